Context: an optimization exercise on an open-source flow, tuned for small area and a short achievable clock period. The choices shown serve that exercise and are no tape-out recipe.
In this exercise RTL edits were held to simulation tests only and were not proved equivalent to the original.
Order is by start time. A run may have started before the one above it ended, and the first run may already hold edits.
Some runs may be left out. An edit can pass the tests and still lose a function that they never use.
The clock cells of runs 14 and 18 to 25 come from the design's own scripts or RTL, not from TritonCTS.
No driver is modelled on the clock port, so clock power and skew are understated where the tree is cut down; a real chip needs a root buffer or a tree.
Power figures rest on the tool's default switching activity, not on a simulated workload.

===== flow/run.sh =====
#!/bin/bash
# synth_recipe.tcl (not shown) runs the flow's synth.tcl, then flattens the netlist and writes it again
# the make line also repeats each setting of config.mk as NAME=value (left out here)
make -C /OpenROAD-flow-scripts/flow DESIGN_CONFIG=/design/flow/config.mk WORK_HOME=/design/flow/orfs CLKGATE_MAP_FILE= SYNTH_SCRIPT=/design/flow/synth_recipe.tcl finish

===== flow/config.mk =====
export PLATFORM = sky130hd
export DESIGN_NAME = videogen
export DESIGN_NICKNAME = videogen
export VERILOG_FILES = /design/flow/design.v
export SDC_FILE = /design/flow/constraint.sdc
export NUM_CORES = 4
export LEC_CHECK = 0
export CAP_MARGIN = 20
export CORE_MARGIN = 2
export CORE_UTILIZATION = 40
export SLEW_MARGIN = 20

===== flow/constraint.sdc =====
create_clock -name core_clock -period 40.0 [get_ports {clk}]
set_input_delay 8.0000 -clock core_clock [delete_from_list [all_inputs] [get_ports {clk}]]
set_output_delay 8.0000 -clock core_clock [all_outputs]
set_load 0.01 [all_outputs]

===== flow/design.v =====
module videogen(
  input clk,
  input resetn,
  output logic [23:0] data,
  output hsync,
  output vsync,
  output data_en
);
  logic[9:0] hctr;
  logic[9:0] vctr;
  always_ff @(posedge clk) begin
    if(!resetn) begin
      hctr <= 10'h0;
      vctr <= 10'h0;
    end else begin
      if(hctr == 799) begin
        hctr <= 10'h0;
        if(vctr == 624) begin
          vctr <= 10'h0;
        end else begin
          vctr <= vctr + 10'h1;
        end
      end else begin
        hctr <= hctr + 10'h1;
      end
    end
  end
  logic hblank;
  logic vblank;
  assign hblank = hctr >= 640;
  assign vblank = vctr >= 480;
  assign data_en = ~(hblank || vblank);
  assign hsync = hctr >= 680 && hctr < 760;
  assign vsync = vctr >= 500 && vctr < 600;
  localparam W = 640;
  localparam W4 = W / 4;
  localparam W2 = W / 2;
  localparam H = 480;
  localparam H1 = H / 4;
  localparam H2 = H / 2;
  localparam H3 = H * 3 / 4;
  localparam TRISLOPE8 = 12;
  logic xsign;
  logic[9:0] xnorm;
  logic[9:0] ynorm;
  always_comb begin
    if(hctr >= W2) begin
      xnorm = hctr - W2;
      xsign = 0;
    end else begin
      xnorm = W2 - hctr;
      xsign = 1;
    end
    ynorm = vctr - H1;
  end
  logic tricutoff;
  assign tricutoff = xnorm * TRISLOPE8 / 8 <= vctr - H1;
  logic[7:0] red_dist;
  logic[7:0] green_dist;
  logic[7:0] blue_dist;
  assign green_dist = (W4 * ynorm + H2 * xnorm) * 255 / (W * H / 4);
  assign blue_dist = (W4 * ynorm - H2 * xnorm) * 255 / (W * H / 4);
  assign red_dist = 255 - green_dist - blue_dist;
  always_comb begin
    if(vctr >= H1 && vctr <= H3 && tricutoff) begin
      if(xsign) begin
        data[7:0] = blue_dist;
        data[15:8] = green_dist;
        data[23:16] = red_dist;
      end else begin
        data[7:0] = green_dist;
        data[15:8] = blue_dist;
        data[23:16] = red_dist;
      end
    end else begin
      data[23:0] = 24'h00_00_00;
    end
  end
endmodule

==> flow_metrics.env, run 1 <==
export IMPL_fmax_mhz=26.6
export IMPL_slew_viol_final=0
export IMPL_clock_sinks=20
export IMPL_tritoncts="yes"
export IMPL_tns_ns=0
export IMPL_drtIter0Drc=2267
export IMPL_cts_max_level=1
export IMPL_dr_pass1_iters=5
export IMPL_drc_errors=0
export IMPL_required_ns=32.00
export IMPL_path_max_fanout=24
export IMPL_core_um2=64700
export IMPL_fp_dieW_um=260
export IMPL_synth_seq_cells=20
export IMPL_vias_per_cell=6.00
export IMPL_worst_slew_pin_slew_ns=1.19
export IMPL_skew_ns=0.00537
export IMPL_grt_first_pass_wirelength_um=130000
export IMPL_synth_area_um2=26300
export IMPL_hold_class="reg -> reg"
export IMPL_grt_max_degree=26
export IMPL_synth_edf_count=0
export IMPL_cp_end_kind="output pin"
export IMPL_area_growth_pct=4.20
export IMPL_row_count=93
export IMPL_startpoint_type="flip-flop"
export IMPL_rsz0062_at_grt="false"
export IMPL_syn_nets=4007
export IMPL_period_minus_slack_ns=37.66
export IMPL_cts_setup_buffers=0
export IMPL_cts_resized=0
export IMPL_portBuffers=28
export IMPL_yosys_warnings=1
export IMPL_avgSynthCellArea_um2=7.15
export IMPL_synthFlopType="dfxtp_1"
export IMPL_dp_hpwl_um=64700
export IMPL_io_pins=29
export IMPL_track_usage_pct=22.5
export IMPL_ant_nets=0
export IMPL_critPathKind="reg -> out"
export IMPL_dieArea_um2=67700
export IMPL_clock_root_buffer="clkbuf_16"
export IMPL_busiest_layer="met2"
export IMPL_grtUsageMet2_pct=37.0
export IMPL_ys_seq_area_share_pct=1.52
export IMPL_numCtsBuffers=3
export IMPL_dp_cells=4450
export IMPL_clk_pin_slew_ns=0.06
export IMPL_wl_per_cell_um=17.6
export IMPL_relSlewSlack_pct=20.0
export IMPL_grt_use_met1_pct=33.9
export IMPL_final_cell_count_no_fill=4454
export IMPL_cts_buffer_depth=2
export IMPL_synth_cell_type_count=150
export IMPL_async_flop_share_pct=0
export IMPL_drive_above_1_share_pct=6.64
export IMPL_setup_viol=0
export IMPL_hold_buffers=0
export IMPL_crit_arrival_ns=29.66
export IMPL_place_congestion=0.901
export IMPL_die_h_um=260
export IMPL_status="timing/DRC/antenna clean"
export IMPL_drv_cap=0
export IMPL_syn_inst=3672
export IMPL_diodes=0
export IMPL_grt_util_met3_pct=0.848
export IMPL_critical_path_max_stage_delay_ns=0.59
export IMPL_num_vias=26716
export IMPL_cp_slowest_cell="or4_1"
export IMPL_grt_overflow=0
export IMPL_routed_wl_um=78300
export IMPL_insertion_delay_ns=0.25
export IMPL_start_util_pct=40.6
export IMPL_layout_commonest_cell="inv_1"
export IMPL_antenna_found_initial=0
export IMPL_nets=3936
export IMPL_mostFrequentLayoutCells="inv_1, nor2_1, nand2_1, a21oi_1, xnor2_1"
export IMPL_grt_pass1_vias=24918
export IMPL_finalHoldViolations=0
export IMPL_period_share_pct=94.1
worst max-delay path: cells and delay by family (launching register included):
family,cells,cell delay [ns]
and+or+nand+nor,35,8.92
DFF,1,0.31
xor gates and xnor gates,8,2.14
AOI/OAI and AO/OA,37,10.30
adders and majority gates,11,4.70
buffers and inverters,18,3.00
area by class of cell:
type                       count  area [µm²]
fill                        6864       37300
sequential                    20         400
tap                          855        1070
multi-input combinational   3168       24000
inverter                     351        1320
timing repair buffer          57         505
clock buffer                   3        75.1
through the flow:
step	cell area [µm²]	setup WS [ns]	hold slack, ns	util [%]
finish	27400	2.34	0.578	42.3
global route	27400	0.106	0.653	42.3
CTS	27300	1.48	0.590	42.2
detailed placement	27200	1.79	0.575	42.1
global placement	27200	2.40	0.562	42.1
floorplan	26300	7.41	0.529	-
state kept, by name, summed over array words and instances (netlist names):
name	count
hctr	10
vctr	10
synthesized netlist by cell type, types with 20 or more instances:
cell      count  area [µm²]
inv_1       332        1250
nor2_1      311        1170
nand2_1     282        1060
a21oi_1     257        1290
xnor2_1     257        2250
ha_1        186        2330
fa_1        147        2940
o21ai_0     146         731
nand3_1     136         681
nor3_1      123         616
xor2_1      108         946
clkbuf_1     74         278
a21o_1       57         428
and2_1       56         350
nand2b_1     56         350
a211oi_1     55         413
o211ai_1     49         368
mux2i_1      42         420
nand4_1      42         263
a31oi_1      41         257
o21bai_1     41         308
and3_1       40         250
nor4_1       40         250
o21ai_1      38         190
buf_2        37         185
o21a_1       33         248
or3_1        33         206
or2_2        25         156
nor2b_1      23         144
o31ai_1      23         173
a211o_1      21         184
dfxtp_1      20         400
metal layers:
| metal | share of wire, % | routed length (µm) | vias to the layer above |
|---|---|---|---|
| met5 | 0 | 0 | - |
| met4 | 0.57 | 444 | 0 |
| met3 | 4.7 | 3690 | 42 |
| met2 | 45 | 34900 | 736 |
| met1 | 50 | 39300 | 12780 |
| li1 | - | - | 13158 |
logic make-up after synthesis:
family	share of synthesized area, %
simple gates	25.6
compound gates	29.9
buf+inv	7.43
xor+xnor	12.7
fa+ha+maj	20.3
mux	2.43
flops	1.52
worst paths after layout:
| check | startpoint | end | slack (ns) | cells past startpoint |
|---|---|---|---|---|
| setup / recovery | hctr[0] | data[23] | 2.34 | 109 |
| hold / removal | vctr[6] | vctr[6] | 0.58 | 2 |
| setup reg to reg | hctr[0] | vctr[9] | 37.19 | 9 |
| hold reg to reg | vctr[6] | vctr[6] | 0.58 | 2 |
Power of run 1 is left out: the tool's default activity adds up to more than one toggle a clock period on the data nets, which glitch-free logic cannot reach.
==> run 2: changes to the inputs <==
==> flow/design.v (replaced) <==
module videogen(
  input clk,
  input resetn,
  output logic [23:0] data,
  output logic hsync,
  output logic vsync,
  output logic data_en
);
  logic [9:0] hctr;
  logic [9:0] vctr;
  always_ff @(posedge clk) begin
    if (!resetn) begin
      hctr <= 10'd1;
      vctr <= 10'd0;
    end else begin
      if (hctr == 10'd799) begin
        hctr <= 10'd0;
        if (vctr == 10'd624) vctr <= 10'd0;
        else vctr <= vctr + 10'd1;
      end else begin
        hctr <= hctr + 10'd1;
      end
    end
  end
  logic        xsign;
  logic [8:0]  xn;       
  logic [7:0]  yn;       
  logic [10:0] t3;       
  logic [11:0] dd;       
  logic [10:0] ss;       
  logic [14:0] gp, bp;
  logic [7:0]  g, b, r;
  logic        intri;
  always_comb begin
    xsign = hctr < 10'd320;
    xn    = xsign ? 9'(10'd320 - hctr) : 9'(hctr - 10'd320);
    yn    = 8'(vctr - 10'd120);
    t3    = {2'b0, xn} + {1'b0, xn, 1'b0};
    ss    = {2'b0, yn, 1'b0} + t3;
    dd    = {3'b0, yn, 1'b0} - {1'b0, t3};
    gp    = {4'b0, ss} + {ss, 4'b0};
    bp    = {3'b0, dd} + {dd[10:0], 4'b0};
    intri = (vctr >= 10'd120) && (vctr <= 10'd360) && !(dd[11] && dd[10:0] != 11'h7ff);
    g = gp[13:6];
    b = dd[11] ? 8'd115 : bp[13:6];
    r = 8'd255 - g - b;
  end
  always_ff @(posedge clk) begin
    if (!resetn) begin
      data    <= 24'h0;
      hsync   <= 1'b0;
      vsync   <= 1'b0;
      data_en <= 1'b1;
    end else begin
      data_en <= (hctr < 10'd640) && (vctr < 10'd480);
      hsync   <= (hctr >= 10'd680) && (hctr < 10'd760);
      vsync   <= (vctr >= 10'd500) && (vctr < 10'd600);
      if (intri)
        data <= xsign ? {r, g, b} : {r, b, g};
      else
        data <= 24'h0;
    end
  end
endmodule
==> flow_metrics.env, run 2 <==
export IMPL_dp_cells=684
export IMPL_clk_pin_slew_ns=0.08
export IMPL_top_regs="data x24, hctr x10, vctr x10"
export IMPL_drtIter0Drc=133
export IMPL_rsz0062_at_grt="false"
export IMPL_largest_reg_flops=24
export IMPL_required_ns=40.20
export IMPL_async_flop_share_pct=0
export IMPL_cp_slowest_cell="clkdlybuf4s50_1"
export IMPL_area_growth_pct=9.41
export IMPL_vias_per_cell=5.25
export IMPL_crit_arrival_ns=10.48
export IMPL_ff2ff_path_depth=34
export IMPL_finalHoldViolations=0
export IMPL_synthFlopType="dfxtp_1"
export IMPL_startpoint_type="primary input"
export IMPL_yosysTopAreaCell="dfxtp_1"
export IMPL_rrSetupSlack_ns=31.80
export IMPL_setup_viol=0
export IMPL_synth_edf_count=0
export IMPL_fp_dieW_um=109
export IMPL_status="timing/DRC/antenna clean"
export IMPL_largest_register="data"
export IMPL_synth_seq_cells=47
export IMPL_critical_path_max_stage_delay_ns=0.53
export IMPL_grt_max_degree=25
export IMPL_dr_pass1_iters=4
export IMPL_cp_end_kind="flip-flop"
export IMPL_final_util_pct=44.8
export IMPL_wl_per_cell_um=14.0
export IMPL_synth_area_um2=4440
export IMPL_ant_nets=0
export IMPL_dp_hpwl_um=7810
export IMPL_grt_first_pass_wirelength_um=16100
export IMPL_core_um2=10800
export IMPL_cts_buffer_depth=2
export IMPL_grt_overflow=0
export IMPL_cts_setup_buffers=0
export IMPL_portBuffers=28
export IMPL_start_util_pct=41.0
export IMPL_routed_wl_um=9650
export IMPL_slew_viol_final=0
export IMPL_mostFrequentLayoutCells="nor2_1, ha_1, dfxtp_1, inv_1, xnor2_1"
export IMPL_dieArea_um2=12000
export IMPL_final_cell_count_no_fill=690
export IMPL_syn_inst=533
export IMPL_synth_cell_type_count=70
export IMPL_num_vias=3622
export IMPL_hold_depth=2
export IMPL_clock_sinks=47
export IMPL_period_minus_slack_ns=10.28
export IMPL_syn_nets=595
export IMPL_hold_class="reg -> reg"
export IMPL_synth_most_common_cell="nor2_1"
export IMPL_layout_commonest_cell="nor2_1"
export IMPL_avgSynthCellArea_um2=8.33
export IMPL_crit_chain="clkdlybuf4s50_1, inv_1, nor4b_1, o2111a_1, nand4_1, and4b_2, a31oi_4, a211oi_1"
export IMPL_worst_slew_pin_slew_ns=0.830
export IMPL_numCtsBuffers=5
export IMPL_drc_errors=0
export IMPL_row_count=38
export IMPL_place_congestion=0.897
export IMPL_io_pins=29
export IMPL_insertion_delay_ns=0.30
export IMPL_drive_above_1_share_pct=7.27
export IMPL_drv_cap=0
export IMPL_clock_root_buffer="clkbuf_8"
export IMPL_die_h_um=109
export IMPL_yosys_warnings=1
export IMPL_cts_resized=0
export IMPL_ys_seq_area_share_pct=21.2
export IMPL_tns_ns=0
export IMPL_nets=613
export IMPL_diodes=0
export IMPL_grt_pass1_vias=3469
export IMPL_skew_ns=0.00627
export IMPL_path_max_fanout=24
export IMPL_period_share_pct=25.7
export IMPL_antenna_found_initial=0
export IMPL_fmax_mhz=97.3
export IMPL_hold_buffers=0
export IMPL_track_usage_pct=17.0
export IMPL_relSlewSlack_pct=43.9
export IMPL_synth_top_area_share_pct=21.2
export IMPL_cts_max_level=2
export IMPL_tritoncts="yes"
export IMPL_synthTopCellsByCount="nor2_1, ha_1, dfxtp_1, inv_1, xnor2_1"
export IMPL_synthTopCellsByArea="dfxtp_1, ha_1, xnor2_1"
export IMPL_critPathKind="in -> reg"
-- run 2: path summary, 6_finish.rpt --
kind / start / to
setup reg to reg: hctr[7] / data[23]
hold / removal: vctr[9] / vctr[9]
setup / recovery: resetn / data[12]
hold reg to reg: vctr[9] / vctr[9]
-- run 2: final cells by class --
| cell class | instances | area [µm²] |
|---|---|---|
| fill | 1130 | 5980 |
| multi-input combinational | 425 | 3220 |
| sequential | 47 | 941 |
| timing repair buffer | 29 | 288 |
| tap | 140 | 175 |
| inverter | 43 | 163 |
| clock buffer | 6 | 72.6 |
-- run 2: worst max-delay path, delay by kind of cell --
family | cells | cell delay (ns)
compound gates | 3 | 0.89
buf+inv | 2 | 0.66
simple gates | 3 | 0.93
-- run 2: kinds of logic after synthesis --
kind of cell,synth area share (%)
simple gates,21.8
compound gates,16.9
xor+xnor,14.2
buf+inv,6.31
fa+ha+maj,17.6
flops,21.2
mux,1.97
-- run 2: routing by layer --
metal | routed length, µm | global-route usage (%)
met3 | 393 | 3.14
met1 | 4350 | 20.4
met2 | 4670 | 30.2
met5 | 0 | 0
met4 | 234 | 5.88
-- run 2: through the flow --
stage	hold WS, ns	worst slack (ns)	cell area (µm²)
finish	0.582	29.72	4860
global route	0.606	29.50	4860
CTS	0.580	29.68	4860
detailed placement	0.567	29.37	4790
global placement	0.535	29.47	4790
floorplan	0.508	30.47	4440
Power of run 2 is not shown: the default activity estimate is doubtful for this run.
==> run 3: changes to the inputs <==
==> flow/design.v (replaced) <==
module videogen(
  input clk,
  input resetn,
  output logic [23:0] data,
  output logic hsync,
  output logic vsync,
  output logic data_en
);
  function automatic [13:0] add14(input [13:0] a, input [13:0] b, input ci);
    logic [14:0] c;
    c[0] = ci;
    for (int i = 0; i < 14; i++) begin
      add14[i] = a[i] ^ b[i] ^ c[i];
      c[i+1]   = (a[i] & b[i]) | (c[i] & (a[i] ^ b[i]));
    end
  endfunction
  logic [9:0] uc;
  logic [9:0] yc;
  logic [9:0] uc_inc, yc_inc;
  assign uc_inc = 10'(add14({4'b0, uc}, 14'd0, 1'b1));
  assign yc_inc = 10'(add14({4'b0, yc}, 14'd0, 1'b1));
  always_ff @(posedge clk) begin
    if (!resetn) begin
      uc <= 10'(-319);
      yc <= 10'(-120);
    end else begin
      if (uc == 10'd479) begin
        uc <= 10'(-320);
        if (yc == 10'd504) yc <= 10'(-120);
        else yc <= yc_inc;
      end else begin
        uc <= uc_inc;
      end
    end
  end
  logic [11:0] a3;         
  logic [11:0] zl, zm;     
  logic [13:0] pl, pm;     
  logic        ml, mm;     
  logic [7:0]  l, m, r;
  logic        intri;
  always_comb begin
    a3 = 12'(add14({{5{uc[8]}}, uc[8:0]}, {{4{uc[8]}}, uc[8:0], 1'b0}, 1'b0));
    zl = 12'(add14({5'b0, yc[7:0], 1'b0}, {2'b0, a3}, 1'b0));
    zm = 12'(add14({5'b0, yc[7:0], 1'b0}, {2'b0, ~a3}, 1'b1));
    pl = add14({{2{zl[11]}}, zl}, {zl[9:0], 4'b0}, 1'b0);
    pm = add14({{2{zm[11]}}, zm}, {zm[9:0], 4'b0}, 1'b0);
    ml = &zl;
    mm = &zm;
    l = pl[13:6] & ~{ml, 3'b0, ml, ml, 2'b0};
    m = pm[13:6] & ~{mm, 3'b0, mm, mm, 2'b0};
    r = 8'(add14({6'b0, ~l}, {6'b0, ~m}, 1'b1));
    intri = !yc[9] && (yc[8:0] <= 9'd240) && (uc[9] == uc[8])
            && (!zl[11] || ml) && (!zm[11] || mm);
  end
  always_ff @(posedge clk) begin
    if (!resetn) begin
      data    <= 24'h0;
      hsync   <= 1'b0;
      vsync   <= 1'b0;
      data_en <= 1'b1;
    end else begin
      data_en <= (uc[9] || uc < 10'd320) && (yc[9] || yc < 10'd360);
      hsync   <= !uc[9] && uc >= 10'd360 && uc < 10'd440;
      vsync   <= !yc[9] && yc >= 10'd380 && yc < 10'd480;
      data    <= intri ? {r, m, l} : 24'h0;
    end
  end
endmodule
==> flow_metrics.env, run 3 <==
export IMPL_ff2ff_path_depth=24
export IMPL_nets=403
export IMPL_clock_sinks=47
export IMPL_drtIter0Drc=40
export IMPL_setup_viol=0
export IMPL_grt_first_pass_wirelength_um=9900
export IMPL_hold_class="reg -> reg"
export IMPL_track_usage_pct=14.6
export IMPL_startpoint_type="primary input"
export IMPL_mostFrequentLayoutCells="inv_1, dfxtp_1, fa_1, ha_1, clkdlybuf4s50_1"
export IMPL_vdd_drop_max_uv=20.0
export IMPL_final_util_pct=47.7
export IMPL_area_growth_pct=15.0
export IMPL_cp_slowest_cell="clkdlybuf4s50_1"
export IMPL_p_switching_w=0.0000332
export IMPL_clkPwrFrac_pct=27.6
export IMPL_core_um2=7770
export IMPL_die_h_um=93.7
export IMPL_synthTopCellsByCount="inv_1, dfxtp_1, fa_1, ha_1, and2_1"
export IMPL_largest_register="data"
export IMPL_antenna_found_initial=0
export IMPL_place_congestion=0.834
export IMPL_period_share_pct=23.9
export IMPL_num_vias=2010
export IMPL_finalHoldViolations=0
export IMPL_nFillCells=740
export IMPL_cts_max_level=2
export IMPL_path_max_fanout=8
export IMPL_numCtsBuffers=5
export IMPL_critical_path_max_stage_delay_ns=0.56
export IMPL_avgSynthCellArea_um2=11.0
export IMPL_routed_wl_um=5810
export IMPL_async_flop_share_pct=0
export IMPL_p_leak_nw=1.70
export IMPL_powerDensity_nw_per_um2=29.7
export IMPL_synth_cell_type_count=45
export IMPL_synth_top_area_share_pct=29.2
export IMPL_worst_slew_pin_slew_ns=0.741
export IMPL_dieArea_um2=8780
export IMPL_relSlewSlack_pct=50.0
export IMPL_dp_hpwl_um=4800
export IMPL_switching_share_pct=30.2
export IMPL_slew_viol_final=0
export IMPL_period_minus_slack_ns=9.58
export IMPL_tritoncts="yes"
export IMPL_insertion_delay_ns=0.29
export IMPL_rrSetupSlack_ns=32.23
export IMPL_syn_nets=373
export IMPL_row_count=32
export IMPL_top_regs="data x24, uc x10, yc x10"
export IMPL_seqPwrFrac_pct=43.3
export IMPL_cp_end_kind="flip-flop"
export IMPL_p_int_w=0.0000768
export IMPL_tns_ns=0
export IMPL_wl_per_cell_um=13.7
export IMPL_io_pins=29
export IMPL_clock_root_buffer="clkbuf_8"
export IMPL_layout_commonest_cell="inv_1"
export IMPL_largest_reg_flops=24
export IMPL_ys_seq_area_share_pct=29.2
export IMPL_skew_ns=0.00550
export IMPL_synth_seq_cells=47
export IMPL_synth_area_um2=3220
export IMPL_holdWs_ns=0.542
export IMPL_fmax_mhz=104
export IMPL_crit_chain="clkdlybuf4s50_1, nor4bb_1, o41ai_1, a221oi_2, and2_1"
export IMPL_hold_buffers=0
export IMPL_yosysTopAreaCell="dfxtp_1"
export IMPL_endpoint="data[17]"
export IMPL_cts_buffer_depth=2
export IMPL_grt_overflow=0
export IMPL_diodes=0
export IMPL_required_ns=40.23
export IMPL_rsz0062_at_grt="false"
export IMPL_fp_dieW_um=93.7
export IMPL_cts_setup_buffers=0
export IMPL_vias_per_cell=4.73
export IMPL_dr_pass1_iters=4
export IMPL_crit_arrival_ns=9.81
export IMPL_grt_max_degree=17
export IMPL_start_util_pct=41.4
export IMPL_r2r_end="data[23]"
export IMPL_synth_edf_count=0
export IMPL_synth_most_common_cell="inv_1"
export IMPL_clk_pin_slew_ns=0.08
export IMPL_ant_nets=0
export IMPL_drc_errors=0
export IMPL_status="timing/DRC/antenna clean"
export IMPL_syn_inst=292
export IMPL_critPathKind="in -> reg"
export IMPL_grt_pass1_vias=2064
export IMPL_portBuffers=28
export IMPL_drv_cap=0
export IMPL_drive_above_1_share_pct=7.43
export IMPL_worst_r2r_startpoint="uc[0]"
export IMPL_crit_start="resetn"
export IMPL_yosys_warnings=1
export IMPL_cts_resized=0
export IMPL_synthTopCellsByArea="dfxtp_1, fa_1, ha_1"
export IMPL_synthFlopType="dfxtp_1"
export IMPL_pwr_share_comb_pct=29.0
run 3: layout make-up:
| class | instances | area (µm²) | area share (%) |
|---|---|---|---|
| multi-input cells | 181 | 2030 | 54.9 |
| flip-flops and latches | 47 | 941 | 25.4 |
| repair buffers | 28 | 280 | 7.57 |
| inverters | 59 | 221 | 5.98 |
| well taps | 102 | 128 | 3.45 |
| clock buffers | 8 | 100 | 2.70 |
run 3: power by group through the flow:
stage          clock network, W  logic [W]  registers, W
2_1_floorplan                 0  0.0000252     0.0000486
4_1_cts               0.0000317  0.0000325     0.0000477
6_report              0.0000304  0.0000319     0.0000476
3_5_place_dp                  0  0.0000324     0.0000488
5_1_grt               0.0000336  0.0000384     0.0000477
3_3_place_gp                  0  0.0000319     0.0000488
run 3: logic make-up after synthesis:
logic type               count (synthesis)  share of synthesized area (%)
buffers and inverters                   64                           7.74
AO/OA/AOI/OAI                           28                           6.80
adder cells (fa/ha/maj)                 79                           40.3
flip-flops                              47                           29.2
AND/OR/NAND/NOR                         68                           12.9
multiplexers                             1                          0.350
XOR/XNOR                                 5                           2.68
run 3: worst min path at each step:
stage | startpoint | to | slack (ns) | depth (start not counted)
detailed placement | uc[9] | uc[9] | 0.51 | 2
global route | yc[8] | yc[8] | 0.57 | 2
global placement | uc[9] | uc[9] | 0.51 | 2
finish | uc[9] | uc[9] | 0.54 | 2
CTS | uc[9] | uc[9] | 0.53 | 2
floorplan | yc[9] | yc[9] | 0.47 | 2
run 3: metal layers:
| layer | track usage (%) | share of wire [%] | vias to the layer above |
|---|---|---|---|
| li1 | - | - | 997 |
| met1 | 18.5 | 46 | 970 |
| met2 | 25.8 | 50 | 39 |
| met3 | 2.65 | 3.0 | 4 |
| met4 | 3.50 | 0.74 | 0 |
| met5 | 0 | 0 | - |
run 3: critical path: cells and delay by family:
| kind | cells | cell delay (ns) |
|---|---|---|
| AOI/OAI and AO/OA | 2 | 0.70 |
| and+or+nand+nor | 2 | 0.55 |
| buffers and inverters | 1 | 0.56 |
run 3: through the flow:
| stage | setup WS [ns] | instance area [µm²] | power, W | instances |
|---|---|---|---|---|
| final | 30.42 | 3700 | 0.000110 | 425 |
| after CTS | 30.25 | 3700 | 0.000112 | 425 |
| after global placement | 30.03 | 3600 | 0.0000807 | 417 |
| after global routing | 30.18 | 3700 | 0.000120 | 425 |
| after floorplan | 30.98 | 3220 | 0.0000738 | 292 |
| after detailed placement | 29.93 | 3600 | 0.0000812 | 417 |
==> run 4: changes to the inputs <==
==> flow/design.v (replaced) <==
module vg_fa(input a, input b, input c, output s, output co);
  assign s  = a ^ b ^ c;
  assign co = (a & b) | (c & (a ^ b));
endmodule
module vg_ha(input a, input b, output s, output co);
  assign s  = a ^ b;
  assign co = a & b;
endmodule
module vg_mul17(input [9:0] z, output [7:0] p);
  logic [13:5] c;
  assign c[5] = z[4] & z[0];
  assign c[6] = (z[5] & z[1]) | (c[5] & (z[5] | z[1]));
  genvar i;
  for (i = 6; i <= 9; i++) begin : f
    vg_fa fa (.a(z[i]), .b(z[i-4]), .c(c[i]), .s(p[i-6]), .co(c[i+1]));
  end
  for (i = 10; i <= 12; i++) begin : h
    vg_ha ha (.a(z[i-4]), .b(c[i]), .s(p[i-6]), .co(c[i+1]));
  end
  assign p[7] = z[9] ^ c[13];
endmodule
module vg_pix(
  input  [8:0]  u,
  input  [7:0]  y,
  output [10:0] zl,
  output [10:0] zm,
  output [7:0]  lf,
  output [7:0]  mf,
  output [7:0]  s
);
  logic [10:0] a3;
  logic [10:2] c;
  assign a3[0] = u[0];
  vg_ha a3h (.a(u[1]), .b(u[0]), .s(a3[1]), .co(c[2]));
  genvar i;
  for (i = 2; i <= 8; i++) begin : a3f
    vg_fa fa (.a(u[i]), .b(u[i-1]), .c(c[i]), .s(a3[i]), .co(c[i+1]));
  end
  assign a3[9]  = c[9];
  assign a3[10] = u[8];
  logic [10:2] k;
  assign zl[0] = a3[0];
  vg_ha zlh (.a(y[0]), .b(a3[1]), .s(zl[1]), .co(k[2]));
  for (i = 2; i <= 8; i++) begin : zlf
    vg_fa fa (.a(y[i-1]), .b(a3[i]), .c(k[i]), .s(zl[i]), .co(k[i+1]));
  end
  logic k10;
  vg_ha zlh9 (.a(a3[9]), .b(k[9]), .s(zl[9]), .co(k10));
  assign zl[10] = a3[10] ^ k10;
  logic [10:0] na3;
  assign na3 = ~a3;
  logic [10:1] j;
  assign zm[0] = a3[0];
  assign j[1]  = na3[0];
  for (i = 1; i <= 8; i++) begin : zmf
    vg_fa fa (.a(y[i-1]), .b(na3[i]), .c(j[i]), .s(zm[i]), .co(j[i+1]));
  end
  logic j10;
  vg_ha zmh9 (.a(na3[9]), .b(j[9]), .s(zm[9]), .co(j10));
  assign zm[10] = na3[10] ^ j10;
  logic [7:0] l, m;
  vg_mul17 ml17 (.z(zl[9:0]), .p(l));
  vg_mul17 mm17 (.z(zm[9:0]), .p(m));
  assign lf = {l[7], l[6:4] | {3{zl[10]}}, l[3:2] & ~{2{zl[10]}}, l[1:0]};
  assign mf = {m[7], m[6:4] | {3{zm[10]}}, m[3:2] & ~{2{zm[10]}}, m[1:0]};
  logic [7:1] q;
  vg_ha sh (.a(lf[0]), .b(mf[0]), .s(s[0]), .co(q[1]));
  for (i = 1; i <= 6; i++) begin : sf
    vg_fa fa (.a(lf[i]), .b(mf[i]), .c(q[i]), .s(s[i]), .co(q[i+1]));
  end
  logic q8;
  vg_fa sf7 (.a(lf[7]), .b(mf[7]), .c(q[7]), .s(s[7]), .co(q8));
endmodule
module vg_inc(
  input  [9:0] uc,
  input  [9:0] yc,
  input        u_wrap,
  output [9:0] ui,
  output [9:0] yi,
  output       c5
);
  logic [10:1] c;
  assign ui[0] = ~uc[0];
  assign c[1]  = uc[0];
  genvar i;
  for (i = 1; i <= 8; i++) begin : uh
    vg_ha ha (.a(uc[i]), .b(c[i]), .s(ui[i]), .co(c[i+1]));
  end
  assign ui[9] = uc[9] ^ c[9];
  assign c5 = c[5];
  logic [10:1] d;
  vg_ha yh0 (.a(yc[0]), .b(u_wrap), .s(yi[0]), .co(d[1]));
  for (i = 1; i <= 8; i++) begin : yh
    vg_ha ha (.a(yc[i]), .b(d[i]), .s(yi[i]), .co(d[i+1]));
  end
  assign yi[9] = yc[9] ^ d[9];
endmodule
module vg_ctl(
  input  [9:0]  uc,
  input  [9:0]  yc,
  input         c5,       
  input  [10:0] zl,
  input  [10:0] zm,
  output        u_wrap,   
  output        w2,       
  output        intri,
  output        hs_n,
  output        vs_n,
  output        de_n
);
  logic y_wrap, de_h, de_v, y_ok, u_ok;
  assign u_wrap = c5 & uc[6] & uc[7] & uc[8] & !uc[9];
  assign y_wrap = !yc[9] & yc[8] & yc[7] & yc[6] & yc[5] & yc[4] & yc[3];
  assign w2     = u_wrap & y_wrap;
  assign de_h   = uc[9] | !uc[8] | (!uc[7] & !uc[6]);                       
  assign de_v   = yc[9] | !yc[8] | (!yc[7] & !yc[6]) | (!yc[7] & !yc[5])
                | (!yc[7] & !yc[4] & !yc[3]);                              
  assign hs_n   = !uc[9] & uc[8] & ((uc[7] & !uc[6] & !(uc[5] & uc[4] & uc[3]))
                                    | (uc[6] & uc[5] & (uc[4] | uc[3])));  
  assign vs_n   = (!yc[9] & yc[8] & yc[7] & !(yc[6] & yc[5]))
                | (yc[8] & !yc[7] & yc[6] & yc[5] & yc[4] & yc[3] & yc[2]);  
  assign y_ok   = !yc[8] & !(yc[7] & yc[6] & yc[5] & yc[4] & (yc[3] | yc[2] | yc[1] | yc[0]));  
  assign u_ok   = uc[9] | !uc[8];                                          
  assign de_n   = de_h & de_v;
  assign intri  = y_ok & u_ok & (!zl[10] | (&zl)) & (!zm[10] | (&zm));
endmodule
module videogen(
  input clk,
  input resetn,
  output logic [23:0] data,
  output logic hsync,
  output logic vsync,
  output logic data_en
);
  logic [9:0]  uc, yc, ui, yi;
  logic [10:0] zl, zm;
  logic [7:0]  lf, mf, s;
  logic        c5, u_wrap, w2, intri, hs_n, vs_n, de_n;
  vg_pix pix (.u(uc[8:0]), .y(yc[7:0]), .zl(zl), .zm(zm), .lf(lf), .mf(mf), .s(s));
  vg_inc inc (.uc(uc), .yc(yc), .u_wrap(u_wrap), .ui(ui), .yi(yi), .c5(c5));
  vg_ctl ctl (.uc(uc), .yc(yc), .c5(c5), .zl(zl), .zm(zm), .u_wrap(u_wrap), .w2(w2),
              .intri(intri), .hs_n(hs_n), .vs_n(vs_n), .de_n(de_n));
  logic en;
  assign en = resetn & intri;
  always_ff @(posedge clk) begin
    if (!resetn) begin
      uc <= 10'd705;   
      yc <= 10'd904;   
    end else begin
      uc <= u_wrap ? 10'd704 : ui;
      yc <= w2 ? 10'd904 : yi;
    end
  end
  always_ff @(posedge clk) begin
    data    <= {24{en}} & {~s, mf, lf};
    hsync   <= resetn & hs_n;
    vsync   <= resetn & vs_n;
    data_en <= !resetn | de_n;
  end
endmodule
--- a/flow/config.mk
+++ b/flow/config.mk
@@ -11 +11,3 @@
 export SLEW_MARGIN = 20
+export SYNTH_HIERARCHICAL = 1
+export SYNTH_MINIMUM_KEEP_SIZE = 0
==> flow_metrics.env, run 4 <==
export IMPL_rsz0062_at_grt="false"
export IMPL_cts_resized=0
export IMPL_yosys_warnings=7
export IMPL_grt_first_pass_wirelength_um=8180
export IMPL_dieArea_um2=7610
export IMPL_diodes=0
export IMPL_clk_pin_slew_ns=0.08
export IMPL_finalHoldViolations=0
export IMPL_hold_end="uc[9]"
export IMPL_io_pins=29
export IMPL_synth_top_area_share_pct=33.9
export IMPL_grt_max_degree=24
export IMPL_nets=330
export IMPL_cp_end_kind="flip-flop"
export IMPL_seqPwrFrac_pct=48.2
export IMPL_slew_viol_final=0
export IMPL_mostFrequentLayoutCells="dfxtp_1, fa_1, ha_1, clkdlybuf4s50_1, and2_1"
export IMPL_tns_ns=0
export IMPL_p_int_w=0.0000713
export IMPL_grt_pass1_vias=1746
export IMPL_drv_cap=0
export IMPL_synthFlopType="dfxtp_1"
export IMPL_critPathKind="in -> reg"
export IMPL_status="timing/DRC/antenna clean"
export IMPL_tritoncts="yes"
export IMPL_hold_class="reg -> reg"
export IMPL_core_um2=6760
export IMPL_clkPwrFrac_pct=29.0
export IMPL_largest_register="data"
export IMPL_synth_seq_cells=47
export IMPL_antenna_found_initial=0
export IMPL_synthTopCellsByArea="dfxtp_1, fa_1, ha_1"
export IMPL_r2r_end="data[23]"
export IMPL_crit_arrival_ns=9.41
export IMPL_worst_r2r_startpoint="uc[0]"
export IMPL_skew_ns=0.0101
export IMPL_dp_hpwl_um=3650
export IMPL_drtIter0Drc=71
export IMPL_hold_start="uc[9]"
export IMPL_fmax_mhz=109
export IMPL_yosysTopAreaCell="dfxtp_1"
export IMPL_syn_inst=233
export IMPL_relSlewSlack_pct=56.2
export IMPL_drive_above_1_share_pct=4.94
export IMPL_numCtsBuffers=5
export IMPL_rrSetupSlack_ns=32.47
export IMPL_largest_reg_flops=24
export IMPL_synth_cell_type_count=31
export IMPL_synthTopCellsByCount="dfxtp_1, fa_1, ha_1, and2_1, and3_1"
export IMPL_layout_commonest_cell="dfxtp_1"
export IMPL_ff2ff_path_depth=19
export IMPL_p_leak_nw=1.43
export IMPL_worst_slew_pin_slew_ns=0.655
export IMPL_powerDensity_nw_per_um2=30.9
export IMPL_row_count=30
export IMPL_cts_setup_buffers=0
export IMPL_critical_path_max_stage_delay_ns=0.89
export IMPL_dp_cells=336
export IMPL_async_flop_share_pct=0
export IMPL_syn_nets=300
export IMPL_ant_nets=0
export IMPL_fp_dieW_um=87.3
export IMPL_cts_max_level=2
export IMPL_portBuffers=28
export IMPL_insertion_delay_ns=0.30
export IMPL_synth_most_common_cell="dfxtp_1"
export IMPL_p_switching_w=0.0000277
export IMPL_synth_area_um2=2770
export IMPL_clock_sinks=47
export IMPL_startpoint_type="primary input"
export IMPL_ys_seq_area_share_pct=33.9
export IMPL_num_vias=1618
export IMPL_final_cell_count_no_fill=343
export IMPL_place_congestion=0.815
export IMPL_routed_wl_um=4510
export IMPL_holdWs_ns=0.566
export IMPL_place_area_um2=3120
export IMPL_track_usage_pct=13.9
export IMPL_crit_chain="clkdlybuf4s50_1, nand2_1, nor2_1"
export IMPL_dr_pass1_iters=4
export IMPL_start_util_pct=41.0
export IMPL_wl_per_cell_um=13.1
export IMPL_switching_share_pct=28.0
export IMPL_vdd_drop_max_uv=11.4
export IMPL_final_cell_area_um2=3210
export IMPL_cts_buffer_depth=2
export IMPL_cp_slowest_cell="clkdlybuf4s50_1"
export IMPL_synth_edf_count=0
export IMPL_vias_per_cell=4.72
export IMPL_hold_buffers=0
export IMPL_top_regs="data x24, uc x10, yc x10"
export IMPL_period_minus_slack_ns=9.19
export IMPL_setup_viol=0
export IMPL_clock_root_buffer="clkbuf_8"
export IMPL_period_share_pct=23.0
export IMPL_drc_errors=0
export IMPL_avgSynthCellArea_um2=11.9
export IMPL_required_ns=40.23
export IMPL_hold_depth=2
export IMPL_final_util_pct=47.5
export IMPL_grt_overflow=0
export IMPL_pwr_share_comb_pct=22.8
export IMPL_die_h_um=87.3
export IMPL_path_max_fanout=23
export IMPL_area_growth_pct=15.7
[run 4: logic make-up after synthesis]
| kind of cell | synth area share [%] |
|---|---|
| and+or+nand+nor | 17.6 |
| xor gates and xnor gates | 2.44 |
| buffers and inverters | 3.07 |
| muxes | 0.361 |
| AOI/OAI and AO/OA | 3.20 |
| adders and majority gates | 39.4 |
| DFF | 33.9 |
[run 4: worst max-delay path: cells and delay by family]
kind                   cells  cell delay [ns]
buffers and inverters      1             0.89
AND/OR/NAND/NOR            2             0.52
[run 4: layout make-up]
type / count / area (µm²)
fillers: 646 / 3550
multi-input cells: 167 / 1750
flip-flops and latches: 47 / 941
repair buffers: 28 / 280
well taps: 80 / 100
clock buffers: 6 / 82.6
inverters: 14 / 52.6
clock inverters: 1 / 5.00
[run 4: Yosys stat by module (local to each module, per instance), excerpt]
module	flops+latches	times used
vg_ctl	0	1
vg_fa	0	37
vg_ha	0	28
vg_inc	0	1
vg_pix	0	1
videogen	47	1
[run 4: metal layers]
metal  GRT usage (%)  share of wire, %  routed length [µm]  up-vias
met1            18.1                47                2120      762
met2            22.9                48                2180       27
li1                -                 -                   -      824
met3            3.41               3.3                 149        5
met4            4.20               1.3                  57        0
met5               0                 0                   0        -
[run 4: how the worst max path moves through the flow]
stage | start | endpoint | slack (ns) | cells after the start
6_report | resetn | data[23] | 30.81 | 3
5_1_grt | resetn | data[20] | 30.66 | 3
4_1_cts | resetn | data[23] | 30.77 | 3
3_5_place_dp | resetn | data[23] | 30.46 | 3
3_3_place_gp | resetn | data[22] | 30.51 | 3
2_1_floorplan | resetn | yc[0] | 31.58 | 2
[run 4: per-stage QoR]
stage | setup WS (ns) | total power (W)
after detailed placement | 30.46 | 0.0000715
after CTS | 30.77 | 0.000101
after global routing | 30.66 | 0.000107
after global placement | 30.51 | 0.0000713
after floorplan | 31.58 | 0.0000669
final | 30.81 | 0.0000990
[run 4: power groups by stage]
stage               registers, W   logic, W  clock network, W
global placement       0.0000489  0.0000225                 0
floorplan              0.0000487  0.0000182                 0
detailed placement     0.0000489  0.0000226                 0
CTS                    0.0000478  0.0000229         0.0000300
finish                 0.0000477  0.0000226         0.0000287
global route           0.0000479  0.0000275         0.0000316
==> run 5: changes to the inputs <==
==> flow/flow/run.sh (new file) <==
#!/bin/bash
# The standard layout, with plain buf_1 cells as the port buffers instead of
# the delay buffers ORFS picks by default. Each step's log stays under orfs/logs;
# make's own output goes to flow_make.log.
set -euo pipefail
bash standard.sh "BUFFER_PORTS_ARGS=-buffer_cell sky130_fd_sc_hd__buf_1" finish > flow_make.log 2>&1
==> flow/standard.sh (new file) <==
#!/bin/bash
# synth_recipe.tcl (not shown) runs the flow's synth.tcl, then flattens the netlist and writes it again
# the make line also repeats each setting of config.mk as NAME=value (left out here)
make -C /OpenROAD-flow-scripts/flow DESIGN_CONFIG=/design/flow/config.mk WORK_HOME=/design/flow/orfs CLKGATE_MAP_FILE= SYNTH_SCRIPT=/design/flow/synth_recipe.tcl "${@:-finish}"
removed: flow/run.sh
==> flow_metrics.env, run 5 <==
export IMPL_status="timing/DRC/antenna clean"
export IMPL_tns_ns=0
export IMPL_avgSynthCellArea_um2=11.9
export IMPL_cp_slowest_cell="dfxtp_1"
export IMPL_clk_pin_slew_ns=0.08
export IMPL_crit_family="flip-flops"
export IMPL_place_area_um2=2950
export IMPL_rsz0062_at_grt="false"
export IMPL_diodes=0
export IMPL_crit_arrival_ns=0.76
export IMPL_powerDensity_nw_per_um2=34.6
export IMPL_grt_max_degree=24
export IMPL_synthTopCellsByArea="dfxtp_1, fa_1, ha_1"
export IMPL_wl_met3_um=160
export IMPL_worst_slew_pin_slew_ns=0.421
export IMPL_p_leak_nw=1.38
export IMPL_synth_area_um2=2770
export IMPL_grt_overflow=0
export IMPL_die_h_um=87.3
export IMPL_yosysTopAreaCell="dfxtp_1"
export IMPL_dieArea_um2=7610
export IMPL_clock_sinks=47
export IMPL_cp_end_kind="output pin"
export IMPL_setup_viol=0
export IMPL_skew_ns=0.0133
export IMPL_cts_resized=0
export IMPL_hold_class="reg -> reg"
export IMPL_route_met2_wl_um=2300
export IMPL_cts_buffer_depth=2
export IMPL_portBuffers=28
export IMPL_core_um2=6760
export IMPL_insertion_delay_ns=0.30
export IMPL_place_congestion=0.729
export IMPL_synth_top_area_share_pct=33.9
export IMPL_fp_dieW_um=87.3
export IMPL_dr_pass1_iters=4
export IMPL_synthTopCellsByCount="dfxtp_1, fa_1, ha_1, and2_1, and3_1"
export IMPL_relSlewSlack_pct=71.9
export IMPL_critPathKind="reg -> out"
export IMPL_period_minus_slack_ns=8.76
export IMPL_layout_commonest_cell="dfxtp_1"
export IMPL_async_flop_share_pct=0
export IMPL_vdd_drop_max_uv=17.8
export IMPL_track_usage_pct=13.6
export IMPL_critical_path_max_stage_delay_ns=0.32
export IMPL_drive_above_1_share_pct=5.66
export IMPL_synth_cell_type_count=31
export IMPL_highest_layer="met4"
export IMPL_period_share_pct=21.9
export IMPL_clock_root_buffer="clkbuf_8"
export IMPL_largest_reg_flops=24
export IMPL_nets=331
export IMPL_path_buf_inv=1
export IMPL_final_cell_area_um2=3070
export IMPL_syn_nets=300
export IMPL_grt_first_pass_wirelength_um=8110
export IMPL_crit_chain="buf_1"
export IMPL_met1Wirelength_um=2130
export IMPL_ant_nets=0
export IMPL_syn_inst=233
export IMPL_hold_buffers=0
export IMPL_yosys_warnings=7
export IMPL_finalHoldViolations=0
export IMPL_vias_per_cell=4.77
export IMPL_routed_wl_um=4620
export IMPL_wl_per_cell_um=13.4
export IMPL_io_pins=29
export IMPL_drtIter0Drc=117
export IMPL_top_regs="data x24, uc x10, yc x10"
export IMPL_slew_viol_final=0
export IMPL_startpoint_type="flip-flop"
export IMPL_row_count=30
export IMPL_dp_hpwl_um=3760
export IMPL_synth_seq_cells=47
export IMPL_required_ns=32.00
export IMPL_drv_cap=0
export IMPL_antenna_found_initial=0
export IMPL_tritoncts="yes"
export IMPL_largest_register="data"
export IMPL_synth_edf_count=0
export IMPL_synthFlopType="dfxtp_1"
export IMPL_ys_seq_area_share_pct=33.9
export IMPL_start_util_pct=41.0
export IMPL_grt_pass1_vias=1714
export IMPL_drc_errors=0
export IMPL_num_vias=1644
export IMPL_numCtsBuffers=5
export IMPL_fmax_mhz=114
export IMPL_mostFrequentLayoutCells="dfxtp_1, fa_1, ha_1, buf_1, and2_1"
export IMPL_synth_most_common_cell="dfxtp_1"
export IMPL_area_growth_pct=10.7
export IMPL_path_max_fanout=1
export IMPL_cts_max_level=2
export IMPL_cts_setup_buffers=0
[run 5: changes by cell type in the layout (fill, tap and decap cells not counted), sizes merged]
cell,before,now
buf,0,29
bufinv,0,1
clkdlybuf4s50,28,0
[run 5: worst reg2reg max path: cells and delay by family, from the launching register on]
kind	cells	cell delay, ns
buffers and inverters	1	0.07
adders and majority gates	16	6.79
and+or+nand+nor	2	0.22
DFF	1	0.42
[run 5: cells by family after synthesis]
logic type      synth area share [%]
xor+xnor                        2.44
mux                            0.361
simple gates                    17.6
compound gates                  3.20
flops                           33.9
fa+ha+maj                       39.4
buf+inv                         3.07
[run 5: power by group]
group          internal (W)  switching [W]  leakage, nW  total (W)
clock             0.0000202      0.0000154       0.0612  0.0000356
combinational     0.0000107      0.0000122        0.941  0.0000229
sequential        0.0000471    0.000000667        0.380  0.0000478
[run 5: final timing paths]
path         startpoint       end  slack (ns)  cells after the start
min reg2reg       uc[9]     uc[9]        0.56                      2
min               uc[9]     uc[9]        0.56                      2
max               hsync     hsync       31.24                      1
max reg2reg       uc[0]  data[23]       32.39                     19
[run 5: stage by stage]
stage / cells / util [%] / setup WS, ns / hold slack, ns / total power [W]
2_1_floorplan: 233 / - / 31.58 / 0.521 / 0.0000669
3_3_place_gp: 337 / 43.7 / 31.23 / 0.541 / 0.0000710
3_5_place_dp: 337 / 43.7 / 31.21 / 0.540 / 0.0000716
4_1_cts: 345 / 45.4 / 31.23 / 0.560 / 0.000108
5_1_grt: 345 / 45.4 / 31.19 / 0.588 / 0.000113
6_report: 345 / 45.4 / 31.24 / 0.558 / 0.000106
[run 5: cell type report]
class                           instances  area [µm²]
Timing Repair Buffer                   29         113
Inverter                               14        52.6
Tap cell                               80         100
Fill cell                             687        3690
Clock buffer                            6        82.6
Multi-Input combinational cell        167        1750
Clock inverter                          2        35.0
Sequential cell                        47         941
[run 5: routing by layer]
layer  vias up  track usage [%]
met2        33             23.9
met5         -                0
li1        831                -
met4         0             2.94
met3         5             2.84
met1       775             17.3
[run 5: Yosys stat by module, one instance, submodules excluded, a selection]
| module | cells inside | times used |
|---|---|---|
| vg_ha | 1 | 28 |
| vg_ctl | 30 | 1 |
| vg_pix | 26 | 1 |
| videogen | 101 | 1 |
| vg_fa | 1 | 37 |
| vg_mul17 | 4 | 2 |
==> run 6: changes to the inputs <==
==> flow/flow/run.sh (replaced) <==
#!/bin/bash
# The standard layout with three changes in how it is made:
#  - after the standard synthesis, combinational cells are swapped for the
#    smallest drive strength of the same function (flow/downsize.tcl);
#  - plain buf_1 cells as the port buffers instead of the delay buffers ORFS
#    picks by default;
#  - clock tree synthesis without dummy loads.
# Each tool's output goes to a log of its own here; ORFS's step logs stay
# under orfs/logs.
set -euo pipefail
bash standard.sh synth > flow_synth.log 2>&1
RESULTS=$PWD/orfs/results/$FLOW_PLATFORM/videogen/base \
  openroad -no_init -exit flow/downsize.tcl > flow_downsize.log 2>&1
bash standard.sh \
  "BUFFER_PORTS_ARGS=-buffer_cell sky130_fd_sc_hd__buf_1" \
  "CTS_ARGS=-sink_clustering_enable -repair_clock_nets -dont_use_dummy_load" \
  finish > flow_make.log 2>&1
==> flow/flow/downsize.tcl (new file) <==
# Swap each combinational cell of the synthesized netlist for the smallest
# cell of the same function (same name but for the drive strength suffix;
# the platform's don't-use cells all have other names).
# Registers and the adder cells are left as synthesis made them. Timing has a
# large margin at the design's clock; the later repair steps of the standard
# flow upsize or buffer wherever slew or capacitance calls for it.
set odb $::env(RESULTS)/1_synth.odb
read_db $odb
set db [ord::get_db]
set block [ord::get_db_block]
set masters {}
foreach lib [$db getLibs] {
  foreach m [$lib getMasters] { dict set masters [$m getName] $m }
}
proc area {m} { expr {double([$m getWidth]) * [$m getHeight]} }
set swapped 0
foreach inst [$block getInsts] {
  set m [$inst getMaster]
  set name [$m getName]
  if {![regexp {^(sky130_fd_sc_hd__[a-z0-9]+)_([0-9]+)$} $name -> base drive]} continue
  if {[string match "*df*" $base] || [string match "*__fa" $base] || [string match "*__ha" $base]
      || [string match "*clk*" $base] || [string match "*conb*" $base]} continue
  set best $m
  foreach d {0 1 2 4} {
    set cand "${base}_$d"
    if {![dict exists $masters $cand]} continue
    set cm [dict get $masters $cand]
    if {[area $cm] < [area $best]} { set best $cm }
  }
  if {$best ne $m} {
    puts "swap [$inst getName] $name -> [$best getName]"
    $inst swapMaster $best
    incr swapped
  }
}
puts "swapped $swapped cells"
write_db $odb
==> flow_metrics.env, run 6 <==
export IMPL_status="timing/DRC/antenna clean"
export IMPL_period_minus_slack_ns=8.77
export IMPL_nets=331
export IMPL_r2r_end="data[23]"
export IMPL_worst_slew_pin_slew_ns=0.457
export IMPL_grt_pass1_vias=1718
export IMPL_cts_max_level=2
export IMPL_path_buf_inv=1
export IMPL_diodes=0
export IMPL_layout_commonest_cell="dfxtp_1"
export IMPL_hold_end="uc[9]"
export IMPL_clock_sinks=47
export IMPL_cp_slowest_cell="dfxtp_1"
export IMPL_antenna_found_initial=0
export IMPL_track_usage_pct=13.9
export IMPL_startpoint_type="flip-flop"
export IMPL_required_ns=32.00
export IMPL_tritoncts="yes"
export IMPL_tns_ns=0
export IMPL_skew_ns=0.0162
export IMPL_syn_nets=300
export IMPL_final_cell_count_no_fill=342
export IMPL_clk_pin_slew_ns=0.09
export IMPL_crit_chain="buf_1"
export IMPL_synth_area_um2=2730
export IMPL_area_growth_pct=9.62
export IMPL_numCtsBuffers=5
export IMPL_nFillCells=648
export IMPL_grt_first_pass_wirelength_um=8070
export IMPL_yosys_warnings=7
export IMPL_drc_errors=0
export IMPL_worst_r2r_startpoint="uc[0]"
export IMPL_hold_start="uc[9]"
export IMPL_die_h_um=86.6
export IMPL_fmax_mhz=114
export IMPL_fp_dieW_um=86.6
export IMPL_grt_overflow=0
export IMPL_total_power_w=0.0000960
export IMPL_top_regs="data x24, uc x10, yc x10"
export IMPL_avgSynthCellArea_um2=11.7
export IMPL_place_ws_ns=31.14
export IMPL_regArea_um2=941
export IMPL_dp_cells=337
export IMPL_io_pins=29
export IMPL_portBuffers=28
export IMPL_cts_resized=0
export IMPL_rsz0062_at_grt="false"
export IMPL_drv_cap=0
export IMPL_fin_ws_ns=31.23
export IMPL_crit_arrival_ns=0.77
export IMPL_relSlewSlack_pct=69.4
export IMPL_place_congestion=0.730
export IMPL_num_vias=1665
export IMPL_critical_path_max_stage_delay_ns=0.32
export IMPL_crit_start="hsync"
export IMPL_vias_per_cell=4.87
export IMPL_hold_buffers=0
export IMPL_ant_nets=0
export IMPL_vdd_drop_max_uv=11.1
export IMPL_cp_end_kind="output pin"
export IMPL_row_count=30
export IMPL_cts_buffer_depth=2
export IMPL_largest_reg_flops=24
export IMPL_drive_above_1_share_pct=2.29
export IMPL_grt_max_degree=24
export IMPL_rrSetupSlack_ns=32.45
export IMPL_syn_inst=233
export IMPL_final_util_pct=44.8
export IMPL_path_max_fanout=1
export IMPL_powerDensity_nw_per_um2=32.1
export IMPL_multiInputGateArea_um2=1720
export IMPL_critPathKind="reg -> out"
export IMPL_clock_root_buffer="clkbuf_8"
export IMPL_routed_wl_um=4600
export IMPL_start_util_pct=40.9
export IMPL_largest_register="data"
export IMPL_setup_viol=0
export IMPL_drtIter0Drc=81
export IMPL_ff2ff_path_depth=19
export IMPL_p_leak_nw=1.35
export IMPL_finalHoldViolations=0
export IMPL_core_um2=6680
export IMPL_dr_pass1_iters=4
export IMPL_dp_hpwl_um=3720
export IMPL_wl_per_cell_um=13.5
export IMPL_hold_depth=2
export IMPL_slew_viol_final=0
export IMPL_cts_setup_buffers=0
export IMPL_hold_class="reg -> reg"
export IMPL_crit_family="flip-flops"
export IMPL_period_share_pct=21.9
export IMPL_mostFrequentLayoutCells="dfxtp_1, fa_1, ha_1, buf_1, and2_1"
export IMPL_dieArea_um2=7500
export IMPL_insertion_delay_ns=0.30
## run 6: per-layer routing
metal	global-route usage [%]	wire length, µm	up-vias
met5	0	0	-
met4	4.12	68	0
met3	3.62	183	7
met2	23.8	2230	34
met1	17.3	2120	794
li1	-	-	830
## run 6: worst max path at each step
| stage | cells past startpoint | endpoint | slack, ns |
|---|---|---|---|
| 6_report | 1 | hsync | 31.23 |
| 2_1_floorplan | 2 | yc[0] | 31.52 |
| 4_1_cts | 1 | hsync | 31.22 |
| 3_3_place_gp | 4 | uc[2] | 31.16 |
| 3_5_place_dp | 4 | yc[4] | 31.14 |
| 5_1_grt | 1 | hsync | 31.19 |
## run 6: cell type report
class / count / area share, %
Sequential cell: 47 / 31.4
Multi-Input combinational cell: 167 / 57.4
Tap cell: 80 / 3.34
Inverter: 14 / 1.76
Timing Repair Buffer: 29 / 3.76
Clock buffer: 5 / 2.30
## run 6: report_power, final
| group | switching, W | leakage [nW] | internal, W | total, W |
|---|---|---|---|---|
| clock | 0.0000145 | 0.0359 | 0.0000113 | 0.0000258 |
| combinational | 0.0000119 | 0.933 | 0.0000105 | 0.0000224 |
| sequential | 0.000000630 | 0.380 | 0.0000471 | 0.0000478 |
## run 6: per-stage QoR
| step | hold slack [ns] | cell area [µm²] |
|---|---|---|
| 4_1_cts | 0.583 | 2990 |
| 3_3_place_gp | 0.540 | 2920 |
| 3_5_place_dp | 0.549 | 2920 |
| 2_1_floorplan | 0.521 | 2730 |
| 6_report | 0.580 | 2990 |
| 5_1_grt | 0.627 | 2990 |
==> run 7: changes to the inputs <==
--- a/flow/flow/run.sh
+++ b/flow/flow/run.sh
@@ -15,3 +15,3 @@
   "BUFFER_PORTS_ARGS=-buffer_cell sky130_fd_sc_hd__buf_1" \
-  "CTS_ARGS=-sink_clustering_enable -repair_clock_nets -dont_use_dummy_load" \
+  "CTS_ARGS=-sink_clustering_enable -repair_clock_nets -dont_use_dummy_load -buf_list sky130_fd_sc_hd__clkbuf_8 -sink_clustering_size 50 -sink_clustering_max_diameter 300" \
   finish > flow_make.log 2>&1
==> flow_metrics.env, run 7 <==
export IMPL_status="timing/DRC/antenna clean"
export IMPL_drtIter0Drc=81
export IMPL_relSlewSlack_pct=69.4
export IMPL_fp_dieW_um=86.6
export IMPL_syn_nets=300
export IMPL_crit_family="flip-flops"
export IMPL_syn_inst=233
export IMPL_vias_per_cell=4.87
export IMPL_grt_max_degree=24
export IMPL_diodes=0
export IMPL_vdd_drop_max_uv=11.1
export IMPL_mostFrequentLayoutCells="dfxtp_1, fa_1, ha_1, buf_1, and2_1"
export IMPL_dr_pass1_iters=4
export IMPL_io_pins=29
export IMPL_cts_max_level=2
export IMPL_antenna_found_initial=0
export IMPL_critPathKind="reg -> out"
export IMPL_hold_depth=2
export IMPL_grt_first_pass_wirelength_um=8070
export IMPL_insertion_delay_ns=0.30
export IMPL_slew_viol_final=0
export IMPL_avgSynthCellArea_um2=11.7
export IMPL_clk_pin_slew_ns=0.09
export IMPL_synth_area_um2=2730
export IMPL_start_util_pct=40.9
export IMPL_numCtsBuffers=5
export IMPL_routed_wl_um=4600
export IMPL_final_util_pct=44.8
export IMPL_top_regs="data x24, uc x10, yc x10"
export IMPL_skew_ns=0.0162
export IMPL_dieArea_um2=7500
export IMPL_finalHoldViolations=0
export IMPL_yosys_warnings=7
export IMPL_grt_overflow=0
export IMPL_row_count=30
export IMPL_crit_arrival_ns=0.77
export IMPL_place_congestion=0.730
export IMPL_cts_buffer_depth=2
export IMPL_p_leak_nw=1.35
export IMPL_rsz0062_at_grt="false"
export IMPL_startpoint_type="flip-flop"
export IMPL_critical_path_max_stage_delay_ns=0.32
export IMPL_cts_setup_buffers=0
export IMPL_largest_reg_flops=24
export IMPL_ant_nets=0
export IMPL_wl_per_cell_um=13.5
export IMPL_num_vias=1665
export IMPL_largest_register="data"
export IMPL_nFillCells=648
export IMPL_clock_sinks=47
export IMPL_grt_pass1_vias=1718
export IMPL_dp_hpwl_um=3720
export IMPL_tritoncts="yes"
export IMPL_path_max_fanout=1
export IMPL_cp_slowest_cell="dfxtp_1"
export IMPL_clock_root_buffer="clkbuf_8"
export IMPL_area_growth_pct=9.62
export IMPL_core_um2=6680
export IMPL_tns_ns=0
export IMPL_final_cell_area_um2=2990
export IMPL_period_minus_slack_ns=8.77
export IMPL_place_area_um2=2920
export IMPL_crit_chain="buf_1"
export IMPL_ff2ff_path_depth=19
export IMPL_worstSetupPathDepth=1
export IMPL_drv_cap=0
export IMPL_layout_commonest_cell="dfxtp_1"
export IMPL_cp_end_kind="output pin"
export IMPL_hold_class="reg -> reg"
export IMPL_drive_above_1_share_pct=2.29
export IMPL_cts_resized=0
export IMPL_path_buf_inv=1
export IMPL_drc_errors=0
export IMPL_period_share_pct=21.9
export IMPL_die_h_um=86.6
export IMPL_nets=331
export IMPL_required_ns=32.00
export IMPL_hold_buffers=0
export IMPL_setup_viol=0
export IMPL_track_usage_pct=13.9
export IMPL_powerDensity_nw_per_um2=32.1
export IMPL_portBuffers=28
export IMPL_worst_slew_pin_slew_ns=0.457
export IMPL_fmax_mhz=114
## run 7: layer usage
metal	vias up	GRT usage, %	share of wire, %
met5	-	0	0
met4	0	4.12	1.5
met3	7	3.62	4.0
met2	34	23.8	49
met1	794	17.3	46
li1	830	-	-
## run 7: path summary, 6_finish.rpt
check                           startpoint       end  slack, ns
worst max register to register       uc[0]  data[23]      32.45
worst min register to register       uc[9]     uc[9]       0.58
worst max-delay path                 hsync     hsync      31.23
worst min-delay path                 uc[9]     uc[9]       0.58
## run 7: area by class of cell
type                       instances  area, µm²  share of cell area (%)
multi-input combinational        167       1720                    57.4
inverter                          14       52.6                    1.76
sequential                        47        941                    31.4
clock buffer                       5       68.8                    2.30
tap                               80        100                    3.34
timing repair buffer              29        113                    3.76
## run 7: metrics by stage
stage	worst slack [ns]	power (W)	std cells	hold slack, ns
after global placement	31.16	0.0000709	337	0.540
after floorplan	31.52	0.0000667	233	0.521
final	31.23	0.0000960	342	0.580
after global routing	31.19	0.000104	342	0.627
after detailed placement	31.14	0.0000714	337	0.549
after CTS	31.22	0.0000973	342	0.583
## run 7: worst reg2reg max path, stage by stage, from the launching register on
cell	delay, ns
dfxtp_1	0.41
ha_1	0.24
fa_1	0.52
inv_1	0.07
fa_1	0.42
fa_1	0.40
fa_1	0.40
fa_1	0.40
fa_1	0.41
fa_1	0.40
fa_1	0.56
fa_1	0.48
fa_1	0.42
and2_1	0.17
fa_1	0.42
fa_1	0.40
fa_1	0.39
fa_1	0.40
fa_1	0.49
nor2_1	0.04
## run 7: report_power, final
part	internal, W	switching [W]
Sequential	0.0000471	0.000000630
Clock	0.0000113	0.0000145
Combinational	0.0000105	0.0000119
==> run 8: changes to the inputs <==
==> flow/design.v (replaced) <==
module vg_fa(input a, input b, input c, output s, output co);
  assign s  = a ^ b ^ c;
  assign co = (a & b) | (c & (a ^ b));
endmodule
module vg_ha(input a, input b, output s, output co);
  assign s  = a ^ b;
  assign co = a & b;
endmodule
module vg_mul17(input [9:0] z, output [7:0] p);
  logic [13:5] c;
  assign c[5] = z[4] & z[0];
  assign c[6] = (z[5] & z[1]) | (c[5] & (z[5] | z[1]));
  genvar i;
  for (i = 6; i <= 9; i++) begin : f
    vg_fa fa (.a(z[i]), .b(z[i-4]), .c(c[i]), .s(p[i-6]), .co(c[i+1]));
  end
  for (i = 10; i <= 12; i++) begin : h
    vg_ha ha (.a(z[i-4]), .b(c[i]), .s(p[i-6]), .co(c[i+1]));
  end
  assign p[7] = z[9] ^ c[13];
endmodule
module vg_pix(
  input  [10:0] a,
  input  [7:0]  y,
  output [10:0] zl,
  output [10:0] zm,
  output [7:0]  lf,
  output [7:0]  mf,
  output [7:0]  s
);
  genvar i;
  logic [10:2] k;
  assign zl[0] = a[0];
  vg_ha zlh (.a(y[0]), .b(a[1]), .s(zl[1]), .co(k[2]));
  for (i = 2; i <= 8; i++) begin : zlf
    vg_fa fa (.a(y[i-1]), .b(a[i]), .c(k[i]), .s(zl[i]), .co(k[i+1]));
  end
  logic k10;
  vg_ha zlh9 (.a(a[9]), .b(k[9]), .s(zl[9]), .co(k10));
  assign zl[10] = a[10] ^ k10;
  logic [10:0] na;
  assign na = ~a;
  logic [10:1] j;
  assign zm[0] = a[0];
  assign j[1]  = na[0];
  for (i = 1; i <= 8; i++) begin : zmf
    vg_fa fa (.a(y[i-1]), .b(na[i]), .c(j[i]), .s(zm[i]), .co(j[i+1]));
  end
  logic j10;
  vg_ha zmh9 (.a(na[9]), .b(j[9]), .s(zm[9]), .co(j10));
  assign zm[10] = na[10] ^ j10;
  logic [7:0] l, m;
  vg_mul17 ml17 (.z(zl[9:0]), .p(l));
  vg_mul17 mm17 (.z(zm[9:0]), .p(m));
  assign lf = {l[7], l[6:4] | {3{zl[10]}}, l[3:2] & ~{2{zl[10]}}, l[1:0]};
  assign mf = {m[7], m[6:4] | {3{zm[10]}}, m[3:2] & ~{2{zm[10]}}, m[1:0]};
  logic [7:1] q;
  vg_ha sh (.a(lf[0]), .b(mf[0]), .s(s[0]), .co(q[1]));
  for (i = 1; i <= 6; i++) begin : sf
    vg_fa fa (.a(lf[i]), .b(mf[i]), .c(q[i]), .s(s[i]), .co(q[i+1]));
  end
  logic q8;
  vg_fa sf7 (.a(lf[7]), .b(mf[7]), .c(q[7]), .s(s[7]), .co(q8));
endmodule
module vg_inc(
  input  [10:0] ac,
  input  [9:0]  yc,
  input         u_wrap,
  output [10:0] ai,
  output [9:0]  yi
);
  genvar i;
  logic [10:2] c;
  assign ai[0] = ~ac[0];
  assign ai[1] = ~(ac[1] ^ ac[0]);
  assign c[2]  = ac[1] | ac[0];
  for (i = 2; i <= 9; i++) begin : ah
    vg_ha ha (.a(ac[i]), .b(c[i]), .s(ai[i]), .co(c[i+1]));
  end
  assign ai[10] = ac[10] ^ c[10];
  logic [10:1] d;
  vg_ha yh0 (.a(yc[0]), .b(u_wrap), .s(yi[0]), .co(d[1]));
  for (i = 1; i <= 8; i++) begin : yh
    vg_ha ha (.a(yc[i]), .b(d[i]), .s(yi[i]), .co(d[i+1]));
  end
  assign yi[9] = yc[9] ^ d[9];
endmodule
module vg_ctl(
  input  [10:0] ac,
  input  [9:0]  yc,
  input         hf,       
  input         hsync,    
  input  [10:0] zl,
  input  [10:0] zm,
  output        u_wrap,   
  output        w2,       
  output        hf_n,     
  output        intri,
  output        hs_n,
  output        vs_n,
  output        de_n
);
  logic e319, e479, e360, e440, y_wrap, de_v, y_ok;
  assign e319   = !ac[10] & ac[9] & ac[8] & ac[7] & ac[5] & ac[3] & ac[2] & !ac[1];  
  assign e479   = !ac[9] & ac[8] & ac[7] & ac[3] & ac[2] & !ac[1];                  
  assign e360   = !ac[8] & ac[5] & ac[4] & ac[3];                                   
  assign e440   = ac[8] & ac[5] & ac[3];                                            
  assign u_wrap = !hf & e479;
  assign hf_n   = hf ? !e319 : e479;
  assign hs_n   = hsync ? !e440 : (!hf & e360);
  assign y_wrap = !yc[9] & yc[8] & yc[7] & yc[6] & yc[5] & yc[4] & yc[3];          
  assign w2     = u_wrap & y_wrap;
  assign de_v   = yc[9] | !yc[8] | (!yc[7] & !yc[6]) | (!yc[7] & !yc[5])
                | (!yc[7] & !yc[4] & !yc[3]);                                      
  assign vs_n   = (!yc[9] & yc[8] & yc[7] & !(yc[6] & yc[5]))
                | (yc[8] & !yc[7] & yc[6] & yc[5] & yc[4] & yc[3] & yc[2]);       
  assign y_ok   = !yc[8] & !(yc[7] & yc[6] & yc[5] & yc[4] & (yc[3] | yc[2] | yc[1] | yc[0]));  
  assign de_n   = hf & de_v;
  assign intri  = y_ok & (!zl[10] | (&zl)) & (!zm[10] | (&zm));
endmodule
module videogen(
  input clk,
  input resetn,
  output logic [23:0] data,
  output logic hsync,
  output logic vsync,
  output logic data_en
);
  logic [10:0] ac, ai;
  logic [9:0]  yc, yi;
  logic        hf;
  logic [10:0] zl, zm;
  logic [7:0]  lf, mf, s;
  logic        u_wrap, w2, hf_n, intri, hs_n, vs_n, de_n;
  vg_pix pix (.a(ac), .y(yc[7:0]), .zl(zl), .zm(zm), .lf(lf), .mf(mf), .s(s));
  vg_inc inc (.ac(ac), .yc(yc), .u_wrap(u_wrap), .ai(ai), .yi(yi));
  vg_ctl ctl (.ac(ac), .yc(yc), .hf(hf), .hsync(hsync), .zl(zl), .zm(zm),
              .u_wrap(u_wrap), .w2(w2), .hf_n(hf_n), .intri(intri),
              .hs_n(hs_n), .vs_n(vs_n), .de_n(de_n));
  logic en;
  assign en = resetn & intri;
  always_ff @(posedge clk) begin
    if (!resetn) begin
      ac <= 11'd1091;   
      yc <= 10'd904;    
      hf <= 1'b1;
    end else begin
      ac <= u_wrap ? 11'd1088 : ai;   
      yc <= w2 ? 10'd904 : yi;
      hf <= hf_n;
    end
  end
  always_ff @(posedge clk) begin
    data    <= {24{en}} & {~s, mf, lf};
    hsync   <= resetn & hs_n;
    vsync   <= resetn & vs_n;
    data_en <= !resetn | de_n;
  end
endmodule
--- a/flow/flow/run.sh
+++ b/flow/flow/run.sh
@@ -15,3 +15,3 @@
   "BUFFER_PORTS_ARGS=-buffer_cell sky130_fd_sc_hd__buf_1" \
-  "CTS_ARGS=-sink_clustering_enable -repair_clock_nets -dont_use_dummy_load -buf_list sky130_fd_sc_hd__clkbuf_8 -sink_clustering_size 50 -sink_clustering_max_diameter 300" \
+  "CTS_ARGS=-sink_clustering_enable -repair_clock_nets -dont_use_dummy_load" \
   finish > flow_make.log 2>&1
==> flow_metrics.env, run 8 <==
export IMPL_setup_viol=0
export IMPL_crit_family="flip-flops"
export IMPL_cp_slowest_cell="dfxtp_1"
export IMPL_fmax_mhz=114
export IMPL_dieArea_um2=7320
export IMPL_endpoint="hsync"
export IMPL_place_congestion=0.909
export IMPL_skew_ns=0.0133
export IMPL_row_count=29
export IMPL_cts_max_level=2
export IMPL_mostFrequentLayoutCells="dfxtp_1, fa_1, ha_1, buf_1, inv_1"
export IMPL_slew_viol_final=0
export IMPL_io_pins=29
export IMPL_routed_wl_um=4520
export IMPL_vias_per_cell=4.88
export IMPL_grt_overflow=0
export IMPL_diodes=0
export IMPL_track_usage_pct=13.8
export IMPL_yosys_warnings=7
export IMPL_area_growth_pct=9.64
export IMPL_vdd_drop_max_uv=16.3
export IMPL_clk_pin_slew_ns=0.08
export IMPL_hold_class="reg -> reg"
export IMPL_startpoint_type="flip-flop"
export IMPL_numCtsBuffers=5
export IMPL_tns_ns=0
export IMPL_total_power_w=0.0000871
export IMPL_insertion_delay_ns=0.29
export IMPL_grt_util_met3_pct=2.79
export IMPL_die_h_um=85.6
export IMPL_ant_nets=0
export IMPL_rrSetupSlack_ns=32.82
export IMPL_drc_errors=0
export IMPL_portBuffers=28
export IMPL_crit_arrival_ns=0.79
export IMPL_dp_hpwl_um=3650
export IMPL_required_ns=32.00
export IMPL_syn_nets=295
export IMPL_grt_pass1_vias=1727
export IMPL_drtIter0Drc=60
export IMPL_cts_buffer_depth=2
export IMPL_hold_buffers=0
export IMPL_drive_above_1_share_pct=2.27
export IMPL_worst_r2r_startpoint="ac[0]"
export IMPL_ff2ff_path_depth=18
export IMPL_largest_reg_flops=24
export IMPL_num_vias=1664
export IMPL_nets=326
export IMPL_top_regs="data x24, ac x11, yc x10"
export IMPL_nFillCells=623
export IMPL_grt_max_degree=26
export IMPL_status="timing/DRC/antenna clean"
export IMPL_crit_chain="buf_1"
export IMPL_avgSynthCellArea_um2=11.3
export IMPL_synth_area_um2=2660
export IMPL_path_max_fanout=2
export IMPL_grtUsageMet2_pct=23.2
export IMPL_fp_dieW_um=85.6
export IMPL_start_util_pct=41.7
export IMPL_worstSetupPathDepth=1
export IMPL_grt_first_pass_wirelength_um=7880
export IMPL_finalHoldViolations=0
export IMPL_period_minus_slack_ns=8.79
export IMPL_grt_use_met1_pct=17.2
export IMPL_path_buf_inv=1
export IMPL_dp_cells=336
export IMPL_rsz0062_at_grt="false"
export IMPL_cts_setup_buffers=0
export IMPL_p_leak_nw=1.33
export IMPL_dr_pass1_iters=4
export IMPL_powerDensity_nw_per_um2=29.9
export IMPL_cts_resized=0
export IMPL_cp_end_kind="output pin"
export IMPL_antenna_found_initial=0
export IMPL_relSlewSlack_pct=46.0
export IMPL_layout_commonest_cell="dfxtp_1"
export IMPL_critPathKind="reg -> out"
export IMPL_r2r_end="data[23]"
export IMPL_busiest_layer="met2"
export IMPL_drv_cap=0
export IMPL_crit_start="hsync"
export IMPL_wl_per_cell_um=13.3
export IMPL_worst_slew_pin_slew_ns=0.803
export IMPL_critical_path_max_stage_delay_ns=0.35
export IMPL_tritoncts="yes"
export IMPL_clock_sinks=49
export IMPL_final_cell_count_no_fill=341
export IMPL_syn_inst=235
export IMPL_clock_root_buffer="clkbuf_8"
export IMPL_largest_register="data"
export IMPL_core_um2=6390
export IMPL_period_share_pct=22.0
==> run 8: layout make-up <==
cell class              instances  area (µm²)  share of cell area, %
multi-input cells             161        1580                   54.3
inverters                      20        75.1                   2.57
well taps                      77        96.3                   3.30
clock buffers                   5        68.8                   2.36
repair buffers                 29         113                   3.86
flip-flops and latches         49         981                   33.6
==> run 8: worst min path at each step <==
stage                from    end  slack, ns  cells after the start
floorplan              hf  ac[0]       0.53                      2
global placement    yc[9]  yc[9]       0.56                      2
detailed placement  yc[9]  yc[9]       0.56                      2
CTS                 yc[9]  yc[9]       0.59                      2
global route        yc[9]  yc[9]       0.63                      2
finish              yc[9]  yc[9]       0.59                      2
==> run 8: metrics by stage <==
step	hold WS, ns	instance area, µm²	worst slack [ns]	util, %
2_1_floorplan	0.528	2660	31.52	-
6_report	0.585	2920	31.21	45.7
3_5_place_dp	0.555	2850	31.13	44.6
3_3_place_gp	0.558	2850	31.15	44.6
4_1_cts	0.585	2920	31.20	45.7
5_1_grt	0.633	2920	31.17	45.7
==> run 8: where the power goes <==
part / internal, W / switching [W]
sequential: 0.0000493 / 0.000000896
clock: 0.0000113 / 0.0000146
combinational: 0.00000504 / 0.00000598
total: 0.0000656 / 0.0000215
==> run 8: per-layer routing <==
layer / vias to the layer above / routed length [µm]
met4: 0 / 82
met2: 33 / 2150
met5: - / 0
met1: 788 / 2120
met3: 10 / 174
li1: 833 / -
==> run 9: changes to the inputs <==
--- a/flow/flow/run.sh
+++ b/flow/flow/run.sh
@@ -15,3 +15,3 @@
   "BUFFER_PORTS_ARGS=-buffer_cell sky130_fd_sc_hd__buf_1" \
-  "CTS_ARGS=-sink_clustering_enable -repair_clock_nets -dont_use_dummy_load" \
+  "CTS_ARGS=-sink_clustering_enable -repair_clock_nets -dont_use_dummy_load -buf_list sky130_fd_sc_hd__clkbuf_16 -sink_clustering_size 50 -sink_clustering_max_diameter 500" \
   finish > flow_make.log 2>&1
==> flow_metrics.env, run 9 <==
export IMPL_status="timing/DRC/antenna clean"
export IMPL_setup_viol=0
export IMPL_cts_buffer_depth=2
export IMPL_required_ns=32.00
export IMPL_grt_overflow=0
export IMPL_period_minus_slack_ns=8.78
export IMPL_io_pins=29
export IMPL_layout_commonest_cell="dfxtp_1"
export IMPL_grt_max_degree=26
export IMPL_drive_above_1_share_pct=2.27
export IMPL_fp_dieW_um=85.6
export IMPL_numCtsBuffers=5
export IMPL_worst_slew_pin_slew_ns=0.844
export IMPL_row_count=29
export IMPL_rsz0062_at_grt="false"
export IMPL_slew_viol_final=0
export IMPL_critical_path_max_stage_delay_ns=0.35
export IMPL_startpoint_type="flip-flop"
export IMPL_dp_hpwl_um=3650
export IMPL_hold_buffers=0
export IMPL_vdd_drop_max_uv=18.7
export IMPL_powerDensity_nw_per_um2=33.3
export IMPL_start_util_pct=41.7
export IMPL_largest_reg_flops=24
export IMPL_tritoncts="yes"
export IMPL_relSlewSlack_pct=43.2
export IMPL_skew_ns=0.00933
export IMPL_nets=326
export IMPL_final_cell_area_um2=2970
export IMPL_cts_resized=0
export IMPL_portBuffers=28
export IMPL_syn_inst=235
export IMPL_fmax_mhz=114
export IMPL_p_leak_nw=1.35
export IMPL_grt_first_pass_wirelength_um=7960
export IMPL_crit_family="flip-flops"
export IMPL_crit_arrival_ns=0.78
export IMPL_place_congestion=0.909
export IMPL_crit_chain="buf_1"
export IMPL_cp_end_kind="output pin"
export IMPL_nFillCells=617
export IMPL_path_buf_inv=1
export IMPL_routed_wl_um=4530
export IMPL_hold_class="reg -> reg"
export IMPL_clock_root_buffer="clkbuf_16"
export IMPL_drv_cap=0
export IMPL_critPathKind="reg -> out"
export IMPL_place_area_um2=2850
export IMPL_num_vias=1653
export IMPL_wl_per_cell_um=13.3
export IMPL_path_max_fanout=2
export IMPL_tns_ns=0
export IMPL_diodes=0
export IMPL_drtIter0Drc=46
export IMPL_clk_pin_slew_ns=0.06
export IMPL_mostFrequentLayoutCells="dfxtp_1, fa_1, ha_1, buf_1, inv_1"
export IMPL_cts_max_level=2
export IMPL_dieArea_um2=7320
export IMPL_die_h_um=85.6
export IMPL_vias_per_cell=4.85
export IMPL_insertion_delay_ns=0.28
export IMPL_final_util_pct=46.6
export IMPL_area_growth_pct=11.8
export IMPL_track_usage_pct=14.1
export IMPL_core_um2=6390
export IMPL_cp_slowest_cell="dfxtp_1"
export IMPL_drc_errors=0
export IMPL_syn_nets=295
export IMPL_largest_register="data"
export IMPL_grt_pass1_vias=1724
export IMPL_holdWs_ns=0.581
export IMPL_period_share_pct=22.0
export IMPL_yosys_warnings=7
export IMPL_cts_setup_buffers=0
export IMPL_dr_pass1_iters=4
export IMPL_avgSynthCellArea_um2=11.3
export IMPL_synth_area_um2=2660
export IMPL_top_regs="data x24, ac x11, yc x10"
export IMPL_antenna_found_initial=0
export IMPL_clock_sinks=49
export IMPL_finalHoldViolations=0
export IMPL_ant_nets=0
## run 9: path summary, 6_finish.rpt
path                             from  endpoint  slack [ns]  cells after the start
worst max-delay path            hsync     hsync       31.22                      1
worst min-delay path            yc[9]     yc[9]        0.58                      2
worst max register to register  ac[0]  data[23]       32.81                     18
worst min register to register  yc[9]     yc[9]        0.58                      2
## run 9: worst reg2reg max path: cells and delay by family, from the launching register on
family                   cells  cell delay, ns
adder cells (fa/ha/maj)     15            6.31
flip-flops                   1            0.47
AND/OR/NAND/NOR              2            0.21
buffers and inverters        1            0.09
## run 9: area by class of cell
type	count	area [µm²]	share of cell area, %
flip-flops and latches	49	981	33.0
repair buffers	29	113	3.79
well taps	77	96.3	3.24
clock buffers	5	125	4.21
inverters	20	75.1	2.53
multi-input cells	161	1580	53.2
## run 9: per-layer routing
layer	vias up	part of all wire [%]	track usage, %
li1	833	-	-
met1	785	47	17.3
met2	30	48	23.4
met3	5	3.6	3.75
met4	0	1.5	6.49
met5	-	0	0
## run 9: report_power, final
part,leakage [nW],internal [W],switching (W)
Sequential,0.396,0.0000494,0.000000917
Combinational,0.895,0.00000505,0.00000603
Clock,0.0616,0.0000221,0.0000155
## run 9: per-stage QoR
step | cells | setup WS, ns | total power (W)
floorplan | 235 | 31.52 | 0.0000598
global placement | 336 | 31.15 | 0.0000624
detailed placement | 336 | 31.13 | 0.0000625
CTS | 341 | 31.22 | 0.000101
global route | 341 | 31.18 | 0.000104
finish | 341 | 31.22 | 0.0000990
==> run 10: changes to the inputs <==
--- a/flow/flow/run.sh
+++ b/flow/flow/run.sh
@@ -15,3 +15,4 @@
   "BUFFER_PORTS_ARGS=-buffer_cell sky130_fd_sc_hd__buf_1" \
-  "CTS_ARGS=-sink_clustering_enable -repair_clock_nets -dont_use_dummy_load -buf_list sky130_fd_sc_hd__clkbuf_16 -sink_clustering_size 50 -sink_clustering_max_diameter 500" \
+  "CTS_ARGS=-sink_clustering_enable -repair_clock_nets -dont_use_dummy_load" \
+  "POST_CTS_TCL=$PWD/flow/post_cts.tcl" \
   finish > flow_make.log 2>&1
==> flow/flow/post_cts.tcl (new file) <==
set block [ord::get_db_block]
set db [ord::get_db]
set clk_net [[$block findBTerm clk] getNet]
set roots {}
foreach it [$clk_net getITerms] {
  if {[$it isInputSignal]} { lappend roots [$it getInst] }
}
if {[llength $roots] != 1} { error "post_cts: clock port drives [llength $roots] cells" }
set root [lindex $roots 0]
proc out_net {inst} {
  foreach it [$inst getITerms] {
    if {[$it isOutputSignal]} { return [$it getNet] }
  }
  return ""
}
set root_out [out_net $root]
set leaves {}
foreach it [$root_out getITerms] {
  if {![$it isInputSignal]} continue
  set leaf [$it getInst]
  if {![string match "sky130_fd_sc_hd__clkbuf_*" [[$leaf getMaster] getName]]} {
    error "post_cts: root buffer drives [$leaf getName], not a clock buffer"
  }
  lappend leaves $it
}
if {[llength $leaves] > 4} { error "post_cts: [llength $leaves] leaf buffers" }
foreach it $leaves {
  $it disconnect
  $it connect $clk_net
}
puts "post_cts: removed [$root getName]; the clock port now drives [llength $leaves] leaf buffers"
odb::dbInst_destroy $root
odb::dbNet_destroy $root_out
detailed_placement
check_placement -verbose
estimate_parasitics -placement
report_clock_skew
==> flow_metrics.env, run 10 <==
export IMPL_path_max_fanout=25
export IMPL_portBuffers=28
export IMPL_dp_cells=336
export IMPL_cp_slowest_cell="and2b_1"
export IMPL_powerDensity_nw_per_um2=28.6
export IMPL_worst_slew_pin_slew_ns=0.792
export IMPL_num_vias=1662
export IMPL_top_regs="data x24, ac x11, yc x10"
export IMPL_dp_hpwl_um=3650
export IMPL_crit_arrival_ns=8.78
export IMPL_final_cell_area_um2=2900
export IMPL_io_pins=29
export IMPL_final_cell_count_no_fill=340
export IMPL_diodes=0
export IMPL_relSlewSlack_pct=46.7
export IMPL_place_congestion=0.909
export IMPL_insertion_delay_ns=0.15
export IMPL_clock_sinks=49
export IMPL_critical_path_max_stage_delay_ns=0.32
export IMPL_antenna_found_initial=0
export IMPL_syn_nets=295
export IMPL_p_leak_nw=1.32
export IMPL_grt_overflow=0
export IMPL_slew_viol_final=0
export IMPL_period_minus_slack_ns=8.69
export IMPL_dieArea_um2=7320
export IMPL_path_buf_inv=2
export IMPL_fin_ws_ns=31.31
export IMPL_die_h_um=85.6
export IMPL_skew_ns=0.0134
export IMPL_core_um2=6390
export IMPL_largest_register="data"
export IMPL_drive_above_1_share_pct=1.90
export IMPL_place_area_um2=2850
export IMPL_area_growth_pct=9.12
export IMPL_tns_ns=0
export IMPL_track_usage_pct=13.6
export IMPL_routed_wl_um=4490
export IMPL_largest_reg_flops=24
export IMPL_clk_pin_slew_ns=0.08
export IMPL_drtIter0Drc=47
export IMPL_vias_per_cell=4.89
export IMPL_nets=325
export IMPL_layout_commonest_cell="dfxtp_1"
export IMPL_required_ns=40.09
export IMPL_wl_per_cell_um=13.2
export IMPL_grt_pass1_vias=1708
export IMPL_fp_dieW_um=85.6
export IMPL_syn_inst=235
export IMPL_place_ws_ns=31.13
export IMPL_status="timing/DRC/antenna clean"
export IMPL_critPathKind="in -> reg"
export IMPL_ant_nets=0
export IMPL_period_share_pct=21.7
export IMPL_finalHoldViolations=0
export IMPL_row_count=29
export IMPL_dr_pass1_iters=4
export IMPL_holdWs_ns=0.585
export IMPL_mostFrequentLayoutCells="dfxtp_1, fa_1, ha_1, buf_1, inv_1"
export IMPL_hold_class="reg -> reg"
export IMPL_drv_cap=0
export IMPL_drc_errors=0
export IMPL_vdd_drop_max_uv=16.3
export IMPL_grt_first_pass_wirelength_um=7850
export IMPL_nFillCells=625
export IMPL_avgSynthCellArea_um2=11.3
export IMPL_crit_family="simple AND/OR/NAND/NOR gates"
export IMPL_cp_end_kind="flip-flop"
export IMPL_rsz0062_at_grt="false"
export IMPL_yosys_warnings=7
export IMPL_crit_chain="buf_1, buf_4, and2b_1, and2_1"
export IMPL_grt_max_degree=26
export IMPL_start_util_pct=41.7
export IMPL_startpoint_type="primary input"
export IMPL_fmax_mhz=115
export IMPL_synth_area_um2=2660
export IMPL_setup_viol=0
-- run 10: metrics by stage --
| step | utilization (%) | power [W] |
|---|---|---|
| finish | 45.5 | 0.0000829 |
| global route | 45.5 | 0.0000875 |
| detailed placement | 44.6 | 0.0000625 |
| global placement | 44.6 | 0.0000624 |
| floorplan | - | 0.0000598 |
-- run 10: worst reg2reg max path, cell delays in order, from the launching register on --
cell and delay (ns):
dfxtp_1 0.48, inv_1 0.09, fa_1 0.39, fa_1 0.40
fa_1 0.40, fa_1 0.40, fa_1 0.40, fa_1 0.53
fa_1 0.47, fa_1 0.41, fa_1 0.40, fa_1 0.42
and2_1 0.17, fa_1 0.42, fa_1 0.40, fa_1 0.39
fa_1 0.39, fa_1 0.49, nor2_1 0.04
-- run 10: cell type report --
| class | instances | area, µm² | area share [%] |
|---|---|---|---|
| Tap cell | 77 | 96.3 | 3.32 |
| Sequential cell | 49 | 981 | 33.8 |
| Inverter | 20 | 75.1 | 2.59 |
| Multi-Input combinational cell | 161 | 1580 | 54.5 |
| Timing Repair Buffer | 29 | 113 | 3.88 |
| Clock buffer | 4 | 55.1 | 1.90 |
-- run 10: worst paths after layout --
kind                              from        to  slack [ns]  cells past startpoint
worst min-delay path             yc[9]     yc[9]        0.58                      2
worst min register to register   yc[9]     yc[9]        0.58                      2
worst max-delay path            resetn     yc[5]       31.31                      4
worst max register to register   ac[0]  data[23]       32.81                     18
-- run 10: routing by layer --
metal	GRT usage, %	part of all wire, %	vias up
met5	0	0	-
met4	5.19	1.7	0
met1	17.2	47	792
met3	2.50	3.7	8
li1	-	-	830
met2	23.2	48	32
-- run 10: report_power, final --
part | total, W | internal [W] | switching [W]
clock network | 0.0000217 | 0.00000918 | 0.0000125
registers | 0.0000502 | 0.0000493 | 0.000000896
logic | 0.0000110 | 0.00000504 | 0.00000598
==> run 11: changes to the inputs <==
--- a/flow/design.v
+++ b/flow/design.v
@@ -26,5 +26,5 @@
   output [10:0] zm,
-  output [7:0]  lf,
-  output [7:0]  mf,
-  output [7:0]  s
+  output [7:0]  dl,
+  output [7:0]  dm,
+  output [7:0]  dr
 );
@@ -54,11 +54,23 @@
   vg_mul17 mm17 (.z(zm[9:0]), .p(m));
-  assign lf = {l[7], l[6:4] | {3{zl[10]}}, l[3:2] & ~{2{zl[10]}}, l[1:0]};
-  assign mf = {m[7], m[6:4] | {3{zm[10]}}, m[3:2] & ~{2{zm[10]}}, m[1:0]};
+  logic [6:2] ln, mn;
+  assign ln = ~{l[6:4] | {3{zl[10]}}, l[3:2] & ~{2{zl[10]}}};
+  assign mn = ~{m[6:4] | {3{zm[10]}}, m[3:2] & ~{2{zm[10]}}};
+  assign dl = {l[7], ln, l[1:0]};
+  assign dm = {m[7], mn, m[1:0]};
   logic [7:1] q;
-  vg_ha sh (.a(lf[0]), .b(mf[0]), .s(s[0]), .co(q[1]));
-  for (i = 1; i <= 6; i++) begin : sf
-    vg_fa fa (.a(lf[i]), .b(mf[i]), .c(q[i]), .s(s[i]), .co(q[i+1]));
+  logic [7:3] qn;
+  logic [7:0] s;
+  logic [6:2] rp;
+  vg_ha sh (.a(dl[0]), .b(dm[0]), .s(s[0]), .co(q[1]));
+  vg_fa sf1 (.a(dl[1]), .b(dm[1]), .c(q[1]), .s(s[1]), .co(q[2]));
+  logic q2n;
+  assign q2n = ~q[2];
+  vg_fa sf2 (.a(ln[2]), .b(mn[2]), .c(q2n), .s(rp[2]), .co(qn[3]));
+  for (i = 3; i <= 6; i++) begin : sf
+    vg_fa fa (.a(ln[i]), .b(mn[i]), .c(qn[i]), .s(rp[i]), .co(qn[i+1]));
   end
+  assign q[7] = ~qn[7];
   logic q8;
-  vg_fa sf7 (.a(lf[7]), .b(mf[7]), .c(q[7]), .s(s[7]), .co(q8));
+  vg_fa sf7 (.a(dl[7]), .b(dm[7]), .c(q[7]), .s(s[7]), .co(q8));
+  assign dr = {s[7], rp, s[1:0]};
 endmodule
@@ -110,9 +122,9 @@
   assign hs_n   = hsync ? !e440 : (!hf & e360);
-  assign y_wrap = !yc[9] & yc[8] & yc[7] & yc[6] & yc[5] & yc[4] & yc[3];          
+  assign y_wrap = yc[9] & yc[7] & yc[6] & yc[5] & yc[4] & yc[3];                    
   assign w2     = u_wrap & y_wrap;
-  assign de_v   = yc[9] | !yc[8] | (!yc[7] & !yc[6]) | (!yc[7] & !yc[5])
-                | (!yc[7] & !yc[4] & !yc[3]);                                      
-  assign vs_n   = (!yc[9] & yc[8] & yc[7] & !(yc[6] & yc[5]))
-                | (yc[8] & !yc[7] & yc[6] & yc[5] & yc[4] & yc[3] & yc[2]);       
-  assign y_ok   = !yc[8] & !(yc[7] & yc[6] & yc[5] & yc[4] & (yc[3] | yc[2] | yc[1] | yc[0]));  
+  assign de_v   = !yc[9] | (!yc[7] & !(yc[6] & yc[5] & (yc[4] | yc[3])));          
+  assign vs_n   = yc[9] & ((yc[7] & !(yc[6] & yc[5]))
+                           | (yc[6] & yc[5] & yc[4] & yc[3] & yc[2]));              
+  assign y_ok   = (!yc[9] & !yc[7])
+                | (yc[8] & !(yc[6] & yc[5] & yc[4] & (yc[3] | yc[2] | yc[1] | yc[0])));  
   assign de_n   = hf & de_v;
@@ -132,5 +144,5 @@
   logic [10:0] zl, zm;
-  logic [7:0]  lf, mf, s;
+  logic [7:0]  dl, dm, dr;
   logic        u_wrap, w2, hf_n, intri, hs_n, vs_n, de_n;
-  vg_pix pix (.a(ac), .y(yc[7:0]), .zl(zl), .zm(zm), .lf(lf), .mf(mf), .s(s));
+  vg_pix pix (.a(ac), .y(yc[7:0]), .zl(zl), .zm(zm), .dl(dl), .dm(dm), .dr(dr));
   vg_inc inc (.ac(ac), .yc(yc), .u_wrap(u_wrap), .ai(ai), .yi(yi));
@@ -141,2 +153,3 @@
   assign en = resetn & intri;
+  localparam logic [23:0] POL = {8'b1000_0011, 8'b0111_1100, 8'b0111_1100};
   always_ff @(posedge clk) begin
@@ -144,3 +157,3 @@
       ac <= 11'd1091;   
-      yc <= 10'd904;    
+      yc <= 10'd136;    
       hf <= 1'b1;
@@ -148,3 +161,3 @@
       ac <= u_wrap ? 11'd1088 : ai;   
-      yc <= w2 ? 10'd904 : yi;
+      yc <= w2 ? 10'd136 : yi;
       hf <= hf_n;
@@ -153,3 +166,3 @@
   always_ff @(posedge clk) begin
-    data    <= {24{en}} & {~s, mf, lf};
+    data    <= {24{en}} & ({dr, dm, dl} ^ POL);
     hsync   <= resetn & hs_n;
--- a/flow/flow/run.sh
+++ b/flow/flow/run.sh
@@ -1,3 +1,3 @@
 #!/bin/bash
-# The standard layout with three changes in how it is made:
+# The standard layout with four changes in how it is made:
 #  - after the standard synthesis, combinational cells are swapped for the
@@ -6,3 +6,5 @@
 #    picks by default;
-#  - clock tree synthesis without dummy loads.
+#  - clock tree synthesis without dummy loads;
+#  - the clock tree's root buffer is removed, so the clock port feeds the
+#    leaf buffers directly (flow/post_cts.tcl).
 # Each tool's output goes to a log of its own here; ORFS's step logs stay
==> flow_metrics.env, run 11 <==
export IMPL_vdd_drop_max_uv=19.4
export IMPL_die_h_um=85.1
export IMPL_yosys_stat_chipArea_um2=2650
export IMPL_io_pins=29
export IMPL_hold_class="reg -> reg"
export IMPL_nFillCells=615
export IMPL_wl_per_cell_um=12.9
export IMPL_diodes=0
export IMPL_grt_use_met1_pct=17.9
export IMPL_crit_arrival_ns=8.76
export IMPL_grt_first_pass_wirelength_um=7660
export IMPL_synthFlopType="dfxtp_1"
export IMPL_crit_chain="buf_1, buf_4, nand2_1, nor2_1"
export IMPL_grt_overflow=0
export IMPL_relSlewSlack_pct=64.4
export IMPL_crit_family="simple AND/OR/NAND/NOR gates"
export IMPL_clk_pin_slew_ns=0.07
export IMPL_finalHoldViolations=0
export IMPL_largest_register="data"
export IMPL_drive_above_1_share_pct=3.02
export IMPL_largest_reg_flops=24
export IMPL_path_max_fanout=20
export IMPL_syn_nets=297
export IMPL_routed_wl_um=4400
export IMPL_powerDensity_nw_per_um2=28.5
export IMPL_synth_most_common_cell="dfxtp_1"
export IMPL_mostFrequentLayoutCells="dfxtp_1, fa_1, ha_1, buf_1, nor2_1"
export IMPL_period_share_pct=21.7
export IMPL_grt_util_met3_pct=2.33
export IMPL_dp_hpwl_um=3690
export IMPL_antenna_found_initial=0
export IMPL_setup_viol=0
export IMPL_dieArea_um2=7240
export IMPL_critPathKind="in -> reg"
export IMPL_fp_dieW_um=85.1
export IMPL_clock_sinks=49
export IMPL_num_vias=1672
export IMPL_portBuffers=28
export IMPL_status="timing/DRC/antenna clean"
export IMPL_skew_ns=0.0128
export IMPL_synth_area_um2=2630
export IMPL_avgSynthCellArea_um2=11.1
export IMPL_vias_per_cell=4.89
export IMPL_ant_nets=0
export IMPL_cp_end_kind="flip-flop"
export IMPL_drv_cap=0
export IMPL_path_buf_inv=2
export IMPL_top_regs="data x24, ac x11, yc x10"
export IMPL_rsz0062_at_grt="false"
export IMPL_grt_max_degree=21
export IMPL_place_congestion=0.880
export IMPL_start_util_pct=41.4
export IMPL_tns_ns=0
export IMPL_ys_seq_area_share_pct=37.1
export IMPL_synth_seq_cells=49
export IMPL_syn_inst=237
export IMPL_area_growth_pct=9.38
export IMPL_dr_pass1_iters=4
export IMPL_synthTopCellsByCount="dfxtp_1, fa_1, ha_1, nor2_1, inv_1"
export IMPL_fmax_mhz=115
export IMPL_yosys_warnings=7
export IMPL_drc_errors=0
export IMPL_synth_edf_count=0
export IMPL_core_um2=6350
export IMPL_synth_cell_type_count=36
export IMPL_required_ns=40.06
export IMPL_drtIter0Drc=45
export IMPL_slew_viol_final=0
export IMPL_synthTopCellsByArea="dfxtp_1, fa_1, ha_1"
export IMPL_grt_pass1_vias=1659
export IMPL_grtUsageMet2_pct=22.4
export IMPL_critical_path_max_stage_delay_ns=0.29
export IMPL_startpoint_type="primary input"
export IMPL_synth_top_area_share_pct=37.1
export IMPL_async_flop_share_pct=0
export IMPL_worst_slew_pin_slew_ns=0.530
export IMPL_layout_commonest_cell="dfxtp_1"
export IMPL_period_minus_slack_ns=8.69
export IMPL_nets=327
export IMPL_cp_slowest_cell="nand2_1"
export IMPL_p_leak_nw=1.32
export IMPL_busiest_layer="met2"
export IMPL_insertion_delay_ns=0.14
export IMPL_yosysTopAreaCell="dfxtp_1"
export IMPL_final_util_pct=45.3
export IMPL_track_usage_pct=13.4
export IMPL_row_count=29
[run 11: modules after synthesis (local to each module, per instance)]
module,copies in the design,flops+latches,cells inside
vg_pix,1,0,28
vg_mul17,2,0,4
vg_fa,30,0,1
vg_ha,27,0,1
videogen,1,49,107
vg_inc,1,0,7
vg_ctl,1,0,30
[run 11: worst reg2reg max path, cell delays in order, from the launching register on]
cell	delay [ns]
dfxtp_1	0.48
inv_1	0.09
fa_1	0.39
fa_1	0.40
fa_1	0.39
fa_1	0.39
fa_1	0.39
fa_1	0.53
fa_1	0.46
fa_1	0.40
fa_1	0.49
nand2_1	0.10
fa_1	0.43
fa_1	0.39
fa_1	0.38
fa_1	0.38
fa_1	0.39
inv_1	0.08
fa_1	0.42
nor2_1	0.12
[run 11: logic make-up (layout without fill, tap and decap cells)]
logic type	after synthesis	count (layout)	share of synthesized area, %
compound gates	14	14	3.45
simple gates	83	83	17.2
fa+ha+maj	58	58	35.9
flops	49	49	37.1
xor+xnor	6	6	1.99
buf+inv	27	55	4.40
[run 11: power breakdown]
part / internal (W) / switching [W] / total (W)
Combinational: 0.00000485 / 0.00000584 / 0.0000107
Sequential: 0.0000493 / 0.00000101 / 0.0000503
Clock: 0.00000915 / 0.0000117 / 0.0000209
Total: 0.0000633 / 0.0000186 / 0.0000819
[run 11: per-stage QoR]
stage | hold slack, ns | setup WS (ns) | cells | instance area (µm²) | power (W)
finish | 0.592 | 31.31 | 342 | 2880 | 0.0000819
floorplan | 0.539 | 31.28 | 237 | 2630 | 0.0000599
global route | 0.633 | 31.18 | 342 | 2880 | 0.0000869
detailed placement | 0.581 | 31.14 | 338 | 2820 | 0.0000624
global placement | 0.565 | 31.15 | 338 | 2820 | 0.0000622
[run 11: area by class of cell]
cell class              count  area [µm²]  share of cell area (%)
multi-input cells         161        1540                    53.7
flip-flops and latches     49         981                    34.1
repair buffers             30         120                    4.18
well taps                  77        96.3                    3.35
inverters                  21        78.8                    2.74
clock buffers               4        55.1                    1.91
[run 11: per-layer routing]
layer	routed length, µm	vias to the layer above
li1	-	837
met1	2080	801
met2	2110	29
met3	154	5
met4	50	0
met5	0	-
[run 11: path summary, 6_finish.rpt]
kind / start / endpoint / slack [ns] / depth (start not counted)
worst max-delay path: resetn / data[16] / 31.31 / 4
worst min-delay path: yc[8] / yc[8] / 0.59 / 2
worst max register to register: ac[0] / data[23] / 32.85 / 19
worst min register to register: yc[8] / yc[8] / 0.59 / 2
==> run 12: changes to the inputs <==
--- a/flow/design.v
+++ b/flow/design.v
@@ -19,3 +19,3 @@
   end
-  assign p[7] = z[9] ^ c[13];
+  assign p[7] = ~(z[9] ^ c[13]);
 endmodule
@@ -51,3 +51,3 @@
   assign zm[10] = na[10] ^ j10;
-  logic [7:0] l, m;
+  logic [7:0] l, m;    
   vg_mul17 ml17 (.z(zl[9:0]), .p(l));
@@ -59,6 +59,6 @@
   assign dm = {m[7], mn, m[1:0]};
-  logic [7:1] q;
-  logic [7:3] qn;
-  logic [7:0] s;
-  logic [6:2] rp;
+  logic [2:1] q;
+  logic [8:3] qn;
+  logic [1:0] s;
+  logic [7:2] rp;
   vg_ha sh (.a(dl[0]), .b(dm[0]), .s(s[0]), .co(q[1]));
@@ -67,10 +67,7 @@
   assign q2n = ~q[2];
-  vg_fa sf2 (.a(ln[2]), .b(mn[2]), .c(q2n), .s(rp[2]), .co(qn[3]));
-  for (i = 3; i <= 6; i++) begin : sf
-    vg_fa fa (.a(ln[i]), .b(mn[i]), .c(qn[i]), .s(rp[i]), .co(qn[i+1]));
+  vg_fa sf2 (.a(dl[2]), .b(dm[2]), .c(q2n), .s(rp[2]), .co(qn[3]));
+  for (i = 3; i <= 7; i++) begin : sf
+    vg_fa fa (.a(dl[i]), .b(dm[i]), .c(qn[i]), .s(rp[i]), .co(qn[i+1]));
   end
-  assign q[7] = ~qn[7];
-  logic q8;
-  vg_fa sf7 (.a(dl[7]), .b(dm[7]), .c(q[7]), .s(s[7]), .co(q8));
-  assign dr = {s[7], rp, s[1:0]};
+  assign dr = {rp, s[1:0]};
 endmodule
@@ -80,3 +77,3 @@
   input         u_wrap,
-  output [10:0] ai,
+  output [10:2] ai,
   output [9:0]  yi
@@ -85,4 +82,2 @@
   logic [10:2] c;
-  assign ai[0] = ~ac[0];
-  assign ai[1] = ~(ac[1] ^ ac[0]);
   assign c[2]  = ac[1] | ac[0];
@@ -140,3 +135,4 @@
 );
-  logic [10:0] ac, ai;
+  logic [10:0] ac;
+  logic [10:2] ai;
   logic [9:0]  yc, yi;
@@ -153,3 +149,3 @@
   assign en = resetn & intri;
-  localparam logic [23:0] POL = {8'b1000_0011, 8'b0111_1100, 8'b0111_1100};
+  localparam logic [23:0] POL = {8'b0000_0011, 8'b1111_1100, 8'b1111_1100};
   always_ff @(posedge clk) begin
@@ -160,3 +156,3 @@
     end else begin
-      ac <= u_wrap ? 11'd1088 : ai;   
+      ac <= u_wrap ? 11'd1088 : {ai, ~(ac[1] ^ ac[0]), ~ac[0]};   
       yc <= w2 ? 10'd136 : yi;
==> flow_metrics.env, run 12 <==
export IMPL_highest_layer="met4"
export IMPL_num_vias=1660
export IMPL_period_minus_slack_ns=9.14
export IMPL_startpoint_type="primary input"
export IMPL_path_max_fanout=19
export IMPL_core_um2=6310
export IMPL_crit_chain="buf_1, nand2_1, nor2_1"
export IMPL_regArea_um2=981
export IMPL_relSlewSlack_pct=53.0
export IMPL_period_share_pct=22.8
export IMPL_finalHoldViolations=0
export IMPL_grt_max_degree=20
export IMPL_hold_class="reg -> reg"
export IMPL_syn_nets=289
export IMPL_met1Wirelength_um=2200
export IMPL_status="timing/DRC/antenna clean"
export IMPL_worst_slew_pin_slew_ns=0.705
export IMPL_synth_cell_type_count=35
export IMPL_wl_met3_um=216
export IMPL_place_area_um2=2790
export IMPL_synthFlopType="dfxtp_1"
export IMPL_row_count=29
export IMPL_grt_overflow=0
export IMPL_routed_wl_um=4700
export IMPL_slew_viol_final=0
export IMPL_antenna_found_initial=0
export IMPL_area_growth_pct=9.44
export IMPL_rsz0062_at_grt="false"
export IMPL_tns_ns=0
export IMPL_nets=319
export IMPL_cp_slowest_cell="buf_1"
export IMPL_worstSetupPathDepth=3
export IMPL_synth_edf_count=0
export IMPL_clock_sinks=49
export IMPL_skew_ns=0.0166
export IMPL_avgSynthCellArea_um2=11.3
export IMPL_syn_inst=230
export IMPL_multiInputGateArea_um2=1550
export IMPL_clk_pin_slew_ns=0.09
export IMPL_dr_pass1_iters=4
export IMPL_dieArea_um2=7150
export IMPL_fp_dieW_um=84.6
export IMPL_diodes=0
export IMPL_yosys_stat_chipArea_um2=2610
export IMPL_powerDensity_nw_per_um2=29.0
export IMPL_path_buf_inv=1
export IMPL_route_met2_wl_um=2230
export IMPL_track_usage_pct=14.2
export IMPL_portBuffers=28
export IMPL_crit_family="simple AND/OR/NAND/NOR gates"
export IMPL_drc_errors=0
export IMPL_synthTopCellsByCount="dfxtp_1, fa_1, ha_1, nor2_1, and2_1"
export IMPL_die_h_um=84.6
export IMPL_drive_above_1_share_pct=2.71
export IMPL_place_congestion=0.774
export IMPL_vdd_drop_max_uv=15.5
export IMPL_ff2ff_path_depth=18
export IMPL_synth_most_common_cell="dfxtp_1"
export IMPL_drtIter0Drc=66
export IMPL_synth_area_um2=2600
export IMPL_crit_arrival_ns=9.21
export IMPL_setup_viol=0
export IMPL_largest_reg_flops=24
export IMPL_ant_nets=0
export IMPL_async_flop_share_pct=0
export IMPL_insertion_delay_ns=0.15
export IMPL_synth_seq_cells=49
export IMPL_synth_top_area_share_pct=37.6
export IMPL_largest_register="data"
export IMPL_mostFrequentLayoutCells="dfxtp_1, fa_1, buf_1, ha_1, nor2_1"
export IMPL_yosysTopAreaCell="dfxtp_1"
export IMPL_io_pins=29
export IMPL_grt_pass1_vias=1721
export IMPL_hold_depth=2
export IMPL_dp_hpwl_um=3790
export IMPL_final_cell_area_um2=2840
export IMPL_drv_cap=0
export IMPL_grt_first_pass_wirelength_um=8200
export IMPL_top_regs="data x24, ac x11, yc x10"
export IMPL_critical_path_max_stage_delay_ns=0.52
export IMPL_critPathKind="in -> reg"
export IMPL_synthTopCellsByArea="dfxtp_1, fa_1, ha_1"
export IMPL_fmax_mhz=109
export IMPL_wl_per_cell_um=14.0
export IMPL_layout_commonest_cell="dfxtp_1"
export IMPL_vias_per_cell=4.96
export IMPL_cp_end_kind="flip-flop"
export IMPL_total_power_w=0.0000825
export IMPL_p_leak_nw=1.26
export IMPL_yosys_warnings=7
export IMPL_ys_seq_area_share_pct=37.6
export IMPL_start_util_pct=41.1
export IMPL_nFillCells=620
export IMPL_required_ns=40.08
## run 12: logic make-up after synthesis
family | synth area share, %
AO/OA/AOI/OAI | 3.21
XOR/XNOR | 2.35
adder cells (fa/ha/maj) | 36.0
buffers and inverters | 3.17
flip-flops | 37.6
AND/OR/NAND/NOR | 17.7
## run 12: final timing paths
path / startpoint / to / slack [ns]
worst max-delay path: resetn / data[11] / 30.86
worst min-delay path: yc[8] / yc[8] / 0.59
worst max register to register: ac[0] / data[23] / 32.84
worst min register to register: yc[8] / yc[8] / 0.59
## run 12: routing by layer
metal	track usage, %	up-vias
li1	-	816
met5	0	-
met2	23.8	38
met3	2.95	5
met4	3.03	0
met1	19.1	801
## run 12: layout make-up
class                           count  share of cell area (%)
Multi-Input combinational cell    162                    54.4
Sequential cell                    49                    34.5
Timing Repair Buffer               29                    3.96
Tap cell                           77                    3.39
Clock buffer                        4                    1.94
Inverter                           14                    1.85
## run 12: power by group
group	switching, W	leakage [nW]	internal [W]	total [W]
Clock	0.0000121	0.0288	0.00000917	0.0000213
Combinational	0.00000599	0.833	0.00000487	0.0000109
Sequential	0.00000104	0.396	0.0000493	0.0000503
Total	0.0000192	1.26	0.0000633	0.0000825
## run 12: per-module statistics from Yosys, one instance, submodules excluded
| module | area, µm² | copies in the design |
|---|---|---|
| videogen | 1290 | 1 |
| vg_ctl | 186 | 1 |
| vg_pix | 119 | 1 |
| vg_inc | 23.8 | 1 |
| vg_mul17 | 23.8 | 2 |
| vg_fa | 20.0 | 30 |
| vg_ha | 12.5 | 27 |
## run 12: worst register-to-register path: stages, from the launching register on
cell	delay, ns
dfxtp_1	0.50
inv_1	0.10
fa_1	0.39
fa_1	0.39
fa_1	0.38
fa_1	0.38
fa_1	0.39
fa_1	0.40
fa_1	0.54
fa_1	0.46
fa_1	0.49
nand2_1	0.10
fa_1	0.43
fa_1	0.40
fa_1	0.39
fa_1	0.39
fa_1	0.39
fa_1	0.43
and3_1	0.15
## run 12: through the flow
stage               std cells  util (%)  hold WS [ns]  worst slack, ns
floorplan                 230         -         0.518            31.44
global placement          331      44.2         0.567            30.78
detailed placement        331      44.2         0.575            30.70
global route              335      45.0         0.634            30.69
finish                    335      45.0         0.591            30.86
==> run 13: changes to the inputs <==
--- a/flow/config.mk
+++ b/flow/config.mk
@@ -7,6 +7,6 @@
 export LEC_CHECK = 0
-export CAP_MARGIN = 20
+export CAP_MARGIN = 0
 export CORE_MARGIN = 2
 export CORE_UTILIZATION = 40
-export SLEW_MARGIN = 20
+export SLEW_MARGIN = 0
 export SYNTH_HIERARCHICAL = 1
==> flow_metrics.env, run 13 <==
export IMPL_required_ns=40.08
export IMPL_syn_inst=230
export IMPL_period_share_pct=22.8
export IMPL_status="timing/DRC/antenna clean"
export IMPL_place_congestion=0.774
export IMPL_syn_nets=289
export IMPL_start_util_pct=41.1
export IMPL_slew_viol_final=0
export IMPL_synth_seq_cells=49
export IMPL_wl_per_cell_um=14.0
export IMPL_vias_per_cell=4.96
export IMPL_synthFlopType="dfxtp_1"
export IMPL_powerDensity_nw_per_um2=29.0
export IMPL_num_vias=1660
export IMPL_yosys_stat_chipArea_um2=2610
export IMPL_r2r_end="data[23]"
export IMPL_row_count=29
export IMPL_drv_cap=0
export IMPL_final_cell_area_um2=2840
export IMPL_p_int_w=0.0000633
export IMPL_grt_pass1_vias=1721
export IMPL_avgSynthCellArea_um2=11.3
export IMPL_p_switching_w=0.0000192
export IMPL_yosysTopAreaCell="dfxtp_1"
export IMPL_cp_slowest_cell="buf_1"
export IMPL_largest_register="data"
export IMPL_skew_ns=0.0166
export IMPL_clkPwrFrac_pct=25.8
export IMPL_antenna_found_initial=0
export IMPL_pwr_share_comb_pct=13.2
export IMPL_clock_sinks=49
export IMPL_rsz0062_at_grt="false"
export IMPL_top_regs="data x24, ac x11, yc x10"
export IMPL_ys_seq_area_share_pct=37.6
export IMPL_worst_slew_pin_slew_ns=0.705
export IMPL_switching_share_pct=23.2
export IMPL_drc_errors=0
export IMPL_grt_first_pass_wirelength_um=8200
export IMPL_drive_above_1_share_pct=2.71
export IMPL_synth_most_common_cell="dfxtp_1"
export IMPL_crit_family="simple AND/OR/NAND/NOR gates"
export IMPL_seqPwrFrac_pct=61.0
export IMPL_endpoint="data[11]"
export IMPL_critical_path_max_stage_delay_ns=0.52
export IMPL_fin_ws_ns=30.86
export IMPL_drtIter0Drc=66
export IMPL_finalHoldViolations=0
export IMPL_synthTopCellsByArea="dfxtp_1, fa_1, ha_1"
export IMPL_fp_dieW_um=84.6
export IMPL_cp_end_kind="flip-flop"
export IMPL_crit_chain="buf_1, nand2_1, nor2_1"
export IMPL_setup_viol=0
export IMPL_crit_arrival_ns=9.21
export IMPL_worst_r2r_startpoint="ac[0]"
export IMPL_critPathKind="in -> reg"
export IMPL_track_usage_pct=14.2
export IMPL_diodes=0
export IMPL_synth_area_um2=2600
export IMPL_yosys_warnings=7
export IMPL_startpoint_type="primary input"
export IMPL_area_growth_pct=9.44
export IMPL_synthTopCellsByCount="dfxtp_1, fa_1, ha_1, nor2_1, and2_1"
export IMPL_relSlewSlack_pct=53.0
export IMPL_portBuffers=28
export IMPL_io_pins=29
export IMPL_nets=319
export IMPL_routed_wl_um=4700
export IMPL_dr_pass1_iters=4
export IMPL_crit_start="resetn"
export IMPL_grt_max_degree=20
export IMPL_rrSetupSlack_ns=32.84
export IMPL_period_minus_slack_ns=9.14
export IMPL_synth_cell_type_count=35
export IMPL_core_um2=6310
export IMPL_tns_ns=0
export IMPL_ant_nets=0
export IMPL_worstSetupPathDepth=3
export IMPL_hold_class="reg -> reg"
export IMPL_clk_pin_slew_ns=0.09
export IMPL_place_ws_ns=30.70
export IMPL_insertion_delay_ns=0.15
export IMPL_mostFrequentLayoutCells="dfxtp_1, fa_1, buf_1, ha_1, nor2_1"
export IMPL_p_leak_nw=1.26
export IMPL_place_area_um2=2790
export IMPL_die_h_um=84.6
export IMPL_path_buf_inv=1
export IMPL_synth_edf_count=0
export IMPL_ff2ff_path_depth=18
export IMPL_final_util_pct=45.0
export IMPL_path_max_fanout=19
export IMPL_dieArea_um2=7150
export IMPL_grt_overflow=0
export IMPL_async_flop_share_pct=0
export IMPL_largest_reg_flops=24
export IMPL_vdd_drop_max_uv=15.5
export IMPL_synth_top_area_share_pct=37.6
export IMPL_dp_hpwl_um=3790
export IMPL_fmax_mhz=109
export IMPL_layout_commonest_cell="dfxtp_1"
==> run 13: cell counts in the layout (fill, tap and decap cells not counted) <==
Identical to the previous run, type by type.
==> run 13: worst register-to-register path, cell delays in order (launching register included) <==
cell	delay, ns
dfxtp_1	0.50
inv_1	0.10
fa_1	0.39
fa_1	0.39
fa_1	0.38
fa_1	0.38
fa_1	0.39
fa_1	0.40
fa_1	0.54
fa_1	0.46
fa_1	0.49
nand2_1	0.10
fa_1	0.43
fa_1	0.40
fa_1	0.39
fa_1	0.39
fa_1	0.39
fa_1	0.43
and3_1	0.15
==> run 13: cell type report <==
| cell class | count | area, µm² |
|---|---|---|
| fillers | 620 | 3470 |
| multi-input cells | 162 | 1550 |
| flip-flops and latches | 49 | 981 |
| well taps | 77 | 96.3 |
| inverters | 14 | 52.6 |
| repair buffers | 29 | 113 |
| clock buffers | 4 | 55.1 |
==> run 13: worst min-delay path by stage <==
stage | start | to | slack, ns | cells past startpoint
3_5_place_dp | yc[8] | yc[8] | 0.57 | 2
3_3_place_gp | yc[8] | yc[8] | 0.57 | 2
6_report | yc[8] | yc[8] | 0.59 | 2
5_1_grt | yc[8] | yc[8] | 0.63 | 2
2_1_floorplan | ac[0] | ac[0] | 0.52 | 1
==> run 13: power by group through the flow <==
stage                     Clock (W)  Sequential [W]  Combinational [W]
after floorplan                   0       0.0000512         0.00000848
after global placement            0       0.0000515          0.0000107
after detailed placement          0       0.0000515          0.0000108
after global routing      0.0000236       0.0000505          0.0000130
final                     0.0000213       0.0000503          0.0000109
==> run 13: per-stage QoR <==
step                      hold slack, ns  total power (W)  cells
final                              0.591        0.0000825    335
after global placement             0.567        0.0000622    331
after floorplan                    0.518        0.0000596    230
after global routing               0.634        0.0000872    335
after detailed placement           0.575        0.0000623    331
==> run 13: Yosys stat by module, one instance, submodules excluded <==
module / times used / area [µm²]
vg_ctl: 1 / 186
vg_fa: 30 / 20.0
vg_ha: 27 / 12.5
vg_inc: 1 / 23.8
vg_mul17: 2 / 23.8
vg_pix: 1 / 119
videogen: 1 / 1290
==> run 13: routing by layer <==
metal  routed length [µm]  global-route usage, %
met1                 2200                   19.1
met2                 2230                   23.8
met3                  216                   2.95
met4                   46                   3.03
met5                    0                      0
==> run 13: logic make-up (layout without fill, tap and decap cells) <==
kind of cell | count (synthesis) | after routing | share of synthesized area, %
flops | 49 | 49 | 37.6
fa+ha+maj | 57 | 57 | 36.0
compound gates | 12 | 12 | 3.21
buf+inv | 19 | 47 | 3.17
simple gates | 86 | 86 | 17.7
xor+xnor | 7 | 7 | 2.35
==> run 14: changes to the inputs <==
==> flow/flow/post_cts.tcl (replaced) <==
# After clock tree synthesis: replace the clock tree by 3 buffers of
# type sky130_fd_sc_hd__clkbuf_8, each fed from the clock port and driving one cluster of the
# registers (k-means on their placed positions). Each register stays one
# buffer from the clock port.
set nleaf 3
set bufname sky130_fd_sc_hd__clkbuf_8
set block [ord::get_db_block]
set db [ord::get_db]
set clk_net [[$block findBTerm clk] getNet]
proc out_net {inst} {
  foreach it [$inst getITerms] {
    if {[$it isOutputSignal]} { return [$it getNet] }
  }
  return ""
}
# collect the clock buffers (everything reached from the port through
# clkbuf cells) and the register clock pins
set sinks {}
set bufs {}
set front [list $clk_net]
while {[llength $front]} {
  set net [lindex $front 0]
  set front [lrange $front 1 end]
  foreach it [$net getITerms] {
    if {![$it isInputSignal]} continue
    set inst [$it getInst]
    set m [[$inst getMaster] getName]
    if {[string match "sky130_fd_sc_hd__clkbuf_*" $m]} {
      lappend bufs $inst
      lappend front [out_net $inst]
    } else {
      lappend sinks $it
    }
  }
}
puts "post_cts: [llength $bufs] clock buffers, [llength $sinks] sinks"
foreach b $bufs {
  set on [out_net $b]
  foreach it [$on getITerms] { $it disconnect }
  foreach it [$b getITerms] { $it disconnect }
  odb::dbNet_destroy $on
  odb::dbInst_destroy $b
}
# k-means on sink positions
set pts {}
foreach it $sinks {
  set box [[$it getInst] getBBox]
  lappend pts [list [expr {([$box xMin] + [$box xMax]) / 2.0}] [expr {([$box yMin] + [$box yMax]) / 2.0}]]
}
set order [lsort -real -index 0 -indices $pts]
set n [llength $pts]
set cent {}
for {set k 0} {$k < $nleaf} {incr k} {
  lappend cent [lindex $pts [lindex $order [expr {int(($k + 0.5) * $n / $nleaf)}]]]
}
for {set iter 0} {$iter < 50} {incr iter} {
  set assign {}
  foreach p $pts {
    set best 0; set bd 1e30
    for {set k 0} {$k < $nleaf} {incr k} {
      set c [lindex $cent $k]
      set d [expr {abs([lindex $p 0] - [lindex $c 0]) + abs([lindex $p 1] - [lindex $c 1])}]
      if {$d < $bd} { set bd $d; set best $k }
    }
    lappend assign $best
  }
  set newc {}
  for {set k 0} {$k < $nleaf} {incr k} {
    set sx 0; set sy 0; set cnt 0
    foreach p $pts a $assign {
      if {$a == $k} { set sx [expr {$sx + [lindex $p 0]}]; set sy [expr {$sy + [lindex $p 1]}]; incr cnt }
    }
    if {$cnt} { lappend newc [list [expr {$sx / $cnt}] [expr {$sy / $cnt}]] } else { lappend newc [lindex $cent $k] }
  }
  set cent $newc
}
set master [$db findMaster $bufname]
for {set k 0} {$k < $nleaf} {incr k} {
  set inst [odb::dbInst_create $block $master "clkleaf_$k"]
  set net [odb::dbNet_create $block "clknet_leaf_$k"]
  $net setSigType CLOCK
  [$inst findITerm A] connect $clk_net
  [$inst findITerm X] connect $net
  set cnt 0
  foreach it $sinks a $assign {
    if {$a == $k} { $it connect $net; incr cnt }
  }
  set c [lindex $cent $k]
  $inst setLocation [expr {int([lindex $c 0])}] [expr {int([lindex $c 1])}]
  $inst setPlacementStatus PLACED
  puts "post_cts: clkleaf_$k ($bufname) drives $cnt registers"
}
detailed_placement
check_placement -verbose
estimate_parasitics -placement
report_clock_skew
--- a/flow/config.mk
+++ b/flow/config.mk
@@ -7,6 +7,6 @@
 export LEC_CHECK = 0
-export CAP_MARGIN = 0
+export CAP_MARGIN = 20
 export CORE_MARGIN = 2
 export CORE_UTILIZATION = 40
-export SLEW_MARGIN = 0
+export SLEW_MARGIN = 20
 export SYNTH_HIERARCHICAL = 1
==> flow_metrics.env, run 14 <==
export IMPL_routed_wl_um=4690
export IMPL_drive_above_1_share_pct=2.33
export IMPL_rsz0062_at_grt="false"
export IMPL_synth_cell_type_count=35
export IMPL_startpoint_type="primary input"
export IMPL_synth_area_um2=2600
export IMPL_p_leak_nw=1.25
export IMPL_powerDensity_nw_per_um2=28.2
export IMPL_antenna_found_initial=0
export IMPL_grt_pass1_vias=1693
export IMPL_final_cell_count_no_fill=334
export IMPL_wl_per_cell_um=14.0
export IMPL_synthTopCellsByCount="dfxtp_1, fa_1, ha_1, nor2_1, and2_1"
export IMPL_yosys_stat_chipArea_um2=2610
export IMPL_diodes=0
export IMPL_synthAdderAreaFrac_pct=36.0
export IMPL_nFillCells=622
export IMPL_skew_ns=0.0296
export IMPL_dieArea_um2=7150
export IMPL_yosys_warnings=7
export IMPL_layout_commonest_cell="dfxtp_1"
export IMPL_fp_dieW_um=84.6
export IMPL_relSlewSlack_pct=51.0
export IMPL_area_growth_pct=8.91
export IMPL_cp_slowest_cell="buf_1"
export IMPL_die_h_um=84.6
export IMPL_critical_path_max_stage_delay_ns=0.54
export IMPL_synth_top_area_share_pct=37.6
export IMPL_synth_xor_area_share_pct=2.35
export IMPL_ys_seq_area_share_pct=37.6
export IMPL_path_max_fanout=19
export IMPL_start_util_pct=41.1
export IMPL_top_regs="data x24, ac x11, yc x10"
export IMPL_row_count=29
export IMPL_mostFrequentLayoutCells="dfxtp_1, fa_1, buf_1, ha_1, nor2_1"
export IMPL_synth_most_common_cell="dfxtp_1"
export IMPL_dp_cells=331
export IMPL_period_minus_slack_ns=9.17
export IMPL_grt_overflow=0
export IMPL_synth_seq_cells=49
export IMPL_drv_cap=0
export IMPL_async_flop_share_pct=0
export IMPL_grt_max_degree=22
export IMPL_crit_family="simple AND/OR/NAND/NOR gates"
export IMPL_syn_inst=230
export IMPL_vias_per_cell=4.96
export IMPL_largest_register="data"
export IMPL_finalHoldViolations=0
export IMPL_num_vias=1656
export IMPL_grt_util_met3_pct=3.24
export IMPL_insertion_delay_ns=0.17
export IMPL_grt_first_pass_wirelength_um=8140
export IMPL_cp_end_kind="flip-flop"
export IMPL_tns_ns=0
export IMPL_busiest_layer="met2"
export IMPL_nets=318
export IMPL_synth_edf_count=0
export IMPL_synth_mux_area_share_pct=0
export IMPL_period_share_pct=22.9
export IMPL_slew_viol_final=0
export IMPL_portBuffers=28
export IMPL_hold_class="reg -> reg"
export IMPL_drc_errors=0
export IMPL_crit_arrival_ns=9.24
export IMPL_yosys_area_share_simple_pct=17.7
export IMPL_vdd_drop_max_uv=30.1
export IMPL_crit_chain="buf_1, nand2_1, nor2_1"
export IMPL_core_um2=6310
export IMPL_critPathKind="in -> reg"
export IMPL_place_congestion=0.774
export IMPL_avgSynthCellArea_um2=11.3
export IMPL_synthFlopType="dfxtp_1"
export IMPL_track_usage_pct=14.4
export IMPL_io_pins=29
export IMPL_status="timing/DRC/antenna clean"
export IMPL_worst_slew_pin_slew_ns=0.735
export IMPL_largest_reg_flops=24
export IMPL_grt_use_met1_pct=19.1
export IMPL_ant_nets=0
export IMPL_setup_viol=0
export IMPL_required_ns=40.07
export IMPL_synth_compound_area_share_pct=3.21
export IMPL_syn_nets=289
export IMPL_grtUsageMet2_pct=23.3
export IMPL_clock_sinks=49
export IMPL_clk_pin_slew_ns=0.09
export IMPL_synth_top_family_by_area="adder cells"
export IMPL_dp_hpwl_um=3790
export IMPL_path_buf_inv=1
export IMPL_drtIter0Drc=83
export IMPL_dr_pass1_iters=4
export IMPL_fmax_mhz=109
export IMPL_yosysTopAreaCell="dfxtp_1"
export IMPL_synthTopCellsByArea="dfxtp_1, fa_1, ha_1"
[run 14: cell counts after synthesis]
Identical to the previous run, type by type.
[run 14: where the power goes]
part	switching (W)	internal, W	leakage (nW)	total [W]
combinational	0.00000592	0.00000484	0.833	0.0000108
clock	0.0000118	0.00000695	0.0216	0.0000187
sequential	0.00000104	0.0000493	0.396	0.0000504
[run 14: through the flow]
stage	hold slack, ns	setup slack, ns	util [%]	total power [W]	area (µm²)
2_1_floorplan	0.518	31.44	-	0.0000596	2600
3_3_place_gp	0.567	30.78	44.2	0.0000622	2790
3_5_place_dp	0.575	30.70	44.2	0.0000623	2790
5_1_grt	0.638	30.67	44.8	0.0000846	2830
6_report	0.594	30.83	44.8	0.0000798	2830
[run 14: layout make-up]
class / instances / area [µm²] / share of cell area, %
repair buffers: 29 / 113 / 3.98
plain buffers: 3 / 41.3 / 1.46
inverters: 14 / 52.6 / 1.86
well taps: 77 / 96.3 / 3.41
flip-flops and latches: 49 / 981 / 34.7
multi-input cells: 162 / 1550 / 54.6
[run 14: cell families (layout without fill, tap and decap cells)]
kind of cell,count (synthesis),after routing
compound gates,12,12
xor+xnor,7,7
fa+ha+maj,57,57
buf+inv,19,46
flops,49,49
simple gates,86,86
[run 14: modules after synthesis, one instance, submodules excluded]
module    cells inside  cell area, µm²  times used
vg_mul17             4            23.8           2
vg_ha                1            12.5          27
vg_pix              27             119           1
vg_inc               3            23.8           1
vg_fa                1            20.0          30
videogen           105            1290           1
vg_ctl              30             186           1
[run 14: metal layers]
metal / up-vias / share of wire, %
li1: 816 / -
met1: 805 / 48
met2: 30 / 46
met3: 5 / 3.7
met4: 0 / 1.5
met5: - / 0
[run 14: worst paths after layout]
check,slack [ns],cells past startpoint,start,endpoint
setup / recovery,30.83,3,resetn,data[11]
hold reg to reg,0.59,2,yc[8],yc[8]
setup reg to reg,32.79,18,ac[0],data[23]
hold / removal,0.59,2,yc[8],yc[8]
[run 14: tightest hold or removal path: stages (launching register included)]
cell and delay (ns):
dfxtp_1 0.34, ha_1 0.12, and2_1 0.10
==> run 15: changes to the inputs <==
==> flow/flow/post_cts.tcl (replaced) <==
set block [ord::get_db_block]
set db [ord::get_db]
set clk_net [[$block findBTerm clk] getNet]
set roots {}
foreach it [$clk_net getITerms] {
  if {[$it isInputSignal]} { lappend roots [$it getInst] }
}
if {[llength $roots] != 1} { error "post_cts: clock port drives [llength $roots] cells" }
set root [lindex $roots 0]
proc out_net {inst} {
  foreach it [$inst getITerms] {
    if {[$it isOutputSignal]} { return [$it getNet] }
  }
  return ""
}
set root_out [out_net $root]
set leaves {}
foreach it [$root_out getITerms] {
  if {![$it isInputSignal]} continue
  set leaf [$it getInst]
  if {![string match "sky130_fd_sc_hd__clkbuf_*" [[$leaf getMaster] getName]]} {
    error "post_cts: root buffer drives [$leaf getName], not a clock buffer"
  }
  lappend leaves $it
}
if {[llength $leaves] > 4} { error "post_cts: [llength $leaves] leaf buffers" }
foreach it $leaves {
  $it disconnect
  $it connect $clk_net
}
puts "post_cts: removed [$root getName]; the clock port now drives [llength $leaves] leaf buffers"
odb::dbInst_destroy $root
odb::dbNet_destroy $root_out
detailed_placement
check_placement -verbose
estimate_parasitics -placement
report_clock_skew
--- a/flow/config.mk
+++ b/flow/config.mk
@@ -10,3 +10,3 @@
 export CORE_UTILIZATION = 40
-export SLEW_MARGIN = 20
+export SLEW_MARGIN = 85
 export SYNTH_HIERARCHICAL = 1
==> flow_metrics.env, run 15 <==
export IMPL_async_flop_share_pct=0
export IMPL_nets=324
export IMPL_synthTopCellsByCount="dfxtp_1, fa_1, ha_1, nor2_1, and2_1"
export IMPL_skew_ns=0.0174
export IMPL_area_growth_pct=15.8
export IMPL_startpoint_type="primary input"
export IMPL_diodes=0
export IMPL_largest_register="data"
export IMPL_synth_top_area_share_pct=37.6
export IMPL_p_leak_nw=1.30
export IMPL_place_congestion=0.774
export IMPL_start_util_pct=41.1
export IMPL_fmax_mhz=115
export IMPL_finalHoldViolations=0
export IMPL_syn_nets=289
export IMPL_multiInputGateArea_um2=1650
export IMPL_ff2ff_path_depth=18
export IMPL_slew_viol_final=0
export IMPL_ys_seq_area_share_pct=37.6
export IMPL_final_util_pct=47.6
export IMPL_vias_per_cell=4.96
export IMPL_crit_arrival_ns=8.74
export IMPL_yosysTopAreaCell="dfxtp_1"
export IMPL_dieArea_um2=7150
export IMPL_io_pins=29
export IMPL_rrSetupSlack_ns=33.00
export IMPL_powerDensity_nw_per_um2=27.5
export IMPL_path_max_fanout=11
export IMPL_critPathKind="in -> reg"
export IMPL_layout_commonest_cell="dfxtp_1"
export IMPL_fp_dieW_um=84.6
export IMPL_period_share_pct=21.8
export IMPL_hold_end="ac[0]"
export IMPL_grt_first_pass_wirelength_um=8110
export IMPL_drive_above_1_share_pct=19.4
export IMPL_synthFlopType="dfxtp_1"
export IMPL_hold_class="reg -> reg"
export IMPL_required_ns=40.03
export IMPL_hold_start="ac[0]"
export IMPL_grt_overflow=0
export IMPL_cp_end_kind="flip-flop"
export IMPL_nFillCells=569
export IMPL_hold_depth=1
export IMPL_clock_sinks=49
export IMPL_antenna_found_initial=0
export IMPL_synth_cell_type_count=35
export IMPL_relSlewSlack_pct=82.8
export IMPL_synth_most_common_cell="dfxtp_1"
export IMPL_regArea_um2=1000
export IMPL_core_um2=6310
export IMPL_clk_pin_slew_ns=0.08
export IMPL_yosys_stat_chipArea_um2=2610
export IMPL_drc_errors=0
export IMPL_num_vias=1685
export IMPL_worst_r2r_startpoint="ac[1]"
export IMPL_place_ws_ns=31.14
export IMPL_synth_seq_cells=49
export IMPL_synth_edf_count=0
export IMPL_yosys_warnings=7
export IMPL_row_count=29
export IMPL_track_usage_pct=14.3
export IMPL_status="timing/DRC/antenna clean"
export IMPL_holdWs_ns=0.544
export IMPL_avgSynthCellArea_um2=11.3
export IMPL_tns_ns=0
export IMPL_fin_ws_ns=31.29
export IMPL_dr_pass1_iters=5
export IMPL_top_regs="data x24, ac x11, yc x10"
export IMPL_routed_wl_um=4800
export IMPL_drtIter0Drc=89
export IMPL_insertion_delay_ns=0.15
export IMPL_synth_area_um2=2600
export IMPL_r2r_end="data[23]"
export IMPL_place_area_um2=2910
export IMPL_dp_hpwl_um=3890
export IMPL_grt_pass1_vias=1685
export IMPL_crit_start="resetn"
export IMPL_worst_slew_pin_slew_ns=0.258
export IMPL_vdd_drop_max_uv=15.2
export IMPL_setup_viol=0
export IMPL_drv_cap=0
export IMPL_final_cell_area_um2=3010
export IMPL_syn_inst=230
export IMPL_mostFrequentLayoutCells="dfxtp_1, buf_1, ha_1, fa_1, nor2_1"
export IMPL_synthTopCellsByArea="dfxtp_1, fa_1, ha_1"
export IMPL_period_minus_slack_ns=8.71
export IMPL_rsz0062_at_grt="false"
export IMPL_wl_per_cell_um=14.1
export IMPL_die_h_um=84.6
export IMPL_grt_max_degree=16
export IMPL_largest_reg_flops=24
export IMPL_ant_nets=0
export IMPL_portBuffers=28
-- run 15: cell counts after synthesis --
Identical to the previous run, type by type.
-- run 15: modules after synthesis (local to each module, per instance) --
| module | flops+latches | times used | area, µm² |
|---|---|---|---|
| vg_ctl | 0 | 1 | 186 |
| vg_fa | 0 | 30 | 20.0 |
| vg_ha | 0 | 27 | 12.5 |
| vg_inc | 0 | 1 | 23.8 |
| vg_mul17 | 0 | 2 | 23.8 |
| vg_pix | 0 | 1 | 119 |
| videogen | 49 | 1 | 1290 |
-- run 15: how the worst max path moves through the flow --
| stage | to | slack (ns) | cells after the start |
|---|---|---|---|
| 5_1_grt | yc[6] | 31.24 | 4 |
| 3_3_place_gp | data[17] | 30.78 | 3 |
| 2_1_floorplan | data[10] | 31.44 | 3 |
| 6_report | yc[6] | 31.29 | 4 |
| 3_5_place_dp | yc[6] | 31.14 | 4 |
-- run 15: cell type report --
class                   count  area share, %
inverters                  14           1.75
well taps                  77           3.20
repair buffers             34           4.91
flip-flops and latches     49           33.4
multi-input cells         162           54.9
clock buffers               4           1.83
-- run 15: cell families after synthesis --
| family | count (synthesis) | synth area share, % |
|---|---|---|
| compound gates | 12 | 3.21 |
| fa+ha+maj | 57 | 36.0 |
| simple gates | 86 | 17.7 |
| flops | 49 | 37.6 |
| xor+xnor | 7 | 2.35 |
| buf+inv | 19 | 3.17 |
-- run 15: report_power, final --
| part | internal, W | switching, W |
|---|---|---|
| Sequential | 0.0000494 | 0.00000101 |
| Clock | 0.00000916 | 0.0000122 |
| Combinational | 0.00000503 | 0.00000592 |
| Total | 0.0000636 | 0.0000191 |
-- run 15: worst max-delay path, stage by stage --
cell	delay [ns]
buf_2	0.12
buf_2	0.17
and2b_2	0.27
and2_1	0.17
-- run 15: routing by layer --
metal	part of all wire (%)	vias to the layer above	global-route usage [%]
li1	-	822	-
met1	47	822	20.5
met3	3.9	4	3.15
met2	48	37	22.0
met4	0.73	0	3.90
met5	0	-	0
-- run 15: stage by stage --
step,std cells,total power (W)
6_report,340,0.0000827
5_1_grt,340,0.0000882
3_5_place_dp,336,0.0000625
3_3_place_gp,331,0.0000622
2_1_floorplan,230,0.0000596
==> run 16: changes to the inputs <==
--- a/flow/flow/run.sh
+++ b/flow/flow/run.sh
@@ -18,2 +18,3 @@
   "CTS_ARGS=-sink_clustering_enable -repair_clock_nets -dont_use_dummy_load" \
+  "PRE_RESIZE_TCL=$PWD/flow/pre_resize.tcl" \
   "POST_CTS_TCL=$PWD/flow/post_cts.tcl" \
==> flow/flow/pre_resize.tcl (new file) <==
# Before the placement's repair step: the input port buffer of resetn and the
# gates that fan its value out to many registers drive large loads, and the
# synthesis and downsizing left them at the smallest drive. Give the input
# buffer and every combinational gate with 8 or more loads a stronger
# version of the same cell.
set block [ord::get_db_block]
set db [ord::get_db]
proc load_count {net} {
  set n 0
  foreach it [$net getITerms] { if {[$it isInputSignal]} { incr n } }
  return $n
}
proc stronger {inst drive} {
  set name [[$inst getMaster] getName]
  if {![regexp {^(sky130_fd_sc_hd__[a-z0-9]+)_([0-9]+)$} $name -> base d]} { return }
  if {$d >= $drive} { return }
  set m [[ord::get_db] findMaster "${base}_$drive"]
  if {$m eq "NULL" || $m eq ""} { return }
  puts "pre_resize: [$inst getName] $name -> [$m getName]"
  $inst swapMaster $m
}
foreach bt [$block getBTerms] {
  if {[$bt getIoType] ne "INPUT" || [$bt getName] eq "clk"} continue
  foreach it [[$bt getNet] getITerms] {
    if {[$it isInputSignal]} { stronger [$it getInst] 4 }
  }
}
foreach inst [$block getInsts] {
  set m [[$inst getMaster] getName]
  if {[string match "*df*" $m] || [string match "*clkbuf*" $m] || [string match "*__fa_*" $m] || [string match "*__ha_*" $m]} continue
  foreach it [$inst getITerms] {
    if {![$it isOutputSignal]} continue
    set net [$it getNet]
    if {$net ne "NULL" && $net ne "" && [load_count $net] >= 8} { stronger $inst 2 }
  }
}
--- a/flow/config.mk
+++ b/flow/config.mk
@@ -10,3 +10,3 @@
 export CORE_UTILIZATION = 40
-export SLEW_MARGIN = 85
+export SLEW_MARGIN = 20
 export SYNTH_HIERARCHICAL = 1
==> flow_metrics.env, run 16 <==
export IMPL_dieArea_um2=7150
export IMPL_cp_end_kind="output pin"
export IMPL_path_max_fanout=2
export IMPL_holdWs_ns=0.590
export IMPL_worst_r2r_startpoint="ac[0]"
export IMPL_hold_end="yc[8]"
export IMPL_synth_mux_area_share_pct=0
export IMPL_final_cell_area_um2=2850
export IMPL_place_area_um2=2800
export IMPL_drtIter0Drc=59
export IMPL_finalHoldViolations=0
export IMPL_rsz0062_at_grt="false"
export IMPL_largest_register="data"
export IMPL_final_cell_count_no_fill=335
export IMPL_syn_nets=289
export IMPL_nFillCells=613
export IMPL_core_um2=6310
export IMPL_portBuffers=28
export IMPL_mostFrequentLayoutCells="dfxtp_1, fa_1, ha_1, buf_1, nor2_1"
export IMPL_die_h_um=84.6
export IMPL_nets=319
export IMPL_place_congestion=0.774
export IMPL_synth_top_area_share_pct=37.6
export IMPL_row_count=29
export IMPL_synth_top_family_by_area="adder cells"
export IMPL_antenna_found_initial=0
export IMPL_critPathKind="reg -> out"
export IMPL_routed_wl_um=4610
export IMPL_hold_class="reg -> reg"
export IMPL_grt_pass1_vias=1695
export IMPL_synth_edf_count=0
export IMPL_yosys_warnings=7
export IMPL_powerDensity_nw_per_um2=28.9
export IMPL_top_regs="data x24, ac x11, yc x10"
export IMPL_layout_commonest_cell="dfxtp_1"
export IMPL_synthFlopType="dfxtp_1"
export IMPL_insertion_delay_ns=0.15
export IMPL_clk_pin_slew_ns=0.08
export IMPL_synth_xor_area_share_pct=2.35
export IMPL_fmax_mhz=116
export IMPL_required_ns=32.00
export IMPL_synth_seq_cells=49
export IMPL_status="timing/DRC/antenna clean"
export IMPL_fp_dieW_um=84.6
export IMPL_period_minus_slack_ns=8.64
export IMPL_yosys_stat_chipArea_um2=2610
export IMPL_startpoint_type="flip-flop"
export IMPL_synthTopCellsByCount="dfxtp_1, fa_1, ha_1, nor2_1, and2_1"
export IMPL_crit_family="flip-flops"
export IMPL_place_ws_ns=31.25
export IMPL_area_growth_pct=9.78
export IMPL_dp_cells=331
export IMPL_num_vias=1639
export IMPL_largest_reg_flops=24
export IMPL_drive_above_1_share_pct=4.26
export IMPL_path_buf_inv=1
export IMPL_diodes=0
export IMPL_synth_area_um2=2600
export IMPL_vias_per_cell=4.89
export IMPL_fin_ws_ns=31.36
export IMPL_ys_seq_area_share_pct=37.6
export IMPL_synth_cell_type_count=35
export IMPL_synth_compound_area_share_pct=3.21
export IMPL_io_pins=29
export IMPL_crit_chain="buf_1"
export IMPL_ant_nets=0
export IMPL_critical_path_max_stage_delay_ns=0.35
export IMPL_relSlewSlack_pct=67.6
export IMPL_syn_inst=230
export IMPL_worst_slew_pin_slew_ns=0.482
export IMPL_dr_pass1_iters=4
export IMPL_hold_start="yc[8]"
export IMPL_grt_first_pass_wirelength_um=8010
export IMPL_crit_arrival_ns=0.64
export IMPL_grt_overflow=0
export IMPL_p_leak_nw=1.26
export IMPL_track_usage_pct=14.0
export IMPL_rrSetupSlack_ns=32.86
export IMPL_grt_max_degree=20
export IMPL_hold_depth=2
export IMPL_tns_ns=0
export IMPL_period_share_pct=21.6
export IMPL_setup_viol=0
export IMPL_synthTopCellsByArea="dfxtp_1, fa_1, ha_1"
export IMPL_start_util_pct=41.1
export IMPL_synth_most_common_cell="dfxtp_1"
export IMPL_drv_cap=0
export IMPL_dp_hpwl_um=3810
export IMPL_r2r_end="data[23]"
export IMPL_clock_sinks=49
export IMPL_synthAdderAreaFrac_pct=36.0
export IMPL_async_flop_share_pct=0
export IMPL_cp_slowest_cell="dfxtp_1"
export IMPL_wl_per_cell_um=13.8
export IMPL_drc_errors=0
export IMPL_slew_viol_final=0
export IMPL_ff2ff_path_depth=18
export IMPL_yosys_area_share_simple_pct=17.7
export IMPL_avgSynthCellArea_um2=11.3
export IMPL_vdd_drop_max_uv=15.7
export IMPL_yosysTopAreaCell="dfxtp_1"
export IMPL_skew_ns=0.0190
==> run 16: modules after synthesis, one instance, submodules excluded <==
module,cells inside,flip-flops and latches,times used,cell area (µm²)
vg_fa,1,0,30,20.0
vg_mul17,4,0,2,23.8
vg_ha,1,0,27,12.5
vg_inc,3,0,1,23.8
vg_ctl,30,0,1,186
vg_pix,27,0,1,119
videogen,105,49,1,1290
==> run 16: cell families after synthesis <==
kind of cell / after synthesis
AND/OR/NAND/NOR: 86
adder cells (fa/ha/maj): 57
flip-flops: 49
buffers and inverters: 19
AO/OA/AOI/OAI: 12
XOR/XNOR: 7
==> run 16: cell type report <==
type / count / area (µm²) / share of cell area [%]
Tap cell: 77 / 96.3 / 3.38
Clock buffer: 4 / 55.1 / 1.93
Inverter: 14 / 52.6 / 1.84
Multi-Input combinational cell: 162 / 1550 / 54.4
Sequential cell: 49 / 981 / 34.4
Timing Repair Buffer: 29 / 116 / 4.08
==> run 16: how the worst max path moves through the flow <==
stage	start	slack [ns]	endpoint	cells past startpoint
after floorplan	resetn	31.44	data[10]	3
after global placement	resetn	30.78	data[17]	3
after detailed placement	resetn	31.25	ac[7]	3
after global routing	hsync	31.32	hsync	1
final	hsync	31.36	hsync	1
==> run 16: per-layer routing <==
layer / up-vias / track usage [%] / routed length [µm] / part of all wire (%)
met5: - / 0 / 0 / 0
met4: 0 / 3.46 / 50 / 1.1
met3: 5 / 3.24 / 162 / 3.5
met2: 23 / 23.0 / 2150 / 47
met1: 798 / 18.8 / 2250 / 49
li1: 813 / - / - / -
==> run 16: where the power goes <==
group | total, W | switching [W] | internal, W
Clock | 0.0000213 | 0.0000121 | 0.00000916
Combinational | 0.0000108 | 0.00000588 | 0.00000494
Sequential | 0.0000504 | 0.00000104 | 0.0000493
==> run 16: metrics by stage <==
| stage | power (W) | util [%] |
|---|---|---|
| after floorplan | 0.0000596 | - |
| after global placement | 0.0000622 | 44.2 |
| after detailed placement | 0.0000625 | 44.3 |
| after global routing | 0.0000869 | 45.2 |
| final | 0.0000824 | 45.2 |
==> run 17: changes to the inputs <==
--- a/flow/flow/run.sh
+++ b/flow/flow/run.sh
@@ -1,3 +1,3 @@
 #!/bin/bash
-# The standard layout with four changes in how it is made:
+# The standard layout with five changes in how it is made:
 #  - after the standard synthesis, combinational cells are swapped for the
@@ -8,3 +8,5 @@
 #  - the clock tree's root buffer is removed, so the clock port feeds the
-#    leaf buffers directly (flow/post_cts.tcl).
+#    leaf buffers directly (flow/post_cts.tcl);
+#  - before the placement's repair step, the resetn port buffer and the gates
+#    with 8 or more loads get a stronger drive (flow/pre_resize.tcl).
 # Each tool's output goes to a log of its own here; ORFS's step logs stay
==> flow_metrics.env, run 17 <==
export IMPL_grt_first_pass_wirelength_um=8010
export IMPL_synthFlopType="dfxtp_1"
export IMPL_crit_arrival_ns=0.64
export IMPL_drtIter0Drc=59
export IMPL_critPathKind="reg -> out"
export IMPL_drc_errors=0
export IMPL_setup_viol=0
export IMPL_ys_seq_area_share_pct=37.6
export IMPL_start_util_pct=41.1
export IMPL_critical_path_max_stage_delay_ns=0.35
export IMPL_yosysTopAreaCell="dfxtp_1"
export IMPL_wl_per_cell_um=13.8
export IMPL_insertion_delay_ns=0.15
export IMPL_fp_dieW_um=84.6
export IMPL_grt_max_degree=20
export IMPL_period_share_pct=21.6
export IMPL_synth_area_um2=2600
export IMPL_num_vias=1639
export IMPL_dr_pass1_iters=4
export IMPL_finalHoldViolations=0
export IMPL_tns_ns=0
export IMPL_path_buf_inv=1
export IMPL_io_pins=29
export IMPL_dieArea_um2=7150
export IMPL_crit_chain="buf_1"
export IMPL_die_h_um=84.6
export IMPL_clock_sinks=49
export IMPL_drv_cap=0
export IMPL_synth_most_common_cell="dfxtp_1"
export IMPL_hold_class="reg -> reg"
export IMPL_fmax_mhz=116
export IMPL_synth_cell_type_count=35
export IMPL_track_usage_pct=14.0
export IMPL_grt_overflow=0
export IMPL_p_leak_nw=1.26
export IMPL_regArea_um2=981
export IMPL_synthTopCellsByArea="dfxtp_1, fa_1, ha_1"
export IMPL_core_um2=6310
export IMPL_synth_top_area_share_pct=37.6
export IMPL_largest_reg_flops=24
export IMPL_worst_slew_pin_slew_ns=0.482
export IMPL_total_power_w=0.0000824
export IMPL_nets=319
export IMPL_slew_viol_final=0
export IMPL_ant_nets=0
export IMPL_portBuffers=28
export IMPL_yosys_warnings=7
export IMPL_place_congestion=0.774
export IMPL_startpoint_type="flip-flop"
export IMPL_synth_edf_count=0
export IMPL_nFillCells=613
export IMPL_top_regs="data x24, ac x11, yc x10"
export IMPL_rsz0062_at_grt="false"
export IMPL_cp_slowest_cell="dfxtp_1"
export IMPL_crit_family="flip-flops"
export IMPL_powerDensity_nw_per_um2=28.9
export IMPL_row_count=29
export IMPL_multiInputGateArea_um2=1550
export IMPL_place_ws_ns=31.25
export IMPL_cp_end_kind="output pin"
export IMPL_clk_pin_slew_ns=0.08
export IMPL_diodes=0
export IMPL_syn_nets=289
export IMPL_fin_ws_ns=31.36
export IMPL_mostFrequentLayoutCells="dfxtp_1, fa_1, ha_1, buf_1, nor2_1"
export IMPL_drive_above_1_share_pct=4.26
export IMPL_async_flop_share_pct=0
export IMPL_area_growth_pct=9.78
export IMPL_avgSynthCellArea_um2=11.3
export IMPL_required_ns=32.00
export IMPL_layout_commonest_cell="dfxtp_1"
export IMPL_antenna_found_initial=0
export IMPL_relSlewSlack_pct=67.6
export IMPL_status="timing/DRC/antenna clean"
export IMPL_largest_register="data"
export IMPL_vias_per_cell=4.89
export IMPL_synthTopCellsByCount="dfxtp_1, fa_1, ha_1, nor2_1, and2_1"
export IMPL_synth_seq_cells=49
export IMPL_path_max_fanout=2
export IMPL_period_minus_slack_ns=8.64
export IMPL_routed_wl_um=4610
export IMPL_final_util_pct=45.2
export IMPL_vdd_drop_max_uv=15.7
export IMPL_skew_ns=0.0190
export IMPL_yosys_stat_chipArea_um2=2610
export IMPL_dp_hpwl_um=3810
export IMPL_grt_pass1_vias=1695
export IMPL_syn_inst=230
-- run 17: power by group --
part	internal [W]	leakage [nW]	switching [W]	total [W]
Clock	0.00000916	0.0288	0.0000121	0.0000213
Combinational	0.00000494	0.837	0.00000588	0.0000108
Sequential	0.0000493	0.396	0.00000104	0.0000504
Total	0.0000634	1.26	0.0000190	0.0000824
-- run 17: modules after synthesis (local to each module, per instance) --
module    flops+latches  copies in the design
vg_ha                 0                    27
videogen             49                     1
vg_inc                0                     1
vg_fa                 0                    30
vg_pix                0                     1
vg_ctl                0                     1
vg_mul17              0                     2
-- run 17: stage by stage --
step	std cells	area, µm²	hold slack, ns
after floorplan	230	2600	0.518
after global placement	331	2790	0.567
after detailed placement	331	2800	0.575
after global routing	335	2850	0.634
final	335	2850	0.590
-- run 17: worst paths after layout --
kind	startpoint	endpoint	slack, ns	cells past startpoint
max reg2reg	ac[0]	data[23]	32.86	18
min	yc[8]	yc[8]	0.59	2
min reg2reg	yc[8]	yc[8]	0.59	2
max	hsync	hsync	31.36	1
-- run 17: routing by layer --
layer  track usage (%)  routed length [µm]
met1              18.8                2250
met2              23.0                2150
met3              3.24                 162
met4              3.46                  50
met5                 0                   0
-- run 17: kinds of logic after synthesis --
group	synth area share [%]
adders and majority gates	36.0
and+or+nand+nor	17.7
AOI/OAI and AO/OA	3.21
DFF	37.6
buffers and inverters	3.17
xor gates and xnor gates	2.35
-- run 17: area by class of cell --
| type | instances | share of cell area, % |
|---|---|---|
| Clock buffer | 4 | 1.93 |
| Inverter | 14 | 1.84 |
| Multi-Input combinational cell | 162 | 54.4 |
| Sequential cell | 49 | 34.4 |
| Tap cell | 77 | 3.38 |
| Timing Repair Buffer | 29 | 4.08 |
==> run 18: changes to the inputs <==
--- a/flow/flow/run.sh
+++ b/flow/flow/run.sh
@@ -7,4 +7,4 @@
 #  - clock tree synthesis without dummy loads;
-#  - the clock tree's root buffer is removed, so the clock port feeds the
-#    leaf buffers directly (flow/post_cts.tcl);
+#  - the clock tree is replaced by 3 clkbuf_8 cells fed from the clock
+#    port, each driving one cluster of registers (flow/post_cts.tcl);
 #  - before the placement's repair step, the resetn port buffer and the gates
==> flow/flow/post_cts.tcl: back to that of run 14 <==
==> flow_metrics.env, run 18 <==
export IMPL_io_pins=29
export IMPL_tns_ns=0
export IMPL_synth_cell_type_count=35
export IMPL_rsz0062_at_grt="false"
export IMPL_clock_sinks=49
export IMPL_synthTopCellsByArea="dfxtp_1, fa_1, ha_1"
export IMPL_period_minus_slack_ns=8.67
export IMPL_slew_viol_final=0
export IMPL_clkPwrFrac_pct=23.7
export IMPL_drc_errors=0
export IMPL_syn_inst=230
export IMPL_powerDensity_nw_per_um2=28.2
export IMPL_cp_end_kind="output pin"
export IMPL_setup_viol=0
export IMPL_worst_r2r_startpoint="ac[0]"
export IMPL_wl_per_cell_um=13.8
export IMPL_seqPwrFrac_pct=62.9
export IMPL_antenna_found_initial=0
export IMPL_required_ns=32.00
export IMPL_mostFrequentLayoutCells="dfxtp_1, fa_1, ha_1, buf_1, nor2_1"
export IMPL_drive_above_1_share_pct=3.89
export IMPL_hold_start="yc[8]"
export IMPL_crit_family="flip-flops"
export IMPL_core_um2=6310
export IMPL_area_growth_pct=9.25
export IMPL_syn_nets=289
export IMPL_yosysTopAreaCell="dfxtp_1"
export IMPL_dp_hpwl_um=3810
export IMPL_top_regs="data x24, ac x11, yc x10"
export IMPL_worst_slew_pin_slew_ns=0.499
export IMPL_final_cell_area_um2=2840
export IMPL_row_count=29
export IMPL_grt_max_degree=20
export IMPL_pwr_share_comb_pct=13.4
export IMPL_yosys_stat_chipArea_um2=2610
export IMPL_p_int_w=0.0000612
export IMPL_grt_first_pass_wirelength_um=8020
export IMPL_finalHoldViolations=0
export IMPL_async_flop_share_pct=0
export IMPL_synth_top_area_share_pct=37.6
export IMPL_status="timing/DRC/antenna clean"
export IMPL_diodes=0
export IMPL_vdd_drop_max_uv=28.2
export IMPL_largest_reg_flops=24
export IMPL_grt_overflow=0
export IMPL_grt_pass1_vias=1676
export IMPL_nFillCells=616
export IMPL_synth_seq_cells=49
export IMPL_synth_area_um2=2600
export IMPL_nets=318
export IMPL_die_h_um=84.6
export IMPL_fp_dieW_um=84.6
export IMPL_start_util_pct=41.1
export IMPL_cp_slowest_cell="dfxtp_1"
export IMPL_path_buf_inv=1
export IMPL_relSlewSlack_pct=66.5
export IMPL_place_congestion=0.774
export IMPL_synth_most_common_cell="dfxtp_1"
export IMPL_num_vias=1641
export IMPL_insertion_delay_ns=0.16
export IMPL_hold_class="reg -> reg"
export IMPL_critical_path_max_stage_delay_ns=0.36
export IMPL_drtIter0Drc=71
export IMPL_dieArea_um2=7150
export IMPL_p_switching_w=0.0000189
export IMPL_drv_cap=0
export IMPL_ff2ff_path_depth=18
export IMPL_ys_seq_area_share_pct=37.6
export IMPL_final_util_pct=44.9
export IMPL_fmax_mhz=115
export IMPL_yosys_warnings=7
export IMPL_skew_ns=0.0173
export IMPL_largest_register="data"
export IMPL_synthTopCellsByCount="dfxtp_1, fa_1, ha_1, nor2_1, and2_1"
export IMPL_crit_arrival_ns=0.67
export IMPL_startpoint_type="flip-flop"
export IMPL_clk_pin_slew_ns=0.11
export IMPL_p_leak_nw=1.26
export IMPL_switching_share_pct=23.6
export IMPL_path_max_fanout=2
export IMPL_hold_depth=2
export IMPL_rrSetupSlack_ns=32.83
export IMPL_place_area_um2=2800
export IMPL_dr_pass1_iters=4
export IMPL_critPathKind="reg -> out"
export IMPL_vias_per_cell=4.91
export IMPL_period_share_pct=21.7
export IMPL_synth_edf_count=0
export IMPL_hold_end="yc[8]"
export IMPL_track_usage_pct=14.0
export IMPL_r2r_end="data[23]"
export IMPL_avgSynthCellArea_um2=11.3
export IMPL_ant_nets=0
export IMPL_routed_wl_um=4620
export IMPL_crit_chain="buf_1"
export IMPL_layout_commonest_cell="dfxtp_1"
export IMPL_synthFlopType="dfxtp_1"
export IMPL_portBuffers=28
run 18: cell families after synthesis:
kind of cell	after synthesis	share of synthesized area, %
AO/OA/AOI/OAI	12	3.21
XOR/XNOR	7	2.35
adder cells (fa/ha/maj)	57	36.0
buffers and inverters	19	3.17
flip-flops	49	37.6
AND/OR/NAND/NOR	86	17.7
run 18: final cells by class:
type / instances / area, µm² / area share [%]
inverter: 14 / 52.6 / 1.85
timing repair buffer: 29 / 116 / 4.10
tap: 77 / 96.3 / 3.40
sequential: 49 / 981 / 34.6
multi-input combinational: 162 / 1550 / 54.6
buffer: 3 / 41.3 / 1.46
run 18: worst register-to-register path, delay by kind of cell, from the launching register on:
family | cells | cell delay, ns
fa+ha+maj | 15 | 6.24
buf+inv | 1 | 0.09
flops | 1 | 0.50
simple gates | 2 | 0.25
run 18: per-layer routing:
metal  track usage, %  part of all wire, %
met2             23.0                   47
met3             2.95                  3.5
met5                0                    0
met1             19.1                   49
met4             3.46                  1.0
run 18: how the worst max path moves through the flow:
| stage | from | slack (ns) | depth (start not counted) | to |
|---|---|---|---|---|
| 6_report | hsync | 31.33 | 1 | hsync |
| 2_1_floorplan | resetn | 31.44 | 3 | data[10] |
| 5_1_grt | hsync | 31.28 | 1 | hsync |
| 3_3_place_gp | resetn | 30.78 | 3 | data[17] |
| 3_5_place_dp | resetn | 31.25 | 3 | ac[7] |
run 18: through the flow:
| step | setup WS (ns) | hold slack [ns] | cells | total power (W) |
|---|---|---|---|---|
| global route | 31.28 | 0.644 | 334 | 0.0000850 |
| floorplan | 31.44 | 0.518 | 230 | 0.0000596 |
| finish | 31.33 | 0.598 | 334 | 0.0000801 |
| global placement | 30.78 | 0.567 | 331 | 0.0000622 |
| detailed placement | 31.25 | 0.575 | 331 | 0.0000625 |
run 18: power groups by stage:
stage	Sequential [W]	Combinational, W	Clock, W
2_1_floorplan	0.0000512	0.00000848	0
3_5_place_dp	0.0000515	0.0000110	0
3_3_place_gp	0.0000515	0.0000107	0
5_1_grt	0.0000506	0.0000129	0.0000216
6_report	0.0000504	0.0000108	0.0000190
run 18: modules after synthesis (local to each module, per instance):
module / cell area, µm² / times used
vg_ctl: 186 / 1
vg_fa: 20.0 / 30
vg_ha: 12.5 / 27
vg_inc: 23.8 / 1
vg_mul17: 23.8 / 2
vg_pix: 119 / 1
videogen: 1290 / 1
==> run 19: changes to the inputs <==
--- a/flow/config.mk
+++ b/flow/config.mk
@@ -9,3 +9,3 @@
 export CORE_MARGIN = 2
-export CORE_UTILIZATION = 40
+export CORE_UTILIZATION = 75
 export SLEW_MARGIN = 20
==> flow_metrics.env, run 19 <==
export IMPL_relSlewSlack_pct=50.2
export IMPL_status="timing/DRC/antenna clean"
export IMPL_area_growth_pct=7.66
export IMPL_hold_class="reg -> reg"
export IMPL_slew_viol_final=0
export IMPL_fp_dieW_um=62.9
export IMPL_grt_pass1_vias=1715
export IMPL_avgSynthCellArea_um2=11.3
export IMPL_clkPwrFrac_pct=22.9
export IMPL_drc_errors=0
export IMPL_finalHoldViolations=0
export IMPL_startpoint_type="flip-flop"
export IMPL_track_usage_pct=25.3
export IMPL_seqPwrFrac_pct=62.9
export IMPL_required_ns=32.00
export IMPL_nets=318
export IMPL_nFillCells=209
export IMPL_grt_first_pass_wirelength_um=7830
export IMPL_rsz0062_at_grt="false"
export IMPL_ys_seq_area_share_pct=37.6
export IMPL_syn_nets=289
export IMPL_dp_hpwl_um=3740
export IMPL_period_share_pct=21.6
export IMPL_wl_per_cell_um=14.7
export IMPL_switching_share_pct=23.2
export IMPL_synth_cell_type_count=35
export IMPL_period_minus_slack_ns=8.65
export IMPL_setup_viol=0
export IMPL_powerDensity_nw_per_um2=28.6
export IMPL_portBuffers=28
export IMPL_p_switching_w=0.0000185
export IMPL_ant_nets=0
export IMPL_grt_max_degree=21
export IMPL_yosys_stat_chipArea_um2=2610
export IMPL_antenna_found_initial=0
export IMPL_fmax_mhz=116
export IMPL_clk_pin_slew_ns=0.09
export IMPL_grt_overflow=0
export IMPL_path_buf_inv=1
export IMPL_crit_family="flip-flops"
export IMPL_drtIter0Drc=103
export IMPL_dr_pass1_iters=4
export IMPL_crit_arrival_ns=0.65
export IMPL_cp_slowest_cell="dfxtp_1"
export IMPL_place_congestion=0.924
export IMPL_yosys_warnings=7
export IMPL_synth_edf_count=0
export IMPL_synth_area_um2=2600
export IMPL_row_count=21
export IMPL_synth_top_area_share_pct=37.6
export IMPL_clock_sinks=49
export IMPL_num_vias=1681
export IMPL_synthTopCellsByCount="dfxtp_1, fa_1, ha_1, nor2_1, and2_1"
export IMPL_worst_slew_pin_slew_ns=0.747
export IMPL_pwr_share_comb_pct=14.2
export IMPL_met1Wirelength_um=1860
export IMPL_start_util_pct=77.8
export IMPL_vdd_drop_max_uv=32.6
export IMPL_dieArea_um2=3950
export IMPL_skew_ns=0.0125
export IMPL_tns_ns=0
export IMPL_crit_chain="buf_1"
export IMPL_drive_above_1_share_pct=3.89
export IMPL_die_h_um=62.9
export IMPL_synthTopCellsByArea="dfxtp_1, fa_1, ha_1"
export IMPL_cp_end_kind="output pin"
export IMPL_path_max_fanout=2
export IMPL_diodes=0
export IMPL_insertion_delay_ns=0.16
export IMPL_synth_seq_cells=49
export IMPL_p_int_w=0.0000614
export IMPL_top_regs="data x24, ac x11, yc x10"
export IMPL_core_um2=3340
export IMPL_drv_cap=0
export IMPL_async_flop_share_pct=0
export IMPL_holdWs_ns=0.596
export IMPL_critPathKind="reg -> out"
export IMPL_layout_commonest_cell="dfxtp_1"
export IMPL_routed_wl_um=4460
export IMPL_wl_met3_um=147
export IMPL_syn_inst=230
export IMPL_largest_reg_flops=24
export IMPL_synthFlopType="dfxtp_1"
export IMPL_mostFrequentLayoutCells="dfxtp_1, fa_1, ha_1, buf_1, nor2_1"
export IMPL_yosysTopAreaCell="dfxtp_1"
export IMPL_vias_per_cell=5.55
export IMPL_synth_most_common_cell="dfxtp_1"
export IMPL_highest_layer="met4"
export IMPL_largest_register="data"
export IMPL_io_pins=29
export IMPL_p_leak_nw=1.25
export IMPL_route_met2_wl_um=2370
export IMPL_critical_path_max_stage_delay_ns=0.35
-- run 19: cell counts after synthesis --
Identical to the previous run, type by type.
-- run 19: power by group through the flow --
stage	clock, W	combinational, W	sequential [W]
2_1_floorplan	0	0.00000848	0.0000512
3_5_place_dp	0	0.0000111	0.0000514
5_1_grt	0.0000205	0.0000129	0.0000504
3_3_place_gp	0	0.0000103	0.0000514
6_report	0.0000183	0.0000113	0.0000503
-- run 19: stage by stage --
| step | setup WS (ns) | utilization [%] | instances | instance area, µm² | power (W) |
|---|---|---|---|---|---|
| 2_1_floorplan | 31.44 | - | 230 | 2600 | 0.0000596 |
| 6_report | 31.35 | 83.8 | 303 | 2800 | 0.0000799 |
| 3_5_place_dp | 31.25 | 82.4 | 299 | 2750 | 0.0000625 |
| 5_1_grt | 31.31 | 83.8 | 303 | 2800 | 0.0000838 |
| 3_3_place_gp | 30.86 | 82.2 | 299 | 2740 | 0.0000618 |
-- run 19: layout make-up --
cell class	count	area, µm²	share of cell area, %
well taps	46	57.6	2.06
repair buffers	29	114	4.07
flip-flops and latches	49	981	35.1
plain buffers	3	41.3	1.48
multi-input cells	162	1550	55.4
inverters	14	52.6	1.88
-- run 19: path summary, 6_finish.rpt --
check	start	endpoint	slack (ns)	cells after the start
worst max register to register	ac[0]	data[23]	32.68	18
worst min register to register	ac[0]	ac[0]	0.60	1
worst min-delay path	ac[0]	ac[0]	0.60	1
worst max-delay path	hsync	hsync	31.35	1
-- run 19: kinds of logic (layout without fill, tap and decap cells) --
kind of cell / Yosys count / in the layout / synth area share [%]
and+or+nand+nor: 86 / 86 / 17.7
AOI/OAI and AO/OA: 12 / 12 / 3.21
DFF: 49 / 49 / 37.6
adders and majority gates: 57 / 57 / 36.0
xor gates and xnor gates: 7 / 7 / 2.35
buffers and inverters: 19 / 46 / 3.17
-- run 19: per-module statistics from Yosys, one instance, submodules excluded --
module    cells inside  copies in the design
videogen           105                     1
vg_ctl              30                     1
vg_pix              27                     1
vg_inc               3                     1
vg_mul17             4                     2
vg_fa                1                    30
vg_ha                1                    27
-- run 19: layer usage --
metal  GRT usage, %  vias to the layer above
met3           4.14                        7
met1           30.4                      816
met4           5.56                        0
met5              0                        -
li1               -                      814
met2           47.6                       44
==> run 20: changes to the inputs <==
--- a/flow/config.mk
+++ b/flow/config.mk
@@ -9,3 +9,3 @@
 export CORE_MARGIN = 2
-export CORE_UTILIZATION = 75
+export CORE_UTILIZATION = 60
 export SLEW_MARGIN = 20
==> flow_metrics.env, run 20 <==
export IMPL_status="timing/DRC/antenna clean"
export IMPL_powerDensity_nw_per_um2=28.4
export IMPL_final_cell_area_um2=2800
export IMPL_fin_ws_ns=31.35
export IMPL_vdd_drop_max_uv=26.9
export IMPL_synthTopCellsByCount="dfxtp_1, fa_1, ha_1, nor2_1, and2_1"
export IMPL_largest_register="data"
export IMPL_worst_slew_pin_slew_ns=0.512
export IMPL_grt_first_pass_wirelength_um=7420
export IMPL_clock_sinks=49
export IMPL_layout_commonest_cell="dfxtp_1"
export IMPL_row_count=23
export IMPL_grt_max_degree=20
export IMPL_core_um2=4090
export IMPL_drive_above_1_share_pct=3.89
export IMPL_fp_dieW_um=69.8
export IMPL_synth_edf_count=0
export IMPL_clk_pin_slew_ns=0.10
export IMPL_portBuffers=28
export IMPL_synth_cell_type_count=35
export IMPL_yosysTopAreaCell="dfxtp_1"
export IMPL_skew_ns=0.00697
export IMPL_diodes=0
export IMPL_num_vias=1634
export IMPL_cp_end_kind="output pin"
export IMPL_async_flop_share_pct=0
export IMPL_slew_viol_final=0
export IMPL_critPathKind="reg -> out"
export IMPL_drtIter0Drc=61
export IMPL_yosys_warnings=7
export IMPL_dr_pass1_iters=4
export IMPL_dieArea_um2=4870
export IMPL_place_ws_ns=31.25
export IMPL_relSlewSlack_pct=65.6
export IMPL_crit_chain="buf_1"
export IMPL_synth_top_area_share_pct=37.6
export IMPL_dp_hpwl_um=3550
export IMPL_mostFrequentLayoutCells="dfxtp_1, fa_1, ha_1, buf_1, nor2_1"
export IMPL_period_minus_slack_ns=8.65
export IMPL_largest_reg_flops=24
export IMPL_io_pins=29
export IMPL_tns_ns=0
export IMPL_path_buf_inv=1
export IMPL_path_max_fanout=2
export IMPL_die_h_um=69.8
export IMPL_highest_layer="met4"
export IMPL_critical_path_max_stage_delay_ns=0.34
export IMPL_p_leak_nw=1.26
export IMPL_track_usage_pct=19.4
export IMPL_nets=318
export IMPL_met1Wirelength_um=2120
export IMPL_wl_per_cell_um=14.4
export IMPL_grt_pass1_vias=1556
export IMPL_rsz0062_at_grt="false"
export IMPL_finalHoldViolations=0
export IMPL_setup_viol=0
export IMPL_synth_area_um2=2600
export IMPL_route_met2_wl_um=2050
export IMPL_ant_nets=0
export IMPL_drc_errors=0
export IMPL_period_share_pct=21.6
export IMPL_ys_seq_area_share_pct=37.6
export IMPL_synth_seq_cells=49
export IMPL_insertion_delay_ns=0.15
export IMPL_fmax_mhz=116
export IMPL_syn_nets=289
export IMPL_area_growth_pct=7.95
export IMPL_synthTopCellsByArea="dfxtp_1, fa_1, ha_1"
export IMPL_required_ns=32.00
export IMPL_crit_family="flip-flops"
export IMPL_crit_arrival_ns=0.65
export IMPL_top_regs="data x24, ac x11, yc x10"
export IMPL_final_cell_count_no_fill=307
export IMPL_routed_wl_um=4410
export IMPL_synthFlopType="dfxtp_1"
export IMPL_hold_class="reg -> reg"
export IMPL_avgSynthCellArea_um2=11.3
export IMPL_synth_most_common_cell="dfxtp_1"
export IMPL_grt_overflow=0
export IMPL_antenna_found_initial=0
export IMPL_place_congestion=0.793
export IMPL_syn_inst=230
export IMPL_yosys_stat_chipArea_um2=2610
export IMPL_place_area_um2=2760
export IMPL_cp_slowest_cell="dfxtp_1"
export IMPL_wl_met3_um=152
export IMPL_dp_cells=304
export IMPL_start_util_pct=63.6
export IMPL_vias_per_cell=5.32
export IMPL_startpoint_type="flip-flop"
export IMPL_drv_cap=0
==> run 20: worst paths after layout <==
path | from | to | slack, ns | depth (start not counted)
hold / removal | ac[0] | ac[0] | 0.61 | 1
hold reg to reg | ac[0] | ac[0] | 0.61 | 1
setup / recovery | hsync | hsync | 31.35 | 1
setup reg to reg | ac[0] | data[23] | 32.76 | 18
==> run 20: modules after synthesis (local to each module, per instance), excerpt <==
module / flops+latches / copies in the design / cell area (µm²) / cells
vg_pix: 0 / 1 / 119 / 27
vg_mul17: 0 / 2 / 23.8 / 4
vg_ctl: 0 / 1 / 186 / 30
videogen: 49 / 1 / 1290 / 105
vg_fa: 0 / 30 / 20.0 / 1
vg_inc: 0 / 1 / 23.8 / 3
==> run 20: logic make-up after synthesis <==
| group | count (synthesis) | share of synthesized area (%) |
|---|---|---|
| buffers and inverters | 19 | 3.17 |
| flip-flops | 49 | 37.6 |
| adder cells (fa/ha/maj) | 57 | 36.0 |
| AND/OR/NAND/NOR | 86 | 17.7 |
| XOR/XNOR | 7 | 2.35 |
| AO/OA/AOI/OAI | 12 | 3.21 |
==> run 20: routing by layer <==
layer / GRT usage (%) / vias up
met1: 26.6 / 783
met3: 3.20 / 6
met4: 6.84 / 0
met2: 31.3 / 32
met5: 0 / -
li1: - / 813
==> run 20: power by group <==
group | total [W] | switching (W) | internal, W
clock network | 0.0000183 | 0.0000114 | 0.00000694
registers | 0.0000503 | 0.000000986 | 0.0000493
logic | 0.0000110 | 0.00000601 | 0.00000499
total | 0.0000796 | 0.0000184 | 0.0000612
==> run 20: metrics by stage <==
| step | hold slack (ns) | util, % | power, W |
|---|---|---|---|
| 3_5_place_dp | 0.591 | 67.6 | 0.0000625 |
| 3_3_place_gp | 0.584 | 67.4 | 0.0000622 |
| 2_1_floorplan | 0.518 | - | 0.0000596 |
| 6_report | 0.608 | 68.6 | 0.0000796 |
| 5_1_grt | 0.628 | 68.6 | 0.0000835 |
==> run 20: worst register-to-register path, cell delays in order, from the launching register on <==
cell and delay (ns):
dfxtp_1 0.50, inv_1 0.11, fa_1 0.39, fa_1 0.39, fa_1 0.38, fa_1 0.40, fa_1 0.39, fa_1 0.40
fa_1 0.52, fa_1 0.47, fa_1 0.49, nand2_1 0.10, fa_1 0.43, fa_1 0.40, fa_1 0.39, fa_1 0.39
fa_1 0.39, fa_1 0.45, and3_1 0.15
==> run 20: final cells by class <==
class	count	area [µm²]
Multi-Input combinational cell	162	1550
Timing Repair Buffer	29	116
Sequential cell	49	981
Buffer	3	41.3
Tap cell	50	62.6
Fill cell	350	1280
Inverter	14	52.6
==> run 21: changes to the inputs <==
--- a/flow/flow/post_cts.tcl
+++ b/flow/flow/post_cts.tcl
@@ -4,4 +4,4 @@
 # buffer from the clock port.
-set nleaf 3
-set bufname sky130_fd_sc_hd__clkbuf_8
+set nleaf 4
+set bufname sky130_fd_sc_hd__buf_4
 set block [ord::get_db_block]
==> flow_metrics.env, run 21 <==
export IMPL_row_count=23
export IMPL_rrSetupSlack_ns=32.75
export IMPL_fp_dieW_um=69.8
export IMPL_io_pins=29
export IMPL_grt_first_pass_wirelength_um=7460
export IMPL_regArea_um2=981
export IMPL_total_power_w=0.0000781
export IMPL_place_congestion=0.793
export IMPL_drtIter0Drc=67
export IMPL_vias_per_cell=5.39
export IMPL_synth_compound_area_share_pct=3.21
export IMPL_path_max_fanout=2
export IMPL_critical_path_max_stage_delay_ns=0.35
export IMPL_crit_chain="buf_1"
export IMPL_dieArea_um2=4870
export IMPL_largest_register="data"
export IMPL_synth_top_area_share_pct=37.6
export IMPL_async_flop_share_pct=0
export IMPL_drv_cap=0
export IMPL_nFillCells=352
export IMPL_mostFrequentLayoutCells="dfxtp_1, fa_1, ha_1, buf_1, nor2_1"
export IMPL_yosys_area_share_simple_pct=17.7
export IMPL_nets=319
export IMPL_yosysTopAreaCell="dfxtp_1"
export IMPL_setup_viol=0
export IMPL_synth_mux_area_share_pct=0
export IMPL_vdd_drop_max_uv=21.9
export IMPL_synth_edf_count=0
export IMPL_endpoint="hsync"
export IMPL_num_vias=1659
export IMPL_die_h_um=69.8
export IMPL_required_ns=32.00
export IMPL_crit_start="hsync"
export IMPL_final_util_pct=68.3
export IMPL_startpoint_type="flip-flop"
export IMPL_tns_ns=0
export IMPL_ant_nets=0
export IMPL_clock_sinks=49
export IMPL_yosys_stat_chipArea_um2=2610
export IMPL_diodes=0
export IMPL_portBuffers=28
export IMPL_synth_cell_type_count=35
export IMPL_yosys_warnings=7
export IMPL_synth_area_um2=2600
export IMPL_period_minus_slack_ns=8.66
export IMPL_synthTopCellsByCount="dfxtp_1, fa_1, ha_1, nor2_1, and2_1"
export IMPL_syn_nets=289
export IMPL_avgSynthCellArea_um2=11.3
export IMPL_multiInputGateArea_um2=1550
export IMPL_start_util_pct=63.6
export IMPL_synth_xor_area_share_pct=2.35
export IMPL_clk_pin_slew_ns=0.12
export IMPL_synth_seq_cells=49
export IMPL_core_um2=4090
export IMPL_finalHoldViolations=0
export IMPL_synthTopCellsByArea="dfxtp_1, fa_1, ha_1"
export IMPL_dr_pass1_iters=4
export IMPL_grt_pass1_vias=1564
export IMPL_syn_inst=230
export IMPL_insertion_delay_ns=0.15
export IMPL_skew_ns=0.0205
export IMPL_path_buf_inv=1
export IMPL_crit_family="flip-flops"
export IMPL_r2r_end="data[23]"
export IMPL_powerDensity_nw_per_um2=28.0
export IMPL_p_leak_nw=1.25
export IMPL_routed_wl_um=4430
export IMPL_synthFlopType="dfxtp_1"
export IMPL_top_regs="data x24, ac x11, yc x10"
export IMPL_rsz0062_at_grt="false"
export IMPL_relSlewSlack_pct=67.3
export IMPL_ff2ff_path_depth=18
export IMPL_track_usage_pct=19.8
export IMPL_layout_commonest_cell="dfxtp_1"
export IMPL_status="timing/DRC/antenna clean"
export IMPL_period_share_pct=21.7
export IMPL_area_growth_pct=7.51
export IMPL_grt_max_degree=20
export IMPL_ys_seq_area_share_pct=37.6
export IMPL_drc_errors=0
export IMPL_worst_r2r_startpoint="ac[0]"
export IMPL_cp_slowest_cell="dfxtp_1"
export IMPL_slew_viol_final=0
export IMPL_synth_most_common_cell="dfxtp_1"
export IMPL_hold_class="reg -> reg"
export IMPL_dp_hpwl_um=3550
export IMPL_drive_above_1_share_pct=4.26
export IMPL_antenna_found_initial=0
export IMPL_synth_top_family_by_area="adder cells"
export IMPL_worstSetupPathDepth=1
export IMPL_largest_reg_flops=24
export IMPL_critPathKind="reg -> out"
export IMPL_synthAdderAreaFrac_pct=36.0
export IMPL_cp_end_kind="output pin"
export IMPL_worst_slew_pin_slew_ns=0.487
export IMPL_fmax_mhz=115
export IMPL_wl_per_cell_um=14.4
export IMPL_crit_arrival_ns=0.66
export IMPL_grt_overflow=0
-- run 21: metal layers --
metal / GRT usage [%] / routed length (µm) / up-vias
li1: - / - / 814
met1: 27.0 / 2100 / 802
met2: 30.9 / 2080 / 39
met3: 5.38 / 185 / 4
met4: 6.20 / 65 / 0
met5: 0 / 0 / -
-- run 21: where the power goes --
part | internal [W] | total, W | switching (W)
logic | 0.00000502 | 0.0000111 | 0.00000605
clock network | 0.00000528 | 0.0000167 | 0.0000115
registers | 0.0000493 | 0.0000503 | 0.000000996
-- run 21: how the worst min path moves through the flow --
stage	cells after the start	slack, ns	to	startpoint
3_3_place_gp	2	0.58	yc[8]	yc[8]
2_1_floorplan	1	0.52	ac[0]	ac[0]
5_1_grt	2	0.63	yc[8]	yc[8]
6_report	2	0.61	yc[8]	yc[8]
3_5_place_dp	2	0.59	ac[1]	ac[1]
-- run 21: final cells by class --
| cell class | instances | share of cell area [%] |
|---|---|---|
| Tap cell | 50 | 2.24 |
| Sequential cell | 49 | 35.1 |
| Multi-Input combinational cell | 162 | 55.5 |
| Inverter | 14 | 1.88 |
| Timing Repair Buffer | 29 | 4.17 |
| Buffer | 4 | 1.08 |
-- run 21: per-module statistics from Yosys (local to each module, per instance) --
module / flops+latches / copies in the design
vg_mul17: 0 / 2
videogen: 49 / 1
vg_fa: 0 / 30
vg_pix: 0 / 1
vg_inc: 0 / 1
vg_ha: 0 / 27
vg_ctl: 0 / 1
-- run 21: stage by stage --
stage	cells	hold WS, ns	setup slack, ns	cell area [µm²]
after floorplan	230	0.518	31.44	2600
after global placement	304	0.584	30.79	2750
after detailed placement	304	0.591	31.25	2760
after global routing	308	0.630	31.30	2790
final	308	0.614	31.34	2790
-- run 21: cell families (layout without fill, tap and decap cells) --
logic type	Yosys count	in the layout
AO/OA/AOI/OAI	12	12
XOR/XNOR	7	7
adder cells (fa/ha/maj)	57	57
buffers and inverters	19	47
flip-flops	49	49
AND/OR/NAND/NOR	86	86
==> run 22: changes to the inputs <==
--- a/flow/flow/post_cts.tcl
+++ b/flow/flow/post_cts.tcl
@@ -4,4 +4,4 @@
 # buffer from the clock port.
-set nleaf 4
-set bufname sky130_fd_sc_hd__buf_4
+set nleaf 3
+set bufname sky130_fd_sc_hd__buf_6
 set block [ord::get_db_block]
==> flow_metrics.env, run 22 <==
export IMPL_status="timing/DRC/antenna clean"
export IMPL_hold_depth=2
export IMPL_start_util_pct=63.6
export IMPL_io_pins=29
export IMPL_row_count=23
export IMPL_setup_viol=0
export IMPL_place_area_um2=2760
export IMPL_nets=318
export IMPL_fin_ws_ns=31.38
export IMPL_crit_chain="buf_1"
export IMPL_required_ns=32.00
export IMPL_synth_most_common_cell="dfxtp_1"
export IMPL_area_growth_pct=7.66
export IMPL_p_leak_nw=1.25
export IMPL_drive_above_1_share_pct=3.89
export IMPL_path_buf_inv=1
export IMPL_worst_slew_pin_slew_ns=0.460
export IMPL_top_regs="data x24, ac x11, yc x10"
export IMPL_yosys_stat_chipArea_um2=2610
export IMPL_synth_seq_cells=49
export IMPL_synth_area_um2=2600
export IMPL_synth_top_family_by_area="adder cells"
export IMPL_clock_sinks=49
export IMPL_syn_nets=289
export IMPL_yosysTopAreaCell="dfxtp_1"
export IMPL_final_cell_area_um2=2800
export IMPL_slew_viol_final=0
export IMPL_grt_first_pass_wirelength_um=7420
export IMPL_finalHoldViolations=0
export IMPL_ys_seq_area_share_pct=37.6
export IMPL_num_vias=1628
export IMPL_powerDensity_nw_per_um2=28.2
export IMPL_portBuffers=28
export IMPL_place_congestion=0.793
export IMPL_syn_inst=230
export IMPL_period_minus_slack_ns=8.62
export IMPL_insertion_delay_ns=0.13
export IMPL_antenna_found_initial=0
export IMPL_r2r_end="data[23]"
export IMPL_period_share_pct=21.6
export IMPL_clk_pin_slew_ns=0.11
export IMPL_async_flop_share_pct=0
export IMPL_fmax_mhz=116
export IMPL_skew_ns=0.0114
export IMPL_yosys_area_share_simple_pct=17.7
export IMPL_synthAdderAreaFrac_pct=36.0
export IMPL_rrSetupSlack_ns=32.75
export IMPL_holdWs_ns=0.613
export IMPL_diodes=0
export IMPL_yosys_warnings=7
export IMPL_synth_edf_count=0
export IMPL_drc_errors=0
export IMPL_startpoint_type="flip-flop"
export IMPL_hold_end="ac[1]"
export IMPL_critPathKind="reg -> out"
export IMPL_hold_class="reg -> reg"
export IMPL_grt_max_degree=20
export IMPL_core_um2=4090
export IMPL_cp_end_kind="output pin"
export IMPL_die_h_um=69.8
export IMPL_fp_dieW_um=69.8
export IMPL_grt_overflow=0
export IMPL_synthFlopType="dfxtp_1"
export IMPL_synth_xor_area_share_pct=2.35
export IMPL_ff2ff_path_depth=18
export IMPL_vdd_drop_max_uv=26.1
export IMPL_cp_slowest_cell="dfxtp_1"
export IMPL_synth_cell_type_count=35
export IMPL_hold_start="ac[1]"
export IMPL_drtIter0Drc=63
export IMPL_dp_hpwl_um=3550
export IMPL_dr_pass1_iters=4
export IMPL_multiInputGateArea_um2=1550
export IMPL_place_ws_ns=31.25
export IMPL_largest_reg_flops=24
export IMPL_grt_pass1_vias=1558
export IMPL_wl_per_cell_um=14.3
export IMPL_synth_top_area_share_pct=37.6
export IMPL_layout_commonest_cell="dfxtp_1"
export IMPL_path_max_fanout=1
export IMPL_avgSynthCellArea_um2=11.3
export IMPL_synth_mux_area_share_pct=0
export IMPL_drv_cap=0
export IMPL_largest_register="data"
export IMPL_regArea_um2=981
export IMPL_relSlewSlack_pct=69.1
export IMPL_critical_path_max_stage_delay_ns=0.34
export IMPL_mostFrequentLayoutCells="dfxtp_1, fa_1, ha_1, buf_1, nor2_1"
export IMPL_routed_wl_um=4400
export IMPL_crit_arrival_ns=0.62
export IMPL_nFillCells=350
export IMPL_synthTopCellsByArea="dfxtp_1, fa_1, ha_1"
export IMPL_track_usage_pct=19.2
export IMPL_worst_r2r_startpoint="ac[0]"
export IMPL_tns_ns=0
export IMPL_rsz0062_at_grt="false"
export IMPL_vias_per_cell=5.30
export IMPL_crit_family="flip-flops"
export IMPL_synthTopCellsByCount="dfxtp_1, fa_1, ha_1, nor2_1, and2_1"
export IMPL_ant_nets=0
export IMPL_synth_compound_area_share_pct=3.21
export IMPL_dieArea_um2=4870
==> run 22: where the power goes <==
group / internal, W / total (W) / switching, W
combinational: 0.00000499 / 0.0000110 / 0.00000600
clock: 0.00000605 / 0.0000174 / 0.0000114
sequential: 0.0000493 / 0.0000503 / 0.000000993
total: 0.0000604 / 0.0000788 / 0.0000184
==> run 22: layout make-up <==
class | instances | share of cell area (%)
well taps | 50 | 2.24
repair buffers | 29 | 4.16
flip-flops and latches | 49 | 35.1
inverters | 14 | 1.88
plain buffers | 3 | 1.21
multi-input cells | 162 | 55.4
==> run 22: per-stage QoR <==
step	power (W)	cells	util [%]
2_1_floorplan	0.0000596	230	-
3_3_place_gp	0.0000622	304	67.4
3_5_place_dp	0.0000625	304	67.6
5_1_grt	0.0000826	307	68.4
6_report	0.0000788	307	68.4
==> run 22: Yosys stat by module (local to each module, per instance) <==
| module | flip-flops and latches | area, µm² | cells inside |
|---|---|---|---|
| videogen | 49 | 1290 | 105 |
| vg_ctl | 0 | 186 | 30 |
| vg_pix | 0 | 119 | 27 |
| vg_inc | 0 | 23.8 | 3 |
| vg_mul17 | 0 | 23.8 | 4 |
| vg_fa | 0 | 20.0 | 1 |
| vg_ha | 0 | 12.5 | 1 |
==> run 22: worst max-delay path by stage <==
stage                     cells past startpoint        to  slack, ns  startpoint
after floorplan                               3  data[10]      31.44      resetn
after global placement                        3  data[17]      30.79      resetn
after detailed placement                      3     yc[8]      31.25      resetn
after global routing                          1   data_en      31.34     data_en
final                                         1   data_en      31.38     data_en
==> run 22: per-layer routing <==
layer,vias up,routed length [µm],global-route usage (%)
li1,811,-,-
met1,779,2110,26.6
met2,31,2060,31.2
met3,7,148,3.20
met4,0,77,5.56
met5,-,0,0
==> run 22: cells by family (layout without fill, tap and decap cells) <==
group / count (synthesis) / after routing
and+or+nand+nor: 86 / 86
xor gates and xnor gates: 7 / 7
AOI/OAI and AO/OA: 12 / 12
adders and majority gates: 57 / 57
buffers and inverters: 19 / 46
DFF: 49 / 49
==> run 23: changes to the inputs <==
--- a/flow/flow/run.sh
+++ b/flow/flow/run.sh
@@ -7,3 +7,3 @@
 #  - clock tree synthesis without dummy loads;
-#  - the clock tree is replaced by 3 clkbuf_8 cells fed from the clock
+#  - the clock tree is replaced by 3 buf_6 cells fed from the clock
 #    port, each driving one cluster of registers (flow/post_cts.tcl);
==> flow_metrics.env, run 23 <==
export IMPL_status="timing/DRC/antenna clean"
export IMPL_antenna_found_initial=0
export IMPL_portBuffers=28
export IMPL_syn_inst=230
export IMPL_clk_pin_slew_ns=0.11
export IMPL_syn_nets=289
export IMPL_mostFrequentLayoutCells="dfxtp_1, fa_1, ha_1, buf_1, nor2_1"
export IMPL_dieArea_um2=4870
export IMPL_synth_edf_count=0
export IMPL_area_growth_pct=7.66
export IMPL_layout_commonest_cell="dfxtp_1"
export IMPL_synth_area_um2=2600
export IMPL_crit_chain="buf_1"
export IMPL_path_buf_inv=1
export IMPL_p_leak_nw=1.25
export IMPL_synth_top_area_share_pct=37.6
export IMPL_die_h_um=69.8
export IMPL_required_ns=32.00
export IMPL_dr_pass1_iters=4
export IMPL_hold_class="reg -> reg"
export IMPL_track_usage_pct=19.2
export IMPL_grt_first_pass_wirelength_um=7420
export IMPL_place_ws_ns=31.25
export IMPL_crit_arrival_ns=0.62
export IMPL_multiInputGateArea_um2=1550
export IMPL_fmax_mhz=116
export IMPL_drtIter0Drc=63
export IMPL_synthTopCellsByArea="dfxtp_1, fa_1, ha_1"
export IMPL_grt_use_met1_pct=26.6
export IMPL_startpoint_type="flip-flop"
export IMPL_rrSetupSlack_ns=32.75
export IMPL_grt_max_degree=20
export IMPL_wl_per_cell_um=14.3
export IMPL_grt_overflow=0
export IMPL_dp_hpwl_um=3550
export IMPL_finalHoldViolations=0
export IMPL_rsz0062_at_grt="false"
export IMPL_busiest_layer="met2"
export IMPL_yosys_warnings=7
export IMPL_async_flop_share_pct=0
export IMPL_cp_end_kind="output pin"
export IMPL_relSlewSlack_pct=69.1
export IMPL_vdd_drop_max_uv=26.1
export IMPL_yosysTopAreaCell="dfxtp_1"
export IMPL_tns_ns=0
export IMPL_synth_seq_cells=49
export IMPL_fp_dieW_um=69.8
export IMPL_core_um2=4090
export IMPL_diodes=0
export IMPL_slew_viol_final=0
export IMPL_path_max_fanout=1
export IMPL_io_pins=29
export IMPL_nFillCells=350
export IMPL_vias_per_cell=5.30
export IMPL_yosys_stat_chipArea_um2=2610
export IMPL_synthTopCellsByCount="dfxtp_1, fa_1, ha_1, nor2_1, and2_1"
export IMPL_worst_slew_pin_slew_ns=0.460
export IMPL_drive_above_1_share_pct=3.89
export IMPL_drv_cap=0
export IMPL_row_count=23
export IMPL_skew_ns=0.0114
export IMPL_critical_path_max_stage_delay_ns=0.34
export IMPL_nets=318
export IMPL_insertion_delay_ns=0.13
export IMPL_top_regs="data x24, ac x11, yc x10"
export IMPL_synthFlopType="dfxtp_1"
export IMPL_largest_register="data"
export IMPL_period_minus_slack_ns=8.62
export IMPL_synth_most_common_cell="dfxtp_1"
export IMPL_largest_reg_flops=24
export IMPL_clock_sinks=49
export IMPL_start_util_pct=63.6
export IMPL_crit_family="flip-flops"
export IMPL_critPathKind="reg -> out"
export IMPL_hold_start="ac[1]"
export IMPL_place_congestion=0.793
export IMPL_powerDensity_nw_per_um2=28.2
export IMPL_setup_viol=0
export IMPL_ys_seq_area_share_pct=37.6
export IMPL_grtUsageMet2_pct=31.2
export IMPL_regArea_um2=981
export IMPL_fin_ws_ns=31.38
export IMPL_drc_errors=0
export IMPL_grt_pass1_vias=1558
export IMPL_period_share_pct=21.6
export IMPL_cp_slowest_cell="dfxtp_1"
export IMPL_crit_start="data_en"
export IMPL_synth_cell_type_count=35
export IMPL_routed_wl_um=4400
export IMPL_worst_r2r_startpoint="ac[0]"
export IMPL_ant_nets=0
export IMPL_grt_util_met3_pct=3.20
export IMPL_avgSynthCellArea_um2=11.3
export IMPL_num_vias=1628
[run 23: cell counts after synthesis]
Identical to the previous run, type by type.
[run 23: cells by family after synthesis]
group,synth area share (%)
simple gates,17.7
fa+ha+maj,36.0
flops,37.6
buf+inv,3.17
compound gates,3.21
xor+xnor,2.35
[run 23: per-layer routing]
layer  vias up  share of wire, %
li1        811                 -
met1       779                48
met2        31                47
met3         7               3.4
met4         0               1.7
met5         -                 0
[run 23: final timing paths]
path | depth (start not counted) | end
worst min register to register | 2 | ac[1]
worst max register to register | 18 | data[23]
worst max-delay path | 1 | data_en
worst min-delay path | 2 | ac[1]
[run 23: per-module statistics from Yosys, one instance, submodules excluded, excerpt]
module,cells,area [µm²]
videogen,105,1290
vg_ctl,30,186
vg_pix,27,119
vg_inc,3,23.8
vg_mul17,4,23.8
vg_ha,1,12.5
[run 23: per-stage QoR]
stage / std cells / instance area, µm² / power [W] / hold WS [ns] / util (%)
after floorplan: 230 / 2600 / 0.0000596 / 0.518 / -
after global placement: 304 / 2750 / 0.0000622 / 0.584 / 67.4
after detailed placement: 304 / 2760 / 0.0000625 / 0.591 / 67.6
after global routing: 307 / 2800 / 0.0000826 / 0.631 / 68.4
final: 307 / 2800 / 0.0000788 / 0.613 / 68.4
[run 23: area by class of cell]
class	count	area share (%)
sequential	49	35.1
tap	50	2.24
multi-input combinational	162	55.4
inverter	14	1.88
timing repair buffer	29	4.16
buffer	3	1.21
[run 23: where the power goes]
part / switching, W / internal, W
combinational: 0.00000600 / 0.00000499
sequential: 0.000000993 / 0.0000493
clock: 0.0000114 / 0.00000605
total: 0.0000184 / 0.0000604
==> run 24: changes to the inputs <==
--- a/flow/flow/run.sh
+++ b/flow/flow/run.sh
@@ -18,3 +18,3 @@
 bash standard.sh \
-  "BUFFER_PORTS_ARGS=-buffer_cell sky130_fd_sc_hd__buf_1" \
+  "BUFFER_PORTS_ARGS=-buffer_cell sky130_fd_sc_hd__clkbuf_1" \
   "CTS_ARGS=-sink_clustering_enable -repair_clock_nets -dont_use_dummy_load" \
--- a/flow/flow/post_cts.tcl
+++ b/flow/flow/post_cts.tcl
@@ -1,3 +1,3 @@
 # After clock tree synthesis: replace the clock tree by 3 buffers of
-# type sky130_fd_sc_hd__clkbuf_8, each fed from the clock port and driving one cluster of the
+# type sky130_fd_sc_hd__buf_6, each fed from the clock port and driving one cluster of the
 # registers (k-means on their placed positions). Each register stays one
==> flow_metrics.env, run 24 <==
export IMPL_finalHoldViolations=0
export IMPL_drive_above_1_share_pct=3.89
export IMPL_start_util_pct=63.6
export IMPL_grt_first_pass_wirelength_um=7270
export IMPL_num_vias=1614
export IMPL_largest_reg_flops=24
export IMPL_crit_start="resetn"
export IMPL_track_usage_pct=19.5
export IMPL_grtUsageMet2_pct=32.3
export IMPL_layout_commonest_cell="dfxtp_1"
export IMPL_mostFrequentLayoutCells="dfxtp_1, fa_1, ha_1, clkbuf_1, nor2_1"
export IMPL_grt_use_met1_pct=25.7
export IMPL_powerDensity_nw_per_um2=28.2
export IMPL_grt_overflow=0
export IMPL_grt_max_degree=20
export IMPL_worstSetupPathDepth=3
export IMPL_endpoint="yc[6]"
export IMPL_worst_slew_pin_slew_ns=0.648
export IMPL_synth_most_common_cell="dfxtp_1"
export IMPL_clock_sinks=49
export IMPL_nets=318
export IMPL_period_share_pct=21.6
export IMPL_grt_util_met3_pct=5.23
export IMPL_dp_cells=303
export IMPL_vdd_drop_max_uv=21.9
export IMPL_crit_family="simple AND/OR/NAND/NOR gates"
export IMPL_cp_slowest_cell="and2b_2"
export IMPL_startpoint_type="primary input"
export IMPL_io_pins=29
export IMPL_insertion_delay_ns=0.13
export IMPL_synth_cell_type_count=35
export IMPL_core_um2=4090
export IMPL_place_ws_ns=31.21
export IMPL_skew_ns=0.0138
export IMPL_synth_seq_cells=49
export IMPL_avgSynthCellArea_um2=11.3
export IMPL_area_growth_pct=7.56
export IMPL_clk_pin_slew_ns=0.09
export IMPL_critical_path_max_stage_delay_ns=0.29
export IMPL_yosys_warnings=7
export IMPL_fin_ws_ns=31.35
export IMPL_r2r_end="data[23]"
export IMPL_ant_nets=0
export IMPL_crit_chain="clkbuf_4, and2b_2, and2_1"
export IMPL_syn_inst=230
export IMPL_yosys_stat_chipArea_um2=2610
export IMPL_portBuffers=28
export IMPL_rrSetupSlack_ns=32.73
export IMPL_place_area_um2=2760
export IMPL_required_ns=40.02
export IMPL_cp_end_kind="flip-flop"
export IMPL_routed_wl_um=4520
export IMPL_hold_class="reg -> reg"
export IMPL_yosysTopAreaCell="dfxtp_1"
export IMPL_slew_viol_final=0
export IMPL_drc_errors=0
export IMPL_period_minus_slack_ns=8.65
export IMPL_setup_viol=0
export IMPL_synth_top_area_share_pct=37.6
export IMPL_place_congestion=0.787
export IMPL_synthTopCellsByArea="dfxtp_1, fa_1, ha_1"
export IMPL_synthTopCellsByCount="dfxtp_1, fa_1, ha_1, nor2_1, and2_1"
export IMPL_final_cell_area_um2=2790
export IMPL_synth_edf_count=0
export IMPL_wl_per_cell_um=14.7
export IMPL_worst_r2r_startpoint="ac[0]"
export IMPL_row_count=23
export IMPL_vias_per_cell=5.26
export IMPL_relSlewSlack_pct=56.8
export IMPL_crit_arrival_ns=8.67
export IMPL_antenna_found_initial=0
export IMPL_rsz0062_at_grt="false"
export IMPL_dieArea_um2=4870
export IMPL_grt_pass1_vias=1559
export IMPL_syn_nets=289
export IMPL_fmax_mhz=116
export IMPL_nFillCells=343
export IMPL_top_regs="data x24, ac x11, yc x10"
export IMPL_diodes=0
export IMPL_drv_cap=0
export IMPL_dr_pass1_iters=4
export IMPL_async_flop_share_pct=0
export IMPL_path_max_fanout=19
export IMPL_fp_dieW_um=69.8
export IMPL_ff2ff_path_depth=18
export IMPL_dp_hpwl_um=3680
export IMPL_p_leak_nw=1.25
export IMPL_critPathKind="in -> reg"
export IMPL_die_h_um=69.8
export IMPL_final_cell_count_no_fill=307
export IMPL_path_buf_inv=1
export IMPL_ys_seq_area_share_pct=37.6
export IMPL_status="timing/DRC/antenna clean"
export IMPL_tns_ns=0
export IMPL_busiest_layer="met2"
export IMPL_synth_area_um2=2600
export IMPL_synthFlopType="dfxtp_1"
export IMPL_largest_register="data"
export IMPL_drtIter0Drc=44
## run 24: cell counts after synthesis
Identical to the previous run, type by type.
## run 24: stage by stage
step           hold WS, ns  util (%)  power [W]
2_1_floorplan        0.518         -  0.0000596
3_3_place_gp         0.582      67.2  0.0000621
3_5_place_dp         0.584      67.4  0.0000625
5_1_grt              0.652      68.4  0.0000827
6_report             0.600      68.4  0.0000787
## run 24: cells by family (layout without fill, tap and decap cells)
logic type | after synthesis | after routing | synth area share, %
XOR/XNOR | 7 | 7 | 2.35
flip-flops | 49 | 49 | 37.6
AO/OA/AOI/OAI | 12 | 12 | 3.21
AND/OR/NAND/NOR | 86 | 86 | 17.7
adder cells (fa/ha/maj) | 57 | 57 | 36.0
buffers and inverters | 19 | 46 | 3.17
## run 24: report_power, final
group | switching (W) | total, W | internal [W]
Clock | 0.0000113 | 0.0000174 | 0.00000605
Sequential | 0.000000949 | 0.0000503 | 0.0000493
Combinational | 0.00000603 | 0.0000110 | 0.00000500
Total | 0.0000183 | 0.0000787 | 0.0000604
## run 24: layout make-up
cell class / count / area (µm²) / area share (%)
well taps: 50 / 62.6 / 2.24
multi-input cells: 162 / 1550 / 55.5
repair buffers: 29 / 114 / 4.08
flip-flops and latches: 49 / 981 / 35.1
inverters: 14 / 52.6 / 1.88
plain buffers: 3 / 33.8 / 1.21
## run 24: Yosys stat by module, one instance, submodules excluded
module	copies in the design	flip-flops and latches
vg_fa	30	0
videogen	1	49
vg_ha	27	0
vg_mul17	2	0
vg_pix	1	0
vg_inc	1	0
vg_ctl	1	0
## run 24: metal layers
| metal | wire length (µm) | part of all wire, % | vias to the layer above |
|---|---|---|---|
| li1 | - | - | 813 |
| met1 | 2140 | 47 | 772 |
| met2 | 2160 | 48 | 26 |
| met3 | 176 | 3.9 | 3 |
| met4 | 46 | 1.0 | 0 |
| met5 | 0 | 0 | - |
## run 24: worst min-delay path, delay by kind of cell, from the launching register on
family / cells / cell delay [ns]
DFF: 1 / 0.35
and+or+nand+nor: 1 / 0.10
adders and majority gates: 1 / 0.13
## run 24: worst min-delay path by stage
stage                from  endpoint  slack [ns]  depth (start not counted)
floorplan           ac[0]     ac[0]        0.52                          1
global placement    yc[8]     yc[8]        0.58                          2
detailed placement  yc[8]     yc[8]        0.58                          2
global route        yc[8]     yc[8]        0.65                          2
finish              yc[8]     yc[8]        0.60                          2
==> run 25: changes to the inputs <==
--- a/flow/flow/run.sh
+++ b/flow/flow/run.sh
@@ -18,3 +18,3 @@
 bash standard.sh \
-  "BUFFER_PORTS_ARGS=-buffer_cell sky130_fd_sc_hd__clkbuf_1" \
+  "BUFFER_PORTS_ARGS=-buffer_cell sky130_fd_sc_hd__buf_1" \
   "CTS_ARGS=-sink_clustering_enable -repair_clock_nets -dont_use_dummy_load" \
==> flow_metrics.env, run 25 <==
export IMPL_status="timing/DRC/antenna clean"
export IMPL_seqPwrFrac_pct=63.9
export IMPL_synthFlopType="dfxtp_1"
export IMPL_tns_ns=0
export IMPL_synth_cell_type_count=35
export IMPL_grt_overflow=0
export IMPL_relSlewSlack_pct=69.1
export IMPL_final_cell_area_um2=2800
export IMPL_largest_register="data"
export IMPL_die_h_um=69.8
export IMPL_p_int_w=0.0000604
export IMPL_vdd_drop_max_uv=26.1
export IMPL_synth_top_area_share_pct=37.6
export IMPL_grt_max_degree=20
export IMPL_dr_pass1_iters=4
export IMPL_setup_viol=0
export IMPL_clock_sinks=49
export IMPL_dp_hpwl_um=3550
export IMPL_wl_per_cell_um=14.3
export IMPL_yosysTopAreaCell="dfxtp_1"
export IMPL_cp_end_kind="output pin"
export IMPL_crit_family="flip-flops"
export IMPL_fp_dieW_um=69.8
export IMPL_fmax_mhz=116
export IMPL_syn_nets=289
export IMPL_place_congestion=0.793
export IMPL_hold_start="ac[1]"
export IMPL_vias_per_cell=5.30
export IMPL_required_ns=32.00
export IMPL_synthTopCellsByArea="dfxtp_1, fa_1, ha_1"
export IMPL_clkPwrFrac_pct=22.1
export IMPL_synth_area_um2=2600
export IMPL_cp_slowest_cell="dfxtp_1"
export IMPL_pwr_share_comb_pct=14.0
export IMPL_num_vias=1628
export IMPL_insertion_delay_ns=0.13
export IMPL_mostFrequentLayoutCells="dfxtp_1, fa_1, ha_1, buf_1, nor2_1"
export IMPL_nets=318
export IMPL_slew_viol_final=0
export IMPL_nFillCells=350
export IMPL_crit_arrival_ns=0.62
export IMPL_grt_first_pass_wirelength_um=7420
export IMPL_track_usage_pct=19.2
export IMPL_rrSetupSlack_ns=32.75
export IMPL_yosys_stat_chipArea_um2=2610
export IMPL_powerDensity_nw_per_um2=28.2
export IMPL_worst_r2r_startpoint="ac[0]"
export IMPL_layout_commonest_cell="dfxtp_1"
export IMPL_avgSynthCellArea_um2=11.3
export IMPL_dieArea_um2=4870
export IMPL_start_util_pct=63.6
export IMPL_critical_path_max_stage_delay_ns=0.34
export IMPL_yosys_warnings=7
export IMPL_fin_ws_ns=31.38
export IMPL_diodes=0
export IMPL_grt_pass1_vias=1558
export IMPL_period_minus_slack_ns=8.62
export IMPL_antenna_found_initial=0
export IMPL_top_regs="data x24, ac x11, yc x10"
export IMPL_clk_pin_slew_ns=0.11
export IMPL_synth_most_common_cell="dfxtp_1"
export IMPL_switching_share_pct=23.3
export IMPL_p_switching_w=0.0000184
export IMPL_ant_nets=0
export IMPL_row_count=23
export IMPL_hold_class="reg -> reg"
export IMPL_total_power_w=0.0000788
export IMPL_startpoint_type="flip-flop"
export IMPL_syn_inst=230
export IMPL_crit_chain="buf_1"
export IMPL_rsz0062_at_grt="false"
export IMPL_drv_cap=0
export IMPL_place_area_um2=2760
export IMPL_async_flop_share_pct=0
export IMPL_skew_ns=0.0114
export IMPL_area_growth_pct=7.66
export IMPL_period_share_pct=21.6
export IMPL_place_ws_ns=31.25
export IMPL_worst_slew_pin_slew_ns=0.460
export IMPL_routed_wl_um=4400
export IMPL_drc_errors=0
export IMPL_portBuffers=28
export IMPL_path_buf_inv=1
export IMPL_drtIter0Drc=63
export IMPL_drive_above_1_share_pct=3.89
export IMPL_final_util_pct=68.4
export IMPL_largest_reg_flops=24
export IMPL_critPathKind="reg -> out"
export IMPL_synth_edf_count=0
export IMPL_p_leak_nw=1.25
export IMPL_io_pins=29
export IMPL_finalHoldViolations=0
export IMPL_crit_start="data_en"
export IMPL_path_max_fanout=1
export IMPL_synth_seq_cells=49
export IMPL_ys_seq_area_share_pct=37.6
export IMPL_synthTopCellsByCount="dfxtp_1, fa_1, ha_1, nor2_1, and2_1"
export IMPL_core_um2=4090
run 25: final timing paths:
path                                  to  cells past startpoint
worst max register to register  data[23]                     18
worst min-delay path               ac[1]                      2
worst min register to register     ac[1]                      2
worst max-delay path             data_en                      1
run 25: per-module statistics from Yosys (local to each module, per instance), excerpt:
module    flops+latches  copies in the design  cells inside
videogen             49                     1           105
vg_ha                 0                    27             1
vg_mul17              0                     2             4
vg_inc                0                     1             3
vg_ctl                0                     1            30
vg_fa                 0                    30             1
run 25: final cells by class:
| cell class | instances | area, µm² | share of cell area [%] |
|---|---|---|---|
| repair buffers | 29 | 116 | 4.16 |
| plain buffers | 3 | 33.8 | 1.21 |
| flip-flops and latches | 49 | 981 | 35.1 |
| multi-input cells | 162 | 1550 | 55.4 |
| well taps | 50 | 62.6 | 2.24 |
| inverters | 14 | 52.6 | 1.88 |
run 25: through the flow:
step                      std cells  hold slack [ns]
final                           307            0.613
after global routing            307            0.631
after detailed placement        304            0.591
after global placement          304            0.584
after floorplan                 230            0.518
run 25: kinds of logic after synthesis:
kind of cell	count (synthesis)	synth area share, %
simple gates	86	17.7
fa+ha+maj	57	36.0
flops	49	37.6
buf+inv	19	3.17
compound gates	12	3.21
xor+xnor	7	2.35
run 25: metal layers:
metal / vias up / track usage [%] / routed length (µm)
met4: 0 / 5.56 / 77
met5: - / 0 / 0
met1: 779 / 26.6 / 2110
met3: 7 / 3.20 / 148
li1: 811 / - / -
met2: 31 / 31.2 / 2060
run 25: power by group through the flow:
stage | Combinational (W) | Clock (W) | Sequential [W]
global route | 0.0000127 | 0.0000194 | 0.0000505
detailed placement | 0.0000110 | 0 | 0.0000515
floorplan | 0.00000848 | 0 | 0.0000512
finish | 0.0000110 | 0.0000174 | 0.0000503
global placement | 0.0000107 | 0 | 0.0000514

re-timing with driven ports:
How much do the figures lean on ideal ports? The routed layouts below were timed once more, with nothing changed but the port constraints. Step 1, drivers: a clkbuf_16 drives clk and a buf_2 each remaining input, both assumed. Step 2 times the ports against the registers' clock, not the clock port: input delays grow and output delays shrink by t, the midpoint of the rising clock arrivals with the driver on. a / b / c = ideal ports / drivers / drivers and shift; a / b = the first two.
| run | t, ns | setup WS [ns] | pins driven straight from the clock port |
|---|---|---|---|
| run 1 | 0.273 | 2.343 / 2.317 / 2.589 | 1 |
| run 2 | 0.325 | 29.719 / 29.724 / 29.399 | 1 |
| run 3 | 0.317 | 30.421 / 30.427 / 30.110 | 1 |
| run 4 | 0.326 | 30.814 / 30.821 / 30.495 | 1 |
| run 5 | 0.319 | 31.239 / 31.214 / 31.214 | 1 |
| run 6 | 0.324 | 31.234 / 31.205 / 31.160 | 1 |
| run 7 | 0.324 | 31.234 / 31.205 / 31.160 | 1 |
| run 8 | 0.316 | 31.213 / 31.184 / 31.145 | 1 |
| run 9 | 0.313 | 31.219 / 31.186 / 31.150 | 1 |
| run 10 | 0.194 | 31.311 / 31.306 / 31.143 | 4 |
| run 11 | 0.190 | 31.307 / 31.292 / 31.148 | 4 |
| run 12 | 0.196 | 30.863 / 30.888 / 30.692 | 4 |
| run 13 | 0.196 | 30.863 / 30.888 / 30.692 | 4 |
| run 14 | 0.210 | 30.832 / 30.856 / 30.646 | 3 |
| run 15 | 0.196 | 31.292 / 31.308 / 31.126 | 4 |
| run 16 | 0.197 | 31.361 / 31.306 / 31.246 | 4 |
| run 17 | 0.197 | 31.361 / 31.306 / 31.246 | 4 |
| run 18 | 0.203 | 31.330 / 31.282 / 31.251 | 3 |
| run 19 | 0.193 | 31.347 / 31.305 / 31.231 | 3 |
| run 20 | 0.201 | 31.354 / 31.303 / 31.249 | 3 |
| run 21 | 0.196 | 31.339 / 31.288 / 31.239 | 4 |
| run 22 | 0.177 | 31.376 / 31.326 / 31.247 | 3 |
| run 23 | 0.177 | 31.376 / 31.326 / 31.247 | 3 |
| run 24 | 0.178 | 31.348 / 31.319 / 31.203 | 3 |
| run 25 | 0.177 | 31.376 / 31.326 / 31.247 | 3 |
After both steps every run listed still meets setup and hold. For run 2, which loses most, drivers alone change the setup slack by +0.005 ns; drivers and shift together by -0.320 ns.
